This design comes from an exercise in tuning for small area on the open sky130 flow, not from production work. RTL that was checked went through simulation tests only; none was proved equivalent to the original. The runs stand in the order in which they began. Some may have run side by side, so a run need not build on the results above it, and the first need not be the original design. Some runs may be left out. An edit can pass the tests and still lose a function that they never use. For runs 7 and 9 to 11, only the layout was checked, not whether the RTL still works. No activity file was given, so power comes from the tool's default toggle rates.

==> design.v <==
module UART_tx(clk,rst_n,TX,tx_data,trmt,tx_done);
input [7:0] tx_data;
input clk,rst_n,trmt;
output TX,tx_done;
typedef enum reg { IDLE, TXS } state_t;
state_t state, nxt_state;
logic tx_done;
logic [3:0] bit_cntr;			 
logic [8:0] shft_reg;
logic [9:0] baud_cntr;			 
logic shft, set_tx_done, rst_bit_cntr, transmitting;
wire baud_full;
always_ff @(posedge clk,negedge rst_n)
    if (!rst_n)
      state <= IDLE;
    else
      state <= nxt_state;
always_ff @(posedge clk,negedge rst_n)
    if (!rst_n)
      tx_done <= 1'b0;
    else if (set_tx_done)
      tx_done <= 1'b1;
    else if (trmt)
      tx_done <= 1'b0;
always_ff @(posedge clk, negedge rst_n)
    if (!rst_n)
      baud_cntr <= 10'h000;
    else if (baud_full)
      baud_cntr <= 10'h000;
    else if (transmitting)
      baud_cntr <= baud_cntr + 1;
always_ff @(posedge clk, negedge rst_n)
    if (!rst_n)
      bit_cntr <= 4'b0;
    else if (rst_bit_cntr)
      bit_cntr <= 4'b0;
    else if (shft)
      bit_cntr <= bit_cntr + 1;
assign baud_full = (baud_cntr==10'h363) ? 1'b1 : 1'b0;
always_ff @(posedge clk,negedge rst_n)
    if (!rst_n)
      shft_reg <= 9'h1FF;
    else if (trmt)
      shft_reg <= {tx_data,1'b0};
    else if (shft)
      shft_reg <= {1'b1,shft_reg[8:1]};		 
assign TX = shft_reg[0];
always_comb
  begin
    shft = 0;
    set_tx_done = 0;
    rst_bit_cntr = 0;
    nxt_state = IDLE;
    transmitting = 0;
    case (state)
      IDLE : begin
        rst_bit_cntr = 1;
        if (trmt) 
	  nxt_state = TXS;
      end
      TXS : begin
        shft = baud_full;
	transmitting = 1;
	if (bit_cntr==4'hA)
          begin
            nxt_state = IDLE;
	    set_tx_done = 1;
	  end
	else
	  nxt_state = TXS;
      end
    endcase
  end
endmodule
module UART_rx(clk,rst_n,RX, rx_data,rdy,clr_rdy);
  output [7:0] rx_data;
  input clk, rst_n, RX, clr_rdy;
  output rdy;
  reg A,data,B,transmitting,rst_bit_cntr,state,nxt_state;
  reg [7:0] rx_data;
  reg rdy;
  reg [3:0] bit_cntr;
  reg [9:0] baud_cntr;
  wire shift, RX_active;
  reg rx_done;
  localparam IDLE = 2'b00;
  localparam RXS = 2'b01;
  localparam DONE = 2'b10;
  always @(posedge clk or negedge rst_n)begin  
    if(!rst_n)begin                            
      A <= 0;                                  
      data <= 0;
      B <= 0;end
    else begin
      A<= RX;
      data <= A ;
      B<= data;end
    end
  assign RX_active = (!data) & B;              
  always @(posedge clk, negedge rst_n)         
    if (!rst_n)
      baud_cntr <= 10'h000;
    else if (shift)
      baud_cntr <= 10'h000;
    else if (transmitting)
      baud_cntr <= baud_cntr + 1;
  assign shift = (baud_cntr== 868) ? 1'b1 : 1'b0;   
  always @(posedge clk, negedge rst_n)begin         
    if (!rst_n)
      bit_cntr <= 4'b0;
    else if (rst_bit_cntr)
      bit_cntr <= 4'b0;
    else if (shift)
      bit_cntr <= bit_cntr + 1; end
  always @(posedge clk,negedge rst_n)               
    if (!rst_n)
      rx_data <= 8'h00;
    else if (shift)
      rx_data <= {data,rx_data[7:1]};
    else
      rx_data<=rx_data;   
  always @(posedge clk,negedge rst_n)                 
    if (!rst_n)
      state <= IDLE;
    else
      state <= nxt_state;  
  always @(*)                                  
    begin
      nxt_state = IDLE;                        
      rst_bit_cntr = 0;
      transmitting = 0;
      rdy = 0;
      case (state)
        IDLE : begin                           
        rdy = 0;                                
        rst_bit_cntr = 1;                      
        transmitting = 0;
        if(RX_active)
          nxt_state = RXS;
        else
          nxt_state = IDLE;
        end
        RXS : begin                            
        transmitting = 1;
        if(bit_cntr == 4'b1000) begin          
           rdy = 1;
          nxt_state = DONE;
         end
        else
        nxt_state = RXS;
      end
      DONE : begin                             
        rdy = 1;                               
        if(clr_rdy)
          nxt_state = IDLE;
        end
     default : begin
          nxt_state = IDLE;                        
      rst_bit_cntr = 0;
      transmitting = 0;
      rdy = 0;
    end
    endcase
  end
endmodule    
module UART(clk, rst_n, trmt, clr_rdy, tx_done, rdy, tx_data, rx_data, TX_C, RX_C);
input clk, rst_n, trmt, clr_rdy;
output tx_done, rdy;
input [7:0] tx_data;
output [7:0] rx_data;
output TX_C;
input RX_C;
UART_tx transmitter(
          .clk(clk),
          .rst_n(rst_n),
          .TX(TX_C),
          .tx_data(tx_data),
          .trmt(trmt),
          .tx_done(tx_done)
                    );
UART_rx receiver(
          .RX(RX_C),
          .clk(clk),
          .rst_n(rst_n),
          .clr_rdy(clr_rdy),
          .rdy(rdy),
          .rx_data(rx_data)
                );
endmodule
module cfg_UART(clk, rst_n, RX_C, TX_C, clr_frm_rdy, snd_rsp, frm_rdy, cfg_data, rsp_data);
input clk, rst_n, RX_C, clr_frm_rdy, snd_rsp;
output TX_C, frm_rdy;
output reg [23:0] cfg_data;
input [15:0] rsp_data;
reg [7:0] tx_data;
wire [7:0] rx_data;
wire rdy, tx_done;
reg trmt, clr_rdy, frm_rdy;
reg [2:0] state, nxt_state;
reg ENH, ENM, S, R, sel;
reg [7:0] rsp_data_low;
  localparam IDLE = 3'b000;
  localparam SENDH = 3'b001;
  localparam SENDM = 3'b010;
  localparam RSPH = 3'b011;
  localparam RSPL = 3'b100;
  localparam DONE = 3'b101;
UART UT(
         .clk(clk), 
         .rst_n(rst_n), 
         .trmt(trmt),
         .clr_rdy(clr_rdy),
         .tx_done(tx_done), 
         .rdy(rdy), 
         .tx_data(tx_data), 
         .rx_data(rx_data), 
         .TX_C(TX_C), 
         .RX_C(RX_C)
        );  
always @(posedge clk or negedge rst_n)     
 if(!rst_n)
  state <= IDLE;
 else
  state <= nxt_state;
 always @(*)
     begin nxt_state = IDLE;
       ENH = 0;                                  
       ENM = 0;                                  
       sel = 0;                                  
       trmt = 0;                                 
       clr_rdy = 0;
       R =0;                                     
       S = 0;                                    
   case(state)
    IDLE:begin                                   
      R = 1;                                     
      if(rdy) begin                              
        ENH = 1;
        nxt_state = SENDH;end
      else
        nxt_state = IDLE;
      end  
    SENDH:begin                                 
      clr_rdy = 1;                               
      if(rdy) begin                              
        ENM = 1;
        nxt_state = SENDM;end
      else
        nxt_state = SENDH;
      end
     SENDM:begin                                  
        clr_rdy = 1;               
        if(rdy)                    
          S = 1;
	if (clr_frm_rdy & ~rdy)
		R = 1'b1;
        if(snd_rsp)                    
          begin
          sel = 0; 
          nxt_state = RSPH;
          trmt = 1;
          end
        else
        nxt_state = SENDM;
      end
      RSPH:begin
	if (clr_frm_rdy)
		R = 1;
        if(tx_done)begin                         
          sel = 1;                                
          nxt_state = RSPL;
          trmt = 1;end
        else
          nxt_state = RSPH;
     end
     RSPL:begin                                  
     if(tx_done)
       nxt_state = DONE;
     else
        nxt_state = RSPL;  
       end
       default:begin                                
            nxt_state = IDLE;
        end
      endcase
    end
always @(posedge clk or negedge rst_n)     
 if(!rst_n)
  cfg_data[23:16] <= 8'b0;
 else
  if(ENH == 1)  
   cfg_data[23:16] <= rx_data[7:0];
  else  
   cfg_data[23:16] <= cfg_data[23:16];
always @(posedge clk or negedge rst_n)     
 if(!rst_n)
  cfg_data[15:8] <= 8'b0;
 else
  if(ENM == 1)  
   cfg_data[15:8] <= rx_data[7:0];
  else  
   cfg_data[15:8] <= cfg_data[15:8];
always @(posedge clk or negedge rst_n)     
 if(!rst_n)
  rsp_data_low <= 8'b0;
 else
  if(snd_rsp == 1)   
   rsp_data_low <= rsp_data[7:0];
  else  
   rsp_data_low <= rsp_data_low;
always @(posedge clk or negedge rst_n)
 if(!rst_n)  
  frm_rdy <= 0;
 else if(S)  
  frm_rdy <= 1;
 else if(R)  
  frm_rdy <= 0;
always @(*)
 begin
 cfg_data[7:0] = rx_data[7:0];
 if(sel == 0)  
  tx_data = rsp_data[15:8];
 else  
  tx_data = rsp_data_low;
 end
endmodule
module accel_UART (RX_A, clk, rst_n, accel_vld, Xmeas);
	input RX_A, clk, rst_n;
	output accel_vld;
	output [13:0] Xmeas;
	wire		rdy;			 
	wire [7:0]	rx_data;		 
	reg		clr_rdy;		 
	reg [5:0] high_byte;
	wire [5:0] high_byte_slct_in;
	reg [7:0] low_byte;
	wire [7:0] low_byte_slct_in;
	reg accel_vld, setA, clrA, rd_high, rd_low;
	reg [1:0] currState, nextState;
	UART_rx receiver ( 
			  .rdy			(rdy),
			  .rx_data		(rx_data[7:0]),
			  .RX			(RX_A),
			  .clr_rdy		(clr_rdy),
			  .clk			(clk),
			  .rst_n		(rst_n));
	localparam IDLE = 2'b00;
	localparam TLOW = 2'b01;
	localparam ACCL = 2'b10;
	assign high_byte_slct_in = rd_high ? rx_data[5:0] : high_byte;
	assign low_byte_slct_in = rd_low ? rx_data : low_byte;
	assign Xmeas = {high_byte, low_byte};
always @(posedge clk, negedge rst_n)
	if (!rst_n)
		high_byte <= 6'h0;
	else
		high_byte <= high_byte_slct_in;
always @(posedge clk, negedge rst_n)
	if (!rst_n)
		low_byte <= 8'h0;
	else
		low_byte <= low_byte_slct_in;
always @(posedge clk, negedge rst_n)
	if (!rst_n)
		accel_vld <= 1'b0;
	else if (setA)
		accel_vld <= 1'b1;
	else if (clrA & ~setA)
		accel_vld <= 1'b0;
	else
		accel_vld <= accel_vld;
always @(posedge clk, negedge rst_n)
	if (!rst_n)
		currState = IDLE;
	else
		currState = nextState;
always @(*)
begin
	setA = 1'b0;
	clrA = 1'b0;
	rd_high = 1'b0;
	rd_low = 1'b0;
	clr_rdy = 1'b0;
	nextState = IDLE;
	case (currState)
		IDLE :
		if (rdy)
		begin
			nextState = TLOW;
			rd_high = 1'b1;
			clr_rdy = 1'b1;
		end
		TLOW :
		if (rdy)
		begin
			nextState = ACCL;
			rd_low = 1'b1;
			clr_rdy = 1'b1;
			clrA = 1'b1;
		end
		else
			nextState = TLOW;
		ACCL :
		if (rdy)
		begin
			nextState = TLOW;
			rd_high = 1'b1;
			clr_rdy = 1'b1;
			clrA = 1'b1;
		end
		else
		begin
			nextState = ACCL;
			setA = 1'b1;
		end
		default :
			nextState = 2'bxx;
	endcase
end  
endmodule
module mathSM(accel_vld, clk, rst_n, Duty_en, Err_en, frm_rdy, PreErr_en, Xset_en, SumErr_en, mans_en, counter_rst, sel, cmplmnt, src1_sel, src0_sel, finish, eep_addr, eep_cs_n, eep_r_w_n, init, SumErr_rst, PreErr_rst, chrg_pmp_en,cfg_data,snd_rsp,clr_rdy, wrt_duty, XsetEEPrd);
input accel_vld, clk, rst_n, finish, frm_rdy;
input [1:0] sel;
output reg Duty_en, Err_en, PreErr_en, Xset_en, SumErr_en, mans_en, counter_rst, cmplmnt, init,snd_rsp,clr_rdy;
output reg [2:0] src1_sel, src0_sel;
reg check_accel;
wire accel_became_vld;
reg [3:0] state, nxt_state;
output reg eep_cs_n, eep_r_w_n,chrg_pmp_en; 
output reg [1:0] eep_addr;
output reg SumErr_rst, PreErr_rst;
output reg wrt_duty;
output reg XsetEEPrd;
input [23:0] cfg_data;
localparam [9:0] WRT_EEP = 10'b000010xx00;
localparam [9:0] READ_EEP = 10'b000001xx00;
localparam [9:0] START_CM = 10'b0000001100;
localparam [9:0] NEW_XSET = 10'b0000110000;
wire counte3ms;
reg[20:0] cntr;
reg in_CM;
reg in_CMS;
reg toCount;
localparam LD_Xset = 4'b0000;
localparam Wait_accel_vld = 4'b0001;
localparam Calc_err = 4'b0010;
localparam Pmult = 4'b0011;
localparam SumErr = 4'b0100;
localparam Imult = 4'b0101;
localparam DmultPrep = 4'b0110;
localparam Dmult = 4'b0111;
localparam PrevErr = 4'b1000;
localparam XSET = 4'b1001;
localparam Clear_PWM = 4'b1010;
localparam CMDINTR = 4'b1011;
localparam Write_EEPROM = 4'b1100;
localparam CMDloop = 4'b1101;
localparam Iadd = 4'b1110;
localparam Dadd = 4'b1111;
assign accel_became_vld = (~check_accel) & accel_vld;
always@(posedge clk, negedge rst_n)
	if(!rst_n)
		check_accel <= 0;
 	else 
  	check_accel <= accel_vld;
always@(posedge clk, negedge rst_n)
	if(!rst_n)
	 	state <= LD_Xset;
	else 
  	state <= nxt_state;
always@(*)
	begin
		Duty_en = 1'b0; 
		Err_en = 1'b0;
		PreErr_en = 1'b0;
		Xset_en = 1'b0;
		snd_rsp = 1'b0;
		src0_sel = 3'b101;
		src1_sel = 3'b110;
		SumErr_en = 1'b0;
		wrt_duty = 1'b0;
		cmplmnt = 1'b0;
		clr_rdy = 1'b0;
		init = 1'b1;
		counter_rst = 1'b1;
		SumErr_rst = 1'b0;
		XsetEEPrd = 1'b0;  
		PreErr_rst = 1'b0;
		eep_cs_n = 1'b1;  
		in_CM = 1'b0;
		eep_r_w_n = 1'b0;  
		eep_addr = 2'b00;  
		nxt_state = LD_Xset;
		chrg_pmp_en = 1'b0;
		mans_en = 1'b0;
		toCount = 1'b0;
case(state)
	LD_Xset:
  		begin
		src1_sel = 3'b110;  
		SumErr_rst = 1'b1;  
		PreErr_rst = 1'b1;  
		src0_sel = 3'b011;  
		eep_cs_n = 1'b0;
        eep_r_w_n = 1'b1;
		cmplmnt = 0;    
		Xset_en = 1;  
		XsetEEPrd = 1'b1;  
		nxt_state = Wait_accel_vld;  
  		end
	Wait_accel_vld:
		begin
		Xset_en = 0; 
		if(accel_became_vld)
			nxt_state = Calc_err;
		else
			nxt_state = Wait_accel_vld;
 		 end
	Calc_err:
		begin
		nxt_state = Pmult; 
		src1_sel = 3'b001; 
		src0_sel = 3'b001; 
		cmplmnt = 1'b1;  
		Err_en = 1'b1;  
		end
	Pmult:
	begin
        eep_cs_n = 0;  
		eep_r_w_n = 1;   
		eep_addr = 2'b01; 
		init = 1'b0; 
		counter_rst = 1'b0;  
		if(!finish)  
		begin
			src1_sel = 3'b010; 
			if(sel == 2'b00 || sel == 2'b11)  
				src0_sel = 3'b101;
				else if(sel == 2'b10) 
				begin
					cmplmnt = 1'b1;  
					src0_sel = 3'b011;  
				end
				else
					src0_sel = 3'b011;  
					nxt_state = Pmult;  
		end
		else
   		begin
			src1_sel = 3'b011;  
			src0_sel = 3'b101;  
			nxt_state = SumErr;  
			Duty_en = 1'b1;  
		end
	end
	SumErr:
	begin
		nxt_state = Imult;  
		SumErr_en = 1'b1;  
		src1_sel = 3'b101;  
		src0_sel = 3'b010;  
	end
	Imult:
	begin
		eep_cs_n = 0; 
		eep_r_w_n = 1;  
		eep_addr = 2'b10;  
		init = 1'b0; 
		counter_rst = 1'b0; 
		if(!finish)
			begin
			src1_sel = 3'b010; 
			if(sel == 2'b00 || sel == 2'b11)  
				src0_sel = 3'b101;
			else if(sel == 2'b10)
				begin
				cmplmnt = 1'b1; 
				src0_sel = 3'b011; 
				end
			else
			src0_sel = 3'b011; 
			nxt_state = Imult; 
			end
		else
			begin
			src1_sel = 3'b011; 
			nxt_state = Iadd; 
            mans_en = 1'b1;
			end
	end
    Iadd: 
			begin
			src1_sel = 3'b100; 
			src0_sel = 3'b111; 
			nxt_state = DmultPrep; 
			Duty_en = 1'b1; 
			end
	DmultPrep:
		begin
		nxt_state = Dmult;  
		src1_sel = 3'b101;  
		src0_sel = 3'b000; 
		cmplmnt = 1'b1;  
		end
	Dmult: 
		begin
		eep_cs_n = 0; 
		eep_r_w_n = 1; 
		eep_addr = 2'b11; 
		init = 1'b0; 
		counter_rst = 1'b0; 
		if(!finish)
			begin
			src1_sel = 3'b010; 
			if(sel == 2'b00 || sel == 2'b11)
 				src0_sel = 3'b101;
			else if(sel == 2'b10) 
				begin
				cmplmnt = 1'b1;  
				src0_sel = 3'b011;  
				end
			else
     			src0_sel = 3'b011;  
			nxt_state = Dmult;  
			end
		else
			begin
			src1_sel = 3'b011;  
			nxt_state = Dadd;  
			mans_en = 1'b1;
			end   
		end
    Dadd: 
			begin
			src1_sel = 3'b100; 
			src0_sel = 3'b111; 
			nxt_state = PrevErr; 
			Duty_en = 1'b1; 
            wrt_duty = 1'b1;
			end
	PrevErr:
		begin
		src1_sel = 3'b101;  
		src0_sel = 3'b101;  
		PreErr_en = 1'b1;  
		if(frm_rdy)
			if(cfg_data[23:14] == NEW_XSET) 
				nxt_state = XSET;
			else 
				nxt_state = Clear_PWM;
		else
			nxt_state = Wait_accel_vld;  
		end 
	XSET:
		begin
		src1_sel = 3'b000;
		Xset_en = 1;
		snd_rsp = 1;	
		clr_rdy = 1;
		nxt_state = Wait_accel_vld;
  		end
 	Clear_PWM:
		begin
		src1_sel = 3'b110;
		src0_sel = 3'b101;
		wrt_duty = 1'b1;
		nxt_state = CMDINTR;
		end
	CMDINTR:
		begin 
		clr_rdy = 1;       
		src1_sel = 3'b110;
		if (cfg_data[23:14] == START_CM) begin
					in_CM = 1;
					src1_sel = 3'b110;
					src0_sel = 3'b100;
					snd_rsp = 1;
					nxt_state = CMDloop;
		end
		else if (in_CMS)
			casex(cfg_data[23:14])
				WRT_EEP :
					begin
					eep_r_w_n = 0;
					eep_cs_n = 0;
					eep_addr = cfg_data[17:16];
				 	src1_sel = 3'b000;
					nxt_state = Write_EEPROM;
					end	
				READ_EEP :
					begin
					eep_addr = cfg_data[17:16];
					src1_sel = 3'b110;
					src0_sel = 3'b011;
					eep_r_w_n = 1;
					eep_cs_n = 0;
					chrg_pmp_en = 1;
					snd_rsp = 1;	
					nxt_state = CMDloop;
					end	
			default:
				begin
					src1_sel = 3'b110;
					src0_sel = 3'b100;
					snd_rsp = 1;
					cmplmnt = 1;
					nxt_state = CMDloop;
				end
  			endcase
		else  
			begin
			src1_sel = 3'b110;
			src0_sel = 3'b100;
			snd_rsp = 1;
			cmplmnt = 1;
			nxt_state = CMDloop;
		end
  	end  
	Write_EEPROM:
		begin
		chrg_pmp_en = 1;
		toCount = 1;
		if(counte3ms) 
			begin
			src1_sel = 3'b110;
			src0_sel = 3'b100;
			snd_rsp = 1;
			nxt_state = CMDloop;
			end
		else
			nxt_state = Write_EEPROM;
		end
	CMDloop:
		if(frm_rdy)
			nxt_state = CMDINTR;
		else
			nxt_state = CMDloop;
	endcase
	end
always@(posedge clk, negedge rst_n)
	if(!rst_n)
		cntr <= 0;
	else if(counte3ms)
		cntr <= 0;
	else if(toCount)
		cntr <= cntr + 1;
assign counte3ms = (cntr == 21'h155cc0)? 1:0;
always@(posedge clk, negedge rst_n)
	if(!rst_n)
		in_CMS <= 0;	
	else if(in_CM)
		in_CMS <= 1;
	else
		in_CMS <= in_CMS;
endmodule
module datapath(EEP_rd_data, dst, clk, rst_n, Xmeas, cfg_data, src0_sel, src1_sel, cmplmnt, counter_rst, finish, Duty_en, Err_en, PreErr_en, Xset_en, SumErr_en, mans_en, sel, init, SumErr_rst, PreErr_rst, XsetEEPrd);
input [2:0] src0_sel;
input cmplmnt; 
input XsetEEPrd;
input [2:0] src1_sel;
input counter_rst;
input Duty_en, Err_en, PreErr_en, Xset_en, SumErr_en, mans_en;
input SumErr_rst, PreErr_rst;
output finish;
input [13:0] Xmeas, cfg_data;
input clk, rst_n;
output reg [13:0] dst;
input [13:0] EEP_rd_data;  
reg [28:0] Preg;
input init;  
reg [3:0] counter;
reg [13:0] Duty, Err, PreErr, Xset, SumErr, mans;
wire [28:0] preShift;
reg [13:0] src1, presrc0;
wire [13:0] src0, preSat;  
output [1:0] sel;
always@(posedge clk, negedge rst_n)  
  if(!rst_n)
      Duty <= 0;
  else
      if(Duty_en) 
          Duty <= dst;
      else
          Duty <= Duty;
always@(posedge clk, negedge rst_n)  
  if(!rst_n)
      Err <= 0;
  else
      if(Err_en) 
          Err <= dst;
      else
          Err <= Err;
always@(posedge clk, negedge rst_n)  
  if(!rst_n)
      PreErr <= 0;
  else if(PreErr_rst)
      PreErr <= 0;
  else
      if(PreErr_en) 
          PreErr <= dst;
      else
          PreErr <= PreErr;
always@(posedge clk, negedge rst_n)  
  if(!rst_n)
      Xset <= 0;
  else
      if (XsetEEPrd)
	 Xset <= EEP_rd_data;
      else if (Xset_en) 
         Xset <= dst;
      else
         Xset <= Xset;
always@(posedge clk, negedge rst_n)  
  if(!rst_n)
      SumErr <= 0;
  else if(SumErr_rst)
      SumErr <= 0;
  else 
      if(SumErr_en)
         SumErr <= dst;
      else
         SumErr <= SumErr;
always@(posedge clk, negedge rst_n)  
  if(!rst_n)
      mans <= 0;
  else
      if(mans_en) 
         mans <= dst;
      else
         mans <= mans;
always@(posedge clk, negedge rst_n)  
  if(!rst_n)
      Preg <= 0;
  else 
  begin
      if(init == 1)
         Preg <={14'h000, dst, 1'b0};  
      else 
         Preg <= {preShift[28], preShift[28:1]}; 
  end
always@(*)  
begin
  case(src1_sel)  
    3'b000: src1 = cfg_data[13:0];  
    3'b001: src1 = Xmeas;  
    3'b010: src1 = Preg[28:15];  
    3'b011: src1 = Preg[25:12];  
    3'b100: src1 = Duty; 
    3'b101: src1 = Err;
    3'b110: src1 = 14'h0;
    default: src1 = 14'bx;
  endcase
  case(src0_sel)  
    3'b000: presrc0 = PreErr;
    3'b001: presrc0 = Xset;
    3'b010: presrc0 = SumErr;
    3'b011: presrc0 = EEP_rd_data;  
    3'b100: presrc0 = 14'hA5A;  
    3'b101: presrc0 = 14'h0;
    3'b110: presrc0 = Duty;  
    3'b111: presrc0 = mans;
  endcase
end
assign sel[1:0] = Preg[1:0];  
assign src0 = (cmplmnt)? ~presrc0 : presrc0;  
assign preShift = {dst, Preg[14:0]};  
assign{co ,preSat} = src1+src0 +cmplmnt;  
assign sat_pos = (src1_sel == 3'b011)?((Preg[28]==0 && Preg[27:25]!= 3'b000)? 1:0):
				((!src1[13] && !src0[13] && preSat[13])? 1:0);  
assign sat_neg = (src1_sel == 3'b011)?((Preg[28]==1 && Preg[27:25]!= 3'b111)? 1:0):
				((src1[13] && src0[13] && !preSat[13])? 1:0);   
assign finish = (counter == 14)? 1 : 0;  
always @(*)  
 case({sat_pos, sat_neg})      
   2'b00: dst = preSat;
   2'b10: dst = 14'h1FFF;
   2'b01: dst = 14'h2000;
   default : dst = 14'hx;
 endcase
always@(posedge clk, negedge rst_n)  
  if(!rst_n)
      counter <= 0;
  else if(counter_rst)  
      counter <= 0;
  else
      counter <= counter + 1;  
endmodule
module dig_cor(clk, rst_n, Xmeas, accel_vld, cfg_data, frm_rdy, clr_rdy,
               eep_rd_data, eep_cs_n, eep_r_w_n, eep_addr, chrg_pmp_en, dst,
               wrt_duty, snd_rsp);
	wire		Duty_en;		 
	wire		mans_en;			 
	wire		Err_en;			 
	wire		PreErr_en;		 
	wire		PreErr_rst;		 
        wire		XsetEEPrd;
	wire		SumErr_en;		 
	wire		SumErr_rst;		 
	wire		Xset_en;		 
	output		chrg_pmp_en;		 
	output		clr_rdy;		 
        output		wrt_duty;
	wire		cmplmnt;		 
	wire		counter_rst;		 
	output [13:0]	dst;			 
	output [1:0]	eep_addr;		 
	output		eep_cs_n;		 
	output		eep_r_w_n;		 
	wire		finish;			 
	wire		init;			 
	wire [1:0]	sel;			 
	output		snd_rsp;		 
	wire [2:0]	src0_sel;		 
	wire [2:0]	src1_sel;		 
	input [13:0]	eep_rd_data;		 
	input	[13:0]	Xmeas;			 
	input		accel_vld;		 
	input [23:0]	cfg_data;		 
	input		clk;			 
	input		frm_rdy;		 
	input		rst_n;			 
	mathSM DUT0( 
		    .Duty_en		(Duty_en),
		    .Err_en		(Err_en),
		    .PreErr_en		(PreErr_en),
		    .Xset_en		(Xset_en),
		    .SumErr_en		(SumErr_en),
		    .mans_en		(mans_en),
		    .counter_rst	(counter_rst),
		    .cmplmnt		(cmplmnt),
		    .init		(init),
		    .snd_rsp		(snd_rsp),
		    .clr_rdy		(clr_rdy),
		    .src1_sel		(src1_sel[2:0]),
		    .src0_sel		(src0_sel[2:0]),
		    .eep_cs_n		(eep_cs_n),
		    .eep_r_w_n		(eep_r_w_n),
		    .XsetEEPrd		(XsetEEPrd),
		    .chrg_pmp_en	(chrg_pmp_en),
		    .eep_addr		(eep_addr[1:0]),
		    .wrt_duty		(wrt_duty),
		    .SumErr_rst		(SumErr_rst),
		    .PreErr_rst		(PreErr_rst),
		    .accel_vld		(accel_vld),
		    .clk		(clk),
		    .rst_n		(rst_n),
		    .finish		(finish),
		    .frm_rdy		(frm_rdy),
		    .sel		(sel[1:0]),
		    .cfg_data		(cfg_data[23:0]));
	datapath DUT1( 
		      .finish		(finish),
		      .dst		(dst[13:0]),
		      .sel		(sel[1:0]),
		      .src0_sel		(src0_sel),
		      .cmplmnt		(cmplmnt),
		      .src1_sel		(src1_sel),
		      .counter_rst	(counter_rst),
		      .Duty_en		(Duty_en),
		      .Err_en		(Err_en),
		      .PreErr_en	(PreErr_en),
		      .Xset_en		(Xset_en),
		      .SumErr_en	(SumErr_en),
		      .mans_en		(mans_en),
		      .XsetEEPrd	(XsetEEPrd),
		      .SumErr_rst	(SumErr_rst),
		      .PreErr_rst	(PreErr_rst),
		      .Xmeas		(Xmeas),
		      .cfg_data		(cfg_data[13:0]),
		      .clk		(clk),
		      .rst_n		(rst_n),
		      .EEP_rd_data	(eep_rd_data[13:0]),
		      .init		(init));
endmodule
module pwm(clk,rst_n,duty,wrt_duty,CH_A,CH_B);
input clk,rst_n;	 
input [13:0] duty;	 
input wrt_duty;		 
output reg CH_A, CH_B;	 
reg [12:0] magnitude,cntr;
reg sign;
wire [12:0] mag;	 
wire set_pwm,clr_pwm;
assign mag = (duty[13]) ? ((duty[12:0]^13'h1FFF)+1) : duty[12:0];
always_ff @(posedge clk, negedge rst_n)
    if (!rst_n) 
      begin
        magnitude <= 13'h0000;
	sign <= 1'b0;
      end
    else if (wrt_duty)
      begin
        magnitude <= mag;
	sign <= duty[13];
      end
always_ff @(posedge clk, negedge rst_n)
    if (!rst_n)
      begin
        CH_A <= 1'b0;
	CH_B <= 1'b0;
      end
    else if (clr_pwm || wrt_duty)
      begin
        CH_A <= 1'b0;
	CH_B <= 1'b0;
      end
    else if (set_pwm)
      if (sign)
        begin
	  CH_B <= 1'b1;
	  CH_A <= 1'b0;
	end
      else
        begin
	  CH_A <= 1'b1;
	  CH_B <= 1'b0;
	end
always_ff @(posedge clk, negedge rst_n)
    if (!rst_n)
      cntr <= 13'h00000;
    else if (wrt_duty)
      cntr <= 13'h00000;
    else
      cntr <= cntr + 1;
assign clr_pwm = (magnitude==cntr) ? 1'b1 : 1'b0;
assign set_pwm = ((!(|cntr)) && (|magnitude)) ? 1'b1 : 1'b0;
endmodule
module cbc_dig(clk,rst_n,RX_A,RX_C,TX_C,CH_A,CH_B,dst,eep_rd_data,eep_addr,eep_cs_n,eep_r_w_n,chrg_pmp_en);
input clk,rst_n;		 
input RX_A;			 
input RX_C;			 
output TX_C;			 
output CH_A;			 
output CH_B;			 
output [13:0] dst;		 
input [13:0] eep_rd_data;	 
output [1:0] eep_addr;
output eep_cs_n;		 
output eep_r_w_n;		 
output chrg_pmp_en;		 
wire [23:0] cfg_data;
wire [13:0] Xmeas;
wire [13:0] dst;
wire accel_vld;
wire frm_rdy,clr_rdy;
dig_cor iDIG(.clk(clk), .rst_n(rst_n), .Xmeas(Xmeas), .accel_vld(accel_vld),
	.cfg_data(cfg_data), .frm_rdy(frm_rdy), .clr_rdy(clr_rdy),
	.eep_rd_data(eep_rd_data), .eep_cs_n(eep_cs_n), .eep_r_w_n(eep_r_w_n),
	.eep_addr(eep_addr), .chrg_pmp_en(chrg_pmp_en), .dst(dst),
	.wrt_duty(wrt_duty), .snd_rsp(snd_rsp));
cfg_UART iCFG(.clk(clk), .rst_n(rst_n), .RX_C(RX_C), .TX_C(TX_C),
	.frm_rdy(frm_rdy), .clr_frm_rdy(clr_rdy), .cfg_data(cfg_data),
	.rsp_data({2'b00,dst}), .snd_rsp(snd_rsp));
accel_UART iACCEL(.clk(clk), .rst_n(rst_n), .RX_A(RX_A), .Xmeas(Xmeas),
	          .accel_vld(accel_vld));
pwm iPWM(.clk(clk), .rst_n(rst_n), .duty(dst), .wrt_duty(wrt_duty), .CH_A(CH_A),
	.CH_B(CH_B));
endmodule
==> constraint.sdc <==
create_clock -name core_clock -period 10.0 [get_ports {clk}]
set_input_delay 2.0000 -clock core_clock [delete_from_list [all_inputs] [get_ports {clk}]]
set_output_delay 2.0000 -clock core_clock [all_outputs]
set_load 0.01 [all_outputs]
==> config.mk <==
export PLATFORM = sky130hd
export DESIGN_NAME = cbc_dig
export DESIGN_NICKNAME = cbc_dig
export VERILOG_FILES = /design/flow/design.v
export SDC_FILE = /design/flow/constraint.sdc
export NUM_CORES = 4
export LEC_CHECK = 0
export CAP_MARGIN = 20
export CORE_MARGIN = 2
export CORE_UTILIZATION = 40
export SLEW_MARGIN = 20
==> run.sh <==
#!/bin/bash
# synth_recipe.tcl (not shown) runs the flow's synth.tcl, then flattens the netlist and writes it again
# the make line also repeats each setting of config.mk as NAME=value (left out here)
make -C /OpenROAD-flow-scripts/flow DESIGN_CONFIG=/design/flow/config.mk WORK_HOME=/design/flow/orfs CLKGATE_MAP_FILE= SYNTH_SCRIPT=/design/flow/synth_recipe.tcl finish
==> results of run 1 <==
==> layer usage <==
layer / vias to the layer above / global-route usage, % / part of all wire [%]
met3: 65 / 3.79 / 5.6
met5: - / 0 / 0
li1: 5441 / - / -
met2: 287 / 32.6 / 46
met1: 5688 / 29.1 / 46
met4: 0 / 6.07 / 2.5
==> Yosys cell counts, drive strengths merged (9+ instances only) <==
master | number | area (sq um)
xnor2 | 67 | 594
o21a | 12 | 97.6
buf | 12 | 85.1
nor3 | 10 | 55.1
a21oi | 77 | 389
dfstp | 9 | 236
and2 | 22 | 138
xor2 | 43 | 377
o22ai | 9 | 62.6
a222oi | 13 | 130
nor2 | 147 | 557
a31oi | 9 | 56.3
inv | 51 | 191
mux2 | 62 | 706
o21ai | 161 | 806
mux2i | 28 | 293
nor2b | 13 | 81.3
nor4 | 10 | 77.6
and3 | 13 | 81.3
nand2b | 10 | 62.6
nand4 | 31 | 200
nand2 | 207 | 780
or3 | 11 | 68.8
ha | 38 | 475
dfrtp | 285 | 7130
a22oi | 15 | 113
clkbuf | 69 | 259
nand3 | 40 | 200
==> layout make-up <==
type	count	area share, %
Clock buffer	49	5.74
Sequential cell	294	43.2
Clock inverter	10	0.550
Tap cell	468	3.43
Timing Repair Buffer	82	4.23
Inverter	53	1.17
Multi-Input combinational cell	1122	41.7
==> power by group <==
group,switching [uW],internal [uW]
clock,491,709
combinational,66.6,50.4
sequential,38.4,1220
==> worst min path at each step <==
stage | end | slack [ns]
floorplan | iACCEL.receiver.data | 0.33
global placement | iACCEL.receiver.data | 0.34
detailed placement | iACCEL.receiver.data | 0.34
CTS | iACCEL.receiver.data | 0.35
global route | iCFG.UT.receiver.data | 0.36
finish | iCFG.UT.receiver.data | 0.35
==> stage by stage <==
stage	hold WS [ns]	total power [uW]	setup slack, ns	cells
floorplan	0.331	1350	2.23	1550
global placement	0.340	1400	0.861	2019
detailed placement	0.336	1400	0.811	2019
CTS	0.350	2610	0.602	2078
global route	0.362	2690	0.0859	2078
finish	0.351	2580	0.529	2078
==> kinds of logic (layout without fill, tap and decap cells) <==
group                    count (synthesis)  in the layout  share of synthesized area, %
AND/OR/NAND/NOR                        539            539                          16.7
AO/OA/AOI/OAI                          344            344                          14.0
flip-flops                             294            294                          49.2
buffers and inverters                  134            194                          3.62
XOR/XNOR                               110            110                          6.48
multiplexers                            90             90                          6.66
adder cells (fa/ha/maj)                 39             39                          3.31
==> summary.txt, run 1 <==
Status
  • Status: complete, no violations

Pwr
  • Max VDD drop: 136 uV
  • Leak: 0.00775 uW
  • Pwr Density: 151 nW/um^2

Floorplanning
  • Core footprint: 36800 sq um
  • Die area: 39000 sq um
  • Initial core utilization: 40.7%
  • IO Pins: 40
  • Die span in y: 198 um
  • Die width: 198 um
  • Core Rows: 70

Synth
  • Netlist cell types: 80
  • Sequential fraction of the synthesis area: 49.2%
  • YS warnings: 12
  • FF+latch count, synth: 294
  • Netlist Area Pre-Place: 15000 sq um
  • Ys async rst share: 100%
  • Post-synth EDFFs: 0
  • Syn Area/Cell: 9.67 sq um
  • Gate Count Post-Synth: 1550
  • Ys flop type: dfrtp_1

Setup path
  • R2R Path End: iPWM.magnitude[12]
  • Crit path from: iDIG.DUT0.state[3]
  • Critical Path Sink: dst[7]
  • Reg2Reg Depth: 29
  • CP Data Required Time: 8.00 ns
  • Worst-path fanout max: 16
  • Crit Path Class: flop to output port
  • Critical Path Max Stage Delay: 0.65 ns
  • Levels on crit path: 26
  • Crit path buf inv count: 6
  • R2r startpoint: iDIG.DUT0.state[3]
  • CP max stage cell: dfrtp_1
  • Setup slack, reg-to-reg: 2.41 ns
  • Crit-path leading delay family: compound AO/OA/AOI/OAI gates
  • Crit end category: output port
  • Worst setup SP type: flop
  • Worst EP arrival: 7.47 ns

Final layout
  • Most common cell after layout, fill and taps aside: dfrtp_1
  • Largest regs: iDIG.DUT1.Preg x28, iDIG.DUT0.cntr x21, iCFG.cfg_data x16
  • Synth-to-layout area growth: 13.8%
  • Multi-input gate area: 7110 sq um
  • Core Util, Final: 46.4%
  • Antenna Diode Count: 0
  • Biggest register: iDIG.DUT1.Preg
  • Final instance area: 17100 sq um
  • Share of post-route cells with drive strength above 1: 12.2%
  • Max FFs per register: 28
  • Nets: 1644
  • Flip-flop and latch area: 7370 sq um
  • Most frequent cells in the layout: 285 x dfrtp_1, 206 x nand2_1, 155 x o21ai_0, 145 x nor2_1, 76 x a21oi_1
  • Fillers: 3457

Clock tree
  • Clock tree from TritonCTS: done
  • Clk latency of the worst-skew pair: 0.53 ns
  • Clock-pin slew of the registers on the worst-case setup and hold paths: 0.06 ns
  • H-Tree Depth: 2
  • Clock buffer count from CTS: 34
  • Clock buffer depth: 3
  • Post-cts resize count: 0
  • CTS Hold Bufs: 0
  • CTS Root Cell: clkbuf_16
  • Post-CTS Setup Bufs: 0
  • CTS Sinks: 294

STA
  • Final Max Tran Viols: 0
  • Final Cycle Share: 94.7%
  • Clk_skew: 0.0240 ns
  • Slew headroom: 28.3%
  • Final setup TNS: 0 ns
  • Measured slew at the worst slew-check pin: 1.07 ns
  • Final setup violation count: 0
  • F_max: 106 MHz
  • RSZ-0062 raised after global routing: false
  • Final hold vios: 0
  • Tmin final: 9.47 ns

Routing
  • WL per Instance: 19.0 um
  • Wirelength, routed: 39400 um
  • Via density: 5.53
  • Antenna-violating nets left: 0
  • Vias: 11481
  • Initial DRC count: 877
  • DR DRC count: 0
  • Drt first pass iters: 7

Placement
  • Gpl congestion: 0.947
  • Hpwl dp: 27300 um
  • Placed inst area: 16000 sq um
  • Port Buffers: 39

Global route
  • Number of global-route vias before repair: 11278
  • First-pass GRT wire length: 63300 um
  • Largest net degree at the start of global routing: 81
  • Global Route Usage Sum: 20.7%
  • Initial antenna violation count: 0
  • Grt total ovfl: 0

Min path
  • HP Class: flop to flop
  • Worst Hold Depth: 0
  • Min-delay src: iCFG.UT.receiver.A

Run
  • Max_cap viols: 0
==> run 2, diff against run 1 <==
==> design.v (replaced) <==
module cbc_dig(clk,rst_n,RX_A,RX_C,TX_C,CH_A,CH_B,dst,eep_rd_data,eep_addr,eep_cs_n,eep_r_w_n,chrg_pmp_en);
input clk,rst_n;
input RX_A;
input RX_C;
output TX_C;
output CH_A;
output CH_B;
output [13:0] dst;
input [13:0] eep_rd_data;
output [1:0] eep_addr;
output eep_cs_n;
output eep_r_w_n;
output chrg_pmp_en;
wire rdyA, rdyC;
wire [7:0] rxA, rxC;
cbc_rx iRXA(.clk(clk), .rst_n(rst_n), .RX(RX_A), .rdy(rdyA), .rx_data(rxA));
cbc_rx iRXC(.clk(clk), .rst_n(rst_n), .RX(RX_C), .rdy(rdyC), .rx_data(rxC));
reg tlow;             
reg [5:0] high_byte;
reg vld1, vld2;       
always @(posedge clk, negedge rst_n)
  if (!rst_n) tlow <= 1'b0;
  else tlow <= tlow ^ rdyA;
always @(posedge clk)
  if (rdyA & ~tlow) high_byte <= rxA[5:0];
always @(posedge clk, negedge rst_n)
  if (!rst_n) vld1 <= 1'b0;
  else vld1 <= rdyA & tlow;
always @(posedge clk)
  vld2 <= vld1;
wire [13:0] Xmeas = {high_byte, rxA};
localparam C_IDLE  = 3'd0;
localparam C_SENDH = 3'd1;
localparam C_SENDM = 3'd2;
localparam C_RSPHB = 3'd3;    
localparam C_RSPHI = 3'd4;    
localparam C_RSPLB = 3'd5;    
localparam C_RSPLI = 3'd6;    
localparam C_DONE  = 3'd7;
reg [2:0] cst;
reg frm_rdy;
reg cok;             
reg [3:0] ch;        
reg [5:0] cmid;      
wire snd_rsp, clr_rdy;
wire [13:0] rsp_val;
wire [13:0] Xset;
wire txbusy = (cst == C_RSPHB) | (cst == C_RSPLB);
reg [9:0] tbaud;
reg [3:0] tbit;
reg [8:0] tsr;
wire tbaud_full = tbaud[9] & tbaud[8] & tbaud[6] & tbaud[5] & tbaud[1] & tbaud[0];  
wire tshft = txbusy & tbaud_full;
wire tx_end = txbusy & tbit[3] & tbit[1];     
wire trmt_h = (cst == C_SENDM) & snd_rsp;
wire trmt_l = (cst == C_RSPHI);
always @(posedge clk, negedge rst_n)
  if (!rst_n) cst <= C_IDLE;
  else case (cst)
    C_IDLE:  if (rdyC) cst <= C_SENDH;
    C_SENDH: if (rdyC) cst <= C_SENDM;
    C_SENDM: if (snd_rsp) cst <= C_RSPHB;
    C_RSPHB: if (tx_end) cst <= C_RSPHI;
    C_RSPHI: cst <= C_RSPLB;
    C_RSPLB: if (tx_end) cst <= C_RSPLI;
    C_RSPLI: cst <= C_DONE;
    default: cst <= C_IDLE;
  endcase
always @(posedge clk, negedge rst_n)
  if (!rst_n) frm_rdy <= 1'b0;
  else if ((cst == C_SENDM) & rdyC) frm_rdy <= 1'b1;
  else if ((cst == C_IDLE) | ((cst == C_SENDM) & clr_rdy) |
           (((cst == C_RSPHB) | (cst == C_RSPHI)) & clr_rdy)) frm_rdy <= 1'b0;
always @(posedge clk)
  if ((cst == C_IDLE) & rdyC) begin
    ch <= rxC[3:0];
    cok <= ~|rxC[7:4];
  end else if ((cst == C_SENDH) & rdyC) begin
    cmid <= rxC[5:0];
    cok <= cok & ~|rxC[7:6];
  end
wire c_newx  = cok & (ch == 4'b1100);
wire c_start = cok & (ch == 4'b0011);
wire c_wrt   = cok & (ch[3:2] == 2'b10);
wire c_read  = cok & (ch[3:2] == 2'b01);
wire [13:0] cfg = {cmid, rxC};
always @(posedge clk, negedge rst_n)
  if (!rst_n) tbaud <= 10'd0;
  else if (tbaud_full) tbaud <= 10'd0;
  else if (txbusy) tbaud <= tbaud + 10'd1;
always @(posedge clk)
  if (!txbusy) tbit <= 4'd0;
  else if (tshft) tbit <= tbit + 4'd1;
always @(posedge clk, negedge rst_n)
  if (!rst_n) tsr[0] <= 1'b1;
  else if (trmt_h) tsr[0] <= 1'b0;
  else if (trmt_l) tsr[0] <= 1'b0;
  else if (tshft) tsr[0] <= tsr[1];
always @(posedge clk)
  if (trmt_h) tsr[8:1] <= {2'b00, rsp_val[13:8]};
  else if (trmt_l) tsr[8:1] <= Xset[7:0];
  else if (tshft) tsr[8:1] <= {1'b1, tsr[8:2]};
assign TX_C = tsr[0];
assign dst = cfg;
localparam LD_Xset   = 4'b0000;
localparam Pmult     = 4'b0001;
localparam Imult     = 4'b0010;
localparam Dmult     = 4'b0011;
localparam Wait_vld  = 4'b0100;
localparam Calc_err  = 4'b0101;
localparam SumErrS   = 4'b0110;
localparam Iadd      = 4'b0111;
localparam DmultPrep = 4'b1000;
localparam Dadd      = 4'b1001;
localparam PrevErr   = 4'b1010;
localparam XSET      = 4'b1011;
localparam Clear_PWM = 4'b1100;
localparam CMDINTR   = 4'b1101;
localparam Write_EEP = 4'b1110;
localparam CMDloop   = 4'b1111;
reg [3:0] st;
reg in_CMS;
reg [3:0] cnt;
wire fin = cnt[3] & cnt[2] & cnt[1];            
wire mult = (st[3:2] == 2'b00) & (st[1:0] != 2'b00);
wire step = mult & ~fin;
reg [12:0] pcnt;     
reg [13:0] Duty;
wire eep_done = Duty[7] & Duty[5] & Duty[3] & Duty[1] &
                pcnt[12] & pcnt[11] & pcnt[10] & pcnt[7] & pcnt[6];   
wire s_ld   = (st == LD_Xset);
wire s_calc = (st == Calc_err);
wire s_sum  = (st == SumErrS);
wire s_dprep= (st == DmultPrep);
wire s_dadd = (st == Dadd);
wire s_xset = (st == XSET);
wire s_clr  = (st == Clear_PWM);
wire s_cmd  = (st == CMDINTR);
wire s_wre  = (st == Write_EEP);
wire cmd_wrt  = s_cmd & in_CMS & c_wrt;
wire cmd_read = s_cmd & in_CMS & c_read;
assign snd_rsp = s_xset | (s_cmd & ~cmd_wrt) | (s_wre & eep_done);
assign clr_rdy = s_xset | s_cmd;
wire wrt_duty = s_dadd | s_clr;
assign eep_cs_n = ~((st[3:2] == 2'b00) | cmd_wrt | cmd_read);
assign eep_r_w_n = ~(st[3] & ch[3]);
assign eep_addr = st[3] ? ch[1:0] : st[1:0];
assign chrg_pmp_en = s_wre | cmd_read;
always @(posedge clk, negedge rst_n)
  if (!rst_n) st <= LD_Xset;
  else case (st)
    LD_Xset:   st <= Wait_vld;
    Wait_vld:  if (vld2) st <= Calc_err;
    Calc_err:  st <= Pmult;
    Pmult:     if (fin) st <= SumErrS;
    SumErrS:   st <= Imult;
    Imult:     if (fin) st <= Iadd;
    Iadd:      st <= DmultPrep;
    DmultPrep: st <= Dmult;
    Dmult:     if (fin) st <= Dadd;
    Dadd:      st <= PrevErr;
    PrevErr:   if (frm_rdy) st <= c_newx ? XSET : Clear_PWM;
               else st <= Wait_vld;
    XSET:      st <= Wait_vld;
    Clear_PWM: st <= CMDINTR;
    CMDINTR:   st <= cmd_wrt ? Write_EEP : CMDloop;
    Write_EEP: if (eep_done) st <= CMDloop;
    CMDloop:   if (frm_rdy) st <= CMDINTR;
  endcase
always @(posedge clk, negedge rst_n)
  if (!rst_n) in_CMS <= 1'b0;
  else if (s_cmd & c_start) in_CMS <= 1'b1;
always @(posedge clk)
  if (!mult) cnt <= 4'd0;
  else cnt <= cnt + 4'd1;
assign rsp_val = s_xset ? cfg :
                 cmd_read ? eep_rd_data :
                 (s_cmd & ~c_start) ? 14'h35A6 : 14'h0A5A;
reg [13:0] Xset_r, SumErr, PreErr, R, A;
reg [2:0] E;
assign Xset = Xset_r;
wire [13:0] mq = (st[1:0] == 2'b10) ? SumErr : R;
wire q0 = mq[0];
wire qm1 = mq[13] & (cnt != 4'd0);
wire bnz = q0 ^ qm1;
wire bsub = q0 & ~qm1;
wire s17_pos = ~A[13] & (A[12:10] != 3'b000);
wire s17_neg = A[13] & (A[12:10] != 3'b111);
wire [13:0] s17 = s17_pos ? 14'h1FFF : s17_neg ? 14'h2000 : {A[10:0], E};
reg [13:0] opa, opb;
reg sub;
always @(*) begin
  opa = 14'd0; opb = 14'd0; sub = 1'b0;
  if (mult) begin
    if (fin) begin
      opa = s17;
      if (st[1]) opb = Duty;
    end else begin
      opa = A;
      opb = bnz ? eep_rd_data : 14'd0;
      sub = bsub;
    end
  end
  if (s_calc) begin opa = Xmeas; opb = Xset_r; sub = 1'b1; end
  if (s_sum)  begin opa = R; opb = SumErr; end
  if (s_dprep) begin opa = R; opb = PreErr; sub = 1'b1; end
  if (s_dadd) begin opb = Duty; sub = Duty[13]; end
  if (s_wre)  opb = Duty;
end
wire cin = sub | (s_wre & (&pcnt));
wire [13:0] opb_x = opb ^ {14{sub}};
wire [13:0] sum = opa + opb_x + {13'd0, cin};
wire ovf = (opa[13] == opb_x[13]) & (sum[13] != opa[13]);
wire [13:0] res = ovf ? (opa[13] ? 14'h2000 : 14'h1FFF) : sum;
always @(posedge clk) begin
  A <= step ? {res[13], res[13:1]} : 14'd0;
  E <= {res[0], E[2:1]};
end
always @(posedge clk)
  if (s_calc | s_dprep) R <= res;
  else if (step & st[0]) R <= {R[0], R[13:1]};
always @(posedge clk)
  if (s_ld) SumErr <= 14'd0;
  else if (s_sum) SumErr <= res;
  else if (step & (st[1:0] == 2'b10)) SumErr <= {SumErr[0], SumErr[13:1]};
always @(posedge clk)
  if (s_ld) PreErr <= 14'd0;
  else if (s_dprep) PreErr <= R;
always @(posedge clk)
  if (s_ld) Xset_r <= eep_rd_data;
  else if (snd_rsp) Xset_r <= rsp_val;
always @(posedge clk)
  if ((mult & fin) | s_wre | s_cmd) Duty <= res;
reg [12:0] magnitude;
reg sign, pon;
always @(posedge clk, negedge rst_n)
  if (!rst_n) magnitude <= 13'd0;
  else if (wrt_duty) magnitude <= sum[12:0];
always @(posedge clk)
  if (wrt_duty) sign <= Duty[13];
always @(posedge clk, negedge rst_n)
  if (!rst_n) pcnt <= 13'd0;
  else if (wrt_duty | s_cmd) pcnt <= 13'd0;
  else pcnt <= pcnt + 13'd1;
always @(posedge clk, negedge rst_n)
  if (!rst_n) pon <= 1'b0;
  else if (wrt_duty | (magnitude == pcnt)) pon <= 1'b0;
  else if ((pcnt == 13'd0) & (magnitude != 13'd0)) pon <= 1'b1;
assign CH_A = pon & ~sign;
assign CH_B = pon & sign;
endmodule
module cbc_rx(clk, rst_n, RX, rdy, rx_data);
input clk, rst_n, RX;
output rdy;
output reg [7:0] rx_data;
reg A, d, B, busy;
reg [9:0] baud;
reg [3:0] bitc;
wire shift = baud[9] & baud[8] & baud[6] & baud[5] & baud[2];   
always @(posedge clk, negedge rst_n)
  if (!rst_n) begin A <= 1'b0; d <= 1'b0; B <= 1'b0; end
  else begin A <= RX; d <= A; B <= d; end
always @(posedge clk, negedge rst_n)
  if (!rst_n) baud <= 10'd0;
  else if (shift) baud <= 10'd0;
  else if (busy) baud <= baud + 10'd1;
always @(posedge clk, negedge rst_n)
  if (!rst_n) busy <= 1'b0;
  else if (busy) busy <= ~bitc[3];
  else busy <= ~d & B;
always @(posedge clk)
  if (!busy) bitc <= 4'd0;
  else if (shift) bitc <= bitc + 4'd1;
always @(posedge clk)
  if (shift) rx_data <= {d, rx_data[7:1]};
assign rdy = busy & bitc[3];
endmodule
==> run 2 against run 1 <==
  * Largest power group unchanged
  * Critical endpoint is now SumErr[5]
  * Fmax increased by 51%
  * Still clean on timing, DRC and antenna
  * Sequential cell count fell by 72
  * Clock power decreased by 18%
  * Final cell count shrank 25%
  * Routed wire length decreased by 23%
  * Total power shrank 20%
  * Final area shrank 25%
  * Area after synthesis decreased by 26%
==> summary.txt, run 2 <==
Routing
  • Antenna-violating nets left: 0 (unchanged)
  • WL per Instance: 19.5 um (+2.7%)
  • Drt first pass iters: 6 (-1)
  • DR DRC count: 0 (unchanged)
  • Initial DRC count: 859 (-2.1%)
  • Vias: 8820 (-23%)
  • Via density: 5.66 (+2.4%)
  • Wirelength, routed: 30300 um (-23%)

Synth
  • Synth area leaders: edfxtp_1 22%, dfrtp_1 17%, dfxtp_1 11%
  • Gate Count Post-Synth: 1139 (-27%)
  • Synth top area share: 22.1% (-25 points)
  • Ys async rst share: 34.7% (-65 points)
  • Netlist Area Pre-Place: 11100 sq um (-26%)
  • Top cell type by total area after synthesis: edfxtp_1
  • Post-synth EDFFs: 82 (+82)
  • Ys flop type: edfxtp_1
  • Syn Area/Cell: 9.79 sq um (+1.2%)
  • FF+latch count, synth: 222 (-24%)
  • YS warnings: 2 (-10)
  • Top cells by count, synth: 141 x nor2_1, 130 x nand2_1, 82 x edfxtp_1, 76 x dfrtp_1, 64 x o21ai_0
  • Top-count cell post-synth: nor2_1
  • Sequential fraction of the synthesis area: 50.7% (+1.5 points)
  • Netlist cell types: 72 (-10%)

STA
  • RSZ-0062 raised after global routing: false
  • Final Cycle Share: 62.9% (-32 points)
  • Final hold vios: 0 (unchanged)
  • Worst hold slack: 0.341 ns (-0.00976 ns)
  • Measured slew at the worst slew-check pin: 1.02 ns (-0.0499 ns)
  • Final setup violation count: 0 (unchanged)
  • F_max: 159 MHz (+51%)
  • Slew headroom: 31.5% (+3.2 points)
  • Final Max Tran Viols: 0 (unchanged)
  • Final setup TNS: 0 ns (unchanged)
  • Clk_skew: 0.0214 ns (-0.00253 ns)
  • Tmin final: 6.29 ns (-3.18 ns)

Setup path
  • CP Data Required Time: 10.43 ns (+2.43 ns)
  • Worst-path fanout max: 27 (+11)
  • Worst EP arrival: 6.72 ns (-0.75 ns)
  • Crit Path Class: flop to flop
  • Worst setup SP type: flop
  • Reg2Reg Depth: 15 (-48%)
  • Crit end category: flop

Placement
  • Gpl congestion: 0.924 (-2.5%)
  • Port Buffers: 39 (unchanged)
  • Placed inst area: 11900 sq um (-26%)
  • Hpwl dp: 21900 um (-20%)

Clock tree
  • CTS Root Cell: clkbuf_16
  • Clock-pin slew of the registers on the worst-case setup and hold paths: 0.06 ns (about the same)
  • Clock buffer depth: 3 (unchanged)
  • Post-cts resize count: 0 (unchanged)
  • Clock tree from TritonCTS: done
  • CTS Sinks: 222 (-24%)
  • Clock buffer count from CTS: 26 (-24%)
  • Clk latency of the worst-skew pair: 0.53 ns (about the same)
  • H-Tree Depth: 1 (-1)
  • Post-CTS Setup Bufs: 0 (unchanged)
  • CTS Hold Bufs: 0 (unchanged)

Min path
  • HP Class: flop to flop
  • Worst Hold Depth: 0 (unchanged)

Final layout
  • Nets: 1207 (-27%)
  • Share of post-route cells with drive strength above 1: 8.38% (-3.9 points)
  • Final instance area: 12800 sq um (-25%)
  • Synth-to-layout area growth: 14.4%
  • Core Util, Final: 46.2% (-0.18 points)
  • Fillers: 2675 (-23%)
  • Antenna Diode Count: 0 (unchanged)
  • Most frequent cells in the layout: 140 x nor2_1, 130 x nand2_1, 82 x edfxtp_1, 76 x dfrtp_1
  • Most common cell after layout, fill and taps aside: nor2_1

Floorplanning
  • Core Rows: 61 (-13%)
  • IO Pins: 40 (unchanged)
  • Core footprint: 27600 sq um (-25%)
  • Initial core utilization: 40.3% (-0.39 points)
  • Die area: 29200 sq um (-25%)
  • Die width: 171 um (-13%)
  • Die span in y: 171 um (-13%)

Global route
  • Largest net degree at the start of global routing: 58 (-28%)
  • First-pass GRT wire length: 47900 um (-24%)
  • Number of global-route vias before repair: 8477 (-25%)
  • Global Route Usage Sum: 21.0% (+0.33 points)
  • M3 GR Usage: 3.19% (-0.60 points)
  • Grt met2 use: 32.5% (-0.052 points)
  • Most used routing layer: met2
  • Initial antenna violation count: 0 (unchanged)
  • Grt total ovfl: 0 (unchanged)
  • GR met1 Demand/Resource: 29.2% (+0.17 points)

Run
  • Max_cap viols: 0 (unchanged)

Pwr
  • Max VDD drop: 151 uV (+11%)
  • Leak: 0.00514 uW (-34%)
  • Pwr Density: 162 nW/um^2 (+7.2%)

Status
  • Status: complete, no violations
[run 2: cell count changes in the layout (fill, tap and decap cells not counted), sizes merged, moves of 41 or more]
cell    delta
edfxtp    +82
xnor2     -41
mux2      -45
o21ai     -84
dfrtp    -209
dfxtp     +63
nand2     -73
[run 2: final cells by class]
| class | count | area [sq um] | area share (%) |
|---|---|---|---|
| Clock inverter | 13 | 151 | 1.19 |
| Inverter | 24 | 90.1 | 0.706 |
| Clock buffer | 35 | 747 | 5.85 |
| Timing Repair Buffer | 52 | 485 | 3.81 |
| Multi-Input combinational cell | 835 | 5160 | 40.4 |
| Sequential cell | 222 | 5650 | 44.3 |
| Tap cell | 378 | 473 | 3.71 |
[run 2: worst paths after layout]
check / startpoint / to / slack, ns
setup / recovery: st[0] / SumErr[5] / 3.71
hold / removal: vld1 / vld2 / 0.34
setup reg to reg: st[0] / SumErr[5] / 3.71
hold reg to reg: vld1 / vld2 / 0.34
max in group asynchronous: rst_n / pcnt[1] / 7.58
min in group asynchronous: rst_n / iRXC.d / 1.37
[run 2: per-stage QoR]
step / power (uW) / instances / worst slack [ns]
finish: 2070 / 1559 / 3.71
global placement: 1100 / 1511 / 4.01
floorplan: 1070 / 1139 / 5.16
global route: 2140 / 1559 / 3.35
detailed placement: 1100 / 1511 / 3.82
CTS: 2090 / 1559 / 3.82
[run 2: routing by layer]
| metal | share of wire (%) | routed length, um |
|---|---|---|
| met5 | 0 | 0 |
| met4 | 4.3 | 1300 |
| met3 | 6.3 | 1930 |
| met2 | 45 | 13600 |
| met1 | 44 | 13500 |
[run 2: power breakdown]
| group | leakage (uW) | total (uW) | switching (uW) | internal [uW] |
|---|---|---|---|---|
| Clock | 0.000428 | 986 | 384 | 602 |
| Combinational | 0.00250 | 86.6 | 45.0 | 41.6 |
| Sequential | 0.00221 | 997 | 30.5 | 967 |
[run 2: kinds of logic (layout without fill, tap and decap cells)]
| group | count (synthesis) | in the layout | share of synthesized area, % |
|---|---|---|---|
| and+or+nand+nor | 427 | 427 | 17.8 |
| AOI/OAI and AO/OA | 260 | 260 | 15.0 |
| DFF | 222 | 222 | 50.7 |
| buffers and inverters | 82 | 124 | 3.18 |
| xor gates and xnor gates | 79 | 79 | 6.21 |
| muxes | 41 | 41 | 3.87 |
| adders and majority gates | 28 | 28 | 3.28 |
[run 2: worst max-delay path: stages (launching register included)]
cell and delay [ns]:
dfrtp_1 0.83, nand2b_1 0.39, mux2_2 0.38, ha_1 0.32, nor2_1 0.79, a221oi_1 0.29, o21ai_0 0.40, xor2_1 0.15
ha_1 0.37, nand4_1 0.12, o21ai_0 0.40, or4_1 0.18, o21ba_2 0.24, and4_1 0.77, nor2_2 0.22, a221oi_1 0.35
==> run 3, diff against run 2 <==
--- a/design.v
+++ b/design.v
@@ -45,3 +45,2 @@
 wire snd_rsp, clr_rdy;
-wire [13:0] rsp_val;
 wire [13:0] Xset;
@@ -51,5 +50,6 @@
 reg [8:0] tsr;
-wire tbaud_full = tbaud[9] & tbaud[8] & tbaud[6] & tbaud[5] & tbaud[1] & tbaud[0];  
+wire tbaud_full = ~tbaud[0] & tbaud[2] & ~tbaud[3] & ~tbaud[4] & tbaud[5] & tbaud[6] &
+                  ~tbaud[7] & tbaud[8] & ~tbaud[9];
 wire tshft = txbusy & tbaud_full;
-wire tx_end = txbusy & tbit[3] & tbit[1];     
+wire tx_end = txbusy & ~tbit[2] & tbit[1] & ~tbit[0];     
 wire trmt_h = (cst == C_SENDM) & snd_rsp;
@@ -89,6 +89,6 @@
   else if (tbaud_full) tbaud <= 10'd0;
-  else if (txbusy) tbaud <= tbaud + 10'd1;
+  else if (txbusy) tbaud <= {tbaud[8:0], ~(tbaud[9] ^ tbaud[6])};
 always @(posedge clk)
   if (!txbusy) tbit <= 4'd0;
-  else if (tshft) tbit <= tbit + 4'd1;
+  else if (tshft) tbit <= {tbit[2:0], ~(tbit[3] ^ tbit[2])};
 always @(posedge clk, negedge rst_n)
@@ -99,3 +99,3 @@
 always @(posedge clk)
-  if (trmt_h) tsr[8:1] <= {2'b00, rsp_val[13:8]};
+  if (trmt_h) tsr[8:1] <= {2'b00, res[13:8]};
   else if (trmt_l) tsr[8:1] <= Xset[7:0];
@@ -123,3 +123,4 @@
 reg [3:0] cnt;
-wire fin = cnt[3] & cnt[2] & cnt[1];            
+wire fin = cnt[3] & ~cnt[2] & ~cnt[1] & ~cnt[0];
+wire cnt0 = ~|cnt;
 wire mult = (st[3:2] == 2'b00) & (st[1:0] != 2'b00);
@@ -127,2 +128,8 @@
 reg [12:0] pcnt;     
+wire [13:0] pcy;     
+assign pcy[0] = 1'b1;
+genvar gp;
+generate for (gp = 0; gp < 13; gp = gp + 1) begin : g_pinc
+  assign pcy[gp+1] = pcy[gp] & pcnt[gp];
+end endgenerate
 reg [13:0] Duty;
@@ -174,6 +181,3 @@
   if (!mult) cnt <= 4'd0;
-  else cnt <= cnt + 4'd1;
-assign rsp_val = s_xset ? cfg :
-                 cmd_read ? eep_rd_data :
-                 (s_cmd & ~c_start) ? 14'h35A6 : 14'h0A5A;
+  else cnt <= {cnt[2:0], ~(cnt[3] ^ cnt[2])};
 reg [13:0] Xset_r, SumErr, PreErr, R, A;
@@ -183,3 +187,3 @@
 wire q0 = mq[0];
-wire qm1 = mq[13] & (cnt != 4'd0);
+wire qm1 = mq[13] & ~cnt0;
 wire bnz = q0 ^ qm1;
@@ -189,29 +193,34 @@
 wire [13:0] s17 = s17_pos ? 14'h1FFF : s17_neg ? 14'h2000 : {A[10:0], E};
-reg [13:0] opa, opb;
-reg sub;
-always @(*) begin
-  opa = 14'd0; opb = 14'd0; sub = 1'b0;
-  if (mult) begin
-    if (fin) begin
-      opa = s17;
-      if (st[1]) opb = Duty;
-    end else begin
-      opa = A;
-      opb = bnz ? eep_rd_data : 14'd0;
-      sub = bsub;
-    end
-  end
-  if (s_calc) begin opa = Xmeas; opb = Xset_r; sub = 1'b1; end
-  if (s_sum)  begin opa = R; opb = SumErr; end
-  if (s_dprep) begin opa = R; opb = PreErr; sub = 1'b1; end
-  if (s_dadd) begin opb = Duty; sub = Duty[13]; end
-  if (s_wre)  opb = Duty;
-end
-wire cin = sub | (s_wre & (&pcnt));
+wire stp0  = step & cnt0;
+wire a_A   = step & ~cnt0;
+wire a_s17 = mult & fin;
+wire a_xm  = s_calc;
+wire a_R   = s_sum | s_dprep;
+wire a_cfg = s_xset;
+wire b_eep = (step & bnz) | s_ld | cmd_read;
+wire b_xs  = s_calc;
+wire b_se  = s_sum;
+wire b_pe  = s_dprep;
+wire b_du  = (mult & fin & st[1]) | s_dadd | (s_wre & ~eep_done);
+wire b_k   = (s_cmd & ~cmd_read & ~cmd_wrt) | (s_wre & eep_done);
+wire sub   = (step & bsub) | s_calc | s_dprep | (s_dadd & Duty[13]) |
+             (s_cmd & ~cmd_read & ~cmd_wrt & ~c_start);
+wire [13:0] opa = ({14{a_A}} & A) | ({14{a_s17}} & s17) | ({14{a_xm}} & Xmeas) |
+                  ({14{a_R}} & R) | ({14{a_cfg}} & cfg);
+wire [13:0] opb = ({14{b_eep}} & eep_rd_data) | ({14{b_xs}} & Xset_r) |
+                  ({14{b_se}} & SumErr) | ({14{b_pe}} & PreErr) |
+                  ({14{b_du}} & Duty) | ({14{b_k}} & 14'h0A5A);
+wire cin = sub | (s_wre & pcy[13]);
 wire [13:0] opb_x = opb ^ {14{sub}};
-wire [13:0] sum = opa + opb_x + {13'd0, cin};
-wire ovf = (opa[13] == opb_x[13]) & (sum[13] != opa[13]);
-wire [13:0] res = ovf ? (opa[13] ? 14'h2000 : 14'h1FFF) : sum;
+wire [14:0] cy;
+assign cy[0] = cin;
+genvar gi;
+generate for (gi = 0; gi < 14; gi = gi + 1) begin : g_add
+  assign cy[gi+1] = (opa[gi] & opb_x[gi]) | (cy[gi] & (opa[gi] ^ opb_x[gi]));
+end endgenerate
+wire [13:0] sum = opa ^ opb_x ^ cy[13:0];
+wire ovf = cy[14] ^ cy[13];
+wire [13:0] res = ovf ? {opa[13], {13{~opa[13]}}} : sum;
 always @(posedge clk) begin
-  A <= step ? {res[13], res[13:1]} : 14'd0;
+  A <= {res[13], res[13:1]};
   E <= {res[0], E[2:1]};
@@ -229,6 +238,5 @@
 always @(posedge clk)
-  if (s_ld) Xset_r <= eep_rd_data;
-  else if (snd_rsp) Xset_r <= rsp_val;
-always @(posedge clk)
-  if ((mult & fin) | s_wre | s_cmd) Duty <= res;
+  if (s_ld | snd_rsp) Xset_r <= res;
+always @(posedge clk)
+  if ((mult & fin) | s_wre | cmd_wrt) Duty <= res;
 reg [12:0] magnitude;
@@ -243,3 +251,3 @@
   else if (wrt_duty | s_cmd) pcnt <= 13'd0;
-  else pcnt <= pcnt + 13'd1;
+  else pcnt <= pcnt ^ pcy[12:0];
 always @(posedge clk, negedge rst_n)
@@ -258,3 +266,5 @@
 reg [3:0] bitc;
-wire shift = baud[9] & baud[8] & baud[6] & baud[5] & baud[2];   
+wire shift = ~baud[0] & ~baud[1] & baud[3] & ~baud[4] & ~baud[5] & baud[6] &
+             baud[7] & ~baud[8] & baud[9];    
+wire bit8 = bitc[2] & ~bitc[1] & ~bitc[0];     
 always @(posedge clk, negedge rst_n)
@@ -265,6 +275,6 @@
   else if (shift) baud <= 10'd0;
-  else if (busy) baud <= baud + 10'd1;
+  else if (busy) baud <= {baud[8:0], ~(baud[9] ^ baud[6])};
 always @(posedge clk, negedge rst_n)
   if (!rst_n) busy <= 1'b0;
-  else if (busy) busy <= ~bitc[3];
+  else if (busy) busy <= ~bit8;
   else busy <= ~d & B;
@@ -272,6 +282,6 @@
   if (!busy) bitc <= 4'd0;
-  else if (shift) bitc <= bitc + 4'd1;
+  else if (shift) bitc <= {bitc[2:0], ~(bitc[3] ^ bitc[2])};
 always @(posedge clk)
   if (shift) rx_data <= {d, rx_data[7:1]};
-assign rdy = busy & bitc[3];
+assign rdy = busy & bit8;
 endmodule
==> run 3 against run 2 <==
  * Still clean on timing, DRC and antenna
  * Clock power decreased by 9.0%
  * Synthesized cell count shrank 15%
  * Register-to-register slack worse by 3.2 ns
  * Worst hold slack better by 0.0057 ns
  * Routed wire length down 9.0%
  * Non-clock buffer count up 16
  * Area after synthesis fell by 4.2%
  * Critical path type unchanged
  * Highest routed layer unchanged
==> summary.txt, run 3 <==
Status
  • Status: complete, no violations

Clock tree
  • CTS Root Cell: clkbuf_16
  • Clock tree from TritonCTS: done
  • H-Tree Depth: 1 (unchanged)
  • CTS Sinks: 222 (unchanged)
  • Clock buffer depth: 3 (unchanged)
  • Clk latency of the worst-skew pair: 0.52 ns (about the same)
  • Clock buffer count from CTS: 24 (-7.7%)
  • Clock-pin slew of the registers on the worst-case setup and hold paths: 0.06 ns (about the same)
  • CTS Hold Bufs: 0 (unchanged)

Synth
  • Gate Count Post-Synth: 964 (-15%)
  • Synth area leaders: edfxtp_1 23%, dfrtp_1 18%, dfxtp_1 12%
  • Synth top area share: 23.1% (+0.98 points)
  • Ys flop type: edfxtp_1
  • Syn Area/Cell: 11.1 sq um (+13%)
  • Top cell type by total area after synthesis: edfxtp_1
  • Ys async rst share: 34.7% (unchanged)
  • Top-count cell post-synth: nand2_1
  • Netlist Area Pre-Place: 10700 sq um (-4.2%)
  • Post-synth EDFFs: 82 (unchanged)
  • YS warnings: 2 (unchanged)
  • Sequential fraction of the synthesis area: 52.9% (+2.2 points)
  • Top cells by count, synth: 136 x nand2_1, 82 x edfxtp_1, 76 x dfrtp_1, 66 x nor2_1, 63 x dfxtp_1
  • FF+latch count, synth: 222 (unchanged)
  • Netlist cell types: 88 (+22%)

Routing
  • Drt first pass iters: 17 (+11)
  • WL per Instance: 20.4 um (+4.9%)
  • Initial DRC count: 752 (-12%)
  • Via density: 5.63 (-0.46%)
  • Antenna-violating nets left: 0 (unchanged)
  • DR DRC count: 0 (unchanged)
  • Vias: 7614 (-14%)
  • Wirelength, routed: 27600 um (-9.0%)

Setup path
  • Worst-path fanout max: 8 (-70%)
  • Critical Path Max Stage Delay: 0.48 ns (-0.35 ns)
  • R2r startpoint: pcnt[1]
  • Worst EP arrival: 9.70 ns (+2.98 ns)
  • Reg2Reg Depth: 34 (+19)
  • Worst setup SP type: flop
  • Setup slack, reg-to-reg: 0.54 ns (-3.17 ns)
  • CP max stage cell: fa_1
  • Crit Path Class: flop to flop
  • CP Data Required Time: 10.24 ns (-0.19 ns)
  • Cell mode on critical path: fa_1
  • R2R Path End: R[3]
  • Crit end category: flop

Global route
  • Initial antenna violation count: 1 (+1)
  • Largest net degree at the start of global routing: 55 (-5.2%)
  • Global Route Usage Sum: 19.6% (-1.4 points)
  • Number of global-route vias before repair: 7353 (-13%)
  • Grt total ovfl: 0 (unchanged)
  • First-pass GRT wire length: 43000 um (-10%)

STA
  • Final Cycle Share: 94.6% (+32 points)
  • Measured slew at the worst slew-check pin: 1.04 ns (+0.0202 ns)
  • Final setup violation count: 0 (unchanged)
  • Slew headroom: 30.1% (-1.4 points)
  • Worst hold slack: 0.347 ns (+0.00575 ns)
  • Final setup TNS: 0 ns (unchanged)
  • RSZ-0062 raised after global routing: false
  • Final Max Tran Viols: 0 (unchanged)
  • Clk_skew: 0.0144 ns (-0.00706 ns)
  • F_max: 106 MHz (-34%)
  • Final hold vios: 0 (unchanged)
  • Tmin final: 9.46 ns (+3.17 ns)

Final layout
  • Fillers: 2427 (-9.3%)
  • Most frequent cells in the layout: 136 x nand2_1, 82 x edfxtp_1, 76 x dfrtp_1, 66 x nor2_1, 63 x dfxtp_1
  • Antenna Diode Count: 0 (unchanged)
  • Most common cell after layout, fill and taps aside: nand2_1
  • Nets: 1051 (-13%)
  • Synth-to-layout area growth: 14.8%
  • Flip-flop and latch area: 5650 sq um (unchanged)
  • Share of post-route cells with drive strength above 1: 12.6% (+4.2 points)
  • Multi-input gate area: 4680 sq um (-9.3%)

Floorplanning
  • Die area: 28000 sq um (-4.1%)
  • Die span in y: 167 um (-2.1%)
  • Initial core utilization: 40.9% (+0.50 points)
  • IO Pins: 40 (unchanged)
  • Core footprint: 26100 sq um (-5.4%)
  • Core Rows: 59 (-3.3%)
  • Die width: 167 um (-2.1%)

Placement
  • Hpwl dp: 20200 um (-8.1%)
  • Port Buffers: 39 (unchanged)
  • Gpl congestion: 0.870 (-5.8%)

Pwr
  • Pwr Density: 163 nW/um^2 (+0.43%)
  • Leak: 0.00466 uW (-9.4%)
  • Pwr Total: 2000 uW (-3.6%)
  • Max VDD drop: 143 uV (-5.0%)

Min path
  • Worst Hold Depth: 0 (unchanged)
  • Hold Path End: iRXA.d
  • HP Class: flop to flop
  • Min-delay src: iRXA.A

Run
  • Max_cap viols: 0 (unchanged)
-- run 3: cell types whose count changed after synthesis, moves of 12 or more --
cell,before,now
a21oi_1,57,33
a221oi_1,15,3
a222oi_1,1,21
and2_1,16,3
fa_1,2,15
nand4_1,19,5
nor2_1,141,66
nor2b_1,7,30
nor3_1,25,10
o21ai_0,64,52
xor2_1,53,11
-- run 3: cell families (layout without fill, tap and decap cells) --
logic type,Yosys count,after routing,synth area share [%]
flip-flops,222,222,52.9
multiplexers,40,40,3.87
adder cells (fa/ha/maj),33,33,4.92
buffers and inverters,84,136,3.69
XOR/XNOR,39,39,3.27
AO/OA/AOI/OAI,202,202,14.9
AND/OR/NAND/NOR,344,345,16.4
-- run 3: critical path, delay by kind of cell (launching register included) --
kind / cells / cell delay [ns]
xor+xnor: 1 / 0.14
buf+inv: 4 / 0.48
compound gates: 3 / 0.43
flops: 1 / 0.40
fa+ha+maj: 26 / 7.73
-- run 3: layer usage --
metal | vias up | wire [um] | GRT usage (%)
li1 | 3572 | - | -
met1 | 3726 | 12600 | 28.6
met2 | 270 | 12200 | 30.0
met3 | 46 | 2120 | 3.55
met4 | 0 | 646 | 5.67
met5 | - | 0 | 0
-- run 3: cell type report --
type,instances,share of cell area [%]
Tap cell,335,3.42
Clock buffer,28,5.20
Multi-Input combinational cell,659,38.2
Inverter,25,0.766
Timing Repair Buffer,68,4.94
Sequential cell,222,46.1
Clock inverter,15,1.34
-- run 3: what timing repair did --
item / in CTS / in global routing
gates resized for setup: 0 / 0
buffers inserted: 0 / 2
setup endpoints to repair: 0 / 2
-- run 3: per-stage QoR --
step	setup slack (ns)	cell area, sq um	instances	util (%)
after floorplan	0.577	10700	964	-
after global placement	0.171	11400	1306	43.7
after detailed placement	0.110	11400	1306	43.7
final	0.538	12300	1352	46.9
after global routing	0.0135	12300	1352	46.9
after CTS	0.447	12200	1349	46.8
-- run 3: worst max-delay path by stage --
stage | startpoint | to | slack [ns]
final | pcnt[1] | R[3] | 0.54
after detailed placement | eep_rd_data[0] | SumErr[1] | 0.11
after global placement | eep_rd_data[0] | tsr[4] | 0.17
after floorplan | eep_rd_data[0] | Duty[10] | 0.58
after CTS | pcnt[0] | SumErr[1] | 0.45
after global routing | pcnt[1] | SumErr[1] | 0.01
-- run 3: power by group --
part	internal, uW	switching [uW]	total (uW)
clock	534	363	897
sequential	983	37.7	1020
combinational	45.2	33.7	78.9
==> run 4, diff against run 3 <==
--- a/config.mk
+++ b/config.mk
@@ -10,2 +10,3 @@
 export CORE_UTILIZATION = 40
+export CTS_BUF_LIST = sky130_fd_sc_hd__clkbuf_4
 export SLEW_MARGIN = 20
==> run 4 against run 3 <==
  * Still clean
  * Sequential share of layout area grew 0.12 points
  * Global-route usage increased by 0.49 points
  * Sequential power about the same
  * Largest cell class unchanged
==> summary.txt, run 4 <==
Floorplanning
  • Core Rows: 59 (unchanged)
  • Core footprint: 26100 sq um (unchanged)
  • Die area: 28000 sq um (unchanged)
  • Die width: 167 um (unchanged)
  • IO Pins: 40 (unchanged)
  • Initial core utilization: 40.9% (unchanged)
  • Die span in y: 167 um (unchanged)

STA
  • RSZ-0062 raised after global routing: true
  • Final hold vios: 0 (unchanged)
  • Clk_skew: 0.0749 ns (+0.0605 ns)
  • F_max: 105 MHz (-0.45%)
  • Tmin final: 9.50 ns (+0.0425 ns)
  • Final Cycle Share: 95.0% (+0.43 points)
  • Worst hold slack: 0.346 ns (-0.000589 ns)
  • Final Max Tran Viols: 0 (unchanged)
  • Slew headroom: 25.0% (-5.1 points)
  • Final setup violation count: 0 (unchanged)
  • Measured slew at the worst slew-check pin: 1.12 ns (+0.0861 ns)
  • Final setup TNS: 0 ns (unchanged)

Synth
  • Post-Synth Adder-Cell Area: 4.92% (unchanged)
  • Sequential fraction of the synthesis area: 52.9% (unchanged)
  • Ys async rst share: 34.7% (unchanged)
  • Post-synth EDFFs: 82 (unchanged)
  • Synth Area in Compound Gates: 14.9% (unchanged)
  • Syn Area/Cell: 11.1 sq um (unchanged)
  • Top cells by count, synth: 136 x nand2_1, 82 x edfxtp_1, 76 x dfrtp_1, 66 x nor2_1, 63 x dfxtp_1
  • Largest family of logic cells by synthesized area: simple AND/OR/NAND/NOR gates
  • Ys flop type: edfxtp_1
  • Synth area leaders: edfxtp_1 23%, dfrtp_1 18%, dfxtp_1 12%
  • Gate Count Post-Synth: 964 (unchanged)
  • YS warnings: 2 (unchanged)
  • Synth Area in XOR/XNOR: 3.27% (unchanged)
  • FF+latch count, synth: 222 (unchanged)
  • Synth top area share: 23.1% (unchanged)
  • Post-synthesis simple-gate area fraction: 16.4% (unchanged)
  • Top-count cell post-synth: nand2_1
  • Top cell type by total area after synthesis: edfxtp_1
  • Netlist cell types: 88 (unchanged)
  • Netlist Area Pre-Place: 10700 sq um (unchanged)
  • Post-synthesis mux area share: 3.87% (unchanged)

Global route
  • Number of global-route vias before repair: 7654 (+4.1%)
  • Grt total ovfl: 0 (unchanged)
  • Global Route Usage Sum: 20.1% (+0.49 points)
  • First-pass GRT wire length: 43800 um (+1.7%)
  • Initial antenna violation count: 2 (+1)
  • Largest net degree at the start of global routing: 55 (unchanged)

Setup path
  • Worst-path fanout max: 10 (+2)
  • Setup slack, reg-to-reg: 0.50 ns (-0.04 ns)
  • Crit end category: flop
  • Worst setup SP type: flop
  • Critical Path Max Stage Delay: 0.48 ns (about the same)
  • Worst EP arrival: 9.86 ns (+0.16 ns)
  • CP Data Required Time: 10.36 ns (+0.12 ns)
  • Reg2Reg Depth: 34 (unchanged)
  • CP max stage cell: fa_1
  • Crit Path Class: flop to flop
  • Cell mode on critical path: fa_1

Placement
  • Gpl congestion: 0.870 (unchanged)
  • Hpwl dp: 20200 um (unchanged)
  • Post-Place Cells: 1306 (unchanged)
  • Placed inst area: 11400 sq um (unchanged)
  • Port Buffers: 39 (unchanged)

Pwr
  • Leak: 0.00474 uW (+1.7%)
  • Pwr Density: 155 nW/um^2 (-4.6%)
  • Max VDD drop: 127 uV (-11%)

Clock tree
  • Clk latency of the worst-skew pair: 0.70 ns (+0.18 ns)
  • CTS Sinks: 222 (unchanged)
  • Post-cts resize count: 0 (unchanged)
  • Clock buffer count from CTS: 59 (+150%)
  • Clock tree from TritonCTS: done
  • H-Tree Depth: 2 (+1)
  • Clock buffer depth: 3 (unchanged)
  • CTS Root Cell: clkbuf_4
  • Clock-pin slew of the registers on the worst-case setup and hold paths: 0.06 ns (about the same)

Routing
  • Antenna-violating nets left: 0 (unchanged)
  • Via density: 5.50 (-2.3%)
  • WL per Instance: 19.7 um (-3.5%)
  • Initial DRC count: 810 (+7.7%)
  • Wirelength, routed: 28000 um (+1.4%)
  • Drt first pass iters: 19 (+2)
  • DR DRC count: 0 (unchanged)
  • Vias: 7817 (+2.7%)

Final layout
  • Final std cells w/o fill: 1420 (+5.0%)
  • Final instance area: 12200 sq um (-0.26%)
  • Most frequent cells in the layout: 136 x nand2_1, 94 x clkbuf_4, 82 x edfxtp_1, 76 x dfrtp_1, 66 x nor2_1
  • Most common cell after layout, fill and taps aside: nand2_1
  • Synth-to-layout area growth: 14.5%
  • Share of post-route cells with drive strength above 1: 17.3% (+4.8 points)
  • Nets: 1086 (+3.3%)

Min path
  • HP Class: flop to flop
  • Worst Hold Depth: 0 (unchanged)

Status
  • Status: complete, no violations

Run
  • Max_cap viols: 0 (unchanged)
[run 4: cell count changes in the layout (fill, tap and decap cells not counted), moves of 2 or more]
cell	change
clkbuf_4	+94
clkbuf_1	-3
clkinv_4	-3
clkbuf_16	-25
clkinv_1	+9
clkinvlp_4	-2
bufinv_16	-3
[run 4: through the flow]
| stage | power, uW | utilization (%) | setup WS, ns |
|---|---|---|---|
| 2_1_floorplan | 1090 | - | 0.577 |
| 3_3_place_gp | 1120 | 43.7 | 0.171 |
| 3_5_place_dp | 1120 | 43.7 | 0.110 |
| 4_1_cts | 1920 | 46.7 | 0.412 |
| 5_1_grt | 1990 | 46.8 | -0.00905 |
| 6_report | 1900 | 46.8 | 0.495 |
[run 4: metal layers]
layer / up-vias / track usage (%) / wire length, um
li1: 3691 / - / -
met4: 0 / 7.49 / 735
met1: 3765 / 28.5 / 12600
met5: - / 0 / 0
met3: 50 / 4.73 / 2270
met2: 311 / 30.1 / 12300
[run 4: path summary, 6_finish.rpt]
check	startpoint	to
max	pcnt[1]	Xset_r[11]
max in group asynchronous	rst_n	cst[0]
min	iRXA.A	iRXA.d
min reg2reg	iRXA.A	iRXA.d
max reg2reg	pcnt[1]	Xset_r[11]
min in group asynchronous	rst_n	pcnt[4]
[run 4: final cells by class]
class / count / area [sq um]
antenna: 1 / 2.50
clock buffer: 94 / 706
clock inverter: 16 / 65.1
fill: 2456 / 13900
inverter: 25 / 93.8
multi-input combinational: 659 / 4680
sequential: 222 / 5650
tap: 335 / 419
timing repair buffer: 68 / 606
[run 4: cell families after synthesis]
family | after synthesis
simple gates | 344
flops | 222
compound gates | 202
buf+inv | 84
mux | 40
xor+xnor | 39
fa+ha+maj | 33
[run 4: critical path: cells and delay by family, from the launching register on]
kind / cells / cell delay (ns)
AO/OA/AOI/OAI: 2 / 0.33
flip-flops: 1 / 0.41
buffers and inverters: 4 / 0.47
AND/OR/NAND/NOR: 1 / 0.11
adder cells (fa/ha/maj): 26 / 7.72
XOR/XNOR: 1 / 0.14
[run 4: where the power goes]
group,switching (uW),internal [uW]
combinational,33.4,45.2
sequential,37.4,982
clock,377,425
[run 4: timing repair]
item	4_1_cts	5_1_grt
hold buffers	0	0
setup buffers	0	2
endpoints found under the setup margin	0	4
==> run 5, diff against run 4 <==
--- a/design.v
+++ b/design.v
@@ -68,5 +68,4 @@
   endcase
-always @(posedge clk, negedge rst_n)
-  if (!rst_n) frm_rdy <= 1'b0;
-  else if ((cst == C_SENDM) & rdyC) frm_rdy <= 1'b1;
+always @(posedge clk)
+  if ((cst == C_SENDM) & rdyC) frm_rdy <= 1'b1;
   else if ((cst == C_IDLE) | ((cst == C_SENDM) & clr_rdy) |
@@ -86,6 +85,9 @@
 wire [13:0] cfg = {cmid, rxC};
-always @(posedge clk, negedge rst_n)
-  if (!rst_n) tbaud <= 10'd0;
-  else if (tbaud_full) tbaud <= 10'd0;
-  else if (txbusy) tbaud <= {tbaud[8:0], ~(tbaud[9] ^ tbaud[6])};
+reg tfirst;
+always @(posedge clk, negedge rst_n)
+  if (!rst_n) tfirst <= 1'b1;
+  else if (tx_end) tfirst <= 1'b0;
+always @(posedge clk)
+  if (txbusy) tbaud <= tbaud_full ? 10'd0 : {tbaud[8:0], ~(tbaud[9] ^ tbaud[6])};
+  else tbaud <= {9'd0, ~tfirst};
 always @(posedge clk)
@@ -128,6 +130,6 @@
 reg [12:0] pcnt;     
-wire [13:0] pcy;     
+wire [12:0] pcy;     
 assign pcy[0] = 1'b1;
 genvar gp;
-generate for (gp = 0; gp < 13; gp = gp + 1) begin : g_pinc
+generate for (gp = 0; gp < 12; gp = gp + 1) begin : g_pinc
   assign pcy[gp+1] = pcy[gp] & pcnt[gp];
@@ -135,4 +137,5 @@
 reg [13:0] Duty;
-wire eep_done = Duty[7] & Duty[5] & Duty[3] & Duty[1] &
-                pcnt[12] & pcnt[11] & pcnt[10] & pcnt[7] & pcnt[6];   
+wire pz = ~|pcnt;
+wire eep_done = Duty[7] & Duty[5] & Duty[3] & Duty[1] & Duty[0] &
+                pcnt[12] & pcnt[11] & pcnt[10] & pcnt[7] & pcnt[6];
 wire s_ld   = (st == LD_Xset);
@@ -140,2 +143,3 @@
 wire s_sum  = (st == SumErrS);
+wire s_iadd = (st == Iadd);
 wire s_dprep= (st == DmultPrep);
@@ -185,5 +189,4 @@
 assign Xset = Xset_r;
-wire [13:0] mq = (st[1:0] == 2'b10) ? SumErr : R;
-wire q0 = mq[0];
-wire qm1 = mq[13] & ~cnt0;
+wire q0 = R[0];
+wire qm1 = R[13] & ~cnt0;
 wire bnz = q0 ^ qm1;
@@ -196,3 +199,3 @@
 wire a_s17 = mult & fin;
-wire a_xm  = s_calc;
+wire a_xm  = s_calc | s_iadd;
 wire a_R   = s_sum | s_dprep;
@@ -200,3 +203,3 @@
 wire b_eep = (step & bnz) | s_ld | cmd_read;
-wire b_xs  = s_calc;
+wire b_xs  = s_calc | s_iadd;
 wire b_se  = s_sum;
@@ -205,3 +208,3 @@
 wire b_k   = (s_cmd & ~cmd_read & ~cmd_wrt) | (s_wre & eep_done);
-wire sub   = (step & bsub) | s_calc | s_dprep | (s_dadd & Duty[13]) |
+wire sub   = (step & bsub) | s_calc | s_iadd | s_dprep | (s_dadd & Duty[13]) |
              (s_cmd & ~cmd_read & ~cmd_wrt & ~c_start);
@@ -212,3 +215,3 @@
                   ({14{b_du}} & Duty) | ({14{b_k}} & 14'h0A5A);
-wire cin = sub | (s_wre & pcy[13]);
+wire cin = sub | (s_wre & pz);
 wire [13:0] opb_x = opb ^ {14{sub}};
@@ -228,4 +231,4 @@
 always @(posedge clk)
-  if (s_calc | s_dprep) R <= res;
-  else if (step & st[0]) R <= {R[0], R[13:1]};
+  if (s_calc | s_sum | s_iadd | s_dprep) R <= res;
+  else if (step) R <= {R[0], R[13:1]};
 always @(posedge clk)
@@ -233,3 +236,2 @@
   else if (s_sum) SumErr <= res;
-  else if (step & (st[1:0] == 2'b10)) SumErr <= {SumErr[0], SumErr[13:1]};
 always @(posedge clk)
@@ -243,10 +245,12 @@
 reg sign, pon;
-always @(posedge clk, negedge rst_n)
-  if (!rst_n) magnitude <= 13'd0;
-  else if (wrt_duty) magnitude <= sum[12:0];
+reg mv;
+always @(posedge clk, negedge rst_n)
+  if (!rst_n) mv <= 1'b0;
+  else if (wrt_duty) mv <= 1'b1;
+always @(posedge clk)
+  if (wrt_duty) magnitude <= sum[12:0];
 always @(posedge clk)
   if (wrt_duty) sign <= Duty[13];
-always @(posedge clk, negedge rst_n)
-  if (!rst_n) pcnt <= 13'd0;
-  else if (wrt_duty | s_cmd) pcnt <= 13'd0;
+always @(posedge clk)
+  if (wrt_duty | s_cmd) pcnt <= 13'd0;
   else pcnt <= pcnt ^ pcy[12:0];
@@ -255,3 +259,3 @@
   else if (wrt_duty | (magnitude == pcnt)) pon <= 1'b0;
-  else if ((pcnt == 13'd0) & (magnitude != 13'd0)) pon <= 1'b1;
+  else if (pz & (magnitude != 13'd0) & mv) pon <= 1'b1;
 assign CH_A = pon & ~sign;
@@ -272,6 +276,9 @@
   else begin A <= RX; d <= A; B <= d; end
-always @(posedge clk, negedge rst_n)
-  if (!rst_n) baud <= 10'd0;
-  else if (shift) baud <= 10'd0;
-  else if (busy) baud <= {baud[8:0], ~(baud[9] ^ baud[6])};
+reg first;
+always @(posedge clk, negedge rst_n)
+  if (!rst_n) first <= 1'b1;
+  else if (rdy) first <= 1'b0;
+always @(posedge clk)
+  if (busy) baud <= shift ? 10'd0 : {baud[8:0], ~(baud[9] ^ baud[6])};
+  else baud <= {9'd0, ~first};
 always @(posedge clk, negedge rst_n)
==> flow/run.sh (new file) <==
#!/bin/bash
# Layout flow: the standard flow (standard.sh, synthesis unchanged) with
# single-drive port buffers and a clock tree without dummy loads.
export BUFFER_PORTS_ARGS="-buffer_cell sky130_fd_sc_hd__buf_1"
export CTS_ARGS="-sink_clustering_enable -repair_clock_nets -dont_use_dummy_load -buf_list sky130_fd_sc_hd__clkbuf_8 -sink_clustering_size 16 -sink_clustering_max_diameter 100"
bash standard.sh > standard.log 2>&1
status=$?
tail -40 standard.log
exit $status
==> standard.sh (new file) <==
#!/bin/bash
# synth_recipe.tcl (not shown) runs the flow's synth.tcl, then flattens the netlist and writes it again
# the make line also repeats each setting of config.mk as NAME=value (left out here)
make -C /OpenROAD-flow-scripts/flow DESIGN_CONFIG=/design/flow/config.mk WORK_HOME=/design/flow/orfs CLKGATE_MAP_FILE= SYNTH_SCRIPT=/design/flow/synth_recipe.tcl "${@:-finish}"
--- a/config.mk
+++ b/config.mk
@@ -7,6 +7,5 @@
 export LEC_CHECK = 0
-export CAP_MARGIN = 20
+export CAP_MARGIN = 0
 export CORE_MARGIN = 2
 export CORE_UTILIZATION = 40
-export CTS_BUF_LIST = sky130_fd_sc_hd__clkbuf_4
-export SLEW_MARGIN = 20
+export SLEW_MARGIN = 0
removed: run.sh
==> run 5 against run 4 <==
  * Clock power is 45% lower
  * Routed wire length down 11%
  * Critical path depth decreased by 8
  * Global-route usage is 0.79 points lower
  * Critical path type unchanged
  * Clock skew decreased by 0.024 ns
  * Register-to-register slack improved by 0.05 ns
  * First-iteration DRC count decreased by 39%
  * Non-clock buffer count is 2 higher
  * Total power shrank 18%
  * Sequential cell count rose by 4
==> summary.txt, run 5 <==
Min path
  • Min-delay src: E[1]
  • Worst Hold Depth: 0 (unchanged)
  • HP Class: flop to flop
  • Hold Path End: E[0]

Setup path
  • Reg2Reg Depth: 26 (-24%)
  • Cell mode on critical path: fa_1
  • Worst-path fanout max: 14 (+4)
  • R2R Path End: Xset_r[7]
  • CP max stage cell: dfrtp_1
  • Worst setup SP type: flop
  • Crit Path Class: flop to flop
  • Crit path buf inv count: 5 (+1)
  • Crit end category: flop
  • CP Data Required Time: 10.24 ns (-0.12 ns)
  • Setup slack, reg-to-reg: 0.55 ns (+0.05 ns)
  • R2r startpoint: st[2]
  • Critical Path Max Stage Delay: 0.55 ns (+0.07 ns)
  • Worst EP arrival: 9.70 ns (-0.16 ns)
  • Crit-path leading delay family: adder cells

Floorplanning
  • IO Pins: 40 (unchanged)
  • Core footprint: 24300 sq um (-6.9%)
  • Die width: 161 um (-3.7%)
  • Core Rows: 57 (-3.4%)
  • Initial core utilization: 40.7% (-0.20 points)
  • Die area: 26000 sq um (-7.2%)
  • Die span in y: 161 um (-3.7%)

Synth
  • Netlist Area Pre-Place: 9890 sq um (-7.4%)
  • Post-synth EDFFs: 95 (+16%)
  • Top cell type by total area after synthesis: edfxtp_1
  • Synth top area share: 28.9% (+5.8 points)
  • YS warnings: 2 (unchanged)
  • Ys flop type: dfxtp_1
  • FF+latch count, synth: 226 (+1.8%)
  • Top-count cell post-synth: dfxtp_1
  • Gate Count Post-Synth: 880 (-8.7%)
  • Synth area leaders: edfxtp_1 29%, dfxtp_1 22%, dfrtp_1 5.1%
  • Top cells by count, synth: 107 x dfxtp_1, 95 x edfxtp_1, 76 x nand2_1, 56 x a21oi_1, 48 x nor2_1
  • Sequential fraction of the synthesis area: 56.6% (+3.7 points)
  • Syn Area/Cell: 11.2 sq um (+1.5%)
  • Ys async rst share: 10.6% (-24 points)
  • Netlist cell types: 73 (-17%)

Global route
  • Global Route Usage Sum: 19.3% (-0.79 points)
  • Grt total ovfl: 0 (unchanged)
  • First-pass GRT wire length: 38700 um (-11%)
  • Initial antenna violation count: 0 (-2)
  • Largest net degree at the start of global routing: 38 (-31%)
  • Number of global-route vias before repair: 6682 (-13%)

Routing
  • Wirelength, routed: 24800 um (-11%)
  • Vias: 6780 (-13%)
  • Metal2 WL: 11800 um (-4.5%)
  • Metal3 WL: 1220 um (-46%)
  • Drt first pass iters: 6 (-13)
  • WL per Instance: 19.9 um (+1.1%)
  • Via density: 5.45 (-1.1%)
  • Max Used Layer: met4
  • Antenna-violating nets left: 0 (unchanged)
  • WL met1: 10900 um (-14%)
  • DR DRC count: 0 (unchanged)
  • Initial DRC count: 498 (-39%)

STA
  • Final setup violation count: 0 (unchanged)
  • Final hold vios: 0 (unchanged)
  • Tmin final: 9.45 ns (-0.0528 ns)
  • RSZ-0062 raised after global routing: false
  • Final Worst Setup Slack: 0.548 ns (+0.0528 ns)
  • Clk_skew: 0.0504 ns (-0.0244 ns)
  • Final setup TNS: 0 ns (unchanged)
  • Slew headroom: 20.6% (-4.4 points)
  • F_max: 106 MHz (+0.56%)
  • Measured slew at the worst slew-check pin: 1.19 ns (+0.0617 ns)
  • Final Max Tran Viols: 0 (unchanged)
  • Final Cycle Share: 94.5% (-0.53 points)

Placement
  • Placed inst area: 10500 sq um (-8.5%)
  • Hpwl dp: 17700 um (-12%)
  • Dpl ws: 0.0385 ns (-0.0717 ns)
  • Gpl congestion: 0.922 (+5.9%)
  • Port Buffers: 39 (unchanged)

Clock tree
  • Clock buffer count from CTS: 18 (-69%)
  • Clock-pin slew of the registers on the worst-case setup and hold paths: 0.11 ns (+0.05 ns)
  • CTS Sinks: 226 (+1.8%)
  • Clock tree from TritonCTS: done
  • CTS Root Cell: clkbuf_8
  • H-Tree Depth: 1 (-1)
  • Clk latency of the worst-skew pair: 0.54 ns (-0.16 ns)
  • Post-cts resize count: 0 (unchanged)
  • Clock buffer depth: 3 (unchanged)
  • Post-CTS Setup Bufs: 0 (unchanged)
  • CTS Hold Bufs: 0 (unchanged)

Pwr
  • Flop pwr share: 66.5% (+13 points)
  • Internal power: 1210 uW (-16%)
  • Leak: 0.00415 uW (-12%)
  • Net Switching: 343 uW (-23%)
  • Pwr Density: 145 nW/um^2 (-6.6%)
  • Clock power frac: 28.6% (-14 points)
  • Max VDD drop: 105 uV (-17%)
  • Logic pwr share: 4.9% (+0.8 points)
  • Net Sw Frac: 22.0% (-1.5 points)

Final layout
  • Most frequent cells in the layout: 107 x dfxtp_1, 95 x edfxtp_1, 76 x nand2_1, 56 x a21oi_1, 48 x nor2_1
  • Synth-to-layout area growth: 8.29%
  • Most common cell after layout, fill and taps aside: dfxtp_1
  • Final instance area: 10700 sq um (-12%)
  • Fillers: 2261 (-7.9%)
  • Antenna Diode Count: 0 (-1)
  • Nets: 973 (-10%)
  • Share of post-route cells with drive strength above 1: 8.03% (-9.3 points)

Run
  • Max_cap viols: 0 (unchanged)

Status
  • Status: complete, no violations
-- run 5: cells by family after synthesis --
family	count (synthesis)	share of synthesized area, %
buffers and inverters	90	3.97
and+or+nand+nor	272	14.7
DFF	226	56.6
adders and majority gates	33	5.29
muxes	26	2.63
xor gates and xnor gates	39	3.45
AOI/OAI and AO/OA	194	13.3
-- run 5: per-layer routing --
layer  global-route usage [%]  vias up
met4                     7.26        0
met3                     2.59       53
met2                     32.1      177
li1                         -     3235
met5                        0        -
met1                     25.8     3315
-- run 5: layout make-up --
cell class / instances / area [sq um] / share of cell area [%]
multi-input cells: 564 / 3910 / 36.5
clock buffers: 18 / 248 / 2.31
flip-flops and latches: 226 / 5600 / 52.3
well taps: 324 / 405 / 3.79
repair buffers: 70 / 380 / 3.55
inverters: 43 / 161 / 1.51
-- run 5: power groups by stage --
stage	registers (uW)	logic [uW]	clock network (uW)
5_1_grt	1040	87.6	493
2_1_floorplan	1050	58.9	0
3_5_place_dp	1050	77.5	0
4_1_cts	1030	78.1	460
3_3_place_gp	1050	74.6	0
6_report	1030	76.2	445
-- run 5: worst max-delay path by stage --
stage                     cells past startpoint  slack [ns]            from        end
after CTS                                    23        0.60  eep_rd_data[0]  Xset_r[7]
after detailed placement                     23        0.04  eep_rd_data[0]       R[4]
final                                        26        0.55           st[2]  Xset_r[7]
after global placement                       23        0.18  eep_rd_data[0]  Xset_r[0]
after floorplan                              22        0.52  eep_rd_data[0]       R[0]
after global routing                         26        0.04           st[2]  Xset_r[7]
-- run 5: through the flow --
stage,total power [uW],hold slack [ns],instances,utilization [%]
finish,1560,0.353,1245,44.0
global route,1620,0.355,1245,44.0
CTS,1570,0.353,1245,44.0
detailed placement,1130,0.331,1227,43.0
global placement,1130,0.328,1227,43.0
floorplan,1110,0.324,880,-
==> run 6, diff against run 5 <==
==> flow/run.sh (replaced) <==
#!/bin/bash
# Layout flow: the standard flow (standard.sh, synthesis unchanged) with
# single-drive port buffers and a clock tree without dummy loads.
export BUFFER_PORTS_ARGS="-buffer_cell sky130_fd_sc_hd__buf_1"
export CTS_ARGS="-sink_clustering_enable -repair_clock_nets -dont_use_dummy_load -buf_list sky130_fd_sc_hd__clkbuf_4 -sink_clustering_size 10 -sink_clustering_max_diameter 60"
bash standard.sh > standard.log 2>&1
status=$?
tail -40 standard.log
exit $status
==> run 6 against run 5 <==
  * Via count up 0.63%
  * Critical path depth stayed put
  * Routed wire length grew 0.26%
  * Sequential share of layout area rose by 0.17 points
  * Fmax is 0.37% higher
  * Final cell count up 0.88%
  * Final area decreased by 0.33%
  * Worst setup slack better by 0.034 ns
  * First-iteration DRC count up 9.0%
  * Sequential power barely moved
  * Total power is 2.4% lower
  * Area after synthesis did not move
==> summary.txt, run 6 <==
Status
  • Status: complete, no violations

Global route
  • Largest net degree at the start of global routing: 38 (unchanged)
  • Initial antenna violation count: 1 (+1)
  • Global Route Usage Sum: 19.3% (about the same)
  • Number of global-route vias before repair: 6761 (+1.2%)
  • First-pass GRT wire length: 38800 um (+0.12%)
  • Grt total ovfl: 0 (unchanged)

Pwr
  • Leak: 0.00415 uW (about the same)
  • Pwr Total: 1520 uW (-2.4%)
  • Max VDD drop: 106 uV (+0.55%)
  • Pwr Density: 142 nW/um^2 (-2.1%)

Min path
  • Min-delay src: E[1]
  • HP Class: flop to flop

Floorplanning
  • Die area: 26000 sq um (unchanged)
  • Die width: 161 um (unchanged)
  • Die span in y: 161 um (unchanged)
  • Core footprint: 24300 sq um (unchanged)
  • Core Rows: 57 (unchanged)
  • IO Pins: 40 (unchanged)
  • Initial core utilization: 40.7% (unchanged)

STA
  • Tmin final: 9.42 ns (-0.0345 ns)
  • RSZ-0062 raised after global routing: false
  • Measured slew at the worst slew-check pin: 1.20 ns (+0.0167 ns)
  • Clk_skew: 0.137 ns (+0.0868 ns)
  • Slew headroom: 19.5% (-1.1 points)
  • Final setup TNS: 0 ns (unchanged)
  • Final hold vios: 0 (unchanged)
  • Final Max Tran Viols: 0 (unchanged)
  • Final Cycle Share: 94.2% (-0.34 points)
  • Final setup violation count: 0 (unchanged)
  • F_max: 106 MHz (+0.37%)

Setup path
  • Cell mode on critical path: fa_1
  • Crit Path Class: flop to flop
  • Crit-path leading delay family: adder cells
  • CP max stage cell: dfrtp_1
  • Worst-path fanout max: 14 (unchanged)
  • Worst EP arrival: 9.77 ns (+0.07 ns)
  • Critical Path Max Stage Delay: 0.54 ns (about the same)
  • Crit end category: flop
  • Worst setup SP type: flop
  • R2r startpoint: st[2]
  • CP Data Required Time: 10.36 ns (+0.12 ns)
  • Crit path buf inv count: 5 (unchanged)
  • Crit path from: st[2]

Synth
  • Top cell type by total area after synthesis: edfxtp_1
  • Netlist Area Pre-Place: 9890 sq um (unchanged)
  • Ys async rst share: 10.6% (unchanged)
  • Synth top area share: 28.9% (unchanged)
  • Post-synth EDFFs: 95 (unchanged)
  • Synth area leaders: edfxtp_1 29%, dfxtp_1 22%, dfrtp_1 5.1%
  • FF+latch count, synth: 226 (unchanged)
  • Sequential fraction of the synthesis area: 56.6% (unchanged)
  • Netlist cell types: 73 (unchanged)
  • YS warnings: 2 (unchanged)
  • Ys flop type: dfxtp_1
  • Syn Area/Cell: 11.2 sq um (unchanged)
  • Top-count cell post-synth: dfxtp_1
  • Top cells by count, synth: 107 x dfxtp_1, 95 x edfxtp_1, 76 x nand2_1, 56 x a21oi_1, 48 x nor2_1
  • Gate Count Post-Synth: 880 (unchanged)

Final layout
  • Synth-to-layout area growth: 7.93%
  • Most frequent cells in the layout: 107 x dfxtp_1, 95 x edfxtp_1, 76 x nand2_1, 56 x a21oi_1, 48 x nor2_1
  • Most common cell after layout, fill and taps aside: dfxtp_1
  • Nets: 983 (+1.0%)
  • Share of post-route cells with drive strength above 1: 9.02% (+0.99 points)

Clock tree
  • CTS Root Cell: clkbuf_4
  • Clock buffer depth: 3 (unchanged)
  • Clk latency of the worst-skew pair: 0.71 ns (+0.17 ns)
  • H-Tree Depth: 1 (unchanged)
  • Post-CTS Setup Bufs: 0 (unchanged)
  • Clock buffer count from CTS: 28 (+10)
  • Clock tree from TritonCTS: done
  • Post-cts resize count: 0 (unchanged)
  • CTS Hold Bufs: 0 (unchanged)
  • Clock-pin slew of the registers on the worst-case setup and hold paths: 0.11 ns (about the same)
  • CTS Sinks: 226 (unchanged)

Routing
  • Via density: 5.43 (-0.25%)
  • Vias: 6823 (+0.63%)
  • DR DRC count: 0 (unchanged)
  • Drt first pass iters: 5 (-1)
  • Wirelength, routed: 24900 um (+0.26%)
  • WL per Instance: 19.8 um (-0.62%)
  • Antenna-violating nets left: 0 (unchanged)
  • Initial DRC count: 543 (+9.0%)

Placement
  • Gpl congestion: 0.922 (unchanged)
  • Port Buffers: 39 (unchanged)
  • Hpwl dp: 17700 um (unchanged)

Run
  • Max_cap viols: 0 (unchanged)
-- run 6: cell counts after synthesis --
Identical to the previous run, type by type.
-- run 6: worst paths after layout --
path | to | depth (start not counted) | slack, ns
min in group asynchronous | iRXC.B | 1 | 1.33
hold / removal | E[0] | 0 | 0.35
max in group asynchronous | st[1] | 1 | 8.08
setup reg to reg | Duty[0] | 26 | 0.58
hold reg to reg | E[0] | 0 | 0.35
setup / recovery | Duty[0] | 26 | 0.58
-- run 6: routing by layer --
metal / GRT usage (%) / share of wire [%] / up-vias
li1: - / - / 3266
met1: 25.7 / 44 / 3302
met2: 32.4 / 48 / 205
met3: 2.49 / 4.9 / 50
met4: 7.39 / 3.5 / 0
met5: 0 / 0 / -
-- run 6: final cells by class --
class | instances | area, sq um
fillers | 2274 | 13600
flip-flops and latches | 226 | 5600
multi-input cells | 564 | 3910
well taps | 324 | 405
repair buffers | 70 | 380
clock buffers | 28 | 210
inverters | 43 | 161
diodes | 1 | 2.50
-- run 6: per-stage QoR --
step	setup slack [ns]	std cells	instance area, sq um	utilization, %	hold slack [ns]
3_3_place_gp	0.180	1227	10500	43.0	0.328
4_1_cts	0.663	1255	10700	43.9	0.354
3_5_place_dp	0.0385	1227	10500	43.0	0.331
6_report	0.583	1256	10700	43.9	0.354
5_1_grt	0.0944	1256	10700	43.9	0.357
2_1_floorplan	0.519	880	9890	-	0.324
-- run 6: where the power goes --
part | switching (uW) | internal [uW] | total (uW)
clock | 280 | 128 | 408
combinational | 34.3 | 42.0 | 76.4
sequential | 26.0 | 1010 | 1030
-- run 6: cell families after synthesis --
family,count (synthesis),synth area share (%)
AOI/OAI and AO/OA,194,13.3
adders and majority gates,33,5.29
buffers and inverters,90,3.97
muxes,26,2.63
and+or+nand+nor,272,14.7
xor gates and xnor gates,39,3.45
DFF,226,56.6
-- run 6: worst reg2reg max path, stage by stage, from the launching register on --
cell and delay (ns):
dfrtp_1 0.54, buf_4 0.27, nor2_1 0.38, nand3_1 0.31, nor2_1 0.19, buf_4 0.23
a221oi_1 0.17, fa_1 0.42, fa_1 0.46, fa_1 0.46, fa_1 0.46, fa_1 0.46
fa_1 0.47, fa_1 0.47, fa_1 0.47, fa_1 0.47, fa_1 0.47, fa_1 0.46
fa_1 0.44, inv_1 0.09, fa_1 0.22, fa_1 0.21, xnor2_1 0.14, a2111o_1 0.24
buf_4 0.19, a21boi_0 0.34, inv_1 0.13
==> run 7, diff against run 6 <==
--- a/design.v
+++ b/design.v
@@ -127,3 +127,6 @@
 wire cnt0 = ~|cnt;
-wire mult = (st[3:2] == 2'b00) & (st[1:0] != 2'b00);
+wire s_pm = (st == Pmult);
+wire s_im = (st == Imult);
+wire s_dm = (st == Dmult);
+wire mult = s_pm | s_im | s_dm;
 wire step = mult & ~fin;
@@ -155,5 +158,5 @@
 wire wrt_duty = s_dadd | s_clr;
-assign eep_cs_n = ~((st[3:2] == 2'b00) | cmd_wrt | cmd_read);
-assign eep_r_w_n = ~(st[3] & ch[3]);
-assign eep_addr = st[3] ? ch[1:0] : st[1:0];
+assign eep_cs_n = ~(s_ld | mult | cmd_wrt | cmd_read);
+assign eep_r_w_n = ~(s_cmd & ch[3]);
+assign eep_addr = s_cmd ? ch[1:0] : {s_im | s_dm, s_pm | s_dm};
 assign chrg_pmp_en = s_wre | cmd_read;
@@ -206,3 +209,3 @@
 wire b_pe  = s_dprep;
-wire b_du  = (mult & fin & st[1]) | s_dadd | (s_wre & ~eep_done);
+wire b_du  = ((s_im | s_dm) & fin) | s_dadd | (s_wre & ~eep_done);
 wire b_k   = (s_cmd & ~cmd_read & ~cmd_wrt) | (s_wre & eep_done);
==> run 7 against run 6 <==
  * First-iteration DRC count up 32%
  * Fmax up 0.79%
  * Clock skew down 0.012 ns
  * Die area up 0.24%
  * Worst hold slack worse by 0.0016 ns
  * Synthesized cell count unchanged
  * Area after synthesis up 0.24%
==> summary.txt, run 7 <==
Placement
  • Port Buffers: 39 (unchanged)
  • Gpl congestion: 0.881 (-4.4%)
  • Hpwl dp: 18100 um (+2.3%)

Setup path
  • Crit path cell chain: buf_1, a221oi_1, xnor2_1, fa_1, fa_1, fa_1, fa_1, fa_1, fa_1, fa_1, fa_1, fa_1, fa_1, fa_1, fa_1, inv_1, fa_1, fa_1, xor2_1, inv_1, buf_4, a21boi_0, inv_1
  • Crit end category: flop
  • Setup slack, reg-to-reg: 0.73 ns (+0.15 ns)
  • Worst EP arrival: 9.71 ns (-0.06 ns)
  • Cell mode on critical path: fa_1
  • Crit path buf inv count: 5 (unchanged)
  • Worst setup SP type: input pin
  • CP Data Required Time: 10.37 ns (about the same)
  • Crit-path leading delay family: adder cells
  • CP max stage cell: fa_1
  • Crit Path Class: input pin to flop
  • Worst-path fanout max: 4 (-10)
  • Critical Path Max Stage Delay: 0.48 ns (-0.06 ns)

Clock tree
  • CTS Hold Bufs: 0 (unchanged)
  • CTS Root Cell: clkbuf_4
  • CTS Sinks: 226 (unchanged)
  • Post-cts resize count: 0 (unchanged)
  • Clk latency of the worst-skew pair: 0.70 ns (about the same)
  • H-Tree Depth: 1 (unchanged)
  • Clock buffer depth: 3 (unchanged)
  • Clock buffer count from CTS: 28 (unchanged)
  • Post-CTS Setup Bufs: 0 (unchanged)
  • Clock-pin slew of the registers on the worst-case setup and hold paths: 0.10 ns (about the same)
  • Clock tree from TritonCTS: done

Final layout
  • Nets: 984 (+0.10%)
  • Core Util, Final: 44.0% (+0.11 points)
  • Share of post-route cells with drive strength above 1: 8.91% (-0.12 points)
  • Most common cell after layout, fill and taps aside: dfxtp_1
  • Most frequent cells in the layout: 107 x dfxtp_1, 95 x edfxtp_1, 76 x nand2_1, 55 x a21oi_1, 45 x nor2_1
  • Synth-to-layout area growth: 7.94% (about the same)

Floorplanning
  • Die width: 161 um (+0.12%)
  • Core Rows: 57 (unchanged)
  • IO Pins: 40 (unchanged)
  • Die span in y: 161 um (+0.12%)
  • Die area: 26100 sq um (+0.24%)
  • Core footprint: 24300 sq um (unchanged)
  • Initial core utilization: 40.8% (+0.098 points)

Global route
  • Number of global-route vias before repair: 6838 (+1.1%)
  • Grt total ovfl: 0 (unchanged)
  • Largest net degree at the start of global routing: 41 (+7.9%)
  • Initial antenna violation count: 1 (unchanged)
  • First-pass GRT wire length: 39600 um (+2.0%)
  • Global Route Usage Sum: 19.6% (+0.29 points)

STA
  • Measured slew at the worst slew-check pin: 1.03 ns (-0.168 ns)
  • Final setup TNS: 0 ns (unchanged)
  • F_max: 107 MHz (+0.79%)
  • Final Max Tran Viols: 0 (unchanged)
  • Final hold vios: 0 (unchanged)
  • Clk_skew: 0.126 ns (-0.0117 ns)
  • Final Cycle Share: 93.4% (-0.74 points)
  • RSZ-0062 raised after global routing: false
  • Slew headroom: 31.0% (+12 points)
  • Tmin final: 9.34 ns (-0.0737 ns)
  • Final setup violation count: 0 (unchanged)

Synth
  • Largest family of logic cells by synthesized area: simple AND/OR/NAND/NOR gates
  • Post-synth EDFFs: 95 (unchanged)
  • Synth Area in XOR/XNOR: 3.45% (-0.0083 points)
  • Post-Synth Adder-Cell Area: 5.18% (-0.11 points)
  • FF+latch count, synth: 226 (unchanged)
  • Netlist cell types: 71 (-2.7%)
  • Gate Count Post-Synth: 880 (unchanged)
  • Top-count cell post-synth: dfxtp_1
  • Netlist Area Pre-Place: 9910 sq um (+0.24%)
  • Top cells by count, synth: 107 x dfxtp_1, 95 x edfxtp_1, 76 x nand2_1, 55 x a21oi_1, 45 x nor2_1
  • Synth area leaders: edfxtp_1 29%, dfxtp_1 22%, dfrtp_1 5.0%
  • Synth top area share: 28.8% (-0.069 points)
  • Top cell type by total area after synthesis: edfxtp_1
  • YS warnings: 2 (unchanged)
  • Sequential fraction of the synthesis area: 56.5% (-0.14 points)
  • Syn Area/Cell: 11.3 sq um (+0.24%)
  • Synth Area in Compound Gates: 13.5% (+0.14 points)
  • Ys flop type: dfxtp_1
  • Post-synthesis mux area share: 2.84% (+0.21 points)
  • Ys async rst share: 10.6% (unchanged)
  • Post-synthesis simple-gate area fraction: 14.6% (-0.12 points)

Routing
  • Vias: 7050 (+3.3%)
  • DR DRC count: 0 (unchanged)
  • Wirelength, routed: 25900 um (+4.3%)
  • WL per Instance: 20.6 um (+4.2%)
  • Drt first pass iters: 7 (+2)
  • Initial DRC count: 715 (+32%)
  • Via density: 5.61 (+3.2%)
  • Antenna-violating nets left: 0 (unchanged)

Min path
  • HP Class: flop to flop

Pwr
  • Pwr Density: 143 nW/um^2 (+0.35%)
  • Leak: 0.00420 uW (+1.2%)
  • Max VDD drop: 104 uV (-2.1%)

Status
  • Status: complete, no violations

Run
  • Max_cap viols: 0 (unchanged)
==> run 7: changes by cell type after synthesis, moves of 3 or more <==
cell	delta
o31ai_1	-3
nor2b_1	-12
o21a_1	+3
buf_4	+4
and3_1	-3
nor3_1	+4
nor2_1	-3
a21boi_1	+4
and2_1	+12
==> run 7: worst paths after layout <==
path	startpoint	endpoint	depth (start not counted)
max reg2reg	st[3]	Duty[10]	26
min in group asynchronous	rst_n	vld1	1
max in group asynchronous	rst_n	mv	1
min reg2reg	iRXA.A	iRXA.d	0
max	eep_rd_data[0]	Duty[10]	23
min	iRXA.A	iRXA.d	0
==> run 7: worst register-to-register path: cells and delay by family (launching register included) <==
family	cells	cell delay, ns
adder cells (fa/ha/maj)	14	5.99
AO/OA/AOI/OAI	4	1.07
buffers and inverters	5	0.73
flip-flops	1	0.58
XOR/XNOR	2	0.36
AND/OR/NAND/NOR	1	0.24
==> run 7: kinds of logic (layout without fill, tap and decap cells) <==
group                    after synthesis  count (layout)
multiplexers                          28              28
XOR/XNOR                              39              39
AO/OA/AOI/OAI                        196             196
AND/OR/NAND/NOR                      268             268
other                                  0               1
adder cells (fa/ha/maj)               32              32
flip-flops                           226             226
buffers and inverters                 91             143
==> run 7: per-layer routing <==
| metal | track usage [%] | share of wire, % | vias up |
|---|---|---|---|
| li1 | - | - | 3286 |
| met1 | 27.0 | 45 | 3441 |
| met3 | 3.00 | 6.1 | 63 |
| met4 | 6.74 | 3.7 | 0 |
| met5 | 0 | 0 | - |
| met2 | 31.6 | 45 | 260 |
==> run 7: cell type report <==
cell class / instances / area (sq um)
tap: 324 / 405
timing repair buffer: 72 / 395
inverter: 43 / 161
antenna: 1 / 2.50
sequential: 226 / 5600
fill: 2289 / 13600
clock buffer: 28 / 210
multi-input combinational: 563 / 3920
==> run 7: per-stage QoR <==
stage / setup WS (ns) / area, sq um / cells / power (uW) / hold WS, ns
2_1_floorplan: 0.556 / 9910 / 880 / 1110 / 0.324
3_3_place_gp: 0.152 / 10500 / 1228 / 1130 / 0.325
3_5_place_dp: 0.0416 / 10500 / 1228 / 1130 / 0.336
4_1_cts: 0.699 / 10700 / 1256 / 1550 / 0.355
5_1_grt: 0.238 / 10700 / 1257 / 1590 / 0.355
6_report: 0.656 / 10700 / 1257 / 1530 / 0.352
==> run 7: power by group <==
part	internal (uW)	leakage (uW)	total, uW	switching [uW]
registers	1010	0.00197	1040	26.7
logic	41.9	0.00210	75.9	34.0
clock network	128	0.000129	417	289
total	1180	0.00420	1530	349
==> run 8, diff against run 7 <==
--- a/design.v
+++ b/design.v
@@ -127,6 +127,3 @@
 wire cnt0 = ~|cnt;
-wire s_pm = (st == Pmult);
-wire s_im = (st == Imult);
-wire s_dm = (st == Dmult);
-wire mult = s_pm | s_im | s_dm;
+wire mult = (st[3:2] == 2'b00) & (st[1:0] != 2'b00);
 wire step = mult & ~fin;
@@ -158,5 +155,5 @@
 wire wrt_duty = s_dadd | s_clr;
-assign eep_cs_n = ~(s_ld | mult | cmd_wrt | cmd_read);
-assign eep_r_w_n = ~(s_cmd & ch[3]);
-assign eep_addr = s_cmd ? ch[1:0] : {s_im | s_dm, s_pm | s_dm};
+assign eep_cs_n = ~((st[3:2] == 2'b00) | cmd_wrt | cmd_read);
+assign eep_r_w_n = ~(st[3] & ch[3]);
+assign eep_addr = st[3] ? ch[1:0] : st[1:0];
 assign chrg_pmp_en = s_wre | cmd_read;
@@ -209,3 +206,3 @@
 wire b_pe  = s_dprep;
-wire b_du  = ((s_im | s_dm) & fin) | s_dadd | (s_wre & ~eep_done);
+wire b_du  = (mult & fin & st[1]) | s_dadd | (s_wre & ~eep_done);
 wire b_k   = (s_cmd & ~cmd_read & ~cmd_wrt) | (s_wre & eep_done);
--- a/config.mk
+++ b/config.mk
@@ -9,3 +9,3 @@
 export CORE_MARGIN = 2
-export CORE_UTILIZATION = 40
+export CORE_UTILIZATION = 65
 export SLEW_MARGIN = 0
==> run 8 against run 7 <==
  * Register-to-register slack lost 0.25 ns
  * Critical path depth grew 3
  * Highest routed layer unchanged
  * Critical path type is now flop to flop
  * Sequential power is essentially flat
  * Still clean
  * Routed wire length shrank 5.1%
  * Clock power shrank 5%
==> summary.txt, run 8 <==
Clock tree
  • Clock buffer depth: 3 (unchanged)
  • CTS Sinks: 226 (unchanged)
  • H-Tree Depth: 1 (unchanged)
  • Clock tree from TritonCTS: done
  • Clock buffer count from CTS: 26 (-7.1%)
  • CTS Root Cell: clkbuf_4
  • Clock-pin slew of the registers on the worst-case setup and hold paths: 0.11 ns (about the same)
  • Clk latency of the worst-skew pair: 0.66 ns (-0.04 ns)

Floorplanning
  • Die area: 16200 sq um (-38%)
  • Core footprint: 15000 sq um (-38%)
  • Die span in y: 127 um (-21%)
  • IO Pins: 40 (unchanged)
  • Initial core utilization: 65.8% (+25 points)
  • Core Rows: 45 (-21%)
  • Die width: 127 um (-21%)

Setup path
  • Worst EP arrival: 9.90 ns (+0.19 ns)
  • CP Data Required Time: 10.38 ns (about the same)
  • Crit-path leading delay family: adder cells
  • Worst setup SP type: flop
  • Critical Path Max Stage Delay: 0.69 ns (+0.21 ns)
  • R2R Path End: Duty[11]
  • Crit path buf inv count: 4 (-1)
  • Worst-path fanout max: 14 (+10)
  • Setup slack, reg-to-reg: 0.48 ns (-0.25 ns)
  • Crit end category: flop
  • Levels on crit path: 26 (+13%)
  • CP max stage cell: dfrtp_1
  • R2r startpoint: st[1]
  • Cell mode on critical path: fa_1
  • Crit Path Class: flop to flop
  • Reg2Reg Depth: 26 (unchanged)

Routing
  • DR DRC count: 0 (unchanged)
  • Via density: 6.41 (+14%)
  • Vias: 7106 (+0.79%)
  • Drt first pass iters: 8 (+1)
  • Wirelength, routed: 24600 um (-5.1%)
  • Antenna-violating nets left: 0 (unchanged)
  • Initial DRC count: 659 (-7.8%)
  • WL per Instance: 22.2 um (+7.5%)

Synth
  • Post-synth EDFFs: 95 (unchanged)
  • Top-count cell post-synth: dfxtp_1
  • Ys flop type: dfxtp_1
  • Netlist Area Pre-Place: 9890 sq um (-0.24%)
  • Netlist cell types: 73 (+2.8%)
  • Top cells by count, synth: 107 x dfxtp_1, 95 x edfxtp_1, 76 x nand2_1, 56 x a21oi_1, 48 x nor2_1
  • Synth top area share: 28.9% (+0.069 points)
  • Ys async rst share: 10.6% (unchanged)
  • Gate Count Post-Synth: 880 (unchanged)
  • Syn Area/Cell: 11.2 sq um (-0.24%)
  • Sequential fraction of the synthesis area: 56.6% (+0.14 points)
  • FF+latch count, synth: 226 (unchanged)
  • Top cell type by total area after synthesis: edfxtp_1
  • Synth area leaders: edfxtp_1 29%, dfxtp_1 22%, dfrtp_1 5.1%
  • YS warnings: 2 (unchanged)

Run
  • Max_cap viols: 0 (unchanged)

STA
  • Final hold vios: 0 (unchanged)
  • Final Cycle Share: 95.2% (+1.7 points)
  • Measured slew at the worst slew-check pin: 1.24 ns (+0.203 ns)
  • Slew headroom: 17.2% (-14 points)
  • Tmin final: 9.52 ns (+0.172 ns)
  • F_max: 105 MHz (-1.8%)
  • Final Max Tran Viols: 0 (unchanged)
  • RSZ-0062 raised after global routing: false
  • Clk_skew: 0.0303 ns (-0.0952 ns)
  • Final Worst Setup Slack: 0.484 ns (-0.172 ns)
  • Final setup violation count: 0 (unchanged)

Global route
  • First-pass GRT wire length: 38000 um (-4.0%)
  • Initial antenna violation count: 1 (unchanged)
  • Global Route Usage Sum: 30.8% (+11 points)
  • Grt total ovfl: 0 (unchanged)
  • Largest net degree at the start of global routing: 30 (-27%)
  • Number of global-route vias before repair: 6754 (-1.2%)

Pwr
  • Pwr Total: 1510 uW (-0.97%)
  • Max VDD drop: 161 uV (+55%)
  • Leak: 0.00409 uW (-2.6%)
  • Pwr Density: 145 nW/um^2 (+1.7%)

Placement
  • Hpwl dp: 17000 um (-5.8%)
  • Gpl congestion: 0.968 (+9.8%)
  • Dpl ws: -0.0229 ns (-0.0645 ns)
  • Port Buffers: 39 (unchanged)

Min path
  • HP Class: flop to flop
  • Worst Hold Depth: 0 (unchanged)
  • Hold Path End: vld2
  • Min-delay src: vld1

Final layout
  • Multi-input gate area: 3910 sq um (-0.38%)
  • Share of post-route cells with drive strength above 1: 7.83% (-1.1 points)
  • Most common cell after layout, fill and taps aside: dfxtp_1
  • Flip-flop and latch area: 5600 sq um (about the same)
  • Most frequent cells in the layout: 107 x dfxtp_1, 95 x edfxtp_1, 76 x nand2_1, 56 x a21oi_1, 48 x nor2_1
  • Nets: 972 (-1.2%)
  • Fillers: 1147 (-50%)
  • Synth-to-layout area growth: 5.34%

Status
  • Status: complete, no violations
==> run 8: cell types whose count changed after synthesis, moves of 3 or more <==
| cell | change |
|---|---|
| buf_4 | -4 |
| nor2_1 | +3 |
| and3_1 | +3 |
| nor2b_1 | +12 |
| a21boi_1 | -4 |
| o21a_1 | -3 |
| nor3_1 | -4 |
| o31ai_1 | +3 |
| and2_1 | -12 |
==> run 8: report_power, final <==
group          internal [uW]  switching, uW  total (uW)
Sequential              1010           27.9        1040
Combinational           41.9           36.4        78.3
Clock                    120            279         398
==> run 8: what timing repair did <==
item / 4_1_cts / 5_1_grt
buffers inserted: 0 / 0
endpoints found under the setup margin: 0 / 2
hold buffers: 0 / 0
resized for setup: 0 / 1
==> run 8: kinds of logic (layout without fill, tap and decap cells) <==
family                     Yosys count  count (layout)  share of synthesized area, %
xor gates and xnor gates            39              39                          3.45
AOI/OAI and AO/OA                  194             194                          13.3
adders and majority gates           33              33                          5.29
muxes                               26              26                          2.63
buffers and inverters               90             130                          3.97
and+or+nand+nor                    272             272                          14.7
DFF                                226             226                          56.6
other                                0               1                             0
==> run 8: layout make-up <==
class	instances	share of cell area [%]
Antenna cell	1	0.0240
Clock buffer	26	1.87
Inverter	43	1.55
Multi-Input combinational cell	564	37.5
Sequential cell	226	53.8
Tap cell	188	2.26
Timing Repair Buffer	61	2.99
==> run 8: per-layer routing <==
layer	global-route usage (%)	up-vias	wire, um
met5	0	-	0
met4	12.0	0	971
met3	6.87	64	2300
met2	48.7	393	11300
met1	42.0	3407	9990
li1	-	3242	-
==> run 8: through the flow <==
stage                     hold WS (ns)  util, %  std cells  TNS (ns)  instance area, sq um
after detailed placement         0.340     68.0       1082   -0.0743                 10200
after global routing             0.364     69.3       1109         0                 10400
final                            0.352     69.3       1109         0                 10400
after floorplan                  0.324        -        880         0                  9890
after global placement           0.333     68.0       1082         0                 10200
after CTS                        0.359     69.3       1108         0                 10400
==> run 8: worst max-delay path by stage <==
stage                 end            from
6_report         Duty[11]           st[1]
2_1_floorplan        R[0]  eep_rd_data[0]
4_1_cts          Duty[11]           st[3]
5_1_grt          Duty[11]           st[1]
3_5_place_dp     Duty[11]  eep_rd_data[0]
3_3_place_gp   Xset_r[10]  eep_rd_data[0]
==> run 9, diff against run 8 <==
--- a/design.v
+++ b/design.v
@@ -217,10 +217,17 @@
 wire [13:0] opb_x = opb ^ {14{sub}};
-wire [14:0] cy;
+wire [9:0] cy;
 assign cy[0] = cin;
 genvar gi;
-generate for (gi = 0; gi < 14; gi = gi + 1) begin : g_add
+generate for (gi = 0; gi < 9; gi = gi + 1) begin : g_add
   assign cy[gi+1] = (opa[gi] & opb_x[gi]) | (cy[gi] & (opa[gi] ^ opb_x[gi]));
 end endgenerate
-wire [13:0] sum = opa ^ opb_x ^ cy[13:0];
-wire ovf = cy[14] ^ cy[13];
+wire [14:9] c0, c1;
+assign c0[9] = 1'b0;
+assign c1[9] = 1'b1;
+generate for (gi = 9; gi < 14; gi = gi + 1) begin : g_sel
+  assign c0[gi+1] = (opa[gi] & opb_x[gi]) | (c0[gi] & (opa[gi] ^ opb_x[gi]));
+  assign c1[gi+1] = (opa[gi] & opb_x[gi]) | (c1[gi] & (opa[gi] ^ opb_x[gi]));
+end endgenerate
+wire [13:0] sum = opa ^ opb_x ^ {(cy[9] ? c1[13:9] : c0[13:9]), cy[8:0]};
+wire ovf = cy[9] ? (c1[14] ^ c1[13]) : (c0[14] ^ c0[13]);
 wire [13:0] res = ovf ? {opa[13], {13{~opa[13]}}} : sum;
--- a/config.mk
+++ b/config.mk
@@ -10,2 +10,3 @@
 export CORE_UTILIZATION = 65
+export GPL_TIMING_DRIVEN = 0
 export SLEW_MARGIN = 0
==> run 9 against run 8 <==
  * Sequential power about the same
  * Largest cell class unchanged
  * Critical path depth down 3
  * Die area up 0.54%
  * Register-to-register slack better by 0.43 ns
  * Fmax up 4.8%
  * Sequential cell count unchanged
  * Combinational power down 18%
  * Still clean
==> summary.txt, run 9 <==
Routing
  • WL per Instance: 21.8 um (-1.8%)
  • DR DRC count: 0 (unchanged)
  • Antenna-violating nets left: 0 (unchanged)
  • Via density: 6.45 (+0.73%)
  • Drt first pass iters: 6 (-2)
  • Wirelength, routed: 25300 um (+2.9%)
  • Vias: 7500 (+5.5%)
  • Initial DRC count: 905 (+37%)

STA
  • Clk_skew: 0.0638 ns (+0.0335 ns)
  • Measured slew at the worst slew-check pin: 1.25 ns (+0.0114 ns)
  • Final Worst Setup Slack: 0.916 ns (+0.432 ns)
  • Final hold vios: 0 (unchanged)
  • RSZ-0062 raised after global routing: false
  • Final setup violation count: 0 (unchanged)
  • Worst hold slack: 0.357 ns (+0.00430 ns)
  • Final setup TNS: 0 ns (unchanged)
  • Slew headroom: 16.4% (-0.76 points)
  • F_max: 110 MHz (+4.8%)
  • Final Cycle Share: 90.8% (-4.3 points)
  • Tmin final: 9.08 ns (-0.432 ns)
  • Final Max Tran Viols: 0 (unchanged)

Synth
  • Netlist Area Pre-Place: 9940 sq um (+0.56%)
  • Top-count cell post-synth: nand2_1
  • Post-synth EDFFs: 95 (unchanged)
  • Gate Count Post-Synth: 905 (+2.8%)
  • FF+latch count, synth: 226 (unchanged)
  • Top cells by count, synth: 113 x nand2_1, 107 x dfxtp_1, 95 x edfxtp_1, 62 x nor2_1, 40 x o21ai_0
  • Synth top area share: 28.7% (-0.16 points)
  • YS warnings: 2 (unchanged)
  • Ys flop type: dfxtp_1
  • Netlist cell types: 71 (-2.7%)
  • Sequential fraction of the synthesis area: 56.3% (-0.31 points)
  • Top cell type by total area after synthesis: edfxtp_1
  • Ys async rst share: 10.6% (unchanged)
  • Syn Area/Cell: 11.0 sq um (-2.2%)
  • Synth area leaders: edfxtp_1 29%, dfxtp_1 22%, dfrtp_1 5.0%

Setup path
  • Worst setup SP type: flop
  • Crit end category: flop
  • Crit path buf inv count: 5 (+1)
  • Cell mode on critical path: fa_1
  • CP max stage cell: nor2_1
  • Worst EP arrival: 9.44 ns (-0.46 ns)
  • Crit-path leading delay family: adder cells
  • Worst-path fanout max: 10 (-4)
  • Crit path cell chain: buf_2, nand2b_1, nor2_1, clkbuf_1, a222oi_1, and3_1, fa_1, fa_1, fa_1, fa_1, fa_1, fa_1, fa_1, inv_1, fa_1, fa_1, nor2_1, o21ai_1, o211ai_1, a211oi_4, buf_8, mux2i_1, inv_1
  • CP Data Required Time: 10.36 ns (-0.02 ns)
  • Critical Path Max Stage Delay: 0.96 ns (+0.27 ns)
  • Crit Path Class: flop to flop

Run
  • Max_cap viols: 0 (unchanged)

Placement
  • Dpl ws: 1.11 ns (+1.14 ns)
  • Hpwl dp: 18800 um (+11%)
  • Post-Place Cells: 1134 (+4.8%)
  • Port Buffers: 39 (unchanged)
  • Gpl congestion: 0.995 (+2.8%)

Clock tree
  • Clock buffer depth: 3 (unchanged)
  • H-Tree Depth: 1 (unchanged)
  • CTS Root Cell: clkbuf_4
  • Clock buffer count from CTS: 26 (unchanged)
  • CTS Hold Bufs: 0 (unchanged)
  • CTS Sinks: 226 (unchanged)
  • Post-cts resize count: 0 (unchanged)
  • Clock-pin slew of the registers on the worst-case setup and hold paths: 0.11 ns (about the same)
  • Post-CTS Setup Bufs: 0 (unchanged)
  • Clk latency of the worst-skew pair: 0.68 ns (+0.02 ns)
  • Clock tree from TritonCTS: done

Pwr
  • Max VDD drop: 130 uV (-19%)
  • Clock power frac: 27.1% (+0.8 points)
  • Flop pwr share: 68.6% (about the same)
  • Pwr Density: 142 nW/um^2 (-1.9%)
  • Pwr Total: 1500 uW (-0.71%)
  • Internal power: 1160 uW (-0.64%)
  • Net Switching: 340 uW (-0.97%)
  • Leak: 0.00417 uW (+1.9%)
  • Net Sw Frac: 22.6% (-0.059 points)
  • Logic pwr share: 4.3% (-0.9 points)

Final layout
  • Final std cells w/o fill: 1162 (+4.8%)
  • Most frequent cells in the layout: 113 x nand2_1, 107 x dfxtp_1, 95 x edfxtp_1, 62 x nor2_1, 42 x buf_1
  • Nets: 1025 (+5.5%)
  • Share of post-route cells with drive strength above 1: 7.91% (+0.088 points)
  • Most common cell after layout, fill and taps aside: nand2_1
  • Synth-to-layout area growth: 6.07%

Floorplanning
  • Core footprint: 15100 sq um (+0.37%)
  • IO Pins: 40 (unchanged)
  • Core Rows: 45 (unchanged)
  • Die area: 16300 sq um (+0.54%)
  • Die width: 128 um (+0.27%)
  • Die span in y: 128 um (+0.27%)
  • Initial core utilization: 65.9% (+0.12 points)

Global route
  • Largest net degree at the start of global routing: 25 (-17%)
  • Global Route Usage Sum: 31.5% (+0.72 points)
  • Number of global-route vias before repair: 7213 (+6.8%)
  • Grt total ovfl: 0 (unchanged)
  • First-pass GRT wire length: 39300 um (+3.4%)
  • Initial antenna violation count: 1 (unchanged)

Status
  • Status: complete, no violations

Min path
  • HP Class: flop to flop
[run 9: cell count changes in the layout (fill, tap and decap cells not counted), moves of 10 or more]
cell | previous run | this run
buf_2 | 0 | 13
and2_1 | 15 | 26
buf_4 | 22 | 7
nor2_1 | 48 | 62
a222oi_1 | 6 | 27
nand3_1 | 15 | 25
a22oi_1 | 23 | 1
a221oi_1 | 25 | 6
clkbuf_1 | 0 | 23
inv_1 | 43 | 29
mux2_2 | 0 | 14
a21oi_1 | 56 | 30
nand2_1 | 76 | 113
[run 9: cell type report]
cell class                 instances  area, sq um
timing repair buffer              42          170
antenna                            1         2.50
inverter                          30          113
multi-input combinational        604         4010
tap                              188          235
clock buffer                      26          195
fill                            1150         4540
sequential                       226         5600
buffer                            45          218
[run 9: kinds of logic (layout without fill, tap and decap cells)]
| group | after synthesis | count (layout) | share of synthesized area [%] |
|---|---|---|---|
| buf+inv | 75 | 143 | 3.32 |
| simple gates | 333 | 333 | 16.5 |
| compound gates | 162 | 162 | 11.7 |
| flops | 226 | 226 | 56.3 |
| xor+xnor | 41 | 41 | 3.61 |
| other cells | 0 | 1 | 0 |
| fa+ha+maj | 32 | 32 | 4.71 |
| mux | 36 | 36 | 3.80 |
[run 9: final timing paths]
kind                       startpoint      end  slack [ns]  cells past startpoint
max in group asynchronous       rst_n     tlow        8.19                      1
hold / removal                 iRXC.A   iRXC.d        0.36                      0
setup reg to reg                st[3]  Duty[9]        0.92                     23
hold reg to reg                iRXC.A   iRXC.d        0.36                      0
setup / recovery                st[3]  Duty[9]        0.92                     23
min in group asynchronous       rst_n   cst[2]        1.36                      1
[run 9: power by group through the flow]
| stage | sequential [uW] | combinational [uW] | clock (uW) |
|---|---|---|---|
| after floorplan | 1040 | 49.3 | 0 |
| after global placement | 1050 | 59.9 | 0 |
| after detailed placement | 1050 | 64.3 | 0 |
| after CTS | 1030 | 65.7 | 410 |
| after global routing | 1040 | 74.8 | 446 |
| final | 1030 | 64.3 | 407 |
[run 9: worst register-to-register path, delay by kind of cell, from the launching register on]
family / cells / cell delay [ns]
AO/OA/AOI/OAI: 4 / 1.09
multiplexers: 1 / 0.73
AND/OR/NAND/NOR: 4 / 1.51
adder cells (fa/ha/maj): 9 / 3.70
flip-flops: 1 / 0.47
buffers and inverters: 5 / 1.31
[run 9: routing by layer]
layer | vias to the layer above | wire length (um) | track usage [%]
li1 | 3411 | - | -
met1 | 3612 | 10100 | 42.7
met2 | 396 | 11600 | 50.5
met3 | 81 | 2480 | 6.14
met4 | 0 | 1050 | 12.9
met5 | - | 0 | 0
[run 9: through the flow]
step | util (%) | area [sq um]
3_3_place_gp | 68.4 | 10300
6_report | 69.9 | 10500
5_1_grt | 69.9 | 10500
4_1_cts | 69.8 | 10500
2_1_floorplan | - | 9940
3_5_place_dp | 68.5 | 10300
==> run 10, diff against run 9 <==
--- a/flow/run.sh
+++ b/flow/run.sh
@@ -2,3 +2,5 @@
 # Layout flow: the standard flow (standard.sh, synthesis unchanged) with
-# single-drive port buffers and a clock tree without dummy loads.
+# the synthesis buffers removed before placement, single-drive port buffers
+# and a clock tree without dummy loads.
+export REMOVE_ABC_BUFFERS=1
 export BUFFER_PORTS_ARGS="-buffer_cell sky130_fd_sc_hd__buf_1"
==> run 10 against run 9 <==
  * Non-clock buffer count is 42 lower
  * Critical path depth is 3 lower
  * Register-to-register slack got worse by 0.37 ns
  * Worst setup slack lost 0.37 ns
  * Clock power is 2% lower
  * Critical endpoint is now Xset_r[9]
  * Global-route usage decreased by 1.3 points
  * Area after synthesis unchanged
  * Highest routed layer unchanged
  * Die area unchanged
==> summary.txt, run 10 <==
Routing
  • Vias: 7275 (-3.0%)
  • WL per Instance: 21.7 um (-0.23%)
  • Initial DRC count: 840 (-7.2%)
  • Via density: 6.49 (+0.55%)
  • Drt first pass iters: 7 (+1)
  • DR DRC count: 0 (unchanged)
  • Antenna-violating nets left: 0 (unchanged)
  • Wirelength, routed: 24400 um (-3.8%)

Min path
  • Worst Hold Depth: 0 (unchanged)
  • Hold Path End: E[0]
  • Min-delay src: E[1]
  • HP Class: flop to flop

Final layout
  • Flip-flop and latch area: 5600 sq um (unchanged)
  • Final std cells w/o fill: 1121 (-3.5%)
  • Share of post-route cells with drive strength above 1: 7.30% (-0.62 points)
  • Most frequent cells in the layout: 113 x nand2_1, 107 x dfxtp_1, 95 x edfxtp_1, 61 x nor2_1, 40 x o21ai_0
  • Multi-input gate area: 4050 sq um (+0.97%)
  • Most common cell after layout, fill and taps aside: nand2_1
  • Synth-to-layout area growth: 4.69%
  • Nets: 984 (-4.0%)
  • Fillers: 1177 (+2.3%)

Floorplanning
  • Core footprint: 15100 sq um (unchanged)
  • Die width: 128 um (unchanged)
  • Die span in y: 128 um (unchanged)
  • Core Rows: 45 (unchanged)
  • Die area: 16300 sq um (unchanged)
  • IO Pins: 40 (unchanged)
  • Initial core utilization: 65.9% (unchanged)

STA
  • Final setup violation count: 0 (unchanged)
  • Final Max Tran Viols: 0 (unchanged)
  • Final hold vios: 0 (unchanged)
  • Final Cycle Share: 94.5% (+3.7 points)
  • Measured slew at the worst slew-check pin: 1.33 ns (+0.0785 ns)
  • Worst hold slack: 0.335 ns (-0.0213 ns)
  • Slew headroom: 11.2% (-5.3 points)
  • F_max: 106 MHz (-3.9%)
  • Tmin final: 9.45 ns (+0.365 ns)
  • Clk_skew: 0.0368 ns (-0.0270 ns)
  • RSZ-0062 raised after global routing: false

Synth
  • Post-synthesis mux area share: 3.80% (unchanged)
  • Synth top area share: 28.7% (unchanged)
  • Ys flop type: dfxtp_1
  • Netlist Area Pre-Place: 9940 sq um (unchanged)
  • Synth area leaders: edfxtp_1 29%, dfxtp_1 22%, dfrtp_1 5.0%
  • Synth Area in XOR/XNOR: 3.61% (unchanged)
  • Largest family of logic cells by synthesized area: simple AND/OR/NAND/NOR gates
  • Syn Area/Cell: 11.0 sq um (unchanged)
  • Top cells by count, synth: 113 x nand2_1, 107 x dfxtp_1, 95 x edfxtp_1, 62 x nor2_1, 40 x o21ai_0
  • Top cell type by total area after synthesis: edfxtp_1
  • Post-synth EDFFs: 95 (unchanged)
  • Synth Area in Compound Gates: 11.7% (unchanged)
  • YS warnings: 2 (unchanged)
  • Sequential fraction of the synthesis area: 56.3% (unchanged)
  • Post-synthesis simple-gate area fraction: 16.5% (unchanged)
  • Ys async rst share: 10.6% (unchanged)
  • Top-count cell post-synth: nand2_1
  • Netlist cell types: 71 (unchanged)
  • Post-Synth Adder-Cell Area: 4.71% (unchanged)
  • Gate Count Post-Synth: 905 (unchanged)
  • FF+latch count, synth: 226 (unchanged)

Clock tree
  • H-Tree Depth: 1 (unchanged)
  • CTS Hold Bufs: 0 (unchanged)
  • Post-CTS Setup Bufs: 0 (unchanged)
  • Clock buffer count from CTS: 26 (unchanged)
  • CTS Sinks: 226 (unchanged)
  • Clock-pin slew of the registers on the worst-case setup and hold paths: 0.11 ns (about the same)
  • Clock buffer depth: 3 (unchanged)
  • CTS Root Cell: clkbuf_4
  • Post-cts resize count: 0 (unchanged)
  • Clk latency of the worst-skew pair: 0.66 ns (-0.02 ns)
  • Clock tree from TritonCTS: done

Setup path
  • Critical Path Max Stage Delay: 1.10 ns (+0.14 ns)
  • Setup slack, reg-to-reg: 0.55 ns (-0.37 ns)
  • Reg2Reg Depth: 20 (-13%)
  • CP max stage cell: nand4b_1
  • Crit Path Class: flop to flop
  • R2r startpoint: st[3]
  • Crit path buf inv count: 2 (-3)
  • Worst-path fanout max: 26 (+16)
  • Crit end category: flop
  • R2R Path End: Xset_r[9]
  • Crit path cell chain: nand2b_1, nor2_2, nand4b_1, xnor2_1, fa_1, fa_1, fa_1, fa_1, fa_1, fa_1, fa_1, inv_1, fa_1, fa_1, nor2_1, o21ai_1, o211ai_1, a211oi_4, mux2i_1, inv_1
  • Cell mode on critical path: fa_1
  • Worst setup SP type: flop
  • Worst EP arrival: 9.84 ns (+0.40 ns)
  • CP Data Required Time: 10.39 ns (+0.03 ns)
  • Crit-path leading delay family: adder cells

Global route
  • Number of global-route vias before repair: 6969 (-3.4%)
  • M3 GR Usage: 6.43% (+0.29 points)
  • Most used routing layer: met2
  • GR met1 Demand/Resource: 42.3% (-0.34 points)
  • Initial antenna violation count: 1 (unchanged)
  • Largest net degree at the start of global routing: 29 (+16%)
  • First-pass GRT wire length: 37900 um (-3.5%)
  • Grt total ovfl: 0 (unchanged)
  • Global Route Usage Sum: 30.2% (-1.3 points)
  • Grt met2 use: 46.8% (-3.6 points)

Pwr
  • Max VDD drop: 159 uV (+22%)
  • Pwr Density: 143 nW/um^2 (+0.48%)
  • Flop pwr share: 69.2% (+0.6 points)
  • Leak: 0.00407 uW (-2.3%)
  • Logic pwr share: 4.1% (-0.2 points)
  • Clock power frac: 26.7% (-0.4 points)
  • Internal power: 1160 uW (about the same)
  • Net Sw Frac: 22.0% (-0.60 points)
  • Net Switching: 328 uW (-3.5%)

Placement
  • Gpl congestion: 0.926 (-7.0%)
  • Port Buffers: 39 (unchanged)
  • Hpwl dp: 17200 um (-8.5%)
  • Post-Place Cells: 1092 (-3.7%)

Status
  • Status: complete, no violations

Run
  • Max_cap viols: 0 (unchanged)
-- run 10: how the worst max path moves through the flow --
| stage | from | endpoint | cells after the start |
|---|---|---|---|
| finish | st[3] | Xset_r[9] | 20 |
| global route | st[0] | tsr[2] | 20 |
| CTS | st[3] | tsr[2] | 20 |
| detailed placement | st[3] | tsr[2] | 20 |
| global placement | st[0] | tsr[2] | 20 |
| floorplan | st[3] | R[10] | 19 |
-- run 10: power by group through the flow --
stage | combinational (uW) | sequential (uW) | clock, uW
after floorplan | 49.1 | 1040 | 0
after global placement | 59.7 | 1050 | 0
after detailed placement | 61.8 | 1050 | 0
after CTS | 62.7 | 1030 | 405
after global routing | 70.9 | 1040 | 440
final | 61.5 | 1030 | 397
-- run 10: routing by layer --
metal  routed length, um  up-vias
met5                   0        -
met4                1090        0
met3                2710       76
met2               10900      394
met1                9650     3478
li1                    -     3327
-- run 10: metrics by stage --
| step | util, % | power (uW) | setup TNS, ns | setup slack (ns) | area, sq um |
|---|---|---|---|---|---|
| after floorplan | - | 1090 | 0 | 1.67 | 9720 |
| after global placement | 67.0 | 1110 | -0.455 | -0.109 | 10100 |
| after detailed placement | 67.5 | 1110 | 0 | 0.566 | 10200 |
| after CTS | 68.8 | 1500 | 0 | 0.575 | 10400 |
| after global routing | 69.0 | 1550 | 0 | 0.110 | 10400 |
| final | 69.0 | 1490 | 0 | 0.550 | 10400 |
-- run 10: cell families (layout without fill, tap and decap cells) --
group / count (synthesis) / after routing
mux: 36 / 36
other cells: 0 / 1
compound gates: 162 / 163
buf+inv: 75 / 101
fa+ha+maj: 32 / 32
simple gates: 333 / 333
xor+xnor: 41 / 41
flops: 226 / 226
-- run 10: area by class of cell --
type / instances / share of cell area [%]
inverter: 30 / 1.08
antenna: 1 / 0.0240
sequential: 226 / 53.8
tap: 188 / 2.26
multi-input combinational: 605 / 38.9
timing repair buffer: 45 / 2.04
clock buffer: 26 / 1.88
==> run 11, diff against run 10 <==
--- a/flow/run.sh
+++ b/flow/run.sh
@@ -6,3 +6,3 @@
 export BUFFER_PORTS_ARGS="-buffer_cell sky130_fd_sc_hd__buf_1"
-export CTS_ARGS="-sink_clustering_enable -repair_clock_nets -dont_use_dummy_load -buf_list sky130_fd_sc_hd__clkbuf_4 -sink_clustering_size 10 -sink_clustering_max_diameter 60"
+export CTS_ARGS="-sink_clustering_enable -repair_clock_nets -dont_use_dummy_load -buf_list sky130_fd_sc_hd__clkbuf_8 -sink_clustering_size 16 -sink_clustering_max_diameter 100"
 bash standard.sh > standard.log 2>&1
==> run 11 against run 10 <==
  * Critical endpoint is now tsr[2]
  * Final area increased by 0.55%
  * First-iteration DRC count is 2.6% lower
  * Area after synthesis unchanged
  * Count of clock-buffer cells in the layout decreased by 8
  * Final cell count shrank 0.71%
  * Non-clock buffer count is 1 higher
  * Sequential share of layout area shrank 0.30 points
  * Highest routed layer unchanged
  * Still clean on timing, DRC and antenna
  * Combinational power hardly changed
  * Routed wire length decreased by 0.52%
  * Fmax shrank 0.18%
  * Total power grew 2.5%
==> summary.txt, run 11 <==
Final layout
  • Synth-to-layout area growth: 5.27%
  • Antenna Diode Count: 0 (-1)
  • Fillers: 1161 (-1.4%)
  • Nets: 977 (-0.71%)
  • Share of post-route cells with drive strength above 1: 6.49% (-0.81 points)
  • Most common cell after layout, fill and taps aside: nand2_1
  • Final std cells w/o fill: 1113 (-0.71%)
  • Most frequent cells in the layout: 113 x nand2_1, 107 x dfxtp_1, 95 x edfxtp_1, 61 x nor2_1, 40 x o21ai_0

Routing
  • WL per Instance: 21.8 um (+0.20%)
  • Via density: 6.42 (-1.0%)
  • Initial DRC count: 818 (-2.6%)
  • DR DRC count: 0 (unchanged)
  • Drt first pass iters: 10 (+3)
  • Wirelength, routed: 24200 um (-0.52%)
  • Vias: 7151 (-1.7%)
  • Antenna-violating nets left: 0 (unchanged)

Pwr
  • Net Sw Frac: 21.1% (-0.93 points)
  • Internal power: 1200 uW (+3.7%)
  • Leak: 0.00409 uW (+0.35%)
  • Max VDD drop: 130 uV (-18%)
  • Clock power frac: 28.4% (+1.7 points)
  • Net Switching: 322 uW (-1.9%)
  • Logic pwr share: 4.0% (about the same)
  • Flop pwr share: 67.5% (-1.7 points)
  • Pwr Density: 146 nW/um^2 (+1.9%)

Synth
  • Netlist cell types: 71 (unchanged)
  • FF+latch count, synth: 226 (unchanged)
  • Ys flop type: dfxtp_1
  • Gate Count Post-Synth: 905 (unchanged)
  • Post-synth EDFFs: 95 (unchanged)
  • Synth area leaders: edfxtp_1 29%, dfxtp_1 22%, dfrtp_1 5.0%
  • Top cells by count, synth: 113 x nand2_1, 107 x dfxtp_1, 95 x edfxtp_1, 62 x nor2_1, 40 x o21ai_0
  • Syn Area/Cell: 11.0 sq um (unchanged)
  • Sequential fraction of the synthesis area: 56.3% (unchanged)
  • Top-count cell post-synth: nand2_1
  • Ys async rst share: 10.6% (unchanged)
  • YS warnings: 2 (unchanged)
  • Top cell type by total area after synthesis: edfxtp_1
  • Synth top area share: 28.7% (unchanged)
  • Netlist Area Pre-Place: 9940 sq um (unchanged)

STA
  • Clk_skew: 0.0637 ns (+0.0269 ns)
  • Final Max Tran Viols: 0 (unchanged)
  • Measured slew at the worst slew-check pin: 1.35 ns (+0.0202 ns)
  • Final Cycle Share: 94.7% (+0.17 points)
  • F_max: 106 MHz (-0.18%)
  • Tmin final: 9.47 ns (+0.0168 ns)
  • Slew headroom: 9.81% (-1.4 points)
  • Final hold vios: 0 (unchanged)
  • Final setup TNS: 0 ns (unchanged)
  • RSZ-0062 raised after global routing: false
  • Final setup violation count: 0 (unchanged)

Clock tree
  • CTS Root Cell: clkbuf_8
  • Clock tree from TritonCTS: done
  • Clock-pin slew of the registers on the worst-case setup and hold paths: 0.10 ns (about the same)
  • Clock buffer count from CTS: 18 (-31%)
  • Clock buffer depth: 3 (unchanged)
  • H-Tree Depth: 1 (unchanged)
  • Post-CTS Setup Bufs: 0 (unchanged)
  • CTS Hold Bufs: 0 (unchanged)
  • CTS Sinks: 226 (unchanged)
  • Clk latency of the worst-skew pair: 0.52 ns (-0.14 ns)

Placement
  • Hpwl dp: 17200 um (unchanged)
  • Post-Place Cells: 1092 (unchanged)
  • Port Buffers: 39 (unchanged)
  • Gpl congestion: 0.926 (unchanged)

Floorplanning
  • Die width: 128 um (unchanged)
  • Initial core utilization: 65.9% (unchanged)
  • Die area: 16300 sq um (unchanged)
  • Core Rows: 45 (unchanged)
  • Core footprint: 15100 sq um (unchanged)
  • Die span in y: 128 um (unchanged)
  • IO Pins: 40 (unchanged)

Setup path
  • Crit-path leading delay family: adder cells
  • Setup slack, reg-to-reg: 0.53 ns (-0.02 ns)
  • CP max stage cell: nand4b_1
  • R2r startpoint: st[3]
  • Levels on crit path: 20 (unchanged)
  • Worst-path fanout max: 26 (unchanged)
  • R2R Path End: tsr[2]
  • Crit path buf inv count: 1 (-1)
  • Crit Path Class: flop to flop
  • Worst setup SP type: flop
  • Crit end category: flop
  • Reg2Reg Depth: 20 (unchanged)
  • Worst EP arrival: 9.70 ns (-0.14 ns)
  • Critical Path Max Stage Delay: 1.09 ns (about the same)
  • Cell mode on critical path: fa_1
  • CP Data Required Time: 10.23 ns (-0.16 ns)
  • Crit path cell chain: nand2b_1, nor2_2, nand4b_1, xnor2_1, fa_1, fa_1, fa_1, fa_1, fa_1, fa_1, fa_1, inv_1, fa_1, fa_1, nor2_1, o21ai_1, o211ai_1, a211oi_4, mux2i_1, o21ai_0

Run
  • Max_cap viols: 0 (unchanged)

Global route
  • Number of global-route vias before repair: 6909 (-0.86%)
  • First-pass GRT wire length: 37600 um (-0.86%)
  • Largest net degree at the start of global routing: 29 (unchanged)
  • Initial antenna violation count: 0 (-1)
  • Grt total ovfl: 0 (unchanged)
  • Global Route Usage Sum: 30.0% (-0.27 points)

Min path
  • Hold Path End: vld2
  • HP Class: flop to flop
  • Min-delay src: vld1
  • Worst Hold Depth: 0 (unchanged)

Status
  • Status: complete, no violations
==> run 11: cell counts after synthesis <==
Identical to the previous run, type by type.
==> run 11: power by group through the flow <==
stage          logic (uW)  registers, uW  clock network, uW
3_3_place_gp         59.7           1050                  0
6_report             61.7           1030                434
3_5_place_dp         61.8           1050                  0
4_1_cts              62.7           1030                444
2_1_floorplan        49.1           1040                  0
5_1_grt              70.9           1040                476
==> run 11: layout make-up <==
type	instances	area, sq um	share of cell area, %
Timing Repair Buffer	46	224	2.14
Sequential cell	226	5600	53.5
Clock buffer	18	248	2.37
Tap cell	188	235	2.25
Inverter	30	113	1.08
Multi-Input combinational cell	605	4050	38.7
==> run 11: metal layers <==
metal	wire length (um)	up-vias	track usage (%)
met1	9890	3455	42.6
met5	0	-	0
met2	11000	349	46.9
met4	805	0	9.76
li1	-	3297	-
met3	2540	50	6.01
==> run 11: worst max-delay path by stage <==
stage	startpoint	end	slack (ns)
floorplan	st[3]	R[10]	1.67
global placement	st[0]	tsr[2]	-0.11
detailed placement	st[3]	tsr[2]	0.57
CTS	st[3]	tsr[2]	0.55
global route	st[0]	tsr[2]	0.08
finish	st[3]	tsr[2]	0.53
==> run 11: cells by family (layout without fill, tap and decap cells) <==
| kind of cell | Yosys count | in the layout | share of synthesized area [%] |
|---|---|---|---|
| simple gates | 333 | 333 | 16.5 |
| mux | 36 | 36 | 3.80 |
| xor+xnor | 41 | 41 | 3.61 |
| buf+inv | 75 | 94 | 3.32 |
| fa+ha+maj | 32 | 32 | 4.71 |
| flops | 226 | 226 | 56.3 |
| compound gates | 162 | 163 | 11.7 |
==> run 11: what timing repair did <==
item                                    4_1_cts  5_1_grt
hold endpoints to repair                      0        0
endpoints found under the setup margin        0        1
gates resized for setup                       0        0
==> run 11: metrics by stage <==
step / utilization (%) / cell area [sq um] / setup slack [ns] / power, uW / hold slack [ns]
floorplan: - / 9720 / 1.67 / 1090 / 0.324
global placement: 67.0 / 10100 / -0.109 / 1110 / 0.327
detailed placement: 67.5 / 10200 / 0.566 / 1110 / 0.327
CTS: 69.2 / 10400 / 0.548 / 1540 / 0.349
global route: 69.4 / 10500 / 0.0808 / 1580 / 0.356
finish: 69.4 / 10500 / 0.533 / 1530 / 0.349
==> run 12, diff against run 11 <==
--- a/design.v
+++ b/design.v
@@ -186,3 +186,4 @@
   else cnt <= {cnt[2:0], ~(cnt[3] ^ cnt[2])};
-reg [13:0] Xset_r, SumErr, PreErr, R, A;
+reg [13:0] Xset_r, SumErr, PreErr, A;
+reg [14:0] R;
 reg [2:0] E;
@@ -190,3 +191,3 @@
 wire q0 = R[0];
-wire qm1 = R[13] & ~cnt0;
+wire qm1 = R[14];
 wire bnz = q0 ^ qm1;
@@ -211,3 +212,3 @@
 wire [13:0] opa = ({14{a_A}} & A) | ({14{a_s17}} & s17) | ({14{a_xm}} & Xmeas) |
-                  ({14{a_R}} & R) | ({14{a_cfg}} & cfg);
+                  ({14{a_R}} & R[13:0]) | ({14{a_cfg}} & cfg);
 wire [13:0] opb = ({14{b_eep}} & eep_rd_data) | ({14{b_xs}} & Xset_r) |
@@ -238,4 +239,4 @@
 always @(posedge clk)
-  if (s_calc | s_sum | s_iadd | s_dprep) R <= res;
-  else if (step) R <= {R[0], R[13:1]};
+  if (s_calc | s_sum | s_iadd | s_dprep) R <= {1'b0, res};
+  else R <= {R[0], R[14:1]};
 always @(posedge clk)
@@ -245,3 +246,3 @@
   if (s_ld) PreErr <= 14'd0;
-  else if (s_dprep) PreErr <= R;
+  else if (s_dprep) PreErr <= R[13:0];
 always @(posedge clk)
--- a/flow/run.sh
+++ b/flow/run.sh
@@ -6,3 +6,3 @@
 export BUFFER_PORTS_ARGS="-buffer_cell sky130_fd_sc_hd__buf_1"
-export CTS_ARGS="-sink_clustering_enable -repair_clock_nets -dont_use_dummy_load -buf_list sky130_fd_sc_hd__clkbuf_8 -sink_clustering_size 16 -sink_clustering_max_diameter 100"
+export CTS_ARGS="-sink_clustering_enable -repair_clock_nets -dont_use_dummy_load -buf_list sky130_fd_sc_hd__clkbuf_4 -sink_clustering_size 8 -sink_clustering_max_diameter 50"
 bash standard.sh > standard.log 2>&1
==> run 12 against run 11 <==
  * Still clean on timing, DRC and antenna
  * Largest power group unchanged
  * Clock skew fell by 0.022 ns
  * Routed wire length rose by 2.6%
  * Die area rose by 0.64%
  * Register-to-register slack improved by 0.18 ns
  * Global-route usage rose by 1.3 points
  * Sequential share of layout area fell by 1.1 points
  * Via count rose by 1.3%
  * Non-clock buffer count fell by 3
  * Critical path type unchanged
==> summary.txt, run 12 <==
Min path
  • Worst Hold Depth: 0 (unchanged)
  • Hold Path End: E[1]
  • HP Class: flop to flop
  • Min-delay src: E[2]

Pwr
  • Pwr Density: 158 nW/um^2 (+8.2%)
  • Net Switching: 412 uW (+28%)
  • Clock power frac: 27.4% (-1.0 points)
  • Max VDD drop: 148 uV (+14%)
  • Pwr Total: 1650 uW (+8.0%)
  • Net Sw Frac: 25.0% (+3.9 points)
  • Logic pwr share: 9.0% (+5.0 points)
  • Flop pwr share: 63.6% (-3.9 points)
  • Leak: 0.00411 uW (+0.54%)
  • Internal power: 1240 uW (+2.7%)

Routing
  • WL per Instance: 22.0 um (+1.1%)
  • DR DRC count: 0 (unchanged)
  • Wirelength, routed: 24900 um (+2.6%)
  • Initial DRC count: 740 (-9.5%)
  • Antenna-violating nets left: 0 (unchanged)
  • Via density: 6.41 (-0.24%)
  • Drt first pass iters: 9 (-1)
  • Vias: 7243 (+1.3%)

STA
  • Final Max Tran Viols: 0 (unchanged)
  • Final setup violation count: 0 (unchanged)
  • Final Cycle Share: 92.9% (-1.8 points)
  • Worst hold slack: 0.325 ns (-0.0235 ns)
  • Final Worst Setup Slack: 0.709 ns (+0.175 ns)
  • Measured slew at the worst slew-check pin: 1.29 ns (-0.0599 ns)
  • Final hold vios: 0 (unchanged)
  • F_max: 108 MHz (+1.9%)
  • Tmin final: 9.29 ns (-0.175 ns)
  • RSZ-0062 raised after global routing: false
  • Slew headroom: 13.8% (+4.0 points)
  • Clk_skew: 0.0418 ns (-0.0220 ns)

Setup path
  • Worst-path fanout max: 27 (+3.8%)
  • Crit path cell chain: nor2_1, or4_4, a21oi_1, a21oi_1, fa_1, fa_1, fa_1, fa_1, fa_1, fa_1, fa_1, inv_1, fa_1, fa_1, o2111ai_1, nand4_1, nand2_1, o21ai_0, inv_1
  • Critical Path Max Stage Delay: 1.03 ns (-0.06 ns)
  • Worst setup SP type: flop
  • Reg2Reg Depth: 19 (-5.0%)
  • CP Data Required Time: 10.28 ns (+0.05 ns)
  • CP max stage cell: o21ai_0
  • Worst EP arrival: 9.57 ns (-0.13 ns)
  • Crit end category: flop
  • Cell mode on critical path: fa_1
  • Setup slack, reg-to-reg: 0.71 ns (+0.18 ns)
  • R2r startpoint: st[0]
  • Crit Path Class: flop to flop
  • R2R Path End: Duty[10]

Final layout
  • Biggest register: R
  • Most frequent cells in the layout: 122 x dfxtp_1, 115 x nand2_1, 81 x edfxtp_1, 52 x nor2_1, 46 x a21oi_1
  • Multi-input gate area: 4130 sq um (+2.2%)
  • Most common cell after layout, fill and taps aside: dfxtp_1
  • Max FFs per register: 15
  • Flip-flop and latch area: 5480 sq um (-2.1%)
  • Fillers: 1160 (-0.086%)
  • Share of post-route cells with drive strength above 1: 9.14% (+2.7 points)
  • Final std cells w/o fill: 1130 (+1.5%)
  • Core Util, Final: 69.0% (-0.36 points)
  • Synth-to-layout area growth: 4.44%
  • Nets: 993 (+1.6%)

Clock tree
  • Clock buffer depth: 3 (unchanged)
  • CTS Root Cell: clkbuf_4
  • CTS Sinks: 227 (+0.44%)
  • Post-CTS Setup Bufs: 0 (unchanged)
  • Clock-pin slew of the registers on the worst-case setup and hold paths: 0.09 ns (about the same)
  • CTS Hold Bufs: 0 (unchanged)
  • H-Tree Depth: 2 (+1)
  • Clock tree from TritonCTS: done
  • Clock buffer count from CTS: 34 (+16)
  • Post-cts resize count: 0 (unchanged)
  • Clk latency of the worst-skew pair: 0.61 ns (+0.09 ns)

Synth
  • Ys flop type: dfxtp_1
  • Netlist cell types: 80 (+13%)
  • Synth Area in Compound Gates: 14.8% (+3.1 points)
  • Sequential fraction of the synthesis area: 54.8% (-1.6 points)
  • Ys async rst share: 10.6% (-0.047 points)
  • Post-Synth Adder-Cell Area: 4.68% (-0.031 points)
  • Gate Count Post-Synth: 910 (+0.55%)
  • Syn Area/Cell: 11.0 sq um (+0.10%)
  • Post-synth EDFFs: 81 (-15%)
  • Netlist Area Pre-Place: 10000 sq um (+0.65%)
  • Post-synthesis mux area share: 2.21% (-1.6 points)
  • Top cells by count, synth: 122 x dfxtp_1, 115 x nand2_1, 81 x edfxtp_1, 52 x nor2_1, 46 x a21oi_1
  • Top cell type by total area after synthesis: dfxtp_1
  • Largest family of logic cells by synthesized area: simple AND/OR/NAND/NOR gates
  • YS warnings: 2 (unchanged)
  • Synth top area share: 24.4% (-4.3 points)
  • Top-count cell post-synth: dfxtp_1
  • Synth area leaders: dfxtp_1 24%, edfxtp_1 24%, dfrtp_1 5.0%
  • Synth Area in XOR/XNOR: 3.59% (-0.023 points)
  • Post-synthesis simple-gate area fraction: 15.9% (-0.63 points)
  • FF+latch count, synth: 227 (+0.44%)

Global route
  • Initial antenna violation count: 1 (+1)
  • Largest net degree at the start of global routing: 29 (unchanged)
  • Number of global-route vias before repair: 7151 (+3.5%)
  • Grt total ovfl: 0 (unchanged)
  • Global Route Usage Sum: 31.3% (+1.3 points)
  • First-pass GRT wire length: 38900 um (+3.6%)

Floorplanning
  • Die width: 128 um (+0.32%)
  • IO Pins: 40 (unchanged)
  • Initial core utilization: 66.1% (+0.18 points)
  • Die span in y: 128 um (+0.32%)
  • Core Rows: 45 (unchanged)
  • Core footprint: 15100 sq um (+0.37%)
  • Die area: 16400 sq um (+0.64%)

Status
  • Status: complete, no violations

Placement
  • Dpl ws: 1.00 ns (+0.437 ns)
  • Post-Place Cells: 1095 (+0.27%)
  • Gpl congestion: 0.929 (+0.32%)
  • Hpwl dp: 17800 um (+3.4%)
  • Port Buffers: 39 (unchanged)

Run
  • Max_cap viols: 0 (unchanged)
run 12: worst max-delay path, delay by kind of cell (launching register included):
family	cells	cell delay, ns
simple gates	4	1.59
compound gates	4	2.38
buf+inv	2	0.28
fa+ha+maj	9	3.76
flops	1	0.94
run 12: layout make-up:
| class | count | share of cell area [%] |
|---|---|---|
| multi-input combinational | 602 | 39.6 |
| tap | 188 | 2.25 |
| antenna | 1 | 0.0239 |
| timing repair buffer | 43 | 2.04 |
| sequential | 227 | 52.4 |
| inverter | 35 | 1.26 |
| clock buffer | 34 | 2.44 |
run 12: power by group through the flow:
stage / logic, uW / clock network (uW) / registers [uW]
3_5_place_dp: 144 / 0 / 1070
6_report: 148 / 452 / 1050
4_1_cts: 146 / 459 / 1050
3_3_place_gp: 138 / 0 / 1070
5_1_grt: 163 / 498 / 1060
2_1_floorplan: 102 / 0 / 1060
run 12: worst max-delay path by stage:
stage	startpoint	to	slack, ns	depth (start not counted)
4_1_cts	st[0]	Xset_r[10]	0.95	19
5_1_grt	st[0]	Xset_r[10]	0.35	19
6_report	st[0]	Duty[10]	0.71	19
3_3_place_gp	st[0]	tsr[3]	-0.43	21
3_5_place_dp	st[0]	tsr[3]	1.00	19
2_1_floorplan	st[0]	tsr[2]	1.98	21
run 12: per-layer routing:
metal  GRT usage [%]  wire length, um  vias up
met5               0                0        -
met4            12.2              761        0
met3            6.39             1980       63
met2            50.7            11800      304
met1            41.7            10300     3524
li1                -                -     3352
run 12: cell families (layout without fill, tap and decap cells):
| family | after synthesis | in the layout |
|---|---|---|
| and+or+nand+nor | 314 | 314 |
| muxes | 22 | 22 |
| AOI/OAI and AO/OA | 193 | 193 |
| other | 0 | 1 |
| DFF | 227 | 227 |
| adders and majority gates | 32 | 32 |
| xor gates and xnor gates | 41 | 41 |
| buffers and inverters | 81 | 112 |
run 12: stage by stage:
step	TNS [ns]	area, sq um
floorplan	0	9730
global placement	-5.74	10100
detailed placement	0	10200
CTS	0	10400
global route	0	10500
finish	0	10500
==> run 13, diff against run 12 <==
--- a/config.mk
+++ b/config.mk
@@ -9,3 +9,3 @@
 export CORE_MARGIN = 2
-export CORE_UTILIZATION = 65
+export CORE_UTILIZATION = 75
 export GPL_TIMING_DRIVEN = 0
==> run 13 against run 12 <==
  * Fmax is 3.3% higher
  * Still clean on timing, DRC and antenna
  * Worst hold slack better by 0.025 ns
  * Clock power grew 1%
  * Global-route usage increased by 4.1 points
  * Area after synthesis unchanged
  * Largest power group unchanged
  * Critical path type unchanged
  * Non-clock buffer count up 1
  * First-iteration DRC count grew 1.5%
  * Register-to-register slack better by 0.30 ns
  * Critical path depth increased by 1
  * Synthesized cell count unchanged
  * Critical endpoint is now Xset_r[10]
==> summary.txt, run 13 <==
Clock tree
  • Clock tree from TritonCTS: done
  • CTS Root Cell: clkbuf_4
  • Post-CTS Setup Bufs: 0 (unchanged)
  • Clk latency of the worst-skew pair: 0.61 ns (about the same)
  • Clock buffer depth: 3 (unchanged)
  • Clock buffer count from CTS: 35 (+2.9%)
  • CTS Hold Bufs: 0 (unchanged)
  • Clock-pin slew of the registers on the worst-case setup and hold paths: 0.09 ns (about the same)
  • H-Tree Depth: 2 (unchanged)
  • CTS Sinks: 227 (unchanged)
  • Post-cts resize count: 0 (unchanged)

Setup path
  • Crit end category: flop
  • Crit path cell chain: nor2_1, or4_4, o211ai_4, a221oi_1, xor2_1, fa_1, fa_1, fa_1, fa_1, fa_1, fa_1, fa_1, inv_1, fa_1, fa_1, o2111ai_1, nand4_1, nand2_1, o21ai_0, inv_1
  • Crit Path Class: flop to flop
  • Worst setup SP type: flop
  • CP Data Required Time: 10.32 ns (+0.04 ns)
  • Crit-path leading delay family: adder cells
  • Cell mode on critical path: fa_1
  • R2r startpoint: st[0]
  • Crit path from: st[0]
  • Worst EP arrival: 9.31 ns (-0.26 ns)
  • CP max stage cell: dfrtp_1
  • Critical Path Max Stage Delay: 0.92 ns (-0.11 ns)
  • Worst-path fanout max: 27 (unchanged)
  • Crit path buf inv count: 2 (unchanged)

Global route
  • Grt total ovfl: 0 (unchanged)
  • Largest net degree at the start of global routing: 29 (unchanged)
  • Initial antenna violation count: 0 (-1)
  • Number of global-route vias before repair: 7265 (+1.6%)
  • First-pass GRT wire length: 38800 um (-0.37%)
  • Global Route Usage Sum: 35.4% (+4.1 points)

Synth
  • Synth top area share: 24.4% (unchanged)
  • Netlist Area Pre-Place: 10000 sq um (unchanged)
  • Top-count cell post-synth: dfxtp_1
  • Syn Area/Cell: 11.0 sq um (unchanged)
  • FF+latch count, synth: 227 (unchanged)
  • Synth area leaders: dfxtp_1 24%, edfxtp_1 24%, dfrtp_1 5.0%
  • Post-synth EDFFs: 81 (unchanged)
  • Netlist cell types: 80 (unchanged)
  • Sequential fraction of the synthesis area: 54.8% (unchanged)
  • Ys async rst share: 10.6% (unchanged)
  • YS warnings: 2 (unchanged)
  • Ys flop type: dfxtp_1
  • Gate Count Post-Synth: 910 (unchanged)
  • Top cells by count, synth: 122 x dfxtp_1, 115 x nand2_1, 81 x edfxtp_1, 52 x nor2_1, 46 x a21oi_1
  • Top cell type by total area after synthesis: dfxtp_1

STA
  • F_max: 111 MHz (+3.3%)
  • Clk_skew: 0.0414 ns (-0.000345 ns)
  • Final Max Tran Viols: 0 (unchanged)
  • Final hold vios: 0 (unchanged)
  • Tmin final: 8.99 ns (-0.296 ns)
  • Final Cycle Share: 89.9% (-3.0 points)
  • Final setup violation count: 0 (unchanged)
  • Measured slew at the worst slew-check pin: 1.23 ns (-0.0575 ns)
  • Slew headroom: 17.7% (+3.8 points)
  • RSZ-0062 raised after global routing: false

Placement
  • Hpwl dp: 17400 um (-2.2%)
  • Gpl congestion: 1.02 (+10%)
  • Placed inst area: 10200 sq um (-0.18%)
  • Port Buffers: 39 (unchanged)

Final layout
  • Antenna Diode Count: 0 (-1)
  • Nets: 995 (+0.20%)
  • Fillers: 847 (-27%)
  • Biggest register: R
  • Share of post-route cells with drive strength above 1: 9.33% (+0.19 points)
  • Most common cell after layout, fill and taps aside: dfxtp_1
  • Synth-to-layout area growth: 4.35% (about the same)
  • Max FFs per register: 15 (unchanged)
  • Most frequent cells in the layout: 122 x dfxtp_1, 115 x nand2_1, 81 x edfxtp_1, 52 x nor2_1, 46 x a21oi_1
  • Final instance area: 10400 sq um (about the same)
  • Flip-flop and latch area: 5480 sq um (unchanged)
  • Multi-input gate area: 4130 sq um (unchanged)

Routing
  • DR DRC count: 0 (unchanged)
  • WL met1: 9200 um (-11%)
  • Antenna-violating nets left: 0 (unchanged)
  • Max Used Layer: met4
  • Metal2 WL: 11500 um (-2.9%)
  • Drt first pass iters: 8 (-1)
  • Vias: 7419 (+2.4%)
  • Metal3 WL: 2770 um (+40%)
  • Initial DRC count: 751 (+1.5%)
  • Via density: 6.63 (+3.4%)
  • WL per Instance: 22.0 um (-0.23%)
  • Wirelength, routed: 24600 um (-1.2%)

Pwr
  • Pwr Total: 1660 uW (+0.56%)
  • Max VDD drop: 137 uV (-7.5%)
  • Pwr Density: 159 nW/um^2 (+0.65%)
  • Leak: 0.00412 uW (+0.21%)
  • Internal power: 1240 uW (+0.36%)
  • Net Sw Frac: 25.1% (+0.15 points)
  • Logic pwr share: 9.0% (about the same)
  • Clock power frac: 27.6% (+0.2 points)
  • Flop pwr share: 63.4% (-0.2 points)
  • Net Switching: 417 uW (+1.2%)

Floorplanning
  • Initial core utilization: 76.2% (+10 points)
  • IO Pins: 40 (unchanged)
  • Core footprint: 13100 sq um (-13%)
  • Die width: 120 um (-6.7%)
  • Die area: 14300 sq um (-13%)
  • Die span in y: 120 um (-6.7%)
  • Core Rows: 42 (-6.7%)

Min path
  • Min-delay src: vld1
  • HP Class: flop to flop

Status
  • Status: complete, no violations

Run
  • Max_cap viols: 0 (unchanged)
## run 13: path summary, 6_finish.rpt
path | endpoint | slack (ns) | cells past startpoint
max | Xset_r[10] | 1.01 | 20
min | vld2 | 0.35 | 0
max reg2reg | Xset_r[10] | 1.01 | 20
min reg2reg | vld2 | 0.35 | 0
max in group asynchronous | iRXA.B | 8.19 | 1
min in group asynchronous | st[3] | 1.40 | 1
## run 13: area by class of cell
class                   count  share of cell area (%)
well taps                 176                    2.11
clock buffers              35                    2.52
flip-flops and latches    227                    52.5
repair buffers             44                    2.05
inverters                  35                    1.26
multi-input cells         602                    39.6
## run 13: routing by layer
metal  GRT usage [%]  vias to the layer above
met1            46.0                     3544
met2            55.1                      444
met3            10.5                       82
li1                -                     3349
met4            16.5                        0
met5               0                        -
## run 13: power by group through the flow
stage | Combinational (uW) | Clock, uW | Sequential, uW
3_5_place_dp | 145 | 0 | 1070
6_report | 149 | 458 | 1050
4_1_cts | 146 | 458 | 1050
3_3_place_gp | 137 | 0 | 1070
2_1_floorplan | 102 | 0 | 1060
5_1_grt | 164 | 499 | 1060
## run 13: metrics by stage
step | util (%) | instances | setup WS [ns] | hold WS (ns) | TNS, ns
CTS | 79.4 | 1118 | 1.13 | 0.351 | 0
floorplan | - | 864 | 1.98 | 0.324 | 0
global route | 79.5 | 1119 | 0.555 | 0.368 | 0
finish | 79.5 | 1119 | 1.01 | 0.351 | 0
detailed placement | 77.4 | 1083 | 1.20 | 0.332 | 0
global placement | 76.8 | 1079 | -0.363 | 0.329 | -3.83
## run 13: cells by family (layout without fill, tap and decap cells)
family,after synthesis,count (layout),synth area share (%)
AOI/OAI and AO/OA,193,193,14.8
xor gates and xnor gates,41,41,3.59
adders and majority gates,32,32,4.68
buffers and inverters,81,114,4.09
DFF,227,227,54.8
muxes,22,22,2.21
and+or+nand+nor,314,314,15.9
## run 13: worst register-to-register path: cells and delay by family (launching register included)
family | cells | cell delay (ns)
xor gates and xnor gates | 1 | 0.21
buffers and inverters | 2 | 0.26
DFF | 1 | 0.92
and+or+nand+nor | 4 | 1.54
adders and majority gates | 9 | 3.79
AOI/OAI and AO/OA | 4 | 1.99
==> run 14, diff against run 13 <==
--- a/flow/run.sh
+++ b/flow/run.sh
@@ -6,3 +6,3 @@
 export BUFFER_PORTS_ARGS="-buffer_cell sky130_fd_sc_hd__buf_1"
-export CTS_ARGS="-sink_clustering_enable -repair_clock_nets -dont_use_dummy_load -buf_list sky130_fd_sc_hd__clkbuf_4 -sink_clustering_size 8 -sink_clustering_max_diameter 50"
+export CTS_ARGS="-sink_clustering_enable -repair_clock_nets -dont_use_dummy_load -buf_list sky130_fd_sc_hd__clkbuf_4 -sink_clustering_size 9 -sink_clustering_max_diameter 55"
 bash standard.sh > standard.log 2>&1
--- a/config.mk
+++ b/config.mk
@@ -9,3 +9,3 @@
 export CORE_MARGIN = 2
-export CORE_UTILIZATION = 75
+export CORE_UTILIZATION = 65
 export GPL_TIMING_DRIVEN = 0
==> run 14 against run 13 <==
  * Highest routed layer unchanged
  * Register-to-register slack worse by 0.26 ns
  * Still clean
  * Critical endpoint unchanged
  * Total power decreased by 2.8%
  * Synthesized cell count is the same
  * Worst hold slack worse by 0.0064 ns
  * Clock power decreased by 9.6%
  * Worst setup slack got worse by 0.26 ns
  * Die area up 15%
  * Sequential share of layout area grew 0.16 points
  * Critical path type unchanged
  * Combinational power hardly changed
  * Largest cell class unchanged
==> summary.txt, run 14 <==
Status
  • Status: complete, no violations

STA
  • Final setup violation count: 0 (unchanged)
  • Final hold vios: 0 (unchanged)
  • Clk_skew: 0.0571 ns (+0.0157 ns)
  • F_max: 108 MHz (-2.8%)
  • Tmin final: 9.25 ns (+0.256 ns)
  • RSZ-0062 raised after global routing: false
  • Final Max Tran Viols: 0 (unchanged)
  • Final setup TNS: 0 ns (unchanged)
  • Final Cycle Share: 92.5% (+2.6 points)
  • Measured slew at the worst slew-check pin: 1.23 ns (+0.00224 ns)
  • Slew headroom: 17.1% (-0.60 points)
  • Worst hold slack: 0.344 ns (-0.00643 ns)
  • Final Worst Setup Slack: 0.750 ns (-0.256 ns)

Synth
  • Synth area leaders: dfxtp_1 24%, edfxtp_1 24%, dfrtp_1 5.0%
  • Ys async rst share: 10.6% (unchanged)
  • Sequential fraction of the synthesis area: 54.8% (unchanged)
  • Netlist cell types: 80 (unchanged)
  • Top-count cell post-synth: dfxtp_1
  • Gate Count Post-Synth: 910 (unchanged)
  • Netlist Area Pre-Place: 10000 sq um (unchanged)
  • Ys flop type: dfxtp_1
  • FF+latch count, synth: 227 (unchanged)
  • Top cells by count, synth: 122 x dfxtp_1, 115 x nand2_1, 81 x edfxtp_1, 52 x nor2_1, 46 x a21oi_1
  • Top cell type by total area after synthesis: dfxtp_1
  • YS warnings: 2 (unchanged)
  • Post-synth EDFFs: 81 (unchanged)
  • Syn Area/Cell: 11.0 sq um (unchanged)
  • Synth top area share: 24.4% (unchanged)

Clock tree
  • Clock tree from TritonCTS: done
  • CTS Root Cell: clkbuf_4
  • CTS Hold Bufs: 0 (unchanged)
  • Post-CTS Setup Bufs: 0 (unchanged)
  • Clock buffer depth: 3 (unchanged)
  • Clock buffer count from CTS: 29 (-17%)
  • Post-cts resize count: 0 (unchanged)
  • Clock-pin slew of the registers on the worst-case setup and hold paths: 0.10 ns (about the same)
  • H-Tree Depth: 1 (-1)
  • Clk latency of the worst-skew pair: 0.64 ns (+0.03 ns)
  • CTS Sinks: 227 (unchanged)

Global route
  • Initial antenna violation count: 1 (+1)
  • Grt total ovfl: 0 (unchanged)
  • Global Route Usage Sum: 30.7% (-4.7 points)
  • First-pass GRT wire length: 38600 um (-0.36%)
  • Largest net degree at the start of global routing: 29 (unchanged)
  • Number of global-route vias before repair: 7099 (-2.3%)

Final layout
  • Most common cell after layout, fill and taps aside: dfxtp_1
  • Most frequent cells in the layout: 122 x dfxtp_1, 115 x nand2_1, 81 x edfxtp_1, 52 x nor2_1, 46 x a21oi_1
  • Nets: 988 (-0.70%)
  • Fillers: 1166 (+38%)
  • Max FFs per register: 15 (unchanged)
  • Flip-flop and latch area: 5480 sq um (unchanged)
  • Antenna Diode Count: 0 (unchanged)
  • Synth-to-layout area growth: 4.04%
  • Multi-input gate area: 4130 sq um (unchanged)
  • Share of post-route cells with drive strength above 1: 8.65% (-0.68 points)
  • Biggest register: R

Routing
  • Drt first pass iters: 6 (-2)
  • Metal2 WL: 11800 um (+2.4%)
  • WL met1: 10300 um (+11%)
  • Via density: 6.43 (-3.1%)
  • Wirelength, routed: 24600 um (+0.24%)
  • Antenna-violating nets left: 0 (unchanged)
  • Max Used Layer: met4
  • DR DRC count: 0 (unchanged)
  • WL per Instance: 21.9 um (-0.20%)
  • Initial DRC count: 898 (+20%)
  • Vias: 7223 (-2.6%)
  • Metal3 WL: 1860 um (-33%)

Floorplanning
  • Core Rows: 45 (+7.1%)
  • Die area: 16400 sq um (+15%)
  • Die width: 128 um (+7.2%)
  • Initial core utilization: 66.1% (-10 points)
  • IO Pins: 40 (unchanged)
  • Core footprint: 15100 sq um (+15%)
  • Die span in y: 128 um (+7.2%)

Setup path
  • Worst EP arrival: 9.60 ns (+0.29 ns)
  • Worst-path fanout max: 27 (unchanged)
  • Worst setup SP type: flop
  • CP Data Required Time: 10.35 ns (+0.03 ns)
  • Crit Path Class: flop to flop
  • Crit end category: flop

Placement
  • Port Buffers: 39 (unchanged)
  • Gpl congestion: 0.929 (-9.3%)
  • Dpl ws: 1.00 ns (-0.194 ns)
  • Hpwl dp: 17800 um (+2.2%)

Pwr
  • Leak: 0.00409 uW (-0.77%)
  • Pwr Density: 155 nW/um^2 (-2.5%)
  • Max VDD drop: 150 uV (+9.5%)
  • Pwr Total: 1610 uW (-2.8%)

Min path
  • HP Class: flop to flop

Run
  • Max_cap viols: 0 (unchanged)
-- run 14: path summary, 6_finish.rpt --
| path | startpoint | depth (start not counted) | slack (ns) | endpoint |
|---|---|---|---|---|
| min in group asynchronous | rst_n | 1 | 1.36 | iRXA.d |
| worst min-delay path | vld1 | 0 | 0.34 | vld2 |
| worst max-delay path | st[0] | 19 | 0.75 | Xset_r[10] |
| worst max register to register | st[0] | 19 | 0.75 | Xset_r[10] |
| worst min register to register | vld1 | 0 | 0.34 | vld2 |
| max in group asynchronous | rst_n | 1 | 8.19 | tfirst |
-- run 14: worst max-delay path, cell delays in order, from the launching register on --
cell	delay [ns]
dfrtp_1	0.93
nor2_1	0.23
or4_4	0.59
a21oi_1	0.86
a21oi_1	0.23
fa_1	0.45
fa_1	0.48
fa_1	0.46
fa_1	0.49
fa_1	0.46
fa_1	0.46
fa_1	0.42
inv_1	0.09
fa_1	0.20
fa_1	0.34
o2111ai_1	0.26
nand4_1	0.28
nand2_1	0.48
o21ai_0	1.02
inv_1	0.20
-- run 14: cell families after synthesis --
group                      Yosys count  synth area share, %
and+or+nand+nor                    314                 15.9
buffers and inverters               81                 4.09
muxes                               22                 2.21
AOI/OAI and AO/OA                  193                 14.8
adders and majority gates           32                 4.68
xor gates and xnor gates            41                 3.59
DFF                                227                 54.8
-- run 14: power breakdown --
group          leakage (uW)  internal [uW]  switching (uW)  total, uW
combinational       0.00195           63.3            84.9        148
sequential          0.00201           1020            33.9       1050
clock              0.000133            133             281        414
total               0.00409           1210             399       1610
-- run 14: metrics by stage --
step                utilization (%)  instances  instance area (sq um)
floorplan                         -        864                   9730
global placement               66.8       1091                  10100
detailed placement             67.3       1095                  10200
CTS                            68.7       1124                  10400
global route                   68.7       1124                  10400
finish                         68.7       1124                  10400
-- run 14: area by class of cell --
type                       instances  share of cell area, %
sequential                       227                   52.6
clock buffer                      29                   2.09
inverter                          35                   1.26
multi-input combinational        602                   39.7
timing repair buffer              43                   2.04
tap                              188                   2.26
-- run 14: routing by layer --
layer,up-vias,track usage (%)
met2,302,50.6
met3,60,5.05
li1,3337,-
met5,-,0
met4,0,10.3
met1,3524,41.7
==> run 15, diff against run 14 <==
--- a/design.v
+++ b/design.v
@@ -48,4 +48,3 @@
 reg [9:0] tbaud;
-reg [3:0] tbit;
-reg [8:0] tsr;
+reg [10:0] tsr;
 wire tbaud_full = ~tbaud[0] & tbaud[2] & ~tbaud[3] & ~tbaud[4] & tbaud[5] & tbaud[6] &
@@ -53,3 +52,3 @@
 wire tshft = txbusy & tbaud_full;
-wire tx_end = txbusy & ~tbit[2] & tbit[1] & ~tbit[0];     
+wire tx_end = txbusy & ~|tsr[10:1];     
 wire trmt_h = (cst == C_SENDM) & snd_rsp;
@@ -93,14 +92,6 @@
 always @(posedge clk)
-  if (!txbusy) tbit <= 4'd0;
-  else if (tshft) tbit <= {tbit[2:0], ~(tbit[3] ^ tbit[2])};
-always @(posedge clk, negedge rst_n)
-  if (!rst_n) tsr[0] <= 1'b1;
-  else if (trmt_h) tsr[0] <= 1'b0;
-  else if (trmt_l) tsr[0] <= 1'b0;
-  else if (tshft) tsr[0] <= tsr[1];
-always @(posedge clk)
-  if (trmt_h) tsr[8:1] <= {2'b00, res[13:8]};
-  else if (trmt_l) tsr[8:1] <= Xset[7:0];
-  else if (tshft) tsr[8:1] <= {1'b1, tsr[8:2]};
-assign TX_C = tsr[0];
+  if (trmt_h) tsr <= {2'b11, 2'b00, res[13:8], 1'b0};
+  else if (trmt_l) tsr <= {2'b11, Xset[7:0], 1'b0};
+  else if (tshft) tsr <= {1'b0, tsr[10:1]};
+assign TX_C = tsr[0] | ~txbusy;
 assign dst = cfg;
==> run 15 against run 14 <==
  * Still clean
  * Total power up 0.72%
  * Sequential power about the same
  * Count of clock-buffer cells in the layout unchanged
  * Combinational power up 6%
  * Utilization up 1.5 points
  * Critical endpoint is now SumErr[9]
  * Highest routed layer unchanged
==> summary.txt, run 15 <==
STA
  • Final setup violation count: 0 (unchanged)
  • Slew headroom: 12.9% (-4.1 points)
  • Measured slew at the worst slew-check pin: 1.31 ns (+0.0733 ns)
  • Worst hold slack: 0.342 ns (-0.00248 ns)
  • F_max: 106 MHz (-1.8%)
  • Final Cycle Share: 94.2% (+1.7 points)
  • Clk_skew: 0.0676 ns (+0.0105 ns)
  • Final hold vios: 0 (unchanged)
  • Final Worst Setup Slack: 0.578 ns (-0.172 ns)
  • Tmin final: 9.42 ns (+0.172 ns)
  • Final Max Tran Viols: 0 (unchanged)
  • RSZ-0062 raised after global routing: false

Synth
  • Top cell type by total area after synthesis: edfxtp_1
  • Synth area leaders: edfxtp_1 25%, dfxtp_1 25%, dfrtp_1 5.1%
  • FF+latch count, synth: 225 (-0.88%)
  • Gate Count Post-Synth: 926 (+1.8%)
  • Ys async rst share: 10.2% (-0.35 points)
  • Sequential fraction of the synthesis area: 55.6% (+0.79 points)
  • Top cells by count, synth: 132 x nand2_1, 121 x dfxtp_1, 81 x edfxtp_1, 67 x nor2_1, 42 x o21ai_0
  • Top-count cell post-synth: nand2_1
  • YS warnings: 2 (unchanged)
  • Post-synth EDFFs: 81 (unchanged)
  • Syn Area/Cell: 10.6 sq um (-4.0%)
  • Netlist Area Pre-Place: 9780 sq um (-2.3%)
  • Ys flop type: dfxtp_1
  • Netlist cell types: 63 (-21%)
  • Synth top area share: 24.9% (+0.46 points)

Clock tree
  • H-Tree Depth: 1 (unchanged)
  • CTS Sinks: 225 (-0.88%)
  • Post-CTS Setup Bufs: 0 (unchanged)
  • Clk latency of the worst-skew pair: 0.70 ns (+0.06 ns)
  • CTS Root Cell: clkbuf_4
  • Clock buffer count from CTS: 29 (unchanged)
  • Clock buffer depth: 3 (unchanged)
  • Clock tree from TritonCTS: done
  • Clock-pin slew of the registers on the worst-case setup and hold paths: 0.10 ns (about the same)
  • Post-cts resize count: 0 (unchanged)
  • CTS Hold Bufs: 0 (unchanged)

Placement
  • Post-Place Cells: 1108 (+1.2%)
  • Port Buffers: 39 (unchanged)
  • Hpwl dp: 17900 um (+0.64%)
  • Gpl congestion: 0.956 (+3.0%)
  • Dpl ws: 0.954 ns (-0.0492 ns)
  • Placed inst area: 10000 sq um (-1.4%)

Pwr
  • Net Switching: 403 uW (+0.78%)
  • Leak: 0.00405 uW (-0.96%)
  • Clock power frac: 25.6% (about the same)
  • Max VDD drop: 150 uV (+0.41%)
  • Net Sw Frac: 24.8% (about the same)
  • Logic pwr share: 9.7% (+0.5 points)
  • Internal power: 1220 uW (+0.70%)
  • Flop pwr share: 64.8% (-0.3 points)
  • Pwr Density: 158 nW/um^2 (+2.0%)

Floorplanning
  • Initial core utilization: 66.8% (+0.72 points)
  • IO Pins: 40 (unchanged)
  • Core Rows: 44 (-2.2%)
  • Die area: 16000 sq um (-2.2%)
  • Die span in y: 127 um (-1.1%)
  • Core footprint: 14600 sq um (-3.3%)
  • Die width: 127 um (-1.1%)

Final layout
  • Final instance area: 10300 sq um (-1.2%)
  • Biggest register: R
  • Antenna Diode Count: 0 (unchanged)
  • Final std cells w/o fill: 1138 (+1.2%)
  • Synth-to-layout area growth: 5.14%
  • Most common cell after layout, fill and taps aside: nand2_1
  • Multi-input gate area: 4030 sq um (-2.4%)
  • Fillers: 1102 (-5.5%)
  • Max FFs per register: 15 (unchanged)
  • Nets: 1010 (+2.2%)
  • Core Util, Final: 70.2% (+1.5 points)
  • Most frequent cells in the layout: 132 x nand2_1, 121 x dfxtp_1, 81 x edfxtp_1, 65 x nor2_1, 41 x o21ai_0
  • Flip-flop and latch area: 5430 sq um (-0.84%)
  • Share of post-route cells with drive strength above 1: 6.60% (-2.1 points)

Routing
  • Initial DRC count: 739 (-18%)
  • Via density: 6.48 (+0.86%)
  • Vias: 7376 (+2.1%)
  • WL per Instance: 21.8 um (-0.63%)
  • Metal2 WL: 11200 um (-4.9%)
  • Antenna-violating nets left: 0 (unchanged)
  • WL met1: 10000 um (-2.3%)
  • Metal3 WL: 2570 um (+39%)
  • DR DRC count: 0 (unchanged)
  • Max Used Layer: met4
  • Wirelength, routed: 24800 um (+0.60%)
  • Drt first pass iters: 8 (+2)

Setup path
  • Worst EP arrival: 9.99 ns (+0.39 ns)
  • CP max stage cell: o21ai_1
  • Critical Path Max Stage Delay: 0.80 ns (-0.22 ns)
  • Worst-path fanout max: 22 (-19%)
  • Cell mode on critical path: fa_1
  • Crit path cell chain: nor2b_1, nand2_1, o21ai_1, a222oi_1, and3_1, fa_1, fa_1, fa_1, fa_1, fa_1, fa_1, fa_1, inv_1, fa_1, fa_1, nor2_1, nand3_1, o211a_1, o211a_1, mux2i_1, inv_1, a22o_1
  • Crit path buf inv count: 2 (unchanged)
  • Worst setup SP type: flop
  • Crit-path leading delay family: adder cells
  • Crit end category: flop
  • Crit Path Class: flop to flop
  • CP Data Required Time: 10.57 ns (+0.22 ns)

Global route
  • Initial antenna violation count: 0 (-1)
  • Global Route Usage Sum: 31.2% (+0.49 points)
  • Grt total ovfl: 0 (unchanged)
  • Number of global-route vias before repair: 7048 (-0.72%)
  • Largest net degree at the start of global routing: 30 (+3.4%)
  • First-pass GRT wire length: 38800 um (+0.45%)

Min path
  • HP Class: flop to flop

Status
  • Status: complete, no violations

Run
  • Max_cap viols: 0 (unchanged)
==> run 15: cell types whose count changed after synthesis, moves of 6 or more <==
cell | before | now
a222oi_1 | 13 | 27
buf_6 | 7 | 0
nor2b_1 | 17 | 24
nand3_1 | 15 | 26
nor2_1 | 52 | 67
a221oi_2 | 12 | 0
a22oi_1 | 8 | 0
nand2_1 | 115 | 132
a21oi_1 | 46 | 39
a211oi_1 | 2 | 10
mux2i_1 | 21 | 10
a211o_1 | 7 | 0
nor3_1 | 15 | 9
==> run 15: metrics by stage <==
stage / setup TNS, ns / total power, uW
floorplan: 0 / 1180
global placement: -11.31 / 1210
detailed placement: 0 / 1230
CTS: 0 / 1630
global route: 0 / 1700
finish: 0 / 1620
==> run 15: per-layer routing <==
layer | up-vias | global-route usage, %
met2 | 426 | 49.3
met4 | 0 | 12.9
met5 | - | 0
met3 | 73 | 6.54
met1 | 3492 | 42.5
li1 | 3385 | -
==> run 15: kinds of logic after synthesis <==
group	count (synthesis)	synth area share (%)
AOI/OAI and AO/OA	178	13.3
xor gates and xnor gates	39	3.49
adders and majority gates	36	5.30
buffers and inverters	80	3.34
DFF	225	55.6
muxes	14	1.48
and+or+nand+nor	354	17.5
==> run 15: final cells by class <==
cell class              instances  area share [%]
flip-flops and latches        225            52.8
multi-input cells             621            39.2
repair buffers                 45            2.34
well taps                     184            2.24
clock buffers                  29            2.12
inverters                      34            1.24
==> run 15: worst reg2reg max path, cell delays in order (launching register included) <==
cell and delay [ns]:
dfrtp_1 0.76, nor2b_1 0.70, nand2_1 0.71, o21ai_1 0.80, a222oi_1 0.20, and3_1 0.25, fa_1 0.41, fa_1 0.48
fa_1 0.46, fa_1 0.47, fa_1 0.47, fa_1 0.46, fa_1 0.46, inv_1 0.10, fa_1 0.20, fa_1 0.30
nor2_1 0.08, nand3_1 0.11, o211a_1 0.22, o211a_1 0.67, mux2i_1 0.54, inv_1 0.20, a22o_1 0.25
==> run 15: power groups by stage <==
stage	combinational [uW]	clock, uW	sequential [uW]
after global placement	149	0	1070
after global routing	180	459	1060
after floorplan	125	0	1060
after CTS	159	420	1050
after detailed placement	157	0	1070
final	157	415	1050
==> run 15: final timing paths <==
| kind | depth (start not counted) | slack (ns) | from | endpoint |
|---|---|---|---|---|
| max | 22 | 0.58 | st[3] | SumErr[9] |
| min | 0 | 0.34 | vld1 | vld2 |
| max reg2reg | 22 | 0.58 | st[3] | SumErr[9] |
| min reg2reg | 0 | 0.34 | vld1 | vld2 |
| max in group asynchronous | 1 | 8.22 | rst_n | cst[2] |
| min in group asynchronous | 1 | 1.30 | rst_n | mv |
==> run 16, diff against run 15 <==
--- a/config.mk
+++ b/config.mk
@@ -7,3 +7,3 @@
 export LEC_CHECK = 0
-export CAP_MARGIN = 0
+export CAP_MARGIN = 10
 export CORE_MARGIN = 2
@@ -11,2 +11,2 @@
 export GPL_TIMING_DRIVEN = 0
-export SLEW_MARGIN = 0
+export SLEW_MARGIN = 10
==> run 16 against run 15 <==
  * Sequential cell count stayed put
  * Non-clock buffer count is 1 lower
  * Final area hardly changed
  * Synthesized cell count stayed put
  * Register-to-register slack better by 0.09 ns
  * Worst setup slack better by 0.090 ns
  * Sequential share of layout area hardly changed
  * Fmax is 0.96% higher
  * Count of clock-buffer cells in the layout stayed put
  * Clock skew is 0.013 ns lower
  * First-iteration DRC count is 28% higher
  * Sequential power hardly changed
  * Critical endpoint is now Duty[8]
  * Largest power group unchanged
==> summary.txt, run 16 <==
Pwr
  • Net Sw Frac: 24.7% (-0.094 points)
  • Logic pwr share: 9.6% (about the same)
  • Flop pwr share: 64.9% (about the same)
  • Max VDD drop: 152 uV (+1.2%)
  • Leak: 0.00405 uW (about the same)
  • Net Switching: 401 uW (-0.49%)
  • Pwr Density: 158 nW/um^2 (-0.14%)
  • Clock power frac: 25.5% (about the same)
  • Internal power: 1220 uW (about the same)

Clock tree
  • CTS Root Cell: clkbuf_4
  • Clock buffer count from CTS: 29 (unchanged)
  • Clock tree from TritonCTS: done
  • Clock-pin slew of the registers on the worst-case setup and hold paths: 0.10 ns (about the same)
  • Post-CTS Setup Bufs: 0 (unchanged)
  • Post-cts resize count: 0 (unchanged)
  • CTS Sinks: 225 (unchanged)
  • Clk latency of the worst-skew pair: 0.67 ns (-0.03 ns)
  • Clock buffer depth: 3 (unchanged)
  • CTS Hold Bufs: 0 (unchanged)
  • H-Tree Depth: 1 (unchanged)

Final layout
  • Nets: 1009 (-0.099%)
  • Antenna Diode Count: 0 (unchanged)
  • Synth-to-layout area growth: 5.17% (about the same)
  • Most frequent cells in the layout: 132 x nand2_1, 121 x dfxtp_1, 81 x edfxtp_1, 64 x nor2_1, 41 x o21ai_0
  • Fillers: 1131 (+2.6%)
  • Max FFs per register: 15 (unchanged)
  • Most common cell after layout, fill and taps aside: nand2_1
  • Share of post-route cells with drive strength above 1: 6.82% (+0.22 points)
  • Biggest register: R

Floorplanning
  • Initial core utilization: 66.8% (unchanged)
  • IO Pins: 40 (unchanged)
  • Die span in y: 127 um (unchanged)
  • Core Rows: 44 (unchanged)
  • Die width: 127 um (unchanged)
  • Die area: 16000 sq um (unchanged)
  • Core footprint: 14600 sq um (unchanged)

Setup path
  • Setup slack, reg-to-reg: 0.67 ns (+0.09 ns)
  • Crit Path Class: flop to flop
  • Worst setup SP type: flop
  • CP Data Required Time: 10.37 ns (-0.20 ns)
  • Worst-path fanout max: 22 (unchanged)
  • Crit end category: flop
  • Worst EP arrival: 9.70 ns (-0.29 ns)

Synth
  • Top cell type by total area after synthesis: edfxtp_1
  • Post-synth EDFFs: 81 (unchanged)
  • Ys flop type: dfxtp_1
  • Netlist cell types: 63 (unchanged)
  • Gate Count Post-Synth: 926 (unchanged)
  • Synth top area share: 24.9% (unchanged)
  • Top cells by count, synth: 132 x nand2_1, 121 x dfxtp_1, 81 x edfxtp_1, 67 x nor2_1, 42 x o21ai_0
  • Sequential fraction of the synthesis area: 55.6% (unchanged)
  • Synth area leaders: edfxtp_1 25%, dfxtp_1 25%, dfrtp_1 5.1%
  • YS warnings: 2 (unchanged)
  • Netlist Area Pre-Place: 9780 sq um (unchanged)
  • FF+latch count, synth: 225 (unchanged)
  • Ys async rst share: 10.2% (unchanged)
  • Syn Area/Cell: 10.6 sq um (unchanged)
  • Top-count cell post-synth: nand2_1

Placement
  • Gpl congestion: 0.956 (unchanged)
  • Port Buffers: 39 (unchanged)
  • Hpwl dp: 17800 um (-0.49%)
  • Dpl ws: 0.959 ns (+0.00538 ns)

Status
  • Status: complete, no violations

Routing
  • Antenna-violating nets left: 0 (unchanged)
  • Initial DRC count: 947 (+28%)
  • WL per Instance: 21.9 um (+0.61%)
  • DR DRC count: 0 (unchanged)
  • Drt first pass iters: 9 (+1)
  • Via density: 6.45 (-0.45%)
  • Vias: 7336 (-0.54%)
  • Wirelength, routed: 24900 um (+0.52%)

Global route
  • Number of global-route vias before repair: 7181 (+1.9%)
  • First-pass GRT wire length: 39300 um (+1.4%)
  • Global Route Usage Sum: 31.5% (+0.36 points)
  • Initial antenna violation count: 0 (unchanged)
  • Grt total ovfl: 0 (unchanged)
  • Largest net degree at the start of global routing: 30 (unchanged)

STA
  • Final setup violation count: 0 (unchanged)
  • Final Worst Setup Slack: 0.668 ns (+0.0899 ns)
  • Final Max Tran Viols: 0 (unchanged)
  • Slew headroom: 17.1% (+4.1 points)
  • Final Cycle Share: 93.3% (-0.90 points)
  • Final hold vios: 0 (unchanged)
  • Tmin final: 9.33 ns (-0.0899 ns)
  • Final setup TNS: 0 ns (unchanged)
  • RSZ-0062 raised after global routing: false
  • F_max: 107 MHz (+0.96%)
  • Clk_skew: 0.0545 ns (-0.0131 ns)
  • Measured slew at the worst slew-check pin: 1.23 ns (-0.0791 ns)

Run
  • Max_cap viols: 0 (unchanged)

Min path
  • HP Class: flop to flop
==> run 16: changes by cell type in the layout (fill, tap and decap cells not counted) <==
cell      before  now
clkbuf_2       1    0
nor2_2         1    2
o21ai_2        0    2
buf_2          0    1
buf_6          2    0
o21ai_1        4    2
buf_8          0    1
nor2_1        65   64
==> run 16: cells by family (layout without fill, tap and decap cells) <==
logic type / Yosys count / count (layout) / synth area share (%)
simple gates: 354 / 354 / 17.5
buf+inv: 80 / 107 / 3.34
xor+xnor: 39 / 39 / 3.49
compound gates: 178 / 178 / 13.3
fa+ha+maj: 36 / 36 / 5.30
mux: 14 / 14 / 1.48
flops: 225 / 225 / 55.6
==> run 16: path summary, 6_finish.rpt <==
kind | from | end | cells past startpoint
worst max-delay path | st[3] | Duty[8] | 20
worst min-delay path | vld1 | vld2 | 0
worst max register to register | st[3] | Duty[8] | 20
worst min register to register | vld1 | vld2 | 0
max in group asynchronous | rst_n | in_CMS | 1
min in group asynchronous | rst_n | st[2] | 1
==> run 16: per-layer routing <==
metal	GRT usage, %	vias up	part of all wire [%]
met1	43.2	3491	40
met3	5.69	76	9.6
li1	-	3379	-
met5	0	-	0
met4	10.8	0	3.8
met2	51.4	390	47
==> run 16: final cells by class <==
type | count | area (sq um) | share of cell area [%]
repair buffers | 44 | 233 | 2.26
well taps | 184 | 230 | 2.24
clock buffers | 29 | 218 | 2.12
inverters | 34 | 128 | 1.24
multi-input cells | 621 | 4040 | 39.3
flip-flops and latches | 225 | 5430 | 52.8
==> run 16: power by group through the flow <==
stage	sequential, uW	clock, uW	combinational [uW]
2_1_floorplan	1060	0	125
3_3_place_gp	1070	0	149
3_5_place_dp	1070	0	157
4_1_cts	1050	420	158
5_1_grt	1060	455	179
6_report	1050	414	156
==> run 16: metrics by stage <==
stage | hold slack [ns] | std cells | utilization [%] | power [uW] | instance area [sq um]
2_1_floorplan | 0.324 | 880 | - | 1180 | 9580
3_3_place_gp | 0.332 | 1103 | 68.0 | 1210 | 9960
3_5_place_dp | 0.330 | 1106 | 68.6 | 1230 | 10000
4_1_cts | 0.348 | 1135 | 70.1 | 1630 | 10300
5_1_grt | 0.362 | 1137 | 70.2 | 1700 | 10300
6_report | 0.342 | 1137 | 70.2 | 1620 | 10300
==> run 16: critical path: stages, from the launching register on <==
cell and delay [ns]:
dfrtp_1 0.75, nor2b_1 0.71, nand2_1 0.65, o21ai_1 0.75
a222oi_1 0.15, and3_1 0.23, fa_1 0.40, fa_1 0.48
fa_1 0.46, fa_1 0.47, fa_1 0.47, fa_1 0.46
fa_1 0.47, inv_1 0.10, fa_1 0.20, fa_1 0.30
nand2b_1 0.12, o211a_1 0.28, o211ai_1 0.77, mux2i_1 0.60
inv_1 0.19
==> run 17, diff against run 16 <==
--- a/config.mk
+++ b/config.mk
@@ -7,6 +7,6 @@
 export LEC_CHECK = 0
-export CAP_MARGIN = 10
+export CAP_MARGIN = 0
 export CORE_MARGIN = 2
-export CORE_UTILIZATION = 65
+export CORE_UTILIZATION = 70
 export GPL_TIMING_DRIVEN = 0
-export SLEW_MARGIN = 10
+export SLEW_MARGIN = 0
==> run 17 against run 16 <==
  * Still clean on timing, DRC and antenna
  * Final area down 0.29%
  * Critical path depth increased by 2
  * Register-to-register slack worse by 0.05 ns
  * Clock power hardly changed
  * Combinational power about the same
  * Highest routed layer unchanged
==> summary.txt, run 17 <==
Status
  • Status: complete, no violations

Setup path
  • Levels on crit path: 22 (+10%)
  • Crit-path leading delay family: adder cells
  • Crit path cell chain: nor2b_1, nand2_1, o21ai_1, a222oi_1, and3_1, fa_1, fa_1, fa_1, fa_1, fa_1, fa_1, fa_1, inv_1, fa_1, fa_1, nor2_1, nand3_1, o211a_1, o211a_1, mux2i_1, inv_1, a22o_1
  • Worst-path fanout max: 22 (unchanged)
  • Critical Path Max Stage Delay: 0.79 ns (+0.02 ns)
  • Worst EP arrival: 9.94 ns (+0.24 ns)
  • Crit end category: flop
  • Reg2Reg Depth: 22 (+10%)
  • CP Data Required Time: 10.56 ns (+0.19 ns)
  • Worst setup SP type: flop
  • CP max stage cell: o21ai_1
  • Cell mode on critical path: fa_1
  • Crit path buf inv count: 2 (unchanged)
  • Setup slack, reg-to-reg: 0.62 ns (-0.05 ns)
  • Crit Path Class: flop to flop

Floorplanning
  • Initial core utilization: 71.0% (+4.2 points)
  • Core footprint: 13800 sq um (-5.9%)
  • IO Pins: 40 (unchanged)
  • Core Rows: 43 (-2.3%)
  • Die width: 122 um (-3.5%)
  • Die span in y: 122 um (-3.5%)
  • Die area: 14900 sq um (-6.9%)

Min path
  • Worst Hold Depth: 0 (unchanged)
  • HP Class: flop to flop

Global route
  • Number of global-route vias before repair: 7222 (+0.57%)
  • Grt total ovfl: 0 (unchanged)
  • First-pass GRT wire length: 38400 um (-2.3%)
  • Global Route Usage Sum: 34.1% (+2.5 points)
  • Largest net degree at the start of global routing: 30 (unchanged)
  • Initial antenna violation count: 0 (unchanged)

Pwr
  • Max VDD drop: 189 uV (+24%)
  • Pwr Density: 159 nW/um^2 (+0.61%)
  • Leak: 0.00403 uW (-0.30%)

STA
  • Final Worst Setup Slack: 0.618 ns (-0.0497 ns)
  • Final setup TNS: 0 ns (unchanged)
  • Final Cycle Share: 93.8% (+0.50 points)
  • Measured slew at the worst slew-check pin: 1.35 ns (+0.124 ns)
  • Final setup violation count: 0 (unchanged)
  • RSZ-0062 raised after global routing: false
  • F_max: 107 MHz (-0.53%)
  • Clk_skew: 0.0507 ns (-0.00385 ns)
  • Tmin final: 9.38 ns (+0.0497 ns)
  • Worst hold slack: 0.354 ns (+0.0123 ns)
  • Final Max Tran Viols: 0 (unchanged)
  • Final hold vios: 0 (unchanged)
  • Slew headroom: 9.92% (-7.1 points)

Final layout
  • Fillers: 972 (-14%)
  • Nets: 1008 (-0.099%)
  • Most frequent cells in the layout: 132 x nand2_1, 121 x dfxtp_1, 81 x edfxtp_1, 64 x nor2_1, 41 x o21ai_0
  • Share of post-route cells with drive strength above 1: 6.62% (-0.20 points)
  • Flip-flop and latch area: 5430 sq um (unchanged)
  • Multi-input gate area: 4040 sq um (about the same)
  • Final instance area: 10300 sq um (-0.29%)
  • Max FFs per register: 15 (unchanged)
  • Synth-to-layout area growth: 4.86%
  • Final std cells w/o fill: 1133 (-0.35%)
  • Most common cell after layout, fill and taps aside: nand2_1
  • Biggest register: R

Placement
  • Post-Place Cells: 1103 (-0.27%)
  • Dpl ws: 0.639 ns (-0.320 ns)
  • Gpl congestion: 0.957 (about the same)
  • Hpwl dp: 17800 um (about the same)
  • Placed inst area: 10000 sq um (-0.17%)
  • Port Buffers: 39 (unchanged)

Synth
  • Gate Count Post-Synth: 926 (unchanged)
  • Synth area leaders: edfxtp_1 25%, dfxtp_1 25%, dfrtp_1 5.1%
  • YS warnings: 2 (unchanged)
  • Top-count cell post-synth: nand2_1
  • Ys flop type: dfxtp_1
  • Post-synth EDFFs: 81 (unchanged)
  • Netlist Area Pre-Place: 9780 sq um (unchanged)
  • Top cells by count, synth: 132 x nand2_1, 121 x dfxtp_1, 81 x edfxtp_1, 67 x nor2_1, 42 x o21ai_0
  • Syn Area/Cell: 10.6 sq um (unchanged)
  • Netlist cell types: 63 (unchanged)
  • Synth top area share: 24.9% (unchanged)
  • FF+latch count, synth: 225 (unchanged)
  • Ys async rst share: 10.2% (unchanged)
  • Top cell type by total area after synthesis: edfxtp_1
  • Sequential fraction of the synthesis area: 55.6% (unchanged)

Clock tree
  • Clock tree from TritonCTS: done
  • CTS Root Cell: clkbuf_4
  • Clock buffer count from CTS: 29 (unchanged)
  • Clock-pin slew of the registers on the worst-case setup and hold paths: 0.11 ns (about the same)
  • H-Tree Depth: 1 (unchanged)
  • Clock buffer depth: 3 (unchanged)
  • CTS Sinks: 225 (unchanged)
  • CTS Hold Bufs: 0 (unchanged)
  • Clk latency of the worst-skew pair: 0.68 ns (about the same)

Routing
  • Initial DRC count: 1044 (+10%)
  • Drt first pass iters: 9 (unchanged)
  • Vias: 7364 (+0.38%)
  • Wirelength, routed: 24900 um (-0.21%)
  • WL per Instance: 21.9 um (+0.14%)
  • DR DRC count: 0 (unchanged)
  • Antenna-violating nets left: 0 (unchanged)
  • Via density: 6.50 (+0.74%)

Run
  • Max_cap viols: 0 (unchanged)
[run 17: cell counts after synthesis]
Identical to the previous run, type by type.
[run 17: kinds of logic after synthesis]
group,count (synthesis),share of synthesized area [%]
simple gates,354,17.5
flops,225,55.6
compound gates,178,13.3
buf+inv,80,3.34
xor+xnor,39,3.49
fa+ha+maj,36,5.30
mux,14,1.48
[run 17: final timing paths]
kind | end | start
max in group asynchronous | in_CMS | rst_n
min | vld2 | vld1
min reg2reg | vld2 | vld1
max | SumErr[10] | st[3]
min in group asynchronous | st[2] | rst_n
max reg2reg | SumErr[10] | st[3]
[run 17: through the flow]
stage / util, % / total power (uW)
2_1_floorplan: - / 1180
4_1_cts: 74.4 / 1630
5_1_grt: 74.4 / 1700
3_5_place_dp: 72.8 / 1230
6_report: 74.5 / 1630
3_3_place_gp: 72.3 / 1210
[run 17: per-layer routing]
metal / part of all wire (%) / track usage (%) / vias to the layer above
met2: 47 / 55.5 / 399
met4: 4.7 / 15.2 / 0
met5: 0 / 0 / -
li1: - / - / 3383
met3: 9.3 / 7.21 / 80
met1: 39 / 44.2 / 3502
[run 17: power breakdown]
group | total (uW) | switching (uW) | internal (uW)
Sequential | 1050 | 39.7 | 1010
Combinational | 159 | 82.5 | 76.1
Clock | 416 | 284 | 132
Total | 1630 | 406 | 1220
[run 17: repair_timing]
item	CTS	global route
gates resized for setup	0	1
setup endpoints to repair	0	2
setup buffers	0	0
[run 17: area by class of cell]
cell class | instances | share of cell area [%]
Clock buffer | 29 | 2.12
Inverter | 34 | 1.24
Antenna cell | 1 | 0.0244
Sequential cell | 225 | 53.0
Timing Repair Buffer | 43 | 2.04
Tap cell | 180 | 2.20
Multi-Input combinational cell | 621 | 39.4
==> run 18, diff against run 17 <==
--- a/config.mk
+++ b/config.mk
@@ -11,2 +11,3 @@
 export GPL_TIMING_DRIVEN = 0
+export PLACE_DENSITY = 0.8
 export SLEW_MARGIN = 0
==> run 18 against run 17 <==
  * Still clean
  * Combinational power is essentially flat
  * Non-clock buffer count is 1 lower
  * Count of clock-buffer cells in the layout did not move
==> summary.txt, run 18 <==
Clock tree
  • Clock tree from TritonCTS: done
  • Clock buffer depth: 3 (unchanged)
  • Clock-pin slew of the registers on the worst-case setup and hold paths: 0.11 ns (about the same)
  • Clk latency of the worst-skew pair: 0.67 ns (about the same)
  • CTS Hold Bufs: 0 (unchanged)
  • Post-CTS Setup Bufs: 0 (unchanged)
  • Post-cts resize count: 0 (unchanged)
  • Clock buffer count from CTS: 29 (unchanged)
  • H-Tree Depth: 1 (unchanged)
  • CTS Root Cell: clkbuf_4
  • CTS Sinks: 225 (unchanged)

Routing
  • Vias: 7413 (+0.67%)
  • Wirelength, routed: 24200 um (-2.6%)
  • Drt first pass iters: 8 (-1)
  • WL per Instance: 21.4 um (-2.5%)
  • Antenna-violating nets left: 0 (unchanged)
  • Initial DRC count: 972 (-6.9%)
  • Via density: 6.55 (+0.75%)
  • DR DRC count: 0 (unchanged)

Setup path
  • Crit path cell chain: nor2b_1, nand2_1, o21ai_1, a222oi_1, and3_1, fa_1, fa_1, fa_1, fa_1, fa_1, fa_1, fa_1, inv_1, fa_1, fa_1, nor2_1, nand3_1, o211a_1, o211a_1, mux2i_1, inv_1, a22o_1
  • CP max stage cell: o21ai_1
  • Worst-path fanout max: 22 (unchanged)
  • CP Data Required Time: 10.51 ns (-0.05 ns)
  • Worst EP arrival: 9.85 ns (-0.09 ns)
  • Cell mode on critical path: fa_1
  • Setup slack, reg-to-reg: 0.65 ns (+0.04 ns)
  • Crit end category: flop
  • Crit Path Class: flop to flop
  • Critical Path Max Stage Delay: 0.77 ns (-0.02 ns)
  • Reg2Reg Depth: 22 (unchanged)
  • Worst setup SP type: flop

STA
  • Final Cycle Share: 93.5% (-0.36 points)
  • RSZ-0062 raised after global routing: false
  • Slew headroom: 6.47% (-3.4 points)
  • Measured slew at the worst slew-check pin: 1.40 ns (+0.0465 ns)
  • Worst hold slack: 0.342 ns (-0.0123 ns)
  • Final Worst Setup Slack: 0.654 ns (+0.0364 ns)
  • F_max: 107 MHz (+0.39%)
  • Final setup violation count: 0 (unchanged)
  • Final setup TNS: 0 ns (unchanged)
  • Tmin final: 9.35 ns (-0.0364 ns)
  • Final Max Tran Viols: 0 (unchanged)
  • Final hold vios: 0 (unchanged)
  • Clk_skew: 0.0592 ns (+0.00848 ns)

Min path
  • Worst Hold Depth: 0 (unchanged)
  • HP Class: flop to flop

Pwr
  • Leak: 0.00402 uW (-0.25%)
  • Max VDD drop: 151 uV (-20%)
  • Pwr Density: 159 nW/um^2 (about the same)
  • Pwr Total: 1620 uW (-0.21%)

Synth
  • Ys async rst share: 10.2% (unchanged)
  • Netlist Area Pre-Place: 9780 sq um (unchanged)
  • Sequential fraction of the synthesis area: 55.6% (unchanged)
  • Top-count cell post-synth: nand2_1
  • YS warnings: 2 (unchanged)
  • Netlist cell types: 63 (unchanged)
  • Synth top area share: 24.9% (unchanged)
  • Ys flop type: dfxtp_1
  • Top cells by count, synth: 132 x nand2_1, 121 x dfxtp_1, 81 x edfxtp_1, 67 x nor2_1, 42 x o21ai_0
  • Top cell type by total area after synthesis: edfxtp_1
  • Syn Area/Cell: 10.6 sq um (unchanged)
  • Synth area leaders: edfxtp_1 25%, dfxtp_1 25%, dfrtp_1 5.1%
  • FF+latch count, synth: 225 (unchanged)
  • Post-synth EDFFs: 81 (unchanged)
  • Gate Count Post-Synth: 926 (unchanged)

Placement
  • Port Buffers: 39 (unchanged)
  • Dpl ws: 0.672 ns (+0.0331 ns)
  • Post-Place Cells: 1102 (-0.091%)
  • Gpl congestion: 0.978 (+2.2%)
  • Hpwl dp: 17400 um (-2.8%)

Final layout
  • Most frequent cells in the layout: 132 x nand2_1, 121 x dfxtp_1, 81 x edfxtp_1, 65 x nor2_1, 41 x o21ai_0
  • Nets: 1007 (-0.099%)
  • Max FFs per register: 15 (unchanged)
  • Final std cells w/o fill: 1132 (-0.088%)
  • Fillers: 982 (+1.0%)
  • Share of post-route cells with drive strength above 1: 6.52% (-0.098 points)
  • Synth-to-layout area growth: 4.62%
  • Most common cell after layout, fill and taps aside: nand2_1
  • Biggest register: R

Floorplanning
  • Core Rows: 43 (unchanged)
  • Initial core utilization: 71.0% (unchanged)
  • Die span in y: 122 um (unchanged)
  • Die width: 122 um (unchanged)
  • Core footprint: 13800 sq um (unchanged)
  • IO Pins: 40 (unchanged)
  • Die area: 14900 sq um (unchanged)

Status
  • Status: complete, no violations

Global route
  • First-pass GRT wire length: 37900 um (-1.5%)
  • Largest net degree at the start of global routing: 41 (+37%)
  • Number of global-route vias before repair: 7302 (+1.1%)
  • Global Route Usage Sum: 33.3% (-0.83 points)
  • Grt total ovfl: 0 (unchanged)
  • Initial antenna violation count: 1 (+1)

Run
  • Max_cap viols: 0 (unchanged)
run 18: layout make-up:
cell class | count | area, sq um | area share [%]
Antenna cell | 1 | 2.50 | 0.0245
Tap cell | 180 | 225 | 2.20
Sequential cell | 225 | 5430 | 53.1
Timing Repair Buffer | 42 | 181 | 1.77
Inverter | 34 | 128 | 1.25
Clock buffer | 29 | 218 | 2.13
Multi-Input combinational cell | 621 | 4040 | 39.5
run 18: routing by layer:
metal  GRT usage [%]  wire length, um
met3            7.35             2370
met4            15.3             1200
met5               0                0
met1            41.9             9200
met2            54.9            11400
run 18: cell families (layout without fill, tap and decap cells):
group                      Yosys count  in the layout  synth area share, %
other                                0              1                    0
buffers and inverters               80            105                 3.34
xor gates and xnor gates            39             39                 3.49
DFF                                225            225                 55.6
AOI/OAI and AO/OA                  178            178                 13.3
and+or+nand+nor                    354            354                 17.5
muxes                               14             14                 1.48
adders and majority gates           36             36                 5.30
run 18: worst paths after layout:
kind,startpoint,to
worst max-delay path,st[3],SumErr[9]
worst min register to register,E[1],E[0]
min in group asynchronous,rst_n,in_CMS
worst max register to register,st[3],SumErr[9]
worst min-delay path,E[1],E[0]
max in group asynchronous,rst_n,pon
run 18: power breakdown:
group	internal, uW	switching, uW	leakage [uW]
Sequential	1010	39.0	0.00200
Combinational	76.7	84.0	0.00190
Clock	133	279	0.000133
run 18: stage by stage:
| step | instance area, sq um | utilization [%] |
|---|---|---|
| 6_report | 10200 | 74.3 |
| 5_1_grt | 10200 | 74.3 |
| 4_1_cts | 10200 | 74.2 |
| 3_5_place_dp | 10000 | 72.6 |
| 3_3_place_gp | 9950 | 72.3 |
| 2_1_floorplan | 9580 | - |
run 18: worst max-delay path, delay by kind of cell (launching register included):
family / cells / cell delay, ns
and+or+nand+nor: 5 / 1.71
buffers and inverters: 2 / 0.29
muxes: 1 / 0.60
adders and majority gates: 9 / 3.71
DFF: 1 / 0.75
AOI/OAI and AO/OA: 5 / 2.15
==> run 19, diff against run 18 <==
--- a/flow/run.sh
+++ b/flow/run.sh
@@ -6,3 +6,3 @@
 export BUFFER_PORTS_ARGS="-buffer_cell sky130_fd_sc_hd__buf_1"
-export CTS_ARGS="-sink_clustering_enable -repair_clock_nets -dont_use_dummy_load -buf_list sky130_fd_sc_hd__clkbuf_4 -sink_clustering_size 9 -sink_clustering_max_diameter 55"
+export CTS_ARGS="-sink_clustering_enable -repair_clock_nets -dont_use_dummy_load -buf_list {sky130_fd_sc_hd__clkbuf_2 sky130_fd_sc_hd__clkbuf_4} -sink_clustering_size 9 -sink_clustering_max_diameter 55"
 bash standard.sh > standard.log 2>&1
--- a/config.mk
+++ b/config.mk
@@ -11,3 +11,2 @@
 export GPL_TIMING_DRIVEN = 0
-export PLACE_DENSITY = 0.8
 export SLEW_MARGIN = 0
==> run 19 against run 18 <==
  * Area after synthesis did not move
  * Sequential share of layout area down 0.12 points
  * Critical path type unchanged
  * Worst setup slack lost 0.036 ns
  * First-iteration DRC count up 7.4%
  * Worst hold slack improved by 0.012 ns
==> summary.txt, run 19 <==
Routing
  • Wirelength, routed: 24900 um (+2.7%)
  • WL per Instance: 21.9 um (+2.6%)
  • Initial DRC count: 1044 (+7.4%)
  • Antenna-violating nets left: 0 (unchanged)
  • Drt first pass iters: 9 (+1)
  • DR DRC count: 0 (unchanged)
  • Via density: 6.50 (-0.75%)
  • Vias: 7364 (-0.66%)

Clock tree
  • CTS Root Cell: clkbuf_4
  • Clk latency of the worst-skew pair: 0.68 ns (about the same)
  • Post-CTS Setup Bufs: 0 (unchanged)
  • Clock buffer count from CTS: 29 (unchanged)
  • CTS Sinks: 225 (unchanged)
  • Clock tree from TritonCTS: done
  • H-Tree Depth: 1 (unchanged)
  • Clock-pin slew of the registers on the worst-case setup and hold paths: 0.11 ns (about the same)
  • Clock buffer depth: 3 (unchanged)

Synth
  • Post-synth EDFFs: 81 (unchanged)
  • Syn Area/Cell: 10.6 sq um (unchanged)
  • Synth top area share: 24.9% (unchanged)
  • Gate Count Post-Synth: 926 (unchanged)
  • Netlist Area Pre-Place: 9780 sq um (unchanged)
  • Netlist cell types: 63 (unchanged)
  • Sequential fraction of the synthesis area: 55.6% (unchanged)
  • Ys flop type: dfxtp_1
  • YS warnings: 2 (unchanged)
  • Synth area leaders: edfxtp_1 25%, dfxtp_1 25%, dfrtp_1 5.1%
  • FF+latch count, synth: 225 (unchanged)
  • Ys async rst share: 10.2% (unchanged)
  • Top cell type by total area after synthesis: edfxtp_1
  • Top-count cell post-synth: nand2_1
  • Top cells by count, synth: 132 x nand2_1, 121 x dfxtp_1, 81 x edfxtp_1, 67 x nor2_1, 42 x o21ai_0

Min path
  • HP Class: flop to flop

STA
  • Final Cycle Share: 93.8% (+0.36 points)
  • Clk_skew: 0.0507 ns (-0.00848 ns)
  • Measured slew at the worst slew-check pin: 1.35 ns (-0.0465 ns)
  • Final Worst Setup Slack: 0.618 ns (-0.0364 ns)
  • Slew headroom: 9.92% (+3.4 points)
  • Final Max Tran Viols: 0 (unchanged)
  • Tmin final: 9.38 ns (+0.0364 ns)
  • RSZ-0062 raised after global routing: false
  • Final hold vios: 0 (unchanged)
  • Final setup violation count: 0 (unchanged)
  • F_max: 107 MHz (-0.39%)

Setup path
  • Critical Path Sink: SumErr[10]
  • Setup slack, reg-to-reg: 0.62 ns (-0.04 ns)
  • Worst-path fanout max: 22 (unchanged)
  • Levels on crit path: 22 (unchanged)
  • Crit-path leading delay family: adder cells
  • Crit path cell chain: nor2b_1, nand2_1, o21ai_1, a222oi_1, and3_1, fa_1, fa_1, fa_1, fa_1, fa_1, fa_1, fa_1, inv_1, fa_1, fa_1, nor2_1, nand3_1, o211a_1, o211a_1, mux2i_1, inv_1, a22o_1
  • Worst setup SP type: flop
  • Cell mode on critical path: fa_1
  • Crit end category: flop
  • CP Data Required Time: 10.56 ns (+0.05 ns)
  • Reg2Reg Depth: 22 (unchanged)
  • R2R Path End: SumErr[10]
  • Crit path from: st[3]
  • Worst EP arrival: 9.94 ns (+0.09 ns)
  • CP max stage cell: o21ai_1
  • Critical Path Max Stage Delay: 0.79 ns (+0.02 ns)
  • R2r startpoint: st[3]
  • Crit path buf inv count: 2 (unchanged)
  • Crit Path Class: flop to flop

Placement
  • Placed inst area: 10000 sq um (+0.28%)
  • Gpl congestion: 0.957 (-2.2%)
  • Dpl ws: 0.639 ns (-0.0331 ns)
  • Hpwl dp: 17800 um (+2.8%)
  • Port Buffers: 39 (unchanged)
  • Post-Place Cells: 1103 (+0.091%)

Final layout
  • Final std cells w/o fill: 1133 (+0.088%)
  • Max FFs per register: 15 (unchanged)
  • Most frequent cells in the layout: 132 x nand2_1, 121 x dfxtp_1, 81 x edfxtp_1, 64 x nor2_1, 41 x o21ai_0
  • Nets: 1008 (+0.099%)
  • Most common cell after layout, fill and taps aside: nand2_1
  • Biggest register: R
  • Share of post-route cells with drive strength above 1: 6.62% (+0.098 points)
  • Final instance area: 10300 sq um (+0.23%)
  • Synth-to-layout area growth: 4.86%

Pwr
  • Leak: 0.00403 uW (+0.25%)
  • Max VDD drop: 189 uV (+25%)
  • Pwr Density: 159 nW/um^2 (about the same)
  • Pwr Total: 1630 uW (+0.21%)

Run
  • Max_cap viols: 0 (unchanged)

Floorplanning
  • IO Pins: 40 (unchanged)
  • Core Rows: 43 (unchanged)
  • Die area: 14900 sq um (unchanged)
  • Core footprint: 13800 sq um (unchanged)
  • Initial core utilization: 71.0% (unchanged)
  • Die width: 122 um (unchanged)
  • Die span in y: 122 um (unchanged)

Global route
  • Initial antenna violation count: 0 (-1)
  • Grt total ovfl: 0 (unchanged)
  • Global Route Usage Sum: 34.1% (+0.83 points)
  • Number of global-route vias before repair: 7222 (-1.1%)
  • Largest net degree at the start of global routing: 30 (-27%)
  • First-pass GRT wire length: 38400 um (+1.5%)

Status
  • Status: complete, no violations
==> run 19: cell count changes in the layout (fill, tap and decap cells not counted), sizes merged <==
cell and change:
buf +1
==> run 19: worst min path at each step <==
stage                     startpoint    to  depth (start not counted)
after floorplan                 vld1  vld2                          0
after global placement          vld1  vld2                          0
after detailed placement        E[1]  E[0]                          0
after CTS                       E[1]  E[0]                          0
after global routing            vld1  vld2                          0
final                           vld1  vld2                          0
==> run 19: final cells by class <==
type	count	area (sq um)
Sequential cell	225	5430
Fill cell	972	3520
Clock buffer	29	218
Timing Repair Buffer	43	209
Antenna cell	1	2.50
Tap cell	180	225
Inverter	34	128
Multi-Input combinational cell	621	4040
==> run 19: cells by family after synthesis <==
logic type               after synthesis  share of synthesized area (%)
flip-flops                           225                           55.6
AND/OR/NAND/NOR                      354                           17.5
adder cells (fa/ha/maj)               36                           5.30
buffers and inverters                 80                           3.34
XOR/XNOR                              39                           3.49
AO/OA/AOI/OAI                        178                           13.3
multiplexers                          14                           1.48
==> run 19: routing by layer <==
layer	share of wire, %	vias to the layer above	routed length (um)	GRT usage (%)
met5	0	-	0	0
met4	4.7	0	1160	15.2
met3	9.3	80	2310	7.21
met2	47	399	11600	55.5
met1	39	3502	9780	44.2
li1	-	3383	-	-
==> run 19: through the flow <==
step                      hold WS, ns  setup TNS [ns]  util [%]
after floorplan                 0.324               0         -
after global placement          0.326          -11.31      72.3
after detailed placement        0.333               0      72.8
after CTS                       0.354               0      74.4
after global routing            0.366               0      74.4
final                           0.354               0      74.5
==> run 19: report_power, final <==
part | leakage, uW | switching, uW | internal (uW)
Combinational | 0.00191 | 82.5 | 76.1
Clock | 0.000133 | 284 | 132
Sequential | 0.00200 | 39.7 | 1010
==> run 19: timing repair <==
action / 4_1_cts / 5_1_grt
setup endpoints to repair: 0 / 2
hold buffers: 0 / 0
resized for setup: 0 / 1
==> run 20, diff against run 19 <==
--- a/flow/run.sh
+++ b/flow/run.sh
@@ -6,3 +6,3 @@
 export BUFFER_PORTS_ARGS="-buffer_cell sky130_fd_sc_hd__buf_1"
-export CTS_ARGS="-sink_clustering_enable -repair_clock_nets -dont_use_dummy_load -buf_list {sky130_fd_sc_hd__clkbuf_2 sky130_fd_sc_hd__clkbuf_4} -sink_clustering_size 9 -sink_clustering_max_diameter 55"
+export CTS_ARGS="-sink_clustering_enable -repair_clock_nets -dont_use_dummy_load -buf_list sky130_fd_sc_hd__clkbuf_4 -sink_clustering_size 9 -sink_clustering_max_diameter 55"
 bash standard.sh > standard.log 2>&1
--- a/config.mk
+++ b/config.mk
@@ -11,2 +11,3 @@
 export GPL_TIMING_DRIVEN = 0
+export PLACE_DENSITY = 0.7
 export SLEW_MARGIN = 0
==> run 20 against run 19 <==
  * Still clean on timing, DRC and antenna
  * Synthesized cell count unchanged
  * Final area stayed put
  * Worst hold slack stayed put
  * Combinational power hardly changed
  * Utilization unchanged
  * Sequential cell count is the same
  * First-iteration DRC count did not move
  * Largest cell class unchanged
==> summary.txt, run 20 <==
Synth
  • FF+latch count, synth: 225 (unchanged)
  • Ys flop type: dfxtp_1
  • Sequential fraction of the synthesis area: 55.6% (unchanged)
  • Synth top area share: 24.9% (unchanged)
  • Top-count cell post-synth: nand2_1
  • Synth area leaders: edfxtp_1 25%, dfxtp_1 25%, dfrtp_1 5.1%
  • Post-synth EDFFs: 81 (unchanged)
  • YS warnings: 2 (unchanged)
  • Netlist cell types: 63 (unchanged)
  • Netlist Area Pre-Place: 9780 sq um (unchanged)
  • Top cell type by total area after synthesis: edfxtp_1
  • Syn Area/Cell: 10.6 sq um (unchanged)
  • Ys async rst share: 10.2% (unchanged)
  • Top cells by count, synth: 132 x nand2_1, 121 x dfxtp_1, 81 x edfxtp_1, 67 x nor2_1, 42 x o21ai_0
  • Gate Count Post-Synth: 926 (unchanged)

Final layout
  • Most frequent cells in the layout: 132 x nand2_1, 121 x dfxtp_1, 81 x edfxtp_1, 64 x nor2_1, 41 x o21ai_0
  • Max FFs per register: 15 (unchanged)
  • Nets: 1008 (unchanged)
  • Most common cell after layout, fill and taps aside: nand2_1
  • Fillers: 972 (unchanged)
  • Share of post-route cells with drive strength above 1: 6.62% (unchanged)
  • Biggest register: R
  • Final instance area: 10300 sq um (unchanged)
  • Synth-to-layout area growth: 4.86% (unchanged)

Global route
  • Initial antenna violation count: 0 (unchanged)
  • First-pass GRT wire length: 38400 um (unchanged)
  • Largest net degree at the start of global routing: 30 (unchanged)
  • Grt total ovfl: 0 (unchanged)
  • Global Route Usage Sum: 34.1% (unchanged)
  • Number of global-route vias before repair: 7222 (unchanged)

STA
  • Worst hold slack: 0.354 ns (unchanged)
  • Clk_skew: 0.0507 ns (unchanged)
  • F_max: 107 MHz (unchanged)
  • Slew headroom: 9.92% (unchanged)
  • RSZ-0062 raised after global routing: false
  • Tmin final: 9.38 ns (unchanged)
  • Final Max Tran Viols: 0 (unchanged)
  • Final setup violation count: 0 (unchanged)
  • Measured slew at the worst slew-check pin: 1.35 ns (unchanged)
  • Final hold vios: 0 (unchanged)
  • Final Cycle Share: 93.8% (unchanged)

Pwr
  • Pwr Density: 159 nW/um^2 (unchanged)
  • Max VDD drop: 189 uV (unchanged)
  • Leak: 0.00403 uW (unchanged)

Routing
  • Initial DRC count: 1044 (unchanged)
  • Antenna-violating nets left: 0 (unchanged)
  • Drt first pass iters: 9 (unchanged)
  • Wirelength, routed: 24900 um (unchanged)
  • Via density: 6.50 (unchanged)
  • WL per Instance: 21.9 um (unchanged)
  • Vias: 7364 (unchanged)
  • DR DRC count: 0 (unchanged)

Setup path
  • R2R Path End: SumErr[10]
  • Cell mode on critical path: fa_1
  • Crit Path Class: flop to flop
  • Crit path cell chain: nor2b_1, nand2_1, o21ai_1, a222oi_1, and3_1, fa_1, fa_1, fa_1, fa_1, fa_1, fa_1, fa_1, inv_1, fa_1, fa_1, nor2_1, nand3_1, o211a_1, o211a_1, mux2i_1, inv_1, a22o_1
  • R2r startpoint: st[3]
  • Critical Path Max Stage Delay: 0.79 ns (about the same)
  • Worst EP arrival: 9.94 ns (about the same)
  • Worst setup SP type: flop
  • CP max stage cell: o21ai_1
  • Crit path from: st[3]
  • Critical Path Sink: SumErr[10]
  • Reg2Reg Depth: 22 (unchanged)
  • Crit-path leading delay family: adder cells
  • Setup slack, reg-to-reg: 0.62 ns (about the same)
  • Levels on crit path: 22 (unchanged)
  • Worst-path fanout max: 22 (unchanged)
  • CP Data Required Time: 10.56 ns (about the same)
  • Crit end category: flop
  • Crit path buf inv count: 2 (unchanged)

Run
  • Max_cap viols: 0 (unchanged)

Floorplanning
  • IO Pins: 40 (unchanged)
  • Initial core utilization: 71.0% (unchanged)
  • Core Rows: 43 (unchanged)
  • Die width: 122 um (unchanged)
  • Core footprint: 13800 sq um (unchanged)
  • Die span in y: 122 um (unchanged)
  • Die area: 14900 sq um (unchanged)

Status
  • Status: complete, no violations

Clock tree
  • CTS Root Cell: clkbuf_4
  • CTS Sinks: 225 (unchanged)
  • Clock buffer count from CTS: 29 (unchanged)
  • Clock-pin slew of the registers on the worst-case setup and hold paths: 0.11 ns (about the same)
  • Clock buffer depth: 3 (unchanged)
  • H-Tree Depth: 1 (unchanged)
  • Clk latency of the worst-skew pair: 0.68 ns (about the same)
  • CTS Hold Bufs: 0 (unchanged)
  • Clock tree from TritonCTS: done

Placement
  • Gpl congestion: 0.957 (unchanged)
  • Hpwl dp: 17800 um (unchanged)
  • Port Buffers: 39 (unchanged)
  • Placed inst area: 10000 sq um (unchanged)

Min path
  • HP Class: flop to flop
run 20: cell counts in the layout (fill, tap and decap cells not counted):
Identical to the previous run, type by type.
run 20: area by class of cell:
cell class / instances / area, sq um / share of cell area [%]
Multi-Input combinational cell: 621 / 4040 / 39.4
Clock buffer: 29 / 218 / 2.12
Inverter: 34 / 128 / 1.24
Sequential cell: 225 / 5430 / 53.0
Tap cell: 180 / 225 / 2.20
Timing Repair Buffer: 43 / 209 / 2.04
Antenna cell: 1 / 2.50 / 0.0244
run 20: worst min path at each step:
stage	depth (start not counted)	from	slack (ns)	end
2_1_floorplan	0	vld1	0.32	vld2
3_3_place_gp	0	vld1	0.33	vld2
3_5_place_dp	0	E[1]	0.33	E[0]
4_1_cts	0	E[1]	0.35	E[0]
5_1_grt	0	vld1	0.37	vld2
6_report	0	vld1	0.35	vld2
run 20: timing repair:
item / in CTS / in global routing
setup endpoints to repair: 0 / 2
buffers inserted: 0 / 0
gates resized for setup: 0 / 1
run 20: cell families (layout without fill, tap and decap cells):
group	after synthesis	after routing	synth area share (%)
AOI/OAI and AO/OA	178	178	13.3
xor gates and xnor gates	39	39	3.49
adders and majority gates	36	36	5.30
buffers and inverters	80	106	3.34
DFF	225	225	55.6
muxes	14	14	1.48
other	0	1	0
and+or+nand+nor	354	354	17.5
run 20: metal layers:
metal  part of all wire (%)  global-route usage [%]  vias to the layer above
met3                    9.3                    7.21                       80
met2                     47                    55.5                      399
met5                      0                       0                        -
met1                     39                    44.2                     3502
met4                    4.7                    15.2                        0
li1                       -                       -                     3383
run 20: through the flow:
stage	utilization [%]	setup TNS (ns)	cells	setup slack (ns)	total power, uW
after floorplan	-	0	880	1.84	1180
after detailed placement	72.8	0	1103	0.639	1230
after CTS	74.4	0	1132	0.462	1630
final	74.5	0	1133	0.618	1630
after global routing	74.4	0	1132	0.158	1700
after global placement	72.3	-11.31	1099	-0.431	1210
run 20: where the power goes:
group | total, uW | internal, uW | leakage [uW] | switching [uW]
Combinational | 159 | 76.1 | 0.00191 | 82.5
Sequential | 1050 | 1010 | 0.00200 | 39.7
Clock | 416 | 132 | 0.000133 | 284
Total | 1630 | 1220 | 0.00403 | 406
==> run 21, diff against run 20 <==
==> flow/run.sh (replaced) <==
#!/bin/bash
# Layout flow: the standard flow (standard.sh) with its synthesis run
# first and unchanged; then, for placement onwards, the synthesis buffers are
# removed before placement, ports get single-drive buffers, the largest
# buffers are kept out of repair, and the clock tree is built without dummy
# loads.
bash standard.sh synth > synth.log 2>&1 || { tail -40 synth.log; exit 1; }
export REMOVE_ABC_BUFFERS=1
export BUFFER_PORTS_ARGS="-buffer_cell sky130_fd_sc_hd__buf_1"
export DONT_USE_CELLS="sky130_fd_sc_hd__buf_16 sky130_fd_sc_hd__buf_12 sky130_fd_sc_hd__buf_8"
export CTS_ARGS="-sink_clustering_enable -repair_clock_nets -dont_use_dummy_load -buf_list sky130_fd_sc_hd__clkbuf_4 -sink_clustering_size 9 -sink_clustering_max_diameter 55"
bash standard.sh > standard.log 2>&1
status=$?
tail -40 standard.log
exit $status
--- a/config.mk
+++ b/config.mk
@@ -11,3 +11,3 @@
 export GPL_TIMING_DRIVEN = 0
-export PLACE_DENSITY = 0.7
+export PLACE_DENSITY = 0.9
 export SLEW_MARGIN = 0
==> run 21 against run 20 <==
  * Worst hold slack worse by 0.0058 ns
  * Clock skew is 0.026 ns lower
  * Sequential share of layout area is 0.22 points higher
  * Die area stayed put
  * Sequential power hardly changed
  * Clock power is 3% lower
  * Largest power group unchanged
  * Highest routed layer unchanged
==> summary.txt, run 21 <==
Pwr
  • Internal power: 1220 uW (-0.32%)
  • Net Sw Frac: 24.7% (-0.30 points)
  • Net Switching: 398 uW (-1.9%)
  • Leak: 0.00401 uW (-0.51%)
  • Pwr Density: 158 nW/um^2 (-0.31%)
  • Clock power frac: 25.0% (-0.6 points)
  • Flop pwr share: 65.0% (+0.3 points)
  • Logic pwr share: 10.0% (+0.2 points)
  • Max VDD drop: 161 uV (-15%)

Global route
  • Largest net degree at the start of global routing: 41 (+37%)
  • GR met1 Demand/Resource: 42.7% (-1.5 points)
  • Initial antenna violation count: 0 (unchanged)
  • Global Route Usage Sum: 31.5% (-2.6 points)
  • First-pass GRT wire length: 36000 um (-6.4%)
  • Grt total ovfl: 0 (unchanged)
  • Grt met2 use: 50.9% (-4.5 points)
  • Number of global-route vias before repair: 6823 (-5.5%)
  • Most used routing layer: met2
  • M3 GR Usage: 5.43% (-1.8 points)

Placement
  • Hpwl dp: 16100 um (-9.6%)
  • Post-Place Cells: 1100 (-0.27%)
  • Gpl congestion: 0.921 (-3.8%)
  • Port Buffers: 39 (unchanged)

Min path
  • Min-delay src: vld1
  • HP Class: flop to flop

STA
  • Slew headroom: 7.20% (-2.7 points)
  • RSZ-0062 raised after global routing: false
  • Final Max Tran Viols: 0 (unchanged)
  • Final hold vios: 0 (unchanged)
  • F_max: 108 MHz (+1.7%)
  • Final setup TNS: 0 ns (unchanged)
  • Tmin final: 9.23 ns (-0.155 ns)
  • Final Cycle Share: 92.3% (-1.5 points)
  • Clk_skew: 0.0251 ns (-0.0256 ns)
  • Final setup violation count: 0 (unchanged)
  • Measured slew at the worst slew-check pin: 1.38 ns (+0.0315 ns)

Clock tree
  • CTS Hold Bufs: 0 (unchanged)
  • Post-cts resize count: 0 (unchanged)
  • Clock buffer count from CTS: 28 (-3.4%)
  • Clk latency of the worst-skew pair: 0.67 ns (about the same)
  • CTS Root Cell: clkbuf_4
  • Clock-pin slew of the registers on the worst-case setup and hold paths: 0.09 ns (-0.02 ns)
  • Post-CTS Setup Bufs: 0 (unchanged)
  • Clock tree from TritonCTS: done
  • Clock buffer depth: 3 (unchanged)
  • CTS Sinks: 225 (unchanged)
  • H-Tree Depth: 1 (unchanged)

Final layout
  • Synth-to-layout area growth: 4.43%
  • Max FFs per register: 15 (unchanged)
  • Fillers: 974 (+0.21%)
  • Nets: 1005 (-0.30%)
  • Most frequent cells in the layout: 132 x nand2_1, 121 x dfxtp_1, 81 x edfxtp_1, 65 x nor2_1, 41 x o21ai_0
  • Most common cell after layout, fill and taps aside: nand2_1
  • Final std cells w/o fill: 1130 (-0.26%)
  • Share of post-route cells with drive strength above 1: 6.32% (-0.30 points)
  • Biggest register: R

Setup path
  • Crit path from: st[3]
  • R2r startpoint: st[3]
  • Crit Path Class: flop to flop
  • Worst setup SP type: flop
  • Worst-path fanout max: 22 (unchanged)
  • CP Data Required Time: 10.56 ns (about the same)
  • Crit end category: flop
  • Worst EP arrival: 9.78 ns (-0.16 ns)

Synth
  • Synth top area share: 24.9% (unchanged)
  • Syn Area/Cell: 10.6 sq um (unchanged)
  • YS warnings: 2 (unchanged)
  • Ys async rst share: 10.2% (unchanged)
  • FF+latch count, synth: 225 (unchanged)
  • Top cell type by total area after synthesis: edfxtp_1
  • Netlist cell types: 63 (unchanged)
  • Sequential fraction of the synthesis area: 55.6% (unchanged)
  • Top cells by count, synth: 132 x nand2_1, 121 x dfxtp_1, 81 x edfxtp_1, 67 x nor2_1, 42 x o21ai_0
  • Gate Count Post-Synth: 926 (unchanged)
  • Ys flop type: dfxtp_1
  • Post-synth EDFFs: 81 (unchanged)
  • Top-count cell post-synth: nand2_1
  • Synth area leaders: edfxtp_1 25%, dfxtp_1 25%, dfrtp_1 5.1%
  • Netlist Area Pre-Place: 9780 sq um (unchanged)

Routing
  • DR DRC count: 0 (unchanged)
  • Via density: 6.51 (+0.18%)
  • Vias: 7358 (-0.081%)
  • Antenna-violating nets left: 0 (unchanged)
  • Drt first pass iters: 8 (-1)
  • Wirelength, routed: 22800 um (-8.4%)
  • Initial DRC count: 997 (-4.5%)
  • WL per Instance: 20.2 um (-8.1%)

Floorplanning
  • Die span in y: 122 um (unchanged)
  • Die width: 122 um (unchanged)
  • Initial core utilization: 71.0% (unchanged)
  • Die area: 14900 sq um (unchanged)
  • IO Pins: 40 (unchanged)
  • Core footprint: 13800 sq um (unchanged)
  • Core Rows: 43 (unchanged)

Run
  • Max_cap viols: 0 (unchanged)

Status
  • Status: complete, no violations
[run 21: cells by family (layout without fill, tap and decap cells)]
group / count (synthesis) / in the layout / synth area share (%)
compound gates: 178 / 178 / 13.3
flops: 225 / 225 / 55.6
xor+xnor: 39 / 39 / 3.49
simple gates: 354 / 354 / 17.5
fa+ha+maj: 36 / 36 / 5.30
buf+inv: 80 / 103 / 3.34
other cells: 0 / 1 / 0
mux: 14 / 14 / 1.48
[run 21: layout make-up]
cell class	instances	area [sq um]	share of cell area [%]
inverters	34	128	1.25
well taps	180	225	2.21
multi-input cells	621	4040	39.6
clock buffers	28	210	2.06
repair buffers	41	170	1.67
diodes	1	2.50	0.0245
flip-flops and latches	225	5430	53.2
[run 21: metrics by stage]
| stage | util [%] | hold slack (ns) | total power (uW) | setup WS [ns] | cell area (sq um) |
|---|---|---|---|---|---|
| 6_report | 74.2 | 0.348 | 1610 | 0.773 | 10200 |
| 5_1_grt | 74.1 | 0.358 | 1690 | 0.362 | 10200 |
| 4_1_cts | 74.0 | 0.351 | 1620 | 0.394 | 10200 |
| 3_5_place_dp | 72.5 | 0.329 | 1230 | 0.501 | 9980 |
| 3_3_place_gp | 72.3 | 0.328 | 1220 | 0.0377 | 9950 |
| 2_1_floorplan | - | 0.324 | 1180 | 1.84 | 9580 |
[run 21: path summary, 6_finish.rpt]
check	endpoint	slack [ns]	cells past startpoint
worst max register to register	SumErr[10]	0.77	22
max in group asynchronous	cst[2]	8.24	1
worst min-delay path	vld2	0.35	0
worst min register to register	vld2	0.35	0
worst max-delay path	SumErr[10]	0.77	22
min in group asynchronous	st[2]	1.34	1
[run 21: critical path, cell delays in order (launching register included)]
cell	delay [ns]
dfrtp_1	0.74
nor2b_1	0.64
nand2_1	0.65
o21ai_1	0.77
a222oi_1	0.20
and3_1	0.26
fa_1	0.42
fa_1	0.48
fa_1	0.49
fa_1	0.47
fa_1	0.47
fa_1	0.46
fa_1	0.43
inv_1	0.09
fa_1	0.21
fa_1	0.29
nor2_1	0.07
nand3_1	0.12
o211a_1	0.24
o211a_1	0.66
mux2i_1	0.51
inv_1	0.21
a22o_1	0.24
[run 21: power by group through the flow]
stage	combinational (uW)	sequential (uW)	clock, uW
6_report	162	1050	403
5_1_grt	186	1060	444
4_1_cts	163	1050	407
3_5_place_dp	161	1070	0
3_3_place_gp	153	1070	0
2_1_floorplan	125	1060	0
[run 21: per-layer routing]
metal,part of all wire [%],up-vias
met2,47,426
met4,4.3,0
li1,-,3376
met3,9.5,89
met5,0,-
met1,39,3467
==> run 22, diff against run 21 <==
==> flow/run.sh (replaced) <==
#!/bin/bash
# Layout flow: the standard flow (standard.sh, synthesis unchanged) with
# the synthesis buffers removed before placement, single-drive port buffers
# and a clock tree without dummy loads.
export REMOVE_ABC_BUFFERS=1
export BUFFER_PORTS_ARGS="-buffer_cell sky130_fd_sc_hd__buf_1"
export CTS_ARGS="-sink_clustering_enable -repair_clock_nets -dont_use_dummy_load -buf_list sky130_fd_sc_hd__clkbuf_4 -sink_clustering_size 9 -sink_clustering_max_diameter 55"
bash standard.sh > standard.log 2>&1
status=$?
tail -40 standard.log
exit $status
==> run 22 against run 21 <==
  * Count of clock-buffer cells in the layout unchanged
  * Total power unchanged
  * Via count unchanged
  * Non-clock buffer count unchanged
  * Clock power about the same
  * Sequential power about the same
  * Largest power group unchanged
==> summary.txt, run 22 <==
Status
  • Status: complete, no violations

Synth
  • Synth area leaders: edfxtp_1 25%, dfxtp_1 25%, dfrtp_1 5.1%
  • Netlist cell types: 63 (unchanged)
  • Top cell type by total area after synthesis: edfxtp_1
  • FF+latch count, synth: 225 (unchanged)
  • Ys flop type: dfxtp_1
  • Netlist Area Pre-Place: 9780 sq um (unchanged)
  • Ys async rst share: 10.2% (unchanged)
  • Gate Count Post-Synth: 926 (unchanged)
  • Sequential fraction of the synthesis area: 55.6% (unchanged)
  • Post-synth EDFFs: 81 (unchanged)
  • Synth top area share: 24.9% (unchanged)
  • YS warnings: 2 (unchanged)
  • Top cells by count, synth: 132 x nand2_1, 121 x dfxtp_1, 81 x edfxtp_1, 67 x nor2_1, 42 x o21ai_0
  • Syn Area/Cell: 10.6 sq um (unchanged)
  • Top-count cell post-synth: nand2_1

Clock tree
  • Clock tree from TritonCTS: done
  • CTS Sinks: 225 (unchanged)
  • Post-CTS Setup Bufs: 0 (unchanged)
  • CTS Root Cell: clkbuf_4
  • H-Tree Depth: 1 (unchanged)
  • Post-cts resize count: 0 (unchanged)
  • Clock buffer depth: 3 (unchanged)
  • Clock buffer count from CTS: 28 (unchanged)
  • Clock-pin slew of the registers on the worst-case setup and hold paths: 0.09 ns (about the same)
  • Clk latency of the worst-skew pair: 0.67 ns (about the same)
  • CTS Hold Bufs: 0 (unchanged)

Floorplanning
  • IO Pins: 40 (unchanged)
  • Die area: 14900 sq um (unchanged)
  • Die span in y: 122 um (unchanged)
  • Core footprint: 13800 sq um (unchanged)
  • Core Rows: 43 (unchanged)
  • Die width: 122 um (unchanged)
  • Initial core utilization: 71.0% (unchanged)

Routing
  • Drt first pass iters: 8 (unchanged)
  • WL per Instance: 20.2 um (unchanged)
  • Antenna-violating nets left: 0 (unchanged)
  • Via density: 6.51 (unchanged)
  • Initial DRC count: 997 (unchanged)
  • DR DRC count: 0 (unchanged)
  • Wirelength, routed: 22800 um (unchanged)
  • Vias: 7358 (unchanged)

Setup path
  • Critical Path Max Stage Delay: 0.77 ns (about the same)
  • Worst EP arrival: 9.78 ns (about the same)
  • Cell mode on critical path: fa_1
  • Crit-path leading delay family: adder cells
  • Crit path buf inv count: 2 (unchanged)
  • Worst-path fanout max: 22 (unchanged)
  • CP Data Required Time: 10.56 ns (about the same)
  • Crit path cell chain: nor2b_1, nand2_1, o21ai_1, a222oi_1, and3_1, fa_1, fa_1, fa_1, fa_1, fa_1, fa_1, fa_1, inv_1, fa_1, fa_1, nor2_1, nand3_1, o211a_1, o211a_1, mux2i_1, inv_1, a22o_1
  • Worst setup SP type: flop
  • CP max stage cell: o21ai_1
  • Crit end category: flop
  • Crit Path Class: flop to flop

STA
  • Tmin final: 9.23 ns (unchanged)
  • Final setup violation count: 0 (unchanged)
  • RSZ-0062 raised after global routing: false
  • Slew headroom: 7.20% (unchanged)
  • Worst hold slack: 0.348 ns (unchanged)
  • Final Max Tran Viols: 0 (unchanged)
  • Final Cycle Share: 92.3% (unchanged)
  • Clk_skew: 0.0251 ns (unchanged)
  • Final hold vios: 0 (unchanged)
  • F_max: 108 MHz (unchanged)
  • Measured slew at the worst slew-check pin: 1.38 ns (unchanged)
  • Final setup TNS: 0 ns (unchanged)

Final layout
  • Final std cells w/o fill: 1130 (unchanged)
  • Share of post-route cells with drive strength above 1: 6.32% (unchanged)
  • Synth-to-layout area growth: 4.43% (unchanged)
  • Nets: 1005 (unchanged)
  • Core Util, Final: 74.2% (unchanged)
  • Final instance area: 10200 sq um (unchanged)
  • Most common cell after layout, fill and taps aside: nand2_1
  • Most frequent cells in the layout: 132 x nand2_1, 121 x dfxtp_1, 81 x edfxtp_1, 65 x nor2_1, 41 x o21ai_0
  • Biggest register: R
  • Max FFs per register: 15 (unchanged)

Global route
  • Grt total ovfl: 0 (unchanged)
  • Global Route Usage Sum: 31.5% (unchanged)
  • Largest net degree at the start of global routing: 41 (unchanged)
  • Initial antenna violation count: 0 (unchanged)
  • Number of global-route vias before repair: 6823 (unchanged)
  • First-pass GRT wire length: 36000 um (unchanged)

Pwr
  • Net Sw Frac: 24.7% (unchanged)
  • Internal power: 1220 uW (unchanged)
  • Pwr Density: 158 nW/um^2 (unchanged)
  • Flop pwr share: 65.0% (about the same)
  • Net Switching: 398 uW (unchanged)
  • Logic pwr share: 10.0% (about the same)
  • Max VDD drop: 161 uV (unchanged)
  • Leak: 0.00401 uW (unchanged)
  • Clock power frac: 25.0% (about the same)

Min path
  • HP Class: flop to flop

Placement
  • Gpl congestion: 0.921 (unchanged)
  • Placed inst area: 9980 sq um (unchanged)
  • Post-Place Cells: 1100 (unchanged)
  • Hpwl dp: 16100 um (unchanged)
  • Port Buffers: 39 (unchanged)

Run
  • Max_cap viols: 0 (unchanged)
## run 22: cell counts in the layout (fill, tap and decap cells not counted)
Identical to the previous run, type by type.
## run 22: cell families (layout without fill, tap and decap cells)
kind of cell / count (synthesis) / in the layout / synth area share (%)
xor+xnor: 39 / 39 / 3.49
flops: 225 / 225 / 55.6
simple gates: 354 / 354 / 17.5
compound gates: 178 / 178 / 13.3
fa+ha+maj: 36 / 36 / 5.30
other cells: 0 / 1 / 0
buf+inv: 80 / 103 / 3.34
mux: 14 / 14 / 1.48
## run 22: metrics by stage
step / power [uW] / worst slack (ns)
after floorplan: 1180 / 1.84
after global placement: 1220 / 0.0377
after detailed placement: 1230 / 0.501
after CTS: 1620 / 0.394
after global routing: 1690 / 0.362
final: 1610 / 0.773
## run 22: cell type report
class / count / area (sq um)
antenna: 1 / 2.50
clock buffer: 28 / 210
fill: 974 / 3560
inverter: 34 / 128
multi-input combinational: 621 / 4040
sequential: 225 / 5430
tap: 180 / 225
timing repair buffer: 41 / 170
## run 22: path summary, 6_finish.rpt
kind                       slack [ns]  startpoint          to  depth (start not counted)
hold reg to reg                  0.35        vld1        vld2                          0
hold / removal                   0.35        vld1        vld2                          0
max in group asynchronous        8.24       rst_n      cst[2]                          1
setup reg to reg                 0.77       st[3]  SumErr[10]                         22
setup / recovery                 0.77       st[3]  SumErr[10]                         22
min in group asynchronous        1.34       rst_n       st[2]                          1
## run 22: per-layer routing
metal	vias up	global-route usage [%]	wire (um)
met5	-	0	0
met4	0	12.4	980
met3	89	5.43	2160
met2	426	50.9	10700
met1	3467	42.7	8970
li1	3376	-	-
## run 22: power groups by stage
| stage | sequential, uW | clock, uW | combinational [uW] |
|---|---|---|---|
| floorplan | 1060 | 0 | 125 |
| global placement | 1070 | 0 | 153 |
| detailed placement | 1070 | 0 | 161 |
| CTS | 1050 | 407 | 163 |
| global route | 1060 | 444 | 186 |
| finish | 1050 | 403 | 162 |
## run 22: worst reg2reg max path, stage by stage (launching register included)
cell and delay [ns]:
dfrtp_1 0.74, nor2b_1 0.64, nand2_1 0.65, o21ai_1 0.77, a222oi_1 0.21, and3_1 0.26
fa_1 0.42, fa_1 0.48, fa_1 0.49, fa_1 0.47, fa_1 0.47, fa_1 0.46
fa_1 0.44, inv_1 0.09, fa_1 0.21, fa_1 0.29, nor2_1 0.07, nand3_1 0.12
o211a_1 0.24, o211a_1 0.66, mux2i_1 0.51, inv_1 0.21, a22o_1 0.24
==> run 23, diff against run 22 <==
--- a/design.v
+++ b/design.v
@@ -84,9 +84,9 @@
 wire [13:0] cfg = {cmid, rxC};
-reg tfirst;
-always @(posedge clk, negedge rst_n)
-  if (!rst_n) tfirst <= 1'b1;
-  else if (tx_end) tfirst <= 1'b0;
+reg tseen;
+always @(posedge clk, negedge rst_n)
+  if (!rst_n) tseen <= 1'b0;
+  else if (tx_end) tseen <= 1'b1;
 always @(posedge clk)
   if (txbusy) tbaud <= tbaud_full ? 10'd0 : {tbaud[8:0], ~(tbaud[9] ^ tbaud[6])};
-  else tbaud <= {9'd0, ~tfirst};
+  else tbaud <= {9'd0, tseen};
 always @(posedge clk)
@@ -258,3 +258,3 @@
   else if (wrt_duty | (magnitude == pcnt)) pon <= 1'b0;
-  else if (pz & (magnitude != 13'd0) & mv) pon <= 1'b1;
+  else if (pz & mv) pon <= 1'b1;      
 assign CH_A = pon & ~sign;
@@ -266,3 +266,3 @@
 output reg [7:0] rx_data;
-reg A, d, B, busy;
+reg A, d, busy, seen;
 reg [9:0] baud;
@@ -272,18 +272,17 @@
 wire bit8 = bitc[2] & ~bitc[1] & ~bitc[0];     
-always @(posedge clk, negedge rst_n)
-  if (!rst_n) begin A <= 1'b0; d <= 1'b0; B <= 1'b0; end
-  else begin A <= RX; d <= A; B <= d; end
-reg first;
-always @(posedge clk, negedge rst_n)
-  if (!rst_n) first <= 1'b1;
-  else if (rdy) first <= 1'b0;
-always @(posedge clk)
-  if (busy) baud <= shift ? 10'd0 : {baud[8:0], ~(baud[9] ^ baud[6])};
-  else baud <= {9'd0, ~first};
+wire start = ~A & d;
+always @(posedge clk, negedge rst_n)
+  if (!rst_n) begin A <= 1'b0; d <= 1'b0; end
+  else begin A <= RX; d <= A; end
+always @(posedge clk, negedge rst_n)
+  if (!rst_n) seen <= 1'b0;
+  else if (rdy) seen <= 1'b1;
+always @(posedge clk)
+  if (busy & ~bit8) baud <= shift ? 10'd0 : {baud[8:0], ~(baud[9] ^ baud[6])};
+  else baud <= {~(seen | bit8), 9'd0};
 always @(posedge clk, negedge rst_n)
   if (!rst_n) busy <= 1'b0;
-  else if (busy) busy <= ~bit8;
-  else busy <= ~d & B;
-always @(posedge clk)
-  if (!busy) bitc <= 4'd0;
+  else busy <= (busy & ~bit8) | start;
+always @(posedge clk)
+  if (~busy | bit8) bitc <= 4'd0;
   else if (shift) bitc <= {bitc[2:0], ~(bitc[3] ^ bitc[2])};
==> run 23 against run 22 <==
  * Still clean on timing, DRC and antenna
  * Sequential power hardly changed
  * Count of clock-buffer cells in the layout unchanged
  * Final area shrank 0.31%
  * Sequential cell count down 2
  * Routed wire length decreased by 0.14%
  * Clock skew increased by 0.028 ns
  * Critical endpoint is now tsr[4]
  * Largest cell class unchanged
==> summary.txt, run 23 <==
Status
  • Status: complete, no violations

Final layout
  • Final instance area: 10200 sq um (-0.31%)
  • Synth-to-layout area growth: 4.25%
  • Most common cell after layout, fill and taps aside: dfxtp_1
  • Fillers: 991 (+1.7%)
  • Nets: 980 (-2.5%)
  • Core Util, Final: 73.9% (-0.23 points)
  • Most frequent cells in the layout: 121 x dfxtp_1, 96 x nand2_1, 81 x edfxtp_1, 58 x a21oi_1, 46 x nor2_1
  • Share of post-route cells with drive strength above 1: 8.41% (+2.1 points)
  • Max FFs per register: 15 (unchanged)
  • Biggest register: R

Global route
  • First-pass GRT wire length: 35900 um (-0.19%)
  • Initial antenna violation count: 2 (+2)
  • Grt met2 use: 53.5% (+2.6 points)
  • M3 GR Usage: 5.76% (+0.33 points)
  • Number of global-route vias before repair: 6935 (+1.6%)
  • Global Route Usage Sum: 31.5% (about the same)
  • Most used routing layer: met2
  • Grt total ovfl: 0 (unchanged)
  • GR met1 Demand/Resource: 40.8% (-1.9 points)
  • Largest net degree at the start of global routing: 36 (-12%)

Pwr
  • Net Switching: 336 uW (-16%)
  • Internal power: 1150 uW (-5.4%)
  • Net Sw Frac: 22.6% (-2.1 points)
  • Pwr Density: 146 nW/um^2 (-7.7%)
  • Max VDD drop: 133 uV (-17%)
  • Clock power frac: 27.2% (+2.2 points)
  • Leak: 0.00389 uW (-3.0%)
  • Flop pwr share: 68.7% (+3.7 points)
  • Logic pwr share: 4.1% (-5.9 points)

STA
  • Final setup violation count: 0 (unchanged)
  • Final hold vios: 0 (unchanged)
  • RSZ-0062 raised after global routing: false
  • Final Max Tran Viols: 0 (unchanged)
  • Final Worst Setup Slack: 0.552 ns (-0.221 ns)
  • Tmin final: 9.45 ns (+0.221 ns)
  • Slew headroom: 14.3% (+7.1 points)
  • Final Cycle Share: 94.5% (+2.2 points)
  • F_max: 106 MHz (-2.3%)
  • Final setup TNS: 0 ns (unchanged)
  • Clk_skew: 0.0531 ns (+0.0281 ns)
  • Measured slew at the worst slew-check pin: 1.28 ns (-0.102 ns)

Setup path
  • Crit path buf inv count: 2 (unchanged)
  • Crit end category: flop
  • Worst-path fanout max: 28 (+27%)
  • Crit Path Class: flop to flop
  • Crit path cell chain: inv_1, nor3_4, a311oi_1, nand2_1, xor2_1, fa_1, fa_1, fa_1, fa_1, fa_1, fa_1, fa_1, inv_1, fa_1, fa_1, nand2_1, a311oi_4, o21ai_2, o21ai_1, o21ai_1, a221o_1
  • Worst setup SP type: flop
  • CP Data Required Time: 10.38 ns (-0.18 ns)
  • Worst EP arrival: 9.83 ns (+0.05 ns)
  • Cell mode on critical path: fa_1
  • Critical Path Max Stage Delay: 1.01 ns (+0.24 ns)
  • CP max stage cell: nor3_4
  • Crit-path leading delay family: adder cells

Routing
  • Vias: 7187 (-2.3%)
  • WL per Instance: 20.5 um (+1.8%)
  • Antenna-violating nets left: 0 (unchanged)
  • Drt first pass iters: 8 (unchanged)
  • DR DRC count: 0 (unchanged)
  • Via density: 6.48 (-0.47%)
  • Wirelength, routed: 22700 um (-0.14%)
  • Initial DRC count: 896 (-10%)

Placement
  • Placed inst area: 9960 sq um (-0.19%)
  • Gpl congestion: 0.919 (-0.18%)
  • Port Buffers: 39 (unchanged)
  • Dpl ws: 0.741 ns (+0.240 ns)
  • Hpwl dp: 16300 um (+0.97%)

Clock tree
  • CTS Hold Bufs: 0 (unchanged)
  • CTS Sinks: 223 (-0.89%)
  • Post-cts resize count: 0 (unchanged)
  • Clk latency of the worst-skew pair: 0.65 ns (-0.02 ns)
  • Clock buffer count from CTS: 28 (unchanged)
  • Clock-pin slew of the registers on the worst-case setup and hold paths: 0.11 ns (+0.02 ns)
  • H-Tree Depth: 1 (unchanged)
  • Clock buffer depth: 3 (unchanged)
  • Clock tree from TritonCTS: done
  • Post-CTS Setup Bufs: 0 (unchanged)
  • CTS Root Cell: clkbuf_4

Synth
  • Ys async rst share: 9.42% (-0.81 points)
  • Netlist Area Pre-Place: 9770 sq um (-0.14%)
  • Synth Area in Compound Gates: 14.8% (+1.5 points)
  • Gate Count Post-Synth: 896 (-3.2%)
  • Synth area leaders: edfxtp_1 25%, dfxtp_1 25%, dfrtp_1 5.4%
  • Post-synth EDFFs: 81 (unchanged)
  • Synth Area in XOR/XNOR: 3.77% (+0.27 points)
  • Post-Synth Adder-Cell Area: 4.79% (-0.50 points)
  • Top cell type by total area after synthesis: edfxtp_1
  • Post-synthesis simple-gate area fraction: 16.2% (-1.3 points)
  • FF+latch count, synth: 223 (-0.89%)
  • Netlist cell types: 78 (+24%)
  • YS warnings: 2 (unchanged)
  • Synth top area share: 24.9% (+0.035 points)
  • Ys flop type: dfxtp_1
  • Syn Area/Cell: 10.9 sq um (+3.2%)
  • Post-synthesis mux area share: 1.69% (+0.21 points)
  • Largest family of logic cells by synthesized area: simple AND/OR/NAND/NOR gates
  • Top cells by count, synth: 121 x dfxtp_1, 96 x nand2_1, 81 x edfxtp_1, 58 x a21oi_1, 46 x nor2_1
  • Top-count cell post-synth: dfxtp_1
  • Sequential fraction of the synthesis area: 55.1% (-0.47 points)

Min path
  • HP Class: flop to flop

Floorplanning
  • Die area: 14900 sq um (-0.14%)
  • Core footprint: 13800 sq um (unchanged)
  • Die span in y: 122 um (about the same)
  • Die width: 122 um (about the same)
  • IO Pins: 40 (unchanged)
  • Initial core utilization: 70.9% (-0.10 points)
  • Core Rows: 43 (unchanged)

Run
  • Max_cap viols: 0 (unchanged)
## run 23: cells by family after synthesis
kind of cell | count (synthesis)
AOI/OAI and AO/OA | 206
adders and majority gates | 32
DFF | 223
buffers and inverters | 77
muxes | 15
xor gates and xnor gates | 42
and+or+nand+nor | 301
## run 23: per-stage QoR
stage / instances / power, uW / hold slack (ns)
floorplan: 857 / 1070 / 0.324
global placement: 1076 / 1090 / 0.326
detailed placement: 1079 / 1100 / 0.331
CTS: 1107 / 1490 / 0.353
global route: 1109 / 1540 / 0.359
finish: 1109 / 1490 / 0.358
## run 23: worst register-to-register path, cell delays in order, from the launching register on
cell      delay [ns]
dfrtp_1         0.72
inv_1           0.39
nor3_4          1.01
a311oi_1        0.09
nand2_1         0.72
xor2_1          0.21
fa_1            0.47
fa_1            0.47
fa_1            0.47
fa_1            0.47
fa_1            0.46
fa_1            0.46
fa_1            0.44
inv_1           0.09
fa_1            0.21
fa_1            0.28
nand2_1         0.15
a311oi_4        0.34
o21ai_2         0.14
o21ai_1         0.69
o21ai_1         0.49
a221o_1         0.46
## run 23: power groups by stage
stage	clock network, uW	registers (uW)	logic [uW]
CTS	408	1020	61.7
detailed placement	0	1040	60.0
global route	445	1030	69.4
finish	404	1020	60.9
floorplan	0	1030	46.1
global placement	0	1040	55.9
## run 23: final timing paths
| path | startpoint | end | slack (ns) | cells past startpoint |
|---|---|---|---|---|
| max in group asynchronous | rst_n | pon | 8.17 | 1 |
| max reg2reg | st[0] | tsr[4] | 0.55 | 21 |
| max | st[0] | tsr[4] | 0.55 | 21 |
| min in group asynchronous | rst_n | cst[1] | 1.37 | 1 |
| min | E[1] | E[0] | 0.36 | 0 |
| min reg2reg | E[1] | E[0] | 0.36 | 0 |
## run 23: layout make-up
cell class | instances | area, sq um | area share, %
inverter | 38 | 143 | 1.40
tap | 180 | 225 | 2.21
timing repair buffer | 43 | 183 | 1.79
clock buffer | 28 | 210 | 2.06
sequential | 223 | 5380 | 52.8
multi-input combinational | 596 | 4040 | 39.7
antenna | 1 | 2.50 | 0.0246
## run 23: layer usage
layer	vias up	part of all wire (%)
met5	-	0.057
met4	2	2.9
met3	54	10
met2	410	49
met1	3420	38
li1	3301	-
==> run 24, diff against run 23 <==
--- a/config.mk
+++ b/config.mk
@@ -9,3 +9,3 @@
 export CORE_MARGIN = 2
-export CORE_UTILIZATION = 70
+export CORE_UTILIZATION = 65
 export GPL_TIMING_DRIVEN = 0
==> run 24 against run 23 <==
  * Clock power is essentially flat
  * Count of clock-buffer cells in the layout is the same
  * Sequential power is essentially flat
  * Critical path depth is the same
  * Via count shrank 0.85%
  * Critical endpoint unchanged
==> summary.txt, run 24 <==
Synth
  • Ys async rst share: 9.42% (unchanged)
  • Top cells by count, synth: 121 x dfxtp_1, 96 x nand2_1, 81 x edfxtp_1, 58 x a21oi_1, 46 x nor2_1
  • Synth area leaders: edfxtp_1 25%, dfxtp_1 25%, dfrtp_1 5.4%
  • Ys flop type: dfxtp_1
  • Synth top area share: 24.9% (unchanged)
  • Post-synth EDFFs: 81 (unchanged)
  • Netlist Area Pre-Place: 9770 sq um (unchanged)
  • Netlist cell types: 78 (unchanged)
  • YS warnings: 2 (unchanged)
  • Syn Area/Cell: 10.9 sq um (unchanged)
  • FF+latch count, synth: 223 (unchanged)
  • Gate Count Post-Synth: 896 (unchanged)
  • Top cell type by total area after synthesis: edfxtp_1
  • Top-count cell post-synth: dfxtp_1
  • Sequential fraction of the synthesis area: 55.1% (unchanged)

Global route
  • First-pass GRT wire length: 35800 um (-0.19%)
  • Grt total ovfl: 0 (unchanged)
  • Global Route Usage Sum: 28.2% (-3.3 points)
  • Largest net degree at the start of global routing: 36 (unchanged)
  • Initial antenna violation count: 1 (-1)
  • Number of global-route vias before repair: 6853 (-1.2%)

Final layout
  • Biggest register: R
  • Fillers: 1052 (+6.2%)
  • Share of post-route cells with drive strength above 1: 8.52% (+0.12 points)
  • Final std cells w/o fill: 1112 (+0.27%)
  • Synth-to-layout area growth: 4.37%
  • Max FFs per register: 15 (unchanged)
  • Nets: 979 (-0.10%)
  • Most frequent cells in the layout: 121 x dfxtp_1, 96 x nand2_1, 81 x edfxtp_1, 58 x a21oi_1, 45 x nor2_1
  • Core Util, Final: 69.9% (-4.1 points)
  • Most common cell after layout, fill and taps aside: dfxtp_1

STA
  • Final Worst Setup Slack: 0.565 ns (+0.0134 ns)
  • F_max: 106 MHz (+0.14%)
  • RSZ-0062 raised after global routing: false
  • Final Max Tran Viols: 0 (unchanged)
  • Slew headroom: 16.7% (+2.4 points)
  • Final setup violation count: 0 (unchanged)
  • Final Cycle Share: 94.4% (-0.13 points)
  • Worst hold slack: 0.353 ns (-0.00473 ns)
  • Final hold vios: 0 (unchanged)
  • Measured slew at the worst slew-check pin: 1.25 ns (-0.0306 ns)
  • Tmin final: 9.44 ns (-0.0134 ns)
  • Clk_skew: 0.0897 ns (+0.0365 ns)

Clock tree
  • Clk latency of the worst-skew pair: 0.69 ns (+0.04 ns)
  • H-Tree Depth: 1 (unchanged)
  • Post-CTS Setup Bufs: 0 (unchanged)
  • CTS Root Cell: clkbuf_4
  • Clock-pin slew of the registers on the worst-case setup and hold paths: 0.12 ns (about the same)
  • Clock buffer count from CTS: 28 (unchanged)
  • Clock tree from TritonCTS: done
  • Post-cts resize count: 0 (unchanged)
  • CTS Hold Bufs: 0 (unchanged)
  • CTS Sinks: 223 (unchanged)
  • Clock buffer depth: 3 (unchanged)

Placement
  • Post-Place Cells: 1083 (+0.37%)
  • Gpl congestion: 0.959 (+4.3%)
  • Port Buffers: 39 (unchanged)
  • Hpwl dp: 16100 um (-1.4%)
  • Dpl ws: 0.775 ns (+0.0333 ns)

Routing
  • Initial DRC count: 775 (-14%)
  • Antenna-violating nets left: 0 (unchanged)
  • Drt first pass iters: 9 (+1)
  • Vias: 7126 (-0.85%)
  • Via density: 6.41 (-1.1%)
  • WL per Instance: 20.1 um (-1.9%)
  • Wirelength, routed: 22400 um (-1.6%)
  • DR DRC count: 0 (unchanged)

Setup path
  • Critical Path Max Stage Delay: 1.06 ns (+0.05 ns)
  • Worst setup SP type: flop
  • Worst EP arrival: 9.87 ns (+0.04 ns)
  • CP max stage cell: nor3_4
  • Crit end category: flop
  • Crit path cell chain: inv_1, nor3_4, a311oi_1, nand2_1, xor2_1, fa_1, fa_1, fa_1, fa_1, fa_1, fa_1, fa_1, inv_1, fa_1, fa_1, nand2_1, a311oi_4, o21ai_2, o21ai_1, o21ai_1, a221o_1
  • CP Data Required Time: 10.43 ns (+0.05 ns)
  • Cell mode on critical path: fa_1
  • Crit Path Class: flop to flop
  • Worst-path fanout max: 28 (unchanged)

Status
  • Status: complete, no violations

Pwr
  • Leak: 0.00389 uW (about the same)
  • Pwr Density: 145 nW/um^2 (-0.34%)
  • Max VDD drop: 128 uV (-3.7%)
  • Pwr Total: 1480 uW (-0.23%)

Floorplanning
  • Die area: 16000 sq um (+7.4%)
  • Die width: 127 um (+3.7%)
  • Initial core utilization: 66.9% (-4.0 points)
  • Core footprint: 14600 sq um (+5.9%)
  • Core Rows: 44 (+2.3%)
  • Die span in y: 127 um (+3.7%)
  • IO Pins: 40 (unchanged)

Min path
  • HP Class: flop to flop

Run
  • Max_cap viols: 0 (unchanged)
run 24: cell counts after synthesis:
No cell type changed its count.
run 24: worst paths after layout:
path                       startpoint  slack, ns  cells past startpoint     end
max                             st[0]       0.56                     21  tsr[4]
min                              E[2]       0.35                      0    E[1]
max reg2reg                     st[0]       0.56                     21  tsr[4]
min reg2reg                      E[2]       0.35                      0    E[1]
max in group asynchronous       rst_n       8.24                      1     pon
min in group asynchronous       rst_n       1.30                      1  cst[1]
run 24: logic make-up after synthesis:
logic type,share of synthesized area (%)
simple gates,16.2
flops,55.1
compound gates,14.8
buf+inv,3.66
xor+xnor,3.77
fa+ha+maj,4.79
mux,1.69
run 24: report_power, final:
group	leakage [uW]	switching, uW	internal [uW]
clock network	0.000129	279	128
logic	0.00176	22.5	34.8
registers	0.00200	31.5	987
run 24: worst max-delay path: cells and delay by family (launching register included):
kind / cells / cell delay, ns
adders and majority gates: 9 / 3.73
AOI/OAI and AO/OA: 6 / 2.07
xor gates and xnor gates: 1 / 0.23
and+or+nand+nor: 3 / 1.96
DFF: 1 / 0.73
buffers and inverters: 2 / 0.49
run 24: metal layers:
metal,track usage [%],up-vias,wire (um)
met5,0,-,0
met3,3.96,74,2130
met2,46.9,399,10700
met4,10.1,0,759
met1,38.2,3341,8780
li1,-,3312,-
run 24: cell type report:
type / count / area (sq um) / share of cell area [%]
sequential: 223 / 5380 / 52.8
multi-input combinational: 596 / 4050 / 39.7
tap: 184 / 230 / 2.26
clock buffer: 28 / 210 / 2.06
timing repair buffer: 42 / 181 / 1.78
inverter: 38 / 143 / 1.40
antenna: 1 / 2.50 / 0.0245
run 24: metrics by stage:
stage,area (sq um),setup TNS [ns]
after detailed placement,9970,0
final,10200,0
after global routing,10200,0
after global placement,9930,-1.12
after CTS,10200,0
after floorplan,9550,0

-- what the ideal ports hide --
The results above use ideal ports. As a check the final layouts listed here were re-extracted and re-timed, cells and wires unchanged. Step 1 (the two cells are an assumption about what drives the block):
set clk [get_ports {clk}]
set_driving_cell -lib_cell sky130_fd_sc_hd__clkbuf_16 $clk
set_driving_cell -lib_cell sky130_fd_sc_hd__buf_2 [delete_from_list [all_inputs] $clk]
Step 2 also shifts input and output timing later by t, the mid clock arrival at the registers, as if the neighbouring blocks saw the same clock. a / b / c = ideal / step 1 / step 2; a / b = the first two.
run | shift t [ns] | slack for setup (ns) | worst setup path after step 2
run 1 | 0.575 | 0.529 / 0.474 / 0.756 | input to output
run 2 | 0.573 | 3.710 / 3.710 / 3.710 | register to register
run 3 | 0.562 | 0.538 / 0.538 / 0.075 | input to register
run 4 | 0.711 | 0.495 / 0.495 / 0.040 | input to register
run 5 | 0.552 | 0.548 / 0.548 / 0.027 | input to register
run 6 | 0.683 | 0.583 / 0.583 / 0.037 | input to register
run 7 | 0.670 | 0.656 / 0.670 / 0.000 | input to register
run 8 | 0.681 | 0.484 / 0.484 / -0.084 | input to register
run 9 | 0.686 | 0.916 / 0.916 / 0.916 | register to register
run 10 | 0.688 | 0.550 / 0.550 / 0.550 | register to register
run 11 | 0.529 | 0.533 / 0.533 / 0.533 | register to register
run 12 | 0.631 | 0.709 / 0.709 / 0.709 | register to register
run 13 | 0.626 | 1.005 / 1.005 / 1.005 | register to register
run 14 | 0.661 | 0.750 / 0.750 / 0.750 | register to register
run 15 | 0.707 | 0.578 / 0.578 / 0.578 | register to register
run 16 | 0.682 | 0.668 / 0.668 / 0.668 | register to register
run 17 | 0.691 | 0.618 / 0.618 / 0.618 | register to register
run 18 | 0.675 | 0.654 / 0.654 / 0.654 | register to register
run 19 | 0.691 | 0.618 / 0.618 / 0.618 | register to register
run 20 | 0.691 | 0.618 / 0.618 / 0.618 | register to register
run 21 | 0.688 | 0.773 / 0.773 / 0.773 | register to register
run 22 | 0.688 | 0.773 / 0.773 / 0.773 | register to register
run 23 | 0.662 | 0.552 / 0.552 / 0.552 | register to register
run 24 | 0.685 | 0.565 / 0.565 / 0.565 | register to register
With both steps, setup timing fails in run 8, where it was met with ideal ports. For run 7, which loses most, drivers alone change the setup slack by +0.014 ns; drivers and shift together by -0.656 ns.
